Context: an optimization exercise on an open-source flow, tuned for small area. The choices shown serve that exercise and are no tape-out recipe. Only simulation tests tie the RTL to the original design; equivalence was not proved. Runs are listed by start time; runs that overlapped did not see each other's results, and the first one shown may already differ from the original design. Some runs may be left out. An edit can pass the tests and still lose a function that they never use. Power is estimated from default activity; no workload was simulated.

==> flow/design.v <==
module mult12x16 (
  input  logic [11:0] Din,
  input  logic [15:0] Coeff,
  output logic [27:0] Product
);
localparam XOR_VAL = 28'hFFFFFFF;
logic [15:0][27:0]  next_r;
logic [27:0] 	      next_r2;
logic [15:0]        b;
genvar  i;
integer j;
generate
  for (i=0; i < 16; i++) begin
    assign next_r[i] = (b[i] == 1) ? (Din << i) : 28'd0;
  end
endgenerate
always_comb begin
  if (Coeff[15]) begin
    b = (Coeff ^ XOR_VAL) + 16'd1;
    Product = (next_r2 ^ XOR_VAL) + 16'd1;
  end
  else begin
    b = Coeff;
    Product = next_r2;
  end
end
always_comb begin
  next_r2 = '0;
  for (j = 0; j < 16; j=j+1) begin
    next_r2 = next_r2 + next_r[j];
  end
end
endmodule
module fir_transpose #(
  parameter NUMTAPS = 32
)(
  input   logic               clk,             
  input   logic               rst_n,           
  input   logic [NUMTAPS-1:0][15:0]  coefficients,
  input   logic [11:0]        din,             
  output  logic [11:0]        dout             
);
logic signed  [NUMTAPS-1:0][27:0]  product_c;
logic signed  [NUMTAPS-1:0][27:0]  sum_r;
integer i;
integer l;
genvar  k;
generate
  for (k = 0; k < NUMTAPS; k=k+1) begin : generate_multipliers
    mult12x16 multiplier (
      .Din(din),
      .Coeff(coefficients[NUMTAPS-k-1]),
      .Product(product_c[k])
    );
  end
endgenerate
always_ff @(posedge clk or negedge rst_n) begin
  if (~rst_n) begin
    for (l = 0; l < NUMTAPS; l=l+1) begin
      sum_r[l] <= '0;
    end    
  end
  else begin
    sum_r[0] <= product_c[0];
    for (i = 1; i < NUMTAPS; i=i+1) begin
      sum_r[i] <= sum_r[i-1] + $signed(product_c[i]);
    end
  end
end
assign dout = sum_r[NUMTAPS-1][26:15];
endmodule
module fir_coeff_reg #(
  parameter NUMTAPS = 32
)(
  input   logic                      clk,
  input   logic                      rst_n,
  input   logic [7:0]                write_address,
  input   logic [15:0]               write_data,
  input   logic                      write_en,
  output  logic [NUMTAPS-1:0][15:0]  fir_coeff
);
integer i;
always_ff @(posedge clk or negedge rst_n) begin
  if (~rst_n) begin
    for (i = 0; i < NUMTAPS; i = i + 1) begin
      fir_coeff[i] <= '0;
    end
  end
  else begin
    for (i = 0; i < NUMTAPS; i = i + 1) begin
      if (write_en && write_address == 8'h50 + i) begin
        fir_coeff[i] <= write_data;
      end
    end
  end
end
endmodule
module fir_top (
  input   logic clk,
  input   logic rst_n,
  input   logic [11:0] din,
  output  logic [11:0] dout,
  input   logic        coef_we,
  input   logic [7:0]  coef_addr,
  input   logic [15:0] coef_data
);
logic [11:0]        din_r;
logic [11:0]        dout_r;
logic [31:0][15:0]  fir_coeff;
logic       [11:0]  fir_dout;
fir_transpose #(
  .NUMTAPS(32)
)
fir_filter (
  .clk(clk),
  .rst_n(rst_n),
  .coefficients(fir_coeff),
  .din(din_r),
  .dout(fir_dout)
);
fir_coeff_reg #(
  .NUMTAPS(32)
)
coeff_reg (
  .clk(clk),
  .rst_n(rst_n),
  .write_address(coef_addr),
  .write_data(coef_data),
  .write_en(coef_we),
  .fir_coeff(fir_coeff)
);
always_ff @(posedge clk or negedge rst_n) begin
  if (~rst_n) begin
    din_r   <= '0;
    dout_r  <= '0;
  end
  else begin
    din_r   <= din;
    dout_r  <= fir_dout;
  end
end
assign dout = dout_r;
endmodule
==> flow/run.sh <==
#!/bin/bash
# synth_recipe.tcl (not shown) runs the flow's synth.tcl, then flattens the netlist and writes it again
# the make line also repeats each setting of config.mk as NAME=value (left out here)
make -C /OpenROAD-flow-scripts/flow DESIGN_CONFIG=/design/flow/config.mk WORK_HOME=/design/flow/orfs CLKGATE_MAP_FILE= SYNTH_SCRIPT=/design/flow/synth_recipe.tcl finish
==> flow/config.mk <==
export PLATFORM = sky130hd
export DESIGN_NAME = fir_top
export DESIGN_NICKNAME = fir_top
export VERILOG_FILES = /design/flow/design.v
export SDC_FILE = /design/flow/constraint.sdc
export NUM_CORES = 4
export LEC_CHECK = 0
export CAP_MARGIN = 20
export CORE_MARGIN = 2
export CORE_UTILIZATION = 40
export SLEW_MARGIN = 20
==> flow/constraint.sdc <==
create_clock -name core_clock -period 12.0 [get_ports {clk}]
set_input_delay 2.4000 -clock core_clock [delete_from_list [all_inputs] [get_ports {clk}]]
set_output_delay 2.4000 -clock core_clock [all_outputs]
set_load 0.01 [all_outputs]
==> impl_metrics.toml, run 1 <==
[cts]
worstSkewPairLatency_ps = 960
cts_num_sinks = 1385
clock_tree.buffer_depth = 4
worst_setup_hold_path_clk_slew_ps = 60
post-cts-setup-buffers = 0
post_cts_hold_buffer_count = 0
ctsRootBufferMaster = "clkbuf_16"
quantity_of_gates_resized_following_cts = 0
tritoncts = "done"
cts_buffers = 182
cts-htree-levels = 4

[yosys]
post_synth.cell_area_avg_um2 = 8.974
yosys_warnings = 4
synth_ff_type = "dfrtp_1"
mappedNetlistNets = 39010
count_of_mapped_cells_out_of_synthesis = 31690
synthArstFlopShare = 1.000
proportion_of_synthesized_chip_area_in_sequential_cells = 0.1219
post_synth_instance_area_mm2 = 0.2844
synth-seq-cells = 1385
synth_enable_flop_cells = 0
yosys.cell_types.count = 107

[flow_run]
max_cap_viol_count = 0

[setup_path]
cpMaxStageDelayCell = "fa_1"
timing.critical_path.arrival_ps = 11700
path_common_cell = "a21oi_1"
setup.worst_path.start_class = "flip-flop"
critical_path.max_stage_delay_ps = 510
crit_required_ps = 12820
crit_type = "reg -> reg"
critPathMaxFanout = 12
setup.worst_path.end_class = "flip-flop"

[global_routing]
groute.usage.overall = 0.2139
grt_antenna_before_repair = 52
grt_max_degree = 161
grt_pass1_vias = 226400
grt_overflow = 0
grt_first_pass_wirelength_um = 1239000

[timing]
max_slew.worst_pin.slew_ps = 1162
max_slew_vio_count = 0
hold_viol = 0
maxClockFrequency_mhz = 91.92
timing.max_slew.rel_slack = 0.2256
grt_setup_unrepaired = "false"
setup-violations-final = 0
fraction_of_the_cycle_the_final_worst_path_needs = 0.9065
clock_skew_ps = 70.31
timing.final.crit_period_ps = 10880
setup_tns_final_ps = 0

[die]
coreArea_mm2 = 0.7083
initial_core_utilization = 0.4015
die_area_mm2 = 0.7178
die-width_um = 847.2
std_cell_rows = 309
i_o_pin_count = 51
die_h_um = 847.2

[placed_design]
routability_congestion_estimate_from_global_placement = 0.8826
final_hpwl_from_detailed_placement_um = 582500
buffer_ports.inserted = 50

[final_layout]
largest_register_ffs = 849
area_growth_syn_to_layout_pct = 6.731
fraction_of_final_layout_cells_sized_beyond_drive_strength_1 = 0.05564
num-nets-final = 38320

[routing]
detail_route.drc_violations = 0
first_pass_detailed_route_iteration_total = 6
routed_wl_um = 761800
vias = 214700
drt_first_iter_violations = 12290
routed_via_density = 5.272
post_drt_wl_per_cell_um = 18.70
postRouteAntennaNets = 0

[hold_path]
hp-class = "reg -> reg"

[status]
result_of_the_run = "complete, no violations"
[kinds of logic (layout without fill, tap and decap cells)]
group           after synthesis  count (layout)  synth area share
simple gates              10210           10210            0.1731
xor+xnor                   2629            2629           0.08142
flops                      1385            1385            0.1219
compound gates             3953            3953           0.08934
other cells                   0              99                 0
mux                         459             459           0.01813
fa+ha+maj                  7277            7277            0.4398
buf+inv                    5781            5236           0.07631
[worst paths after layout]
| check | cells past startpoint | slack (ps) | end | startpoint |
|---|---|---|---|---|
| min reg2reg | 0 | 350 | dout_r[3] | fir_filter.sum_r[886] |
| max in group asynchronous | 4 | 8370 | fir_filter.sum_r[647] | rst_n |
| min | 0 | 350 | dout_r[3] | fir_filter.sum_r[886] |
| min in group asynchronous | 1 | 1370 | coeff_reg.fir_coeff[245] | rst_n |
| max | 47 | 1120 | fir_filter.sum_r[894] | coeff_reg.fir_coeff[1] |
| max reg2reg | 47 | 1120 | fir_filter.sum_r[894] | coeff_reg.fir_coeff[1] |
[worst max-delay path, delay by kind of cell (launching register included)]
family / cells / cell delay [ps]
multiplexers: 1 / 140
adder cells (fa/ha/maj): 9 / 3480
buffers and inverters: 7 / 740
AO/OA/AOI/OAI: 20 / 4310
XOR/XNOR: 3 / 520
flip-flops: 1 / 380
AND/OR/NAND/NOR: 7 / 1170
[synth_stat cells, types with 450 or more instances]
library cell / number / area share
nand2b_1: 540 / 0.012
xor2_1: 619 / 0.019
nor2_1: 900 / 0.012
clkbuf_1: 1456 / 0.019
ha_1: 2743 / 0.12
xnor2_1: 2000 / 0.062
mux2_2: 450 / 0.018
a21oi_1: 947 / 0.017
and2_1: 1541 / 0.034
inv_1: 4311 / 0.057
nor2b_1: 800 / 0.018
fa_1: 4534 / 0.32
nand2_1: 4929 / 0.065
o21ai_0: 1043 / 0.018
dfrtp_1: 1385 / 0.12
[final cells by class]
| type | count | area (um^2) |
|---|---|---|
| fill | 69440 | 404700 |
| multi-input combinational | 24520 | 229000 |
| sequential | 1385 | 34700 |
| inverter | 4312 | 16190 |
| tap | 9485 | 11870 |
| timing repair buffer | 595 | 5079 |
| clock buffer | 224 | 5019 |
| clock inverter | 105 | 1410 |
| antenna | 99 | 247.7 |
[stage by stage]
stage / cell area, um^2 / hold slack (ps) / std cells / util / setup WS (ps)
after CTS: 302800 / 355.5 / 40630 / 0.4275 / 1218
after global routing: 303400 / 373.3 / 40660 / 0.4283 / 318.2
after floorplan: 284400 / 331.2 / 31690 / - / 1805
after detailed placement: 296400 / 351.6 / 40300 / 0.4184 / 1335
final: 303500 / 353.0 / 40730 / 0.4286 / 1121
after global placement: 296000 / 346.4 / 40290 / 0.4179 / 981.9
[placed cells by master, fill, tap and decap left out, types with 38 or more instances in the layout]
| cell | Yosys | layout |
|---|---|---|
| xor2_1 | 619 | 585 |
| and3_1 | 121 | 121 |
| mux2_2 | 450 | 450 |
| nand3_1 | 242 | 242 |
| xnor2_1 | 2000 | 1935 |
| nand4_1 | 60 | 60 |
| nor4_1 | 57 | 57 |
| clkbuf_16 | 0 | 187 |
| a21boi_0 | 38 | 38 |
| or4_1 | 91 | 91 |
| nor2_1 | 900 | 885 |
| or3_1 | 220 | 220 |
| a31oi_1 | 108 | 108 |
| nor2b_1 | 800 | 800 |
| fa_1 | 4534 | 4534 |
| a21oi_1 | 947 | 947 |
| nand3b_1 | 53 | 53 |
| dfrtp_1 | 1385 | 1372 |
| nand2b_1 | 540 | 540 |
| o31a_1 | 43 | 43 |
| o21bai_1 | 193 | 193 |
| nand2_1 | 4929 | 4929 |
| ha_1 | 2743 | 2743 |
| o211ai_1 | 60 | 60 |
| o21a_1 | 181 | 181 |
| nor3_1 | 329 | 323 |
| xnor2_2 | 1 | 66 |
| buf_4 | 0 | 517 |
| diode_2 | 0 | 99 |
| and2_1 | 1541 | 1541 |
| o31ai_1 | 298 | 298 |
| or2_2 | 143 | 143 |
| o41ai_1 | 122 | 122 |
| a21o_1 | 436 | 436 |
| inv_1 | 4311 | 4311 |
| a211oi_1 | 115 | 115 |
| o21ai_0 | 1043 | 1029 |
[per-layer routing]
layer,global-route usage,part of all wire,up-vias
li1,-,-,99100
met1,0.2802,0.43,109600
met2,0.3694,0.49,4969
met3,0.02522,0.051,1023
met4,0.06850,0.033,14
met5,0.0005289,0.00011,-
Power of run 1 is not shown: the default activity estimate is doubtful for this run.
==> inputs of run 2 (changes only) <==
==> flow/design.v (replaced) <==
module coef_dec (
  input  logic [15:0] coef,
  input  logic        valid,
  output logic [23:0] sel    
);
  genvar k;
  generate
    for (k = 0; k < 7; k = k + 1) begin : g_d
      assign sel[3*k]   = valid &  coef[2*k] & ~coef[2*k+1];
      assign sel[3*k+1] = valid & ~coef[2*k] &  coef[2*k+1];
      assign sel[3*k+2] = valid &  coef[2*k] &  coef[2*k+1];
    end
  endgenerate
  assign sel[21] = valid &  coef[14] & ~coef[15];
  assign sel[22] = valid &  coef[14] &  coef[15];
  assign sel[23] = valid & ~coef[14] &  coef[15];
endmodule
module mult12x16 (
  input  logic [11:0] m1,    
  input  logic [13:0] m3,    
  input  logic [12:0] n1,    
  input  logic [23:0] sel,
  output logic [110:0] ppn
);
  wire [12:0] m2 = {m1, 1'b0};
  wire [12:0] n2 = {n1[11:0], 1'b0};
  wire s1_0 = sel[0];
  wire s2_0 = sel[1];
  wire s3_0 = sel[2];
  wire s1_1 = sel[3];
  wire s2_1 = sel[4];
  wire s3_1 = sel[5];
  wire s1_2 = sel[6];
  wire s2_2 = sel[7];
  wire s3_2 = sel[8];
  wire s1_3 = sel[9];
  wire s2_3 = sel[10];
  wire s3_3 = sel[11];
  wire s1_4 = sel[12];
  wire s2_4 = sel[13];
  wire s3_4 = sel[14];
  wire s1_5 = sel[15];
  wire s2_5 = sel[16];
  wire s3_5 = sel[17];
  wire s1_6 = sel[18];
  wire s2_6 = sel[19];
  wire s3_6 = sel[20];
  wire t1  = sel[21];
  wire tm1 = sel[22];
  wire tm2 = sel[23];
  assign ppn[0] = ~((s1_0 & m1[0]) | (s3_0 & m3[0]));   
  assign ppn[1] = ~((s1_0 & m1[1]) | (s2_0 & m2[1]) | (s3_0 & m3[1]));   
  assign ppn[2] = ~((s1_0 & m1[2]) | (s2_0 & m2[2]) | (s3_0 & m3[2]));   
  assign ppn[3] = ~((s1_0 & m1[3]) | (s2_0 & m2[3]) | (s3_0 & m3[3]));   
  assign ppn[4] = ~((s1_0 & m1[4]) | (s2_0 & m2[4]) | (s3_0 & m3[4]));   
  assign ppn[5] = ~((s1_0 & m1[5]) | (s2_0 & m2[5]) | (s3_0 & m3[5]));   
  assign ppn[6] = ~((s1_0 & m1[6]) | (s2_0 & m2[6]) | (s3_0 & m3[6]));   
  assign ppn[7] = ~((s1_0 & m1[7]) | (s2_0 & m2[7]) | (s3_0 & m3[7]));   
  assign ppn[8] = ~((s1_0 & m1[8]) | (s2_0 & m2[8]) | (s3_0 & m3[8]));   
  assign ppn[9] = ~((s1_0 & m1[9]) | (s2_0 & m2[9]) | (s3_0 & m3[9]));   
  assign ppn[10] = ~((s1_0 & m1[10]) | (s2_0 & m2[10]) | (s3_0 & m3[10]));   
  assign ppn[11] = ~((s1_0 & m1[11]) | (s2_0 & m2[11]) | (s3_0 & m3[11]));   
  assign ppn[12] = ~((s2_0 & m2[12]) | (s3_0 & m3[12]));   
  assign ppn[13] = ~((s3_0 & m3[13]));   
  assign ppn[14] = ~((s1_1 & m1[0]) | (s3_1 & m3[0]));   
  assign ppn[15] = ~((s1_1 & m1[1]) | (s2_1 & m2[1]) | (s3_1 & m3[1]));   
  assign ppn[16] = ~((s1_1 & m1[2]) | (s2_1 & m2[2]) | (s3_1 & m3[2]));   
  assign ppn[17] = ~((s1_1 & m1[3]) | (s2_1 & m2[3]) | (s3_1 & m3[3]));   
  assign ppn[18] = ~((s1_1 & m1[4]) | (s2_1 & m2[4]) | (s3_1 & m3[4]));   
  assign ppn[19] = ~((s1_1 & m1[5]) | (s2_1 & m2[5]) | (s3_1 & m3[5]));   
  assign ppn[20] = ~((s1_1 & m1[6]) | (s2_1 & m2[6]) | (s3_1 & m3[6]));   
  assign ppn[21] = ~((s1_1 & m1[7]) | (s2_1 & m2[7]) | (s3_1 & m3[7]));   
  assign ppn[22] = ~((s1_1 & m1[8]) | (s2_1 & m2[8]) | (s3_1 & m3[8]));   
  assign ppn[23] = ~((s1_1 & m1[9]) | (s2_1 & m2[9]) | (s3_1 & m3[9]));   
  assign ppn[24] = ~((s1_1 & m1[10]) | (s2_1 & m2[10]) | (s3_1 & m3[10]));   
  assign ppn[25] = ~((s1_1 & m1[11]) | (s2_1 & m2[11]) | (s3_1 & m3[11]));   
  assign ppn[26] = ~((s2_1 & m2[12]) | (s3_1 & m3[12]));   
  assign ppn[27] = ~((s3_1 & m3[13]));   
  assign ppn[28] = ~((s1_2 & m1[0]) | (s3_2 & m3[0]));   
  assign ppn[29] = ~((s1_2 & m1[1]) | (s2_2 & m2[1]) | (s3_2 & m3[1]));   
  assign ppn[30] = ~((s1_2 & m1[2]) | (s2_2 & m2[2]) | (s3_2 & m3[2]));   
  assign ppn[31] = ~((s1_2 & m1[3]) | (s2_2 & m2[3]) | (s3_2 & m3[3]));   
  assign ppn[32] = ~((s1_2 & m1[4]) | (s2_2 & m2[4]) | (s3_2 & m3[4]));   
  assign ppn[33] = ~((s1_2 & m1[5]) | (s2_2 & m2[5]) | (s3_2 & m3[5]));   
  assign ppn[34] = ~((s1_2 & m1[6]) | (s2_2 & m2[6]) | (s3_2 & m3[6]));   
  assign ppn[35] = ~((s1_2 & m1[7]) | (s2_2 & m2[7]) | (s3_2 & m3[7]));   
  assign ppn[36] = ~((s1_2 & m1[8]) | (s2_2 & m2[8]) | (s3_2 & m3[8]));   
  assign ppn[37] = ~((s1_2 & m1[9]) | (s2_2 & m2[9]) | (s3_2 & m3[9]));   
  assign ppn[38] = ~((s1_2 & m1[10]) | (s2_2 & m2[10]) | (s3_2 & m3[10]));   
  assign ppn[39] = ~((s1_2 & m1[11]) | (s2_2 & m2[11]) | (s3_2 & m3[11]));   
  assign ppn[40] = ~((s2_2 & m2[12]) | (s3_2 & m3[12]));   
  assign ppn[41] = ~((s3_2 & m3[13]));   
  assign ppn[42] = ~((s1_3 & m1[0]) | (s3_3 & m3[0]));   
  assign ppn[43] = ~((s1_3 & m1[1]) | (s2_3 & m2[1]) | (s3_3 & m3[1]));   
  assign ppn[44] = ~((s1_3 & m1[2]) | (s2_3 & m2[2]) | (s3_3 & m3[2]));   
  assign ppn[45] = ~((s1_3 & m1[3]) | (s2_3 & m2[3]) | (s3_3 & m3[3]));   
  assign ppn[46] = ~((s1_3 & m1[4]) | (s2_3 & m2[4]) | (s3_3 & m3[4]));   
  assign ppn[47] = ~((s1_3 & m1[5]) | (s2_3 & m2[5]) | (s3_3 & m3[5]));   
  assign ppn[48] = ~((s1_3 & m1[6]) | (s2_3 & m2[6]) | (s3_3 & m3[6]));   
  assign ppn[49] = ~((s1_3 & m1[7]) | (s2_3 & m2[7]) | (s3_3 & m3[7]));   
  assign ppn[50] = ~((s1_3 & m1[8]) | (s2_3 & m2[8]) | (s3_3 & m3[8]));   
  assign ppn[51] = ~((s1_3 & m1[9]) | (s2_3 & m2[9]) | (s3_3 & m3[9]));   
  assign ppn[52] = ~((s1_3 & m1[10]) | (s2_3 & m2[10]) | (s3_3 & m3[10]));   
  assign ppn[53] = ~((s1_3 & m1[11]) | (s2_3 & m2[11]) | (s3_3 & m3[11]));   
  assign ppn[54] = ~((s2_3 & m2[12]) | (s3_3 & m3[12]));   
  assign ppn[55] = ~((s3_3 & m3[13]));   
  assign ppn[56] = ~((s1_4 & m1[0]) | (s3_4 & m3[0]));   
  assign ppn[57] = ~((s1_4 & m1[1]) | (s2_4 & m2[1]) | (s3_4 & m3[1]));   
  assign ppn[58] = ~((s1_4 & m1[2]) | (s2_4 & m2[2]) | (s3_4 & m3[2]));   
  assign ppn[59] = ~((s1_4 & m1[3]) | (s2_4 & m2[3]) | (s3_4 & m3[3]));   
  assign ppn[60] = ~((s1_4 & m1[4]) | (s2_4 & m2[4]) | (s3_4 & m3[4]));   
  assign ppn[61] = ~((s1_4 & m1[5]) | (s2_4 & m2[5]) | (s3_4 & m3[5]));   
  assign ppn[62] = ~((s1_4 & m1[6]) | (s2_4 & m2[6]) | (s3_4 & m3[6]));   
  assign ppn[63] = ~((s1_4 & m1[7]) | (s2_4 & m2[7]) | (s3_4 & m3[7]));   
  assign ppn[64] = ~((s1_4 & m1[8]) | (s2_4 & m2[8]) | (s3_4 & m3[8]));   
  assign ppn[65] = ~((s1_4 & m1[9]) | (s2_4 & m2[9]) | (s3_4 & m3[9]));   
  assign ppn[66] = ~((s1_4 & m1[10]) | (s2_4 & m2[10]) | (s3_4 & m3[10]));   
  assign ppn[67] = ~((s1_4 & m1[11]) | (s2_4 & m2[11]) | (s3_4 & m3[11]));   
  assign ppn[68] = ~((s2_4 & m2[12]) | (s3_4 & m3[12]));   
  assign ppn[69] = ~((s3_4 & m3[13]));   
  assign ppn[70] = ~((s1_5 & m1[0]) | (s3_5 & m3[0]));   
  assign ppn[71] = ~((s1_5 & m1[1]) | (s2_5 & m2[1]) | (s3_5 & m3[1]));   
  assign ppn[72] = ~((s1_5 & m1[2]) | (s2_5 & m2[2]) | (s3_5 & m3[2]));   
  assign ppn[73] = ~((s1_5 & m1[3]) | (s2_5 & m2[3]) | (s3_5 & m3[3]));   
  assign ppn[74] = ~((s1_5 & m1[4]) | (s2_5 & m2[4]) | (s3_5 & m3[4]));   
  assign ppn[75] = ~((s1_5 & m1[5]) | (s2_5 & m2[5]) | (s3_5 & m3[5]));   
  assign ppn[76] = ~((s1_5 & m1[6]) | (s2_5 & m2[6]) | (s3_5 & m3[6]));   
  assign ppn[77] = ~((s1_5 & m1[7]) | (s2_5 & m2[7]) | (s3_5 & m3[7]));   
  assign ppn[78] = ~((s1_5 & m1[8]) | (s2_5 & m2[8]) | (s3_5 & m3[8]));   
  assign ppn[79] = ~((s1_5 & m1[9]) | (s2_5 & m2[9]) | (s3_5 & m3[9]));   
  assign ppn[80] = ~((s1_5 & m1[10]) | (s2_5 & m2[10]) | (s3_5 & m3[10]));   
  assign ppn[81] = ~((s1_5 & m1[11]) | (s2_5 & m2[11]) | (s3_5 & m3[11]));   
  assign ppn[82] = ~((s2_5 & m2[12]) | (s3_5 & m3[12]));   
  assign ppn[83] = ~((s3_5 & m3[13]));   
  assign ppn[84] = ~((s1_6 & m1[0]) | (s3_6 & m3[0]));   
  assign ppn[85] = ~((s1_6 & m1[1]) | (s2_6 & m2[1]) | (s3_6 & m3[1]));   
  assign ppn[86] = ~((s1_6 & m1[2]) | (s2_6 & m2[2]) | (s3_6 & m3[2]));   
  assign ppn[87] = ~((s1_6 & m1[3]) | (s2_6 & m2[3]) | (s3_6 & m3[3]));   
  assign ppn[88] = ~((s1_6 & m1[4]) | (s2_6 & m2[4]) | (s3_6 & m3[4]));   
  assign ppn[89] = ~((s1_6 & m1[5]) | (s2_6 & m2[5]) | (s3_6 & m3[5]));   
  assign ppn[90] = ~((s1_6 & m1[6]) | (s2_6 & m2[6]) | (s3_6 & m3[6]));   
  assign ppn[91] = ~((s1_6 & m1[7]) | (s2_6 & m2[7]) | (s3_6 & m3[7]));   
  assign ppn[92] = ~((s1_6 & m1[8]) | (s2_6 & m2[8]) | (s3_6 & m3[8]));   
  assign ppn[93] = ~((s1_6 & m1[9]) | (s2_6 & m2[9]) | (s3_6 & m3[9]));   
  assign ppn[94] = ~((s1_6 & m1[10]) | (s2_6 & m2[10]) | (s3_6 & m3[10]));   
  assign ppn[95] = ~((s1_6 & m1[11]) | (s2_6 & m2[11]) | (s3_6 & m3[11]));   
  assign ppn[96] = ~((s2_6 & m2[12]) | (s3_6 & m3[12]));   
  assign ppn[97] = ~((s3_6 & m3[13]));   
  assign ppn[98] = ~((t1 & m1[0]) | (tm1 & n1[0]));   
  assign ppn[99] = ~((t1 & m1[1]) | (tm1 & n1[1]) | (tm2 & n2[1]));   
  assign ppn[100] = ~((t1 & m1[2]) | (tm1 & n1[2]) | (tm2 & n2[2]));   
  assign ppn[101] = ~((t1 & m1[3]) | (tm1 & n1[3]) | (tm2 & n2[3]));   
  assign ppn[102] = ~((t1 & m1[4]) | (tm1 & n1[4]) | (tm2 & n2[4]));   
  assign ppn[103] = ~((t1 & m1[5]) | (tm1 & n1[5]) | (tm2 & n2[5]));   
  assign ppn[104] = ~((t1 & m1[6]) | (tm1 & n1[6]) | (tm2 & n2[6]));   
  assign ppn[105] = ~((t1 & m1[7]) | (tm1 & n1[7]) | (tm2 & n2[7]));   
  assign ppn[106] = ~((t1 & m1[8]) | (tm1 & n1[8]) | (tm2 & n2[8]));   
  assign ppn[107] = ~((t1 & m1[9]) | (tm1 & n1[9]) | (tm2 & n2[9]));   
  assign ppn[108] = ~((t1 & m1[10]) | (tm1 & n1[10]) | (tm2 & n2[10]));   
  assign ppn[109] = ~((t1 & m1[11]) | (tm1 & n1[11]) | (tm2 & n2[11]));   
  assign ppn[110] = ~((tm1 & n1[12]) | (tm2 & n2[12]));   
endmodule
module fir_transpose #(
  parameter NUMTAPS = 32
)(
  input  logic clk,
  input  logic rst_n,
  input  logic [NUMTAPS-1:0][15:0] coefficients,
  input  logic [NUMTAPS-1:0]       valid,
  input  logic [11:0] m1,
  input  logic [13:0] m3,
  input  logic [12:0] n1,
  output logic [11:0] sum_hi_n    
);
  logic [NUMTAPS-1:0][110:0] ppn;
  logic [NUMTAPS-2:0][26:0] r;
  genvar k;
  generate
    for (k = 0; k < NUMTAPS; k = k + 1) begin : g_pp
      logic [23:0] sel;
      coef_dec u_dec (.coef(coefficients[NUMTAPS-1-k]), .valid(valid[NUMTAPS-1-k]), .sel(sel));
      mult12x16 u_pp (.m1(m1), .m3(m3), .n1(n1), .sel(sel), .ppn(ppn[k]));
    end
  endgenerate
  mac_first #(.K(27'd45585738)) u_s0 (.clk(clk), .rst_n(rst_n), .ppn(ppn[0]), .r_out(r[0]));
  mac_stage #(.K(27'd819189)) u_s1 (.clk(clk), .rst_n(rst_n), .r_in(r[0]), .ppn(ppn[1]), .r_out(r[1]));
  mac_stage #(.K(27'd90270368)) u_s2 (.clk(clk), .rst_n(rst_n), .r_in(r[1]), .ppn(ppn[2]), .r_out(r[2]));
  mac_stage #(.K(27'd45503819)) u_s3 (.clk(clk), .rst_n(rst_n), .r_in(r[2]), .ppn(ppn[3]), .r_out(r[3]));
  mac_stage #(.K(27'd737270)) u_s4 (.clk(clk), .rst_n(rst_n), .r_in(r[3]), .ppn(ppn[4]), .r_out(r[4]));
  mac_stage #(.K(27'd90188449)) u_s5 (.clk(clk), .rst_n(rst_n), .r_in(r[4]), .ppn(ppn[5]), .r_out(r[5]));
  mac_stage #(.K(27'd45421900)) u_s6 (.clk(clk), .rst_n(rst_n), .r_in(r[5]), .ppn(ppn[6]), .r_out(r[6]));
  mac_stage #(.K(27'd655351)) u_s7 (.clk(clk), .rst_n(rst_n), .r_in(r[6]), .ppn(ppn[7]), .r_out(r[7]));
  mac_stage #(.K(27'd90106530)) u_s8 (.clk(clk), .rst_n(rst_n), .r_in(r[7]), .ppn(ppn[8]), .r_out(r[8]));
  mac_stage #(.K(27'd45339981)) u_s9 (.clk(clk), .rst_n(rst_n), .r_in(r[8]), .ppn(ppn[9]), .r_out(r[9]));
  mac_stage #(.K(27'd573432)) u_s10 (.clk(clk), .rst_n(rst_n), .r_in(r[9]), .ppn(ppn[10]), .r_out(r[10]));
  mac_stage #(.K(27'd90024611)) u_s11 (.clk(clk), .rst_n(rst_n), .r_in(r[10]), .ppn(ppn[11]), .r_out(r[11]));
  mac_stage #(.K(27'd45258062)) u_s12 (.clk(clk), .rst_n(rst_n), .r_in(r[11]), .ppn(ppn[12]), .r_out(r[12]));
  mac_stage #(.K(27'd491513)) u_s13 (.clk(clk), .rst_n(rst_n), .r_in(r[12]), .ppn(ppn[13]), .r_out(r[13]));
  mac_stage #(.K(27'd89942692)) u_s14 (.clk(clk), .rst_n(rst_n), .r_in(r[13]), .ppn(ppn[14]), .r_out(r[14]));
  mac_stage #(.K(27'd45176143)) u_s15 (.clk(clk), .rst_n(rst_n), .r_in(r[14]), .ppn(ppn[15]), .r_out(r[15]));
  mac_stage #(.K(27'd409594)) u_s16 (.clk(clk), .rst_n(rst_n), .r_in(r[15]), .ppn(ppn[16]), .r_out(r[16]));
  mac_stage #(.K(27'd89860773)) u_s17 (.clk(clk), .rst_n(rst_n), .r_in(r[16]), .ppn(ppn[17]), .r_out(r[17]));
  mac_stage #(.K(27'd45094224)) u_s18 (.clk(clk), .rst_n(rst_n), .r_in(r[17]), .ppn(ppn[18]), .r_out(r[18]));
  mac_stage #(.K(27'd327675)) u_s19 (.clk(clk), .rst_n(rst_n), .r_in(r[18]), .ppn(ppn[19]), .r_out(r[19]));
  mac_stage #(.K(27'd89778854)) u_s20 (.clk(clk), .rst_n(rst_n), .r_in(r[19]), .ppn(ppn[20]), .r_out(r[20]));
  mac_stage #(.K(27'd45012305)) u_s21 (.clk(clk), .rst_n(rst_n), .r_in(r[20]), .ppn(ppn[21]), .r_out(r[21]));
  mac_stage #(.K(27'd245756)) u_s22 (.clk(clk), .rst_n(rst_n), .r_in(r[21]), .ppn(ppn[22]), .r_out(r[22]));
  mac_stage #(.K(27'd89696935)) u_s23 (.clk(clk), .rst_n(rst_n), .r_in(r[22]), .ppn(ppn[23]), .r_out(r[23]));
  mac_stage #(.K(27'd44930386)) u_s24 (.clk(clk), .rst_n(rst_n), .r_in(r[23]), .ppn(ppn[24]), .r_out(r[24]));
  mac_stage #(.K(27'd163837)) u_s25 (.clk(clk), .rst_n(rst_n), .r_in(r[24]), .ppn(ppn[25]), .r_out(r[25]));
  mac_stage #(.K(27'd89615016)) u_s26 (.clk(clk), .rst_n(rst_n), .r_in(r[25]), .ppn(ppn[26]), .r_out(r[26]));
  mac_stage #(.K(27'd44848467)) u_s27 (.clk(clk), .rst_n(rst_n), .r_in(r[26]), .ppn(ppn[27]), .r_out(r[27]));
  mac_stage #(.K(27'd81918)) u_s28 (.clk(clk), .rst_n(rst_n), .r_in(r[27]), .ppn(ppn[28]), .r_out(r[28]));
  mac_stage #(.K(27'd89533097)) u_s29 (.clk(clk), .rst_n(rst_n), .r_in(r[28]), .ppn(ppn[29]), .r_out(r[29]));
  mac_stage #(.K(27'd44766548)) u_s30 (.clk(clk), .rst_n(rst_n), .r_in(r[29]), .ppn(ppn[30]), .r_out(r[30]));
  mac_last #(.K(27'd134217727)) u_s31 (.clk(clk), .rst_n(rst_n), .r_in(r[30]), .ppn(ppn[31]), .r_out(sum_hi_n));
endmodule
module mac_first #(
  parameter logic [26:0] K = 27'd0
)(
  input  logic clk,
  input  logic rst_n,
  input  logic [110:0] ppn,
  output logic [26:0] r_out
);
  wire n1 = 1'b1 ^ ppn[0];
  wire n2 = 1'b1 & ppn[0];
  wire n3 = 1'b1 ^ ppn[1] ^ n2;
  wire n4 = (1'b1 & ppn[1]) | (1'b1 & n2) | (ppn[1] & n2);
  wire n5 = 1'b1 ^ ppn[14] ^ ppn[2];
  wire n6 = (1'b1 & ppn[14]) | (1'b1 & ppn[2]) | (ppn[14] & ppn[2]);
  wire n7 = n5 ^ n4;
  wire n8 = n5 & n4;
  wire n9 = 1'b1 ^ ppn[15] ^ ppn[3];
  wire n10 = (1'b1 & ppn[15]) | (1'b1 & ppn[3]) | (ppn[15] & ppn[3]);
  wire n11 = n6 ^ n9 ^ n8;
  wire n12 = (n6 & n9) | (n6 & n8) | (n9 & n8);
  wire n13 = 1'b1 ^ ppn[16] ^ ppn[28];
  wire n14 = (1'b1 & ppn[16]) | (1'b1 & ppn[28]) | (ppn[16] & ppn[28]);
  wire n15 = ppn[4] ^ n10 ^ n13;
  wire n16 = (ppn[4] & n10) | (ppn[4] & n13) | (n10 & n13);
  wire n17 = n15 ^ n12;
  wire n18 = n15 & n12;
  wire n19 = ppn[17] ^ ppn[29] ^ ppn[5];
  wire n20 = (ppn[17] & ppn[29]) | (ppn[17] & ppn[5]) | (ppn[29] & ppn[5]);
  wire n21 = n14 ^ n19 ^ n16;
  wire n22 = (n14 & n19) | (n14 & n16) | (n19 & n16);
  wire n23 = n21 ^ n18;
  wire n24 = n21 & n18;
  wire n25 = ppn[18] ^ ppn[30] ^ ppn[42];
  wire n26 = (ppn[18] & ppn[30]) | (ppn[18] & ppn[42]) | (ppn[30] & ppn[42]);
  wire n27 = ppn[6] ^ n20 ^ n25;
  wire n28 = (ppn[6] & n20) | (ppn[6] & n25) | (n20 & n25);
  wire n29 = n27 ^ n22 ^ n24;
  wire n30 = (n27 & n22) | (n27 & n24) | (n22 & n24);
  wire n31 = 1'b1 ^ ppn[19] ^ ppn[31];
  wire n32 = (1'b1 & ppn[19]) | (1'b1 & ppn[31]) | (ppn[19] & ppn[31]);
  wire n33 = ppn[43] ^ ppn[7] ^ n26;
  wire n34 = (ppn[43] & ppn[7]) | (ppn[43] & n26) | (ppn[7] & n26);
  wire n35 = n31 ^ n28 ^ n33;
  wire n36 = (n31 & n28) | (n31 & n33) | (n28 & n33);
  wire n37 = n35 ^ n30;
  wire n38 = n35 & n30;
  wire n39 = ppn[20] ^ ppn[32] ^ ppn[44];
  wire n40 = (ppn[20] & ppn[32]) | (ppn[20] & ppn[44]) | (ppn[32] & ppn[44]);
  wire n41 = ppn[56] ^ ppn[8] ^ n32;
  wire n42 = (ppn[56] & ppn[8]) | (ppn[56] & n32) | (ppn[8] & n32);
  wire n43 = n39 ^ n34 ^ n41;
  wire n44 = (n39 & n34) | (n39 & n41) | (n34 & n41);
  wire n45 = n36 ^ n43 ^ n38;
  wire n46 = (n36 & n43) | (n36 & n38) | (n43 & n38);
  wire n47 = 1'b1 ^ ppn[21] ^ ppn[33];
  wire n48 = (1'b1 & ppn[21]) | (1'b1 & ppn[33]) | (ppn[21] & ppn[33]);
  wire n49 = ppn[45] ^ ppn[57] ^ ppn[9];
  wire n50 = (ppn[45] & ppn[57]) | (ppn[45] & ppn[9]) | (ppn[57] & ppn[9]);
  wire n51 = n40 ^ n47 ^ n49;
  wire n52 = (n40 & n47) | (n40 & n49) | (n47 & n49);
  wire n53 = n42 ^ n51 ^ n44;
  wire n54 = (n42 & n51) | (n42 & n44) | (n51 & n44);
  wire n55 = n53 ^ n46;
  wire n56 = n53 & n46;
  wire n57 = ppn[10] ^ ppn[22] ^ ppn[34];
  wire n58 = (ppn[10] & ppn[22]) | (ppn[10] & ppn[34]) | (ppn[22] & ppn[34]);
  wire n59 = ppn[46] ^ ppn[58] ^ ppn[70];
  wire n60 = (ppn[46] & ppn[58]) | (ppn[46] & ppn[70]) | (ppn[58] & ppn[70]);
  wire n61 = n48 ^ n50 ^ n57;
  wire n62 = (n48 & n50) | (n48 & n57) | (n50 & n57);
  wire n63 = n59 ^ n52 ^ n61;
  wire n64 = (n59 & n52) | (n59 & n61) | (n52 & n61);
  wire n65 = n63 ^ n54 ^ n56;
  wire n66 = (n63 & n54) | (n63 & n56) | (n54 & n56);
  wire n67 = 1'b1 ^ ppn[11] ^ ppn[23];
  wire n68 = (1'b1 & ppn[11]) | (1'b1 & ppn[23]) | (ppn[11] & ppn[23]);
  wire n69 = ppn[35] ^ ppn[47] ^ ppn[59];
  wire n70 = (ppn[35] & ppn[47]) | (ppn[35] & ppn[59]) | (ppn[47] & ppn[59]);
  wire n71 = ppn[71] ^ n58 ^ n60;
  wire n72 = (ppn[71] & n58) | (ppn[71] & n60) | (n58 & n60);
  wire n73 = n67 ^ n69 ^ n62;
  wire n74 = (n67 & n69) | (n67 & n62) | (n69 & n62);
  wire n75 = n71 ^ n64 ^ n73;
  wire n76 = (n71 & n64) | (n71 & n73) | (n64 & n73);
  wire n77 = n75 ^ n66;
  wire n78 = n75 & n66;
  wire n79 = ppn[12] ^ ppn[24] ^ ppn[36];
  wire n80 = (ppn[12] & ppn[24]) | (ppn[12] & ppn[36]) | (ppn[24] & ppn[36]);
  wire n81 = ppn[48] ^ ppn[60] ^ ppn[72];
  wire n82 = (ppn[48] & ppn[60]) | (ppn[48] & ppn[72]) | (ppn[60] & ppn[72]);
  wire n83 = ppn[84] ^ n68 ^ n70;
  wire n84 = (ppn[84] & n68) | (ppn[84] & n70) | (n68 & n70);
  wire n85 = n79 ^ n81 ^ n72;
  wire n86 = (n79 & n81) | (n79 & n72) | (n81 & n72);
  wire n87 = n83 ^ n74 ^ n85;
  wire n88 = (n83 & n74) | (n83 & n85) | (n74 & n85);
  wire n89 = n76 ^ n87 ^ n78;
  wire n90 = (n76 & n87) | (n76 & n78) | (n87 & n78);
  wire n91 = 1'b1 ^ ppn[13] ^ ppn[25];
  wire n92 = (1'b1 & ppn[13]) | (1'b1 & ppn[25]) | (ppn[13] & ppn[25]);
  wire n93 = ppn[37] ^ ppn[49] ^ ppn[61];
  wire n94 = (ppn[37] & ppn[49]) | (ppn[37] & ppn[61]) | (ppn[49] & ppn[61]);
  wire n95 = ppn[73] ^ ppn[85] ^ n80;
  wire n96 = (ppn[73] & ppn[85]) | (ppn[73] & n80) | (ppn[85] & n80);
  wire n97 = n82 ^ n91 ^ n93;
  wire n98 = (n82 & n91) | (n82 & n93) | (n91 & n93);
  wire n99 = n84 ^ n95 ^ n97;
  wire n100 = (n84 & n95) | (n84 & n97) | (n95 & n97);
  wire n101 = n86 ^ n99 ^ n88;
  wire n102 = (n86 & n99) | (n86 & n88) | (n99 & n88);
  wire n103 = n101 ^ n90;
  wire n104 = n101 & n90;
  wire n105 = ppn[26] ^ ppn[38] ^ ppn[50];
  wire n106 = (ppn[26] & ppn[38]) | (ppn[26] & ppn[50]) | (ppn[38] & ppn[50]);
  wire n107 = ppn[62] ^ ppn[74] ^ ppn[86];
  wire n108 = (ppn[62] & ppn[74]) | (ppn[62] & ppn[86]) | (ppn[74] & ppn[86]);
  wire n109 = ppn[98] ^ n92 ^ n94;
  wire n110 = (ppn[98] & n92) | (ppn[98] & n94) | (n92 & n94);
  wire n111 = n105 ^ n107 ^ n96;
  wire n112 = (n105 & n107) | (n105 & n96) | (n107 & n96);
  wire n113 = n109 ^ n98 ^ n111;
  wire n114 = (n109 & n98) | (n109 & n111) | (n98 & n111);
  wire n115 = n100 ^ n113 ^ n102;
  wire n116 = (n100 & n113) | (n100 & n102) | (n113 & n102);
  wire n117 = n115 ^ n104;
  wire n118 = n115 & n104;
  wire n119 = 1'b1 ^ ppn[27] ^ ppn[39];
  wire n120 = (1'b1 & ppn[27]) | (1'b1 & ppn[39]) | (ppn[27] & ppn[39]);
  wire n121 = ppn[51] ^ ppn[63] ^ ppn[75];
  wire n122 = (ppn[51] & ppn[63]) | (ppn[51] & ppn[75]) | (ppn[63] & ppn[75]);
  wire n123 = ppn[87] ^ ppn[99] ^ n106;
  wire n124 = (ppn[87] & ppn[99]) | (ppn[87] & n106) | (ppn[99] & n106);
  wire n125 = n108 ^ n119 ^ n121;
  wire n126 = (n108 & n119) | (n108 & n121) | (n119 & n121);
  wire n127 = n110 ^ n123 ^ n125;
  wire n128 = (n110 & n123) | (n110 & n125) | (n123 & n125);
  wire n129 = n112 ^ n127 ^ n114;
  wire n130 = (n112 & n127) | (n112 & n114) | (n127 & n114);
  wire n131 = n129 ^ n116 ^ n118;
  wire n132 = (n129 & n116) | (n129 & n118) | (n116 & n118);
  wire n133 = ppn[100] ^ ppn[40] ^ ppn[52];
  wire n134 = (ppn[100] & ppn[40]) | (ppn[100] & ppn[52]) | (ppn[40] & ppn[52]);
  wire n135 = ppn[64] ^ ppn[76] ^ ppn[88];
  wire n136 = (ppn[64] & ppn[76]) | (ppn[64] & ppn[88]) | (ppn[76] & ppn[88]);
  wire n137 = n120 ^ n122 ^ n133;
  wire n138 = (n120 & n122) | (n120 & n133) | (n122 & n133);
  wire n139 = n135 ^ n124 ^ n126;
  wire n140 = (n135 & n124) | (n135 & n126) | (n124 & n126);
  wire n141 = n137 ^ n128 ^ n139;
  wire n142 = (n137 & n128) | (n137 & n139) | (n128 & n139);
  wire n143 = n141 ^ n130 ^ n132;
  wire n144 = (n141 & n130) | (n141 & n132) | (n130 & n132);
  wire n145 = 1'b1 ^ ppn[101] ^ ppn[41];
  wire n146 = (1'b1 & ppn[101]) | (1'b1 & ppn[41]) | (ppn[101] & ppn[41]);
  wire n147 = ppn[53] ^ ppn[65] ^ ppn[77];
  wire n148 = (ppn[53] & ppn[65]) | (ppn[53] & ppn[77]) | (ppn[65] & ppn[77]);
  wire n149 = ppn[89] ^ n134 ^ n136;
  wire n150 = (ppn[89] & n134) | (ppn[89] & n136) | (n134 & n136);
  wire n151 = n145 ^ n147 ^ n138;
  wire n152 = (n145 & n147) | (n145 & n138) | (n147 & n138);
  wire n153 = n149 ^ n140 ^ n151;
  wire n154 = (n149 & n140) | (n149 & n151) | (n140 & n151);
  wire n155 = n142 ^ n153 ^ n144;
  wire n156 = (n142 & n153) | (n142 & n144) | (n153 & n144);
  wire n157 = ppn[102] ^ ppn[54] ^ ppn[66];
  wire n158 = (ppn[102] & ppn[54]) | (ppn[102] & ppn[66]) | (ppn[54] & ppn[66]);
  wire n159 = ppn[78] ^ ppn[90] ^ n146;
  wire n160 = (ppn[78] & ppn[90]) | (ppn[78] & n146) | (ppn[90] & n146);
  wire n161 = n148 ^ n157 ^ n150;
  wire n162 = (n148 & n157) | (n148 & n150) | (n157 & n150);
  wire n163 = n159 ^ n152 ^ n161;
  wire n164 = (n159 & n152) | (n159 & n161) | (n152 & n161);
  wire n165 = n154 ^ n163 ^ n156;
  wire n166 = (n154 & n163) | (n154 & n156) | (n163 & n156);
  wire n167 = ppn[103] ^ ppn[55] ^ ppn[67];
  wire n168 = (ppn[103] & ppn[55]) | (ppn[103] & ppn[67]) | (ppn[55] & ppn[67]);
  wire n169 = ppn[79] ^ ppn[91] ^ n158;
  wire n170 = (ppn[79] & ppn[91]) | (ppn[79] & n158) | (ppn[91] & n158);
  wire n171 = n167 ^ n160 ^ n169;
  wire n172 = (n167 & n160) | (n167 & n169) | (n160 & n169);
  wire n173 = n162 ^ n171 ^ n164;
  wire n174 = (n162 & n171) | (n162 & n164) | (n171 & n164);
  wire n175 = n173 ^ n166;
  wire n176 = n173 & n166;
  wire n177 = ppn[104] ^ ppn[68] ^ ppn[80];
  wire n178 = (ppn[104] & ppn[68]) | (ppn[104] & ppn[80]) | (ppn[68] & ppn[80]);
  wire n179 = ppn[92] ^ n168 ^ n177;
  wire n180 = (ppn[92] & n168) | (ppn[92] & n177) | (n168 & n177);
  wire n181 = n170 ^ n179 ^ n172;
  wire n182 = (n170 & n179) | (n170 & n172) | (n179 & n172);
  wire n183 = n181 ^ n174 ^ n176;
  wire n184 = (n181 & n174) | (n181 & n176) | (n174 & n176);
  wire n185 = 1'b1 ^ ppn[105] ^ ppn[69];
  wire n186 = (1'b1 & ppn[105]) | (1'b1 & ppn[69]) | (ppn[105] & ppn[69]);
  wire n187 = ppn[81] ^ ppn[93] ^ n178;
  wire n188 = (ppn[81] & ppn[93]) | (ppn[81] & n178) | (ppn[93] & n178);
  wire n189 = n185 ^ n180 ^ n187;
  wire n190 = (n185 & n180) | (n185 & n187) | (n180 & n187);
  wire n191 = n189 ^ n182 ^ n184;
  wire n192 = (n189 & n182) | (n189 & n184) | (n182 & n184);
  wire n193 = 1'b1 ^ ppn[106] ^ ppn[82];
  wire n194 = (1'b1 & ppn[106]) | (1'b1 & ppn[82]) | (ppn[106] & ppn[82]);
  wire n195 = ppn[94] ^ n186 ^ n193;
  wire n196 = (ppn[94] & n186) | (ppn[94] & n193) | (n186 & n193);
  wire n197 = n188 ^ n195 ^ n190;
  wire n198 = (n188 & n195) | (n188 & n190) | (n195 & n190);
  wire n199 = n197 ^ n192;
  wire n200 = n197 & n192;
  wire n201 = ppn[107] ^ ppn[83] ^ ppn[95];
  wire n202 = (ppn[107] & ppn[83]) | (ppn[107] & ppn[95]) | (ppn[83] & ppn[95]);
  wire n203 = n194 ^ n201 ^ n196;
  wire n204 = (n194 & n201) | (n194 & n196) | (n201 & n196);
  wire n205 = n203 ^ n198 ^ n200;
  wire n206 = (n203 & n198) | (n203 & n200) | (n198 & n200);
  wire n207 = 1'b1 ^ ppn[108] ^ ppn[96];
  wire n208 = (1'b1 & ppn[108]) | (1'b1 & ppn[96]) | (ppn[108] & ppn[96]);
  wire n209 = n202 ^ n207 ^ n204;
  wire n210 = (n202 & n207) | (n202 & n204) | (n207 & n204);
  wire n211 = n209 ^ n206;
  wire n212 = n209 & n206;
  wire n213 = ppn[109] ^ ppn[97] ^ n208;
  wire n214 = (ppn[109] & ppn[97]) | (ppn[109] & n208) | (ppn[97] & n208);
  wire n215 = n213 ^ n210 ^ n212;
  wire n216 = (n213 & n210) | (n213 & n212) | (n210 & n212);
  wire n217 = 1'b1 ^ ppn[110] ^ n214;
  wire n218 = n217 ^ n216;
  logic [26:0] r_nx;
  assign r_nx[0] = n1;
  assign r_nx[1] = n3;
  assign r_nx[2] = n7;
  assign r_nx[3] = n11;
  assign r_nx[4] = n17;
  assign r_nx[5] = n23;
  assign r_nx[6] = n29;
  assign r_nx[7] = n37;
  assign r_nx[8] = n45;
  assign r_nx[9] = n55;
  assign r_nx[10] = n65;
  assign r_nx[11] = n77;
  assign r_nx[12] = n89;
  assign r_nx[13] = n103;
  assign r_nx[14] = n117;
  assign r_nx[15] = n131;
  assign r_nx[16] = n143;
  assign r_nx[17] = n155;
  assign r_nx[18] = n165;
  assign r_nx[19] = n175;
  assign r_nx[20] = n183;
  assign r_nx[21] = n191;
  assign r_nx[22] = n199;
  assign r_nx[23] = n205;
  assign r_nx[24] = n211;
  assign r_nx[25] = n215;
  assign r_nx[26] = n218;
  always_ff @(posedge clk or negedge rst_n) begin
    if (~rst_n) begin
      r_out <= K[26:0];
    end else begin
      r_out <= r_nx;
    end
  end
endmodule
module mac_stage #(
  parameter logic [26:0] K = 27'd0
)(
  input  logic clk,
  input  logic rst_n,
  input  logic [26:0] r_in,
  input  logic [110:0] ppn,
  output logic [26:0] r_out
);
  wire n1 = r_in[0] ^ ppn[0];
  wire n2 = r_in[0] & ppn[0];
  wire n3 = r_in[1] ^ ppn[1] ^ n2;
  wire n4 = (r_in[1] & ppn[1]) | (r_in[1] & n2) | (ppn[1] & n2);
  wire n5 = r_in[2] ^ ppn[14] ^ ppn[2];
  wire n6 = (r_in[2] & ppn[14]) | (r_in[2] & ppn[2]) | (ppn[14] & ppn[2]);
  wire n7 = n5 ^ n4;
  wire n8 = n5 & n4;
  wire n9 = r_in[3] ^ ppn[15] ^ ppn[3];
  wire n10 = (r_in[3] & ppn[15]) | (r_in[3] & ppn[3]) | (ppn[15] & ppn[3]);
  wire n11 = n6 ^ n9 ^ n8;
  wire n12 = (n6 & n9) | (n6 & n8) | (n9 & n8);
  wire n13 = r_in[4] ^ ppn[16] ^ ppn[28];
  wire n14 = (r_in[4] & ppn[16]) | (r_in[4] & ppn[28]) | (ppn[16] & ppn[28]);
  wire n15 = ppn[4] ^ n10 ^ n13;
  wire n16 = (ppn[4] & n10) | (ppn[4] & n13) | (n10 & n13);
  wire n17 = n15 ^ n12;
  wire n18 = n15 & n12;
  wire n19 = r_in[5] ^ ppn[17] ^ ppn[29];
  wire n20 = (r_in[5] & ppn[17]) | (r_in[5] & ppn[29]) | (ppn[17] & ppn[29]);
  wire n21 = ppn[5] ^ n14 ^ n19;
  wire n22 = (ppn[5] & n14) | (ppn[5] & n19) | (n14 & n19);
  wire n23 = n16 ^ n21 ^ n18;
  wire n24 = (n16 & n21) | (n16 & n18) | (n21 & n18);
  wire n25 = r_in[6] ^ ppn[18] ^ ppn[30];
  wire n26 = (r_in[6] & ppn[18]) | (r_in[6] & ppn[30]) | (ppn[18] & ppn[30]);
  wire n27 = ppn[42] ^ ppn[6] ^ n20;
  wire n28 = (ppn[42] & ppn[6]) | (ppn[42] & n20) | (ppn[6] & n20);
  wire n29 = n25 ^ n22 ^ n27;
  wire n30 = (n25 & n22) | (n25 & n27) | (n22 & n27);
  wire n31 = n29 ^ n24;
  wire n32 = n29 & n24;
  wire n33 = r_in[7] ^ ppn[19] ^ ppn[31];
  wire n34 = (r_in[7] & ppn[19]) | (r_in[7] & ppn[31]) | (ppn[19] & ppn[31]);
  wire n35 = ppn[43] ^ ppn[7] ^ n26;
  wire n36 = (ppn[43] & ppn[7]) | (ppn[43] & n26) | (ppn[7] & n26);
  wire n37 = n33 ^ n28 ^ n35;
  wire n38 = (n33 & n28) | (n33 & n35) | (n28 & n35);
  wire n39 = n30 ^ n37 ^ n32;
  wire n40 = (n30 & n37) | (n30 & n32) | (n37 & n32);
  wire n41 = r_in[8] ^ ppn[20] ^ ppn[32];
  wire n42 = (r_in[8] & ppn[20]) | (r_in[8] & ppn[32]) | (ppn[20] & ppn[32]);
  wire n43 = ppn[44] ^ ppn[56] ^ ppn[8];
  wire n44 = (ppn[44] & ppn[56]) | (ppn[44] & ppn[8]) | (ppn[56] & ppn[8]);
  wire n45 = n34 ^ n41 ^ n43;
  wire n46 = (n34 & n41) | (n34 & n43) | (n41 & n43);
  wire n47 = n36 ^ n45 ^ n38;
  wire n48 = (n36 & n45) | (n36 & n38) | (n45 & n38);
  wire n49 = n47 ^ n40;
  wire n50 = n47 & n40;
  wire n51 = r_in[9] ^ ppn[21] ^ ppn[33];
  wire n52 = (r_in[9] & ppn[21]) | (r_in[9] & ppn[33]) | (ppn[21] & ppn[33]);
  wire n53 = ppn[45] ^ ppn[57] ^ ppn[9];
  wire n54 = (ppn[45] & ppn[57]) | (ppn[45] & ppn[9]) | (ppn[57] & ppn[9]);
  wire n55 = n42 ^ n44 ^ n51;
  wire n56 = (n42 & n44) | (n42 & n51) | (n44 & n51);
  wire n57 = n53 ^ n46 ^ n55;
  wire n58 = (n53 & n46) | (n53 & n55) | (n46 & n55);
  wire n59 = n57 ^ n48 ^ n50;
  wire n60 = (n57 & n48) | (n57 & n50) | (n48 & n50);
  wire n61 = r_in[10] ^ ppn[10] ^ ppn[22];
  wire n62 = (r_in[10] & ppn[10]) | (r_in[10] & ppn[22]) | (ppn[10] & ppn[22]);
  wire n63 = ppn[34] ^ ppn[46] ^ ppn[58];
  wire n64 = (ppn[34] & ppn[46]) | (ppn[34] & ppn[58]) | (ppn[46] & ppn[58]);
  wire n65 = ppn[70] ^ n52 ^ n54;
  wire n66 = (ppn[70] & n52) | (ppn[70] & n54) | (n52 & n54);
  wire n67 = n61 ^ n63 ^ n56;
  wire n68 = (n61 & n63) | (n61 & n56) | (n63 & n56);
  wire n69 = n65 ^ n58 ^ n67;
  wire n70 = (n65 & n58) | (n65 & n67) | (n58 & n67);
  wire n71 = n69 ^ n60;
  wire n72 = n69 & n60;
  wire n73 = r_in[11] ^ ppn[11] ^ ppn[23];
  wire n74 = (r_in[11] & ppn[11]) | (r_in[11] & ppn[23]) | (ppn[11] & ppn[23]);
  wire n75 = ppn[35] ^ ppn[47] ^ ppn[59];
  wire n76 = (ppn[35] & ppn[47]) | (ppn[35] & ppn[59]) | (ppn[47] & ppn[59]);
  wire n77 = ppn[71] ^ n62 ^ n64;
  wire n78 = (ppn[71] & n62) | (ppn[71] & n64) | (n62 & n64);
  wire n79 = n73 ^ n75 ^ n66;
  wire n80 = (n73 & n75) | (n73 & n66) | (n75 & n66);
  wire n81 = n77 ^ n68 ^ n79;
  wire n82 = (n77 & n68) | (n77 & n79) | (n68 & n79);
  wire n83 = n70 ^ n81 ^ n72;
  wire n84 = (n70 & n81) | (n70 & n72) | (n81 & n72);
  wire n85 = r_in[12] ^ ppn[12] ^ ppn[24];
  wire n86 = (r_in[12] & ppn[12]) | (r_in[12] & ppn[24]) | (ppn[12] & ppn[24]);
  wire n87 = ppn[36] ^ ppn[48] ^ ppn[60];
  wire n88 = (ppn[36] & ppn[48]) | (ppn[36] & ppn[60]) | (ppn[48] & ppn[60]);
  wire n89 = ppn[72] ^ ppn[84] ^ n74;
  wire n90 = (ppn[72] & ppn[84]) | (ppn[72] & n74) | (ppn[84] & n74);
  wire n91 = n76 ^ n85 ^ n87;
  wire n92 = (n76 & n85) | (n76 & n87) | (n85 & n87);
  wire n93 = n78 ^ n89 ^ n91;
  wire n94 = (n78 & n89) | (n78 & n91) | (n89 & n91);
  wire n95 = n80 ^ n93 ^ n82;
  wire n96 = (n80 & n93) | (n80 & n82) | (n93 & n82);
  wire n97 = n95 ^ n84;
  wire n98 = n95 & n84;
  wire n99 = r_in[13] ^ ppn[13] ^ ppn[25];
  wire n100 = (r_in[13] & ppn[13]) | (r_in[13] & ppn[25]) | (ppn[13] & ppn[25]);
  wire n101 = ppn[37] ^ ppn[49] ^ ppn[61];
  wire n102 = (ppn[37] & ppn[49]) | (ppn[37] & ppn[61]) | (ppn[49] & ppn[61]);
  wire n103 = ppn[73] ^ ppn[85] ^ n86;
  wire n104 = (ppn[73] & ppn[85]) | (ppn[73] & n86) | (ppn[85] & n86);
  wire n105 = n88 ^ n101 ^ n99;
  wire n106 = (n88 & n101) | (n88 & n99) | (n101 & n99);
  wire n107 = n90 ^ n103 ^ n92;
  wire n108 = (n90 & n103) | (n90 & n92) | (n103 & n92);
  wire n109 = n105 ^ n94 ^ n107;
  wire n110 = (n105 & n94) | (n105 & n107) | (n94 & n107);
  wire n111 = n109 ^ n96 ^ n98;
  wire n112 = (n109 & n96) | (n109 & n98) | (n96 & n98);
  wire n113 = r_in[14] ^ ppn[26] ^ ppn[38];
  wire n114 = (r_in[14] & ppn[26]) | (r_in[14] & ppn[38]) | (ppn[26] & ppn[38]);
  wire n115 = ppn[50] ^ ppn[62] ^ ppn[74];
  wire n116 = (ppn[50] & ppn[62]) | (ppn[50] & ppn[74]) | (ppn[62] & ppn[74]);
  wire n117 = ppn[86] ^ ppn[98] ^ n100;
  wire n118 = (ppn[86] & ppn[98]) | (ppn[86] & n100) | (ppn[98] & n100);
  wire n119 = n102 ^ n113 ^ n115;
  wire n120 = (n102 & n113) | (n102 & n115) | (n113 & n115);
  wire n121 = n104 ^ n106 ^ n117;
  wire n122 = (n104 & n106) | (n104 & n117) | (n106 & n117);
  wire n123 = n119 ^ n108 ^ n121;
  wire n124 = (n119 & n108) | (n119 & n121) | (n108 & n121);
  wire n125 = n110 ^ n123 ^ n112;
  wire n126 = (n110 & n123) | (n110 & n112) | (n123 & n112);
  wire n127 = r_in[15] ^ ppn[27] ^ ppn[39];
  wire n128 = (r_in[15] & ppn[27]) | (r_in[15] & ppn[39]) | (ppn[27] & ppn[39]);
  wire n129 = ppn[51] ^ ppn[63] ^ ppn[75];
  wire n130 = (ppn[51] & ppn[63]) | (ppn[51] & ppn[75]) | (ppn[63] & ppn[75]);
  wire n131 = ppn[87] ^ ppn[99] ^ n114;
  wire n132 = (ppn[87] & ppn[99]) | (ppn[87] & n114) | (ppn[99] & n114);
  wire n133 = n116 ^ n127 ^ n129;
  wire n134 = (n116 & n127) | (n116 & n129) | (n127 & n129);
  wire n135 = n118 ^ n120 ^ n131;
  wire n136 = (n118 & n120) | (n118 & n131) | (n120 & n131);
  wire n137 = n133 ^ n122 ^ n135;
  wire n138 = (n133 & n122) | (n133 & n135) | (n122 & n135);
  wire n139 = n124 ^ n137 ^ n126;
  wire n140 = (n124 & n137) | (n124 & n126) | (n137 & n126);
  wire n141 = r_in[16] ^ ppn[100] ^ ppn[40];
  wire n142 = (r_in[16] & ppn[100]) | (r_in[16] & ppn[40]) | (ppn[100] & ppn[40]);
  wire n143 = ppn[52] ^ ppn[64] ^ ppn[76];
  wire n144 = (ppn[52] & ppn[64]) | (ppn[52] & ppn[76]) | (ppn[64] & ppn[76]);
  wire n145 = ppn[88] ^ n128 ^ n130;
  wire n146 = (ppn[88] & n128) | (ppn[88] & n130) | (n128 & n130);
  wire n147 = n141 ^ n143 ^ n132;
  wire n148 = (n141 & n143) | (n141 & n132) | (n143 & n132);
  wire n149 = n134 ^ n145 ^ n136;
  wire n150 = (n134 & n145) | (n134 & n136) | (n145 & n136);
  wire n151 = n147 ^ n138 ^ n149;
  wire n152 = (n147 & n138) | (n147 & n149) | (n138 & n149);
  wire n153 = n151 ^ n140;
  wire n154 = n151 & n140;
  wire n155 = r_in[17] ^ ppn[101] ^ ppn[41];
  wire n156 = (r_in[17] & ppn[101]) | (r_in[17] & ppn[41]) | (ppn[101] & ppn[41]);
  wire n157 = ppn[53] ^ ppn[65] ^ ppn[77];
  wire n158 = (ppn[53] & ppn[65]) | (ppn[53] & ppn[77]) | (ppn[65] & ppn[77]);
  wire n159 = ppn[89] ^ n142 ^ n144;
  wire n160 = (ppn[89] & n142) | (ppn[89] & n144) | (n142 & n144);
  wire n161 = n155 ^ n157 ^ n146;
  wire n162 = (n155 & n157) | (n155 & n146) | (n157 & n146);
  wire n163 = n159 ^ n148 ^ n161;
  wire n164 = (n159 & n148) | (n159 & n161) | (n148 & n161);
  wire n165 = n150 ^ n163 ^ n152;
  wire n166 = (n150 & n163) | (n150 & n152) | (n163 & n152);
  wire n167 = n165 ^ n154;
  wire n168 = n165 & n154;
  wire n169 = r_in[18] ^ ppn[102] ^ ppn[54];
  wire n170 = (r_in[18] & ppn[102]) | (r_in[18] & ppn[54]) | (ppn[102] & ppn[54]);
  wire n171 = ppn[66] ^ ppn[78] ^ ppn[90];
  wire n172 = (ppn[66] & ppn[78]) | (ppn[66] & ppn[90]) | (ppn[78] & ppn[90]);
  wire n173 = n156 ^ n158 ^ n169;
  wire n174 = (n156 & n158) | (n156 & n169) | (n158 & n169);
  wire n175 = n171 ^ n160 ^ n173;
  wire n176 = (n171 & n160) | (n171 & n173) | (n160 & n173);
  wire n177 = n162 ^ n175 ^ n164;
  wire n178 = (n162 & n175) | (n162 & n164) | (n175 & n164);
  wire n179 = n177 ^ n166 ^ n168;
  wire n180 = (n177 & n166) | (n177 & n168) | (n166 & n168);
  wire n181 = r_in[19] ^ ppn[103] ^ ppn[55];
  wire n182 = (r_in[19] & ppn[103]) | (r_in[19] & ppn[55]) | (ppn[103] & ppn[55]);
  wire n183 = ppn[67] ^ ppn[79] ^ ppn[91];
  wire n184 = (ppn[67] & ppn[79]) | (ppn[67] & ppn[91]) | (ppn[79] & ppn[91]);
  wire n185 = n170 ^ n172 ^ n181;
  wire n186 = (n170 & n172) | (n170 & n181) | (n172 & n181);
  wire n187 = n183 ^ n174 ^ n185;
  wire n188 = (n183 & n174) | (n183 & n185) | (n174 & n185);
  wire n189 = n176 ^ n187 ^ n178;
  wire n190 = (n176 & n187) | (n176 & n178) | (n187 & n178);
  wire n191 = n189 ^ n180;
  wire n192 = n189 & n180;
  wire n193 = r_in[20] ^ ppn[104] ^ ppn[68];
  wire n194 = (r_in[20] & ppn[104]) | (r_in[20] & ppn[68]) | (ppn[104] & ppn[68]);
  wire n195 = ppn[80] ^ ppn[92] ^ n182;
  wire n196 = (ppn[80] & ppn[92]) | (ppn[80] & n182) | (ppn[92] & n182);
  wire n197 = n184 ^ n193 ^ n186;
  wire n198 = (n184 & n193) | (n184 & n186) | (n193 & n186);
  wire n199 = n195 ^ n188 ^ n197;
  wire n200 = (n195 & n188) | (n195 & n197) | (n188 & n197);
  wire n201 = n199 ^ n190 ^ n192;
  wire n202 = (n199 & n190) | (n199 & n192) | (n190 & n192);
  wire n203 = r_in[21] ^ ppn[105] ^ ppn[69];
  wire n204 = (r_in[21] & ppn[105]) | (r_in[21] & ppn[69]) | (ppn[105] & ppn[69]);
  wire n205 = ppn[81] ^ ppn[93] ^ n194;
  wire n206 = (ppn[81] & ppn[93]) | (ppn[81] & n194) | (ppn[93] & n194);
  wire n207 = n203 ^ n196 ^ n205;
  wire n208 = (n203 & n196) | (n203 & n205) | (n196 & n205);
  wire n209 = n198 ^ n207 ^ n200;
  wire n210 = (n198 & n207) | (n198 & n200) | (n207 & n200);
  wire n211 = n209 ^ n202;
  wire n212 = n209 & n202;
  wire n213 = r_in[22] ^ ppn[106] ^ ppn[82];
  wire n214 = (r_in[22] & ppn[106]) | (r_in[22] & ppn[82]) | (ppn[106] & ppn[82]);
  wire n215 = ppn[94] ^ n204 ^ n213;
  wire n216 = (ppn[94] & n204) | (ppn[94] & n213) | (n204 & n213);
  wire n217 = n206 ^ n215 ^ n208;
  wire n218 = (n206 & n215) | (n206 & n208) | (n215 & n208);
  wire n219 = n217 ^ n210 ^ n212;
  wire n220 = (n217 & n210) | (n217 & n212) | (n210 & n212);
  wire n221 = r_in[23] ^ ppn[107] ^ ppn[83];
  wire n222 = (r_in[23] & ppn[107]) | (r_in[23] & ppn[83]) | (ppn[107] & ppn[83]);
  wire n223 = ppn[95] ^ n214 ^ n221;
  wire n224 = (ppn[95] & n214) | (ppn[95] & n221) | (n214 & n221);
  wire n225 = n216 ^ n223 ^ n218;
  wire n226 = (n216 & n223) | (n216 & n218) | (n223 & n218);
  wire n227 = n225 ^ n220;
  wire n228 = n225 & n220;
  wire n229 = r_in[24] ^ ppn[108] ^ ppn[96];
  wire n230 = (r_in[24] & ppn[108]) | (r_in[24] & ppn[96]) | (ppn[108] & ppn[96]);
  wire n231 = n222 ^ n229 ^ n224;
  wire n232 = (n222 & n229) | (n222 & n224) | (n229 & n224);
  wire n233 = n231 ^ n226 ^ n228;
  wire n234 = (n231 & n226) | (n231 & n228) | (n226 & n228);
  wire n235 = r_in[25] ^ ppn[109] ^ ppn[97];
  wire n236 = (r_in[25] & ppn[109]) | (r_in[25] & ppn[97]) | (ppn[109] & ppn[97]);
  wire n237 = n230 ^ n235 ^ n232;
  wire n238 = (n230 & n235) | (n230 & n232) | (n235 & n232);
  wire n239 = n237 ^ n234;
  wire n240 = n237 & n234;
  wire n241 = r_in[26] ^ ppn[110] ^ n236;
  wire n242 = n241 ^ n238 ^ n240;
  logic [26:0] r_nx;
  assign r_nx[0] = n1;
  assign r_nx[1] = n3;
  assign r_nx[2] = n7;
  assign r_nx[3] = n11;
  assign r_nx[4] = n17;
  assign r_nx[5] = n23;
  assign r_nx[6] = n31;
  assign r_nx[7] = n39;
  assign r_nx[8] = n49;
  assign r_nx[9] = n59;
  assign r_nx[10] = n71;
  assign r_nx[11] = n83;
  assign r_nx[12] = n97;
  assign r_nx[13] = n111;
  assign r_nx[14] = n125;
  assign r_nx[15] = n139;
  assign r_nx[16] = n153;
  assign r_nx[17] = n167;
  assign r_nx[18] = n179;
  assign r_nx[19] = n191;
  assign r_nx[20] = n201;
  assign r_nx[21] = n211;
  assign r_nx[22] = n219;
  assign r_nx[23] = n227;
  assign r_nx[24] = n233;
  assign r_nx[25] = n239;
  assign r_nx[26] = n242;
  always_ff @(posedge clk or negedge rst_n) begin
    if (~rst_n) begin
      r_out <= K[26:0];
    end else begin
      r_out <= r_nx;
    end
  end
endmodule
module mac_last #(
  parameter logic [26:0] K = 27'd0
)(
  input  logic clk,
  input  logic rst_n,
  input  logic [26:0] r_in,
  input  logic [110:0] ppn,
  output logic [11:0] r_out
);
  wire n1 = r_in[0] ^ ppn[0];
  wire n2 = r_in[0] & ppn[0];
  wire n3 = r_in[1] ^ ppn[1] ^ n2;
  wire n4 = (r_in[1] & ppn[1]) | (r_in[1] & n2) | (ppn[1] & n2);
  wire n5 = r_in[2] ^ ppn[14] ^ ppn[2];
  wire n6 = (r_in[2] & ppn[14]) | (r_in[2] & ppn[2]) | (ppn[14] & ppn[2]);
  wire n7 = n5 ^ n4;
  wire n8 = n5 & n4;
  wire n9 = r_in[3] ^ ppn[15] ^ ppn[3];
  wire n10 = (r_in[3] & ppn[15]) | (r_in[3] & ppn[3]) | (ppn[15] & ppn[3]);
  wire n11 = n6 ^ n9 ^ n8;
  wire n12 = (n6 & n9) | (n6 & n8) | (n9 & n8);
  wire n13 = r_in[4] ^ ppn[16] ^ ppn[28];
  wire n14 = (r_in[4] & ppn[16]) | (r_in[4] & ppn[28]) | (ppn[16] & ppn[28]);
  wire n15 = ppn[4] ^ n10 ^ n13;
  wire n16 = (ppn[4] & n10) | (ppn[4] & n13) | (n10 & n13);
  wire n17 = n15 ^ n12;
  wire n18 = n15 & n12;
  wire n19 = r_in[5] ^ ppn[17] ^ ppn[29];
  wire n20 = (r_in[5] & ppn[17]) | (r_in[5] & ppn[29]) | (ppn[17] & ppn[29]);
  wire n21 = ppn[5] ^ n14 ^ n19;
  wire n22 = (ppn[5] & n14) | (ppn[5] & n19) | (n14 & n19);
  wire n23 = n16 ^ n21 ^ n18;
  wire n24 = (n16 & n21) | (n16 & n18) | (n21 & n18);
  wire n25 = r_in[6] ^ ppn[18] ^ ppn[30];
  wire n26 = (r_in[6] & ppn[18]) | (r_in[6] & ppn[30]) | (ppn[18] & ppn[30]);
  wire n27 = ppn[42] ^ ppn[6] ^ n20;
  wire n28 = (ppn[42] & ppn[6]) | (ppn[42] & n20) | (ppn[6] & n20);
  wire n29 = n25 ^ n22 ^ n27;
  wire n30 = (n25 & n22) | (n25 & n27) | (n22 & n27);
  wire n31 = n29 ^ n24;
  wire n32 = n29 & n24;
  wire n33 = r_in[7] ^ ppn[19] ^ ppn[31];
  wire n34 = (r_in[7] & ppn[19]) | (r_in[7] & ppn[31]) | (ppn[19] & ppn[31]);
  wire n35 = ppn[43] ^ ppn[7] ^ n26;
  wire n36 = (ppn[43] & ppn[7]) | (ppn[43] & n26) | (ppn[7] & n26);
  wire n37 = n33 ^ n28 ^ n35;
  wire n38 = (n33 & n28) | (n33 & n35) | (n28 & n35);
  wire n39 = n30 ^ n37 ^ n32;
  wire n40 = (n30 & n37) | (n30 & n32) | (n37 & n32);
  wire n41 = r_in[8] ^ ppn[20] ^ ppn[32];
  wire n42 = (r_in[8] & ppn[20]) | (r_in[8] & ppn[32]) | (ppn[20] & ppn[32]);
  wire n43 = ppn[44] ^ ppn[56] ^ ppn[8];
  wire n44 = (ppn[44] & ppn[56]) | (ppn[44] & ppn[8]) | (ppn[56] & ppn[8]);
  wire n45 = n34 ^ n41 ^ n43;
  wire n46 = (n34 & n41) | (n34 & n43) | (n41 & n43);
  wire n47 = n36 ^ n45 ^ n38;
  wire n48 = (n36 & n45) | (n36 & n38) | (n45 & n38);
  wire n49 = n47 ^ n40;
  wire n50 = n47 & n40;
  wire n51 = r_in[9] ^ ppn[21] ^ ppn[33];
  wire n52 = (r_in[9] & ppn[21]) | (r_in[9] & ppn[33]) | (ppn[21] & ppn[33]);
  wire n53 = ppn[45] ^ ppn[57] ^ ppn[9];
  wire n54 = (ppn[45] & ppn[57]) | (ppn[45] & ppn[9]) | (ppn[57] & ppn[9]);
  wire n55 = n42 ^ n44 ^ n51;
  wire n56 = (n42 & n44) | (n42 & n51) | (n44 & n51);
  wire n57 = n53 ^ n46 ^ n55;
  wire n58 = (n53 & n46) | (n53 & n55) | (n46 & n55);
  wire n59 = n57 ^ n48 ^ n50;
  wire n60 = (n57 & n48) | (n57 & n50) | (n48 & n50);
  wire n61 = r_in[10] ^ ppn[10] ^ ppn[22];
  wire n62 = (r_in[10] & ppn[10]) | (r_in[10] & ppn[22]) | (ppn[10] & ppn[22]);
  wire n63 = ppn[34] ^ ppn[46] ^ ppn[58];
  wire n64 = (ppn[34] & ppn[46]) | (ppn[34] & ppn[58]) | (ppn[46] & ppn[58]);
  wire n65 = ppn[70] ^ n52 ^ n54;
  wire n66 = (ppn[70] & n52) | (ppn[70] & n54) | (n52 & n54);
  wire n67 = n61 ^ n63 ^ n56;
  wire n68 = (n61 & n63) | (n61 & n56) | (n63 & n56);
  wire n69 = n65 ^ n58 ^ n67;
  wire n70 = (n65 & n58) | (n65 & n67) | (n58 & n67);
  wire n71 = n69 ^ n60;
  wire n72 = n69 & n60;
  wire n73 = r_in[11] ^ ppn[11] ^ ppn[23];
  wire n74 = (r_in[11] & ppn[11]) | (r_in[11] & ppn[23]) | (ppn[11] & ppn[23]);
  wire n75 = ppn[35] ^ ppn[47] ^ ppn[59];
  wire n76 = (ppn[35] & ppn[47]) | (ppn[35] & ppn[59]) | (ppn[47] & ppn[59]);
  wire n77 = ppn[71] ^ n62 ^ n64;
  wire n78 = (ppn[71] & n62) | (ppn[71] & n64) | (n62 & n64);
  wire n79 = n73 ^ n75 ^ n66;
  wire n80 = (n73 & n75) | (n73 & n66) | (n75 & n66);
  wire n81 = n77 ^ n68 ^ n79;
  wire n82 = (n77 & n68) | (n77 & n79) | (n68 & n79);
  wire n83 = n70 ^ n81 ^ n72;
  wire n84 = (n70 & n81) | (n70 & n72) | (n81 & n72);
  wire n85 = r_in[12] ^ ppn[12] ^ ppn[24];
  wire n86 = (r_in[12] & ppn[12]) | (r_in[12] & ppn[24]) | (ppn[12] & ppn[24]);
  wire n87 = ppn[36] ^ ppn[48] ^ ppn[60];
  wire n88 = (ppn[36] & ppn[48]) | (ppn[36] & ppn[60]) | (ppn[48] & ppn[60]);
  wire n89 = ppn[72] ^ ppn[84] ^ n74;
  wire n90 = (ppn[72] & ppn[84]) | (ppn[72] & n74) | (ppn[84] & n74);
  wire n91 = n76 ^ n85 ^ n87;
  wire n92 = (n76 & n85) | (n76 & n87) | (n85 & n87);
  wire n93 = n78 ^ n89 ^ n91;
  wire n94 = (n78 & n89) | (n78 & n91) | (n89 & n91);
  wire n95 = n80 ^ n93 ^ n82;
  wire n96 = (n80 & n93) | (n80 & n82) | (n93 & n82);
  wire n97 = n95 ^ n84;
  wire n98 = n95 & n84;
  wire n99 = r_in[13] ^ ppn[13] ^ ppn[25];
  wire n100 = (r_in[13] & ppn[13]) | (r_in[13] & ppn[25]) | (ppn[13] & ppn[25]);
  wire n101 = ppn[37] ^ ppn[49] ^ ppn[61];
  wire n102 = (ppn[37] & ppn[49]) | (ppn[37] & ppn[61]) | (ppn[49] & ppn[61]);
  wire n103 = ppn[73] ^ ppn[85] ^ n86;
  wire n104 = (ppn[73] & ppn[85]) | (ppn[73] & n86) | (ppn[85] & n86);
  wire n105 = n88 ^ n101 ^ n99;
  wire n106 = (n88 & n101) | (n88 & n99) | (n101 & n99);
  wire n107 = n90 ^ n103 ^ n92;
  wire n108 = (n90 & n103) | (n90 & n92) | (n103 & n92);
  wire n109 = n105 ^ n94 ^ n107;
  wire n110 = (n105 & n94) | (n105 & n107) | (n94 & n107);
  wire n111 = n109 ^ n96 ^ n98;
  wire n112 = (n109 & n96) | (n109 & n98) | (n96 & n98);
  wire n113 = r_in[14] ^ ppn[26] ^ ppn[38];
  wire n114 = (r_in[14] & ppn[26]) | (r_in[14] & ppn[38]) | (ppn[26] & ppn[38]);
  wire n115 = ppn[50] ^ ppn[62] ^ ppn[74];
  wire n116 = (ppn[50] & ppn[62]) | (ppn[50] & ppn[74]) | (ppn[62] & ppn[74]);
  wire n117 = ppn[86] ^ ppn[98] ^ n100;
  wire n118 = (ppn[86] & ppn[98]) | (ppn[86] & n100) | (ppn[98] & n100);
  wire n119 = n102 ^ n113 ^ n115;
  wire n120 = (n102 & n113) | (n102 & n115) | (n113 & n115);
  wire n121 = n104 ^ n106 ^ n117;
  wire n122 = (n104 & n106) | (n104 & n117) | (n106 & n117);
  wire n123 = n119 ^ n108 ^ n121;
  wire n124 = (n119 & n108) | (n119 & n121) | (n108 & n121);
  wire n125 = n110 ^ n123 ^ n112;
  wire n126 = (n110 & n123) | (n110 & n112) | (n123 & n112);
  wire n127 = r_in[15] ^ ppn[27] ^ ppn[39];
  wire n128 = (r_in[15] & ppn[27]) | (r_in[15] & ppn[39]) | (ppn[27] & ppn[39]);
  wire n129 = ppn[51] ^ ppn[63] ^ ppn[75];
  wire n130 = (ppn[51] & ppn[63]) | (ppn[51] & ppn[75]) | (ppn[63] & ppn[75]);
  wire n131 = ppn[87] ^ ppn[99] ^ n114;
  wire n132 = (ppn[87] & ppn[99]) | (ppn[87] & n114) | (ppn[99] & n114);
  wire n133 = n116 ^ n127 ^ n129;
  wire n134 = (n116 & n127) | (n116 & n129) | (n127 & n129);
  wire n135 = n118 ^ n120 ^ n131;
  wire n136 = (n118 & n120) | (n118 & n131) | (n120 & n131);
  wire n137 = n133 ^ n122 ^ n135;
  wire n138 = (n133 & n122) | (n133 & n135) | (n122 & n135);
  wire n139 = n124 ^ n137 ^ n126;
  wire n140 = (n124 & n137) | (n124 & n126) | (n137 & n126);
  wire n141 = r_in[16] ^ ppn[100] ^ ppn[40];
  wire n142 = (r_in[16] & ppn[100]) | (r_in[16] & ppn[40]) | (ppn[100] & ppn[40]);
  wire n143 = ppn[52] ^ ppn[64] ^ ppn[76];
  wire n144 = (ppn[52] & ppn[64]) | (ppn[52] & ppn[76]) | (ppn[64] & ppn[76]);
  wire n145 = ppn[88] ^ n128 ^ n130;
  wire n146 = (ppn[88] & n128) | (ppn[88] & n130) | (n128 & n130);
  wire n147 = n141 ^ n143 ^ n132;
  wire n148 = (n141 & n143) | (n141 & n132) | (n143 & n132);
  wire n149 = n134 ^ n145 ^ n136;
  wire n150 = (n134 & n145) | (n134 & n136) | (n145 & n136);
  wire n151 = n147 ^ n138 ^ n149;
  wire n152 = (n147 & n138) | (n147 & n149) | (n138 & n149);
  wire n153 = n151 ^ n140;
  wire n154 = n151 & n140;
  wire n155 = r_in[17] ^ ppn[101] ^ ppn[41];
  wire n156 = (r_in[17] & ppn[101]) | (r_in[17] & ppn[41]) | (ppn[101] & ppn[41]);
  wire n157 = ppn[53] ^ ppn[65] ^ ppn[77];
  wire n158 = (ppn[53] & ppn[65]) | (ppn[53] & ppn[77]) | (ppn[65] & ppn[77]);
  wire n159 = ppn[89] ^ n142 ^ n144;
  wire n160 = (ppn[89] & n142) | (ppn[89] & n144) | (n142 & n144);
  wire n161 = n155 ^ n157 ^ n146;
  wire n162 = (n155 & n157) | (n155 & n146) | (n157 & n146);
  wire n163 = n159 ^ n148 ^ n161;
  wire n164 = (n159 & n148) | (n159 & n161) | (n148 & n161);
  wire n165 = n150 ^ n163 ^ n152;
  wire n166 = (n150 & n163) | (n150 & n152) | (n163 & n152);
  wire n167 = n165 ^ n154;
  wire n168 = n165 & n154;
  wire n169 = r_in[18] ^ ppn[102] ^ ppn[54];
  wire n170 = (r_in[18] & ppn[102]) | (r_in[18] & ppn[54]) | (ppn[102] & ppn[54]);
  wire n171 = ppn[66] ^ ppn[78] ^ ppn[90];
  wire n172 = (ppn[66] & ppn[78]) | (ppn[66] & ppn[90]) | (ppn[78] & ppn[90]);
  wire n173 = n156 ^ n158 ^ n169;
  wire n174 = (n156 & n158) | (n156 & n169) | (n158 & n169);
  wire n175 = n171 ^ n160 ^ n173;
  wire n176 = (n171 & n160) | (n171 & n173) | (n160 & n173);
  wire n177 = n162 ^ n175 ^ n164;
  wire n178 = (n162 & n175) | (n162 & n164) | (n175 & n164);
  wire n179 = n177 ^ n166 ^ n168;
  wire n180 = (n177 & n166) | (n177 & n168) | (n166 & n168);
  wire n181 = r_in[19] ^ ppn[103] ^ ppn[55];
  wire n182 = (r_in[19] & ppn[103]) | (r_in[19] & ppn[55]) | (ppn[103] & ppn[55]);
  wire n183 = ppn[67] ^ ppn[79] ^ ppn[91];
  wire n184 = (ppn[67] & ppn[79]) | (ppn[67] & ppn[91]) | (ppn[79] & ppn[91]);
  wire n185 = n170 ^ n172 ^ n181;
  wire n186 = (n170 & n172) | (n170 & n181) | (n172 & n181);
  wire n187 = n183 ^ n174 ^ n185;
  wire n188 = (n183 & n174) | (n183 & n185) | (n174 & n185);
  wire n189 = n176 ^ n187 ^ n178;
  wire n190 = (n176 & n187) | (n176 & n178) | (n187 & n178);
  wire n191 = n189 ^ n180;
  wire n192 = n189 & n180;
  wire n193 = r_in[20] ^ ppn[104] ^ ppn[68];
  wire n194 = (r_in[20] & ppn[104]) | (r_in[20] & ppn[68]) | (ppn[104] & ppn[68]);
  wire n195 = ppn[80] ^ ppn[92] ^ n182;
  wire n196 = (ppn[80] & ppn[92]) | (ppn[80] & n182) | (ppn[92] & n182);
  wire n197 = n184 ^ n193 ^ n186;
  wire n198 = (n184 & n193) | (n184 & n186) | (n193 & n186);
  wire n199 = n195 ^ n188 ^ n197;
  wire n200 = (n195 & n188) | (n195 & n197) | (n188 & n197);
  wire n201 = n199 ^ n190 ^ n192;
  wire n202 = (n199 & n190) | (n199 & n192) | (n190 & n192);
  wire n203 = r_in[21] ^ ppn[105] ^ ppn[69];
  wire n204 = (r_in[21] & ppn[105]) | (r_in[21] & ppn[69]) | (ppn[105] & ppn[69]);
  wire n205 = ppn[81] ^ ppn[93] ^ n194;
  wire n206 = (ppn[81] & ppn[93]) | (ppn[81] & n194) | (ppn[93] & n194);
  wire n207 = n203 ^ n196 ^ n205;
  wire n208 = (n203 & n196) | (n203 & n205) | (n196 & n205);
  wire n209 = n198 ^ n207 ^ n200;
  wire n210 = (n198 & n207) | (n198 & n200) | (n207 & n200);
  wire n211 = n209 ^ n202;
  wire n212 = n209 & n202;
  wire n213 = r_in[22] ^ ppn[106] ^ ppn[82];
  wire n214 = (r_in[22] & ppn[106]) | (r_in[22] & ppn[82]) | (ppn[106] & ppn[82]);
  wire n215 = ppn[94] ^ n204 ^ n213;
  wire n216 = (ppn[94] & n204) | (ppn[94] & n213) | (n204 & n213);
  wire n217 = n206 ^ n215 ^ n208;
  wire n218 = (n206 & n215) | (n206 & n208) | (n215 & n208);
  wire n219 = n217 ^ n210 ^ n212;
  wire n220 = (n217 & n210) | (n217 & n212) | (n210 & n212);
  wire n221 = r_in[23] ^ ppn[107] ^ ppn[83];
  wire n222 = (r_in[23] & ppn[107]) | (r_in[23] & ppn[83]) | (ppn[107] & ppn[83]);
  wire n223 = ppn[95] ^ n214 ^ n221;
  wire n224 = (ppn[95] & n214) | (ppn[95] & n221) | (n214 & n221);
  wire n225 = n216 ^ n223 ^ n218;
  wire n226 = (n216 & n223) | (n216 & n218) | (n223 & n218);
  wire n227 = n225 ^ n220;
  wire n228 = n225 & n220;
  wire n229 = r_in[24] ^ ppn[108] ^ ppn[96];
  wire n230 = (r_in[24] & ppn[108]) | (r_in[24] & ppn[96]) | (ppn[108] & ppn[96]);
  wire n231 = n222 ^ n229 ^ n224;
  wire n232 = (n222 & n229) | (n222 & n224) | (n229 & n224);
  wire n233 = n231 ^ n226 ^ n228;
  wire n234 = (n231 & n226) | (n231 & n228) | (n226 & n228);
  wire n235 = r_in[25] ^ ppn[109] ^ ppn[97];
  wire n236 = (r_in[25] & ppn[109]) | (r_in[25] & ppn[97]) | (ppn[109] & ppn[97]);
  wire n237 = n230 ^ n235 ^ n232;
  wire n238 = (n230 & n235) | (n230 & n232) | (n235 & n232);
  wire n239 = n237 ^ n234;
  wire n240 = n237 & n234;
  wire n241 = r_in[26] ^ ppn[110] ^ n236;
  wire n242 = n241 ^ n238 ^ n240;
  logic [11:0] r_nx;
  assign r_nx[0] = n139;
  assign r_nx[1] = n153;
  assign r_nx[2] = n167;
  assign r_nx[3] = n179;
  assign r_nx[4] = n191;
  assign r_nx[5] = n201;
  assign r_nx[6] = n211;
  assign r_nx[7] = n219;
  assign r_nx[8] = n227;
  assign r_nx[9] = n233;
  assign r_nx[10] = n239;
  assign r_nx[11] = n242;
  always_ff @(posedge clk or negedge rst_n) begin
    if (~rst_n) begin
      r_out <= K[26:15];
    end else begin
      r_out <= r_nx;
    end
  end
endmodule
module fir_coeff_reg #(
  parameter NUMTAPS = 32
)(
  input   logic                      clk,
  input   logic                      rst_n,
  input   logic [7:0]                write_address,
  input   logic [15:0]               write_data,
  input   logic                      write_en,
  output  logic [NUMTAPS-1:0][15:0]  fir_coeff,
  output  logic [NUMTAPS-1:0]        fir_valid
);
integer i;
always_ff @(posedge clk) begin
  for (i = 0; i < NUMTAPS; i = i + 1) begin
    if (write_en && write_address == 8'h50 + i) begin
      fir_coeff[i] <= write_data;
    end
  end
end
always_ff @(posedge clk or negedge rst_n) begin
  if (~rst_n) begin
    fir_valid <= '0;
  end
  else begin
    for (i = 0; i < NUMTAPS; i = i + 1) begin
      if (write_en && write_address == 8'h50 + i) begin
        fir_valid[i] <= 1'b1;
      end
    end
  end
end
endmodule
module fir_top (
  input   logic clk,
  input   logic rst_n,
  input   logic [11:0] din,
  output  logic [11:0] dout,
  input   logic        coef_we,
  input   logic [7:0]  coef_addr,
  input   logic [15:0] coef_data
);
logic [31:0][15:0]  fir_coeff;
logic [31:0]        fir_valid;
logic [11:0]        sum_hi_n;
logic [11:0]        dout_r;
logic [11:0] d_r;
logic [13:1] m3_r;
logic [12:1] n1_r;
wire  [13:0] m3_c = {1'b0, din, 1'b0} + {2'b00, din};
wire  [12:0] n1_c = 13'd0 - {1'b0, din};
always_ff @(posedge clk) begin
  d_r  <= din;
  m3_r <= m3_c[13:1];
  n1_r <= n1_c[12:1];
end
wire [11:0] m1 = d_r;
wire [13:0] m3 = {m3_r, d_r[0]};
wire [12:0] n1 = {n1_r, d_r[0]};
fir_transpose #(
  .NUMTAPS(32)
)
fir_filter (
  .clk(clk),
  .rst_n(rst_n),
  .coefficients(fir_coeff),
  .valid(fir_valid),
  .m1(m1),
  .m3(m3),
  .n1(n1),
  .sum_hi_n(sum_hi_n)
);
fir_coeff_reg #(
  .NUMTAPS(32)
)
coeff_reg (
  .clk(clk),
  .rst_n(rst_n),
  .write_address(coef_addr),
  .write_data(coef_data),
  .write_en(coef_we),
  .fir_coeff(fir_coeff),
  .fir_valid(fir_valid)
);
always_ff @(posedge clk or negedge rst_n) begin
  if (~rst_n) begin
    dout_r  <= '0;
  end
  else begin
    dout_r  <= ~sum_hi_n;
  end
end
assign dout = dout_r;
endmodule
--- a/flow/config.mk
+++ b/flow/config.mk
@@ -5,6 +5,7 @@
 export SDC_FILE = /design/flow/constraint.sdc
 export NUM_CORES = 4
 export LEC_CHECK = 0
+export ABC_AREA = 1
 export CAP_MARGIN = 20
 export CORE_MARGIN = 2
 export CORE_UTILIZATION = 40
==> impl_metrics.toml, run 2 <==
[status]
result_of_the_run = "complete, no violations"

[routing]
postRouteAntennaNets = 0
vias = 159500
first_pass_detailed_route_iteration_total = 13
post_drt_wl_per_cell_um = 33.02
routed_via_density = 6.534
drt_first_iter_violations = 27990
detail_route.drc_violations = 0
routed_wl_um = 806100

[yosys]
post_synth_instance_area_mm2 = 0.1790
synthArstFlopShare = 0.6197
post_synthesis_share_of_cell_area_spent_on_xor_and_xnor_gates = 0.007145
multiplexer_share_of_the_synthesized_area = 0
yosys.cell_types.count = 38
synth_top_family_by_area = "adder cells"
synth-seq-cells = 1441
post-synth-top-area-cell = "fa_1"
synth_enable_flop_cells = 512
mappedNetlistNets = 22690
synth.top_cells.by_count = "inv_1 (4382), fa_1 (3393), a22oi_1 (1612)"
yosys_warnings = 34
proportion_of_synthesized_chip_area_in_sequential_cells = 0.2179
post-synth-top-area-fraction = 0.3795
synth_ff_type = "edfxtp_1"
synth_simple_gate_area_frac = 0.04322
yosys.area_share.adder = 0.4106
post_synth.cell_area_avg_um2 = 9.512
ys_top_cells_by_area = "fa_1 (38%), inv_1 (9.2%), edfxtp_1 (8.6%)"
count_of_mapped_cells_out_of_synthesis = 18820
synth_compound_gate_area_share = 0.1964
yosys.cell_count.top_type = "inv_1"

[final_layout]
finalCoreUtilization = 0.4334
largest_register_ffs = 512
area_growth_syn_to_layout_pct = 7.869
most_common_library_cell_in_the_layout_ignoring_fill_and_taps = "inv_1"
mostFrequentLayoutCells = "inv_1 (4368), fa_1 (3393), a22oi_1 (1612)"
num-nets-final = 22050
fraction_of_final_layout_cells_sized_beyond_drive_strength_1 = 0.08210

[cts]
cts-htree-levels = 4
ctsRootBufferMaster = "clkbuf_16"
cts_num_sinks = 1441
tritoncts = "done"
worstSkewPairLatency_ps = 1000
worst_setup_hold_path_clk_slew_ps = 70
post-cts-setup-buffers = 0
post_cts_hold_buffer_count = 0
clock_tree.buffer_depth = 4
quantity_of_gates_resized_following_cts = 0
cts_buffers = 188

[pwr]
p_leak_nw = 84.45
p_comb_frac = 0.712
p_clk_frac = 0.109
vdd.ir_drop.worst_mv = 0.2556
sw_frac_of_total = 0.4876
cellPowerDensity_mw_per_mm2 = 285.3
power_switching_mw = 26.86
share_seq_of_total_power = 0.178
power.internal_mw = 28.23

[global_routing]
grt_first_pass_wirelength_um = 1147000
grt_overflow = 0
grt_pass1_vias = 159600
grt_max_degree = 132
grt_antenna_before_repair = 74
groute.usage.overall = 0.3497

[die]
die_h_um = 672.9
initial_core_utilization = 0.4018
std_cell_rows = 245
i_o_pin_count = 51
coreArea_mm2 = 0.4454
die_area_mm2 = 0.4528
die-width_um = 672.9

[timing]
clock_skew_ps = 73.44
setup-violations-final = 0
fraction_of_the_cycle_the_final_worst_path_needs = 0.8068
max_slew_vio_count = 0
layout_setup_ws_ps = 2318
grt_setup_unrepaired = "false"
maxClockFrequency_mhz = 103.3
timing.max_slew.rel_slack = 0.1287
max_slew.worst_pin.slew_ps = 1307
setup_tns_final_ps = 0
timing.final.crit_period_ps = 9682
hold_viol = 0

[hold_path]
min_from = "fir_filter.u_s31.r_out[9]"
hp-class = "reg -> reg"

[setup_path]
path_common_cell = "fa_1"
critical_path.max_stage_delay_ps = 940
critical_path.startpoint = "d_r[2]"
setup.worst_path.start_class = "flip-flop"
worstPathBufferInverterCount = 9
setup.worst_path.end_class = "flip-flop"
cpMaxStageDelayCell = "dfxtp_4"
worst_r2r_startpoint = "d_r[2]"
timing.critical_path.arrival_ps = 10520
worst_path_dominant_cell_family = "adder cells"
crit_type = "reg -> reg"
critPathMaxFanout = 53
crit_required_ps = 12840

[flow_run]
max_cap_viol_count = 0

[placed_design]
post-place-ws_ps = 2475
final_hpwl_from_detailed_placement_um = 518200
buffer_ports.inserted = 50
routability_congestion_estimate_from_global_placement = 0.9732
-- run 2: final timing paths --
check / endpoint / slack, ps / cells past startpoint
setup / recovery: fir_filter.u_s0.r_out[26] / 2320 / 36
hold / removal: dout_r[9] / 410 / 1
setup reg to reg: fir_filter.u_s0.r_out[26] / 2320 / 36
hold reg to reg: dout_r[9] / 410 / 1
max in group asynchronous: fir_filter.u_s30.r_out[13] / 8610 / 3
min in group asynchronous: fir_filter.u_s5.r_out[12] / 1370 / 1
-- run 2: stage by stage --
step,hold WS (ps),instance area [um^2],instances,power (mW)
after floorplan,405.1,179000,18820,34.68
after global placement,407.0,186300,23910,48.16
after detailed placement,409.2,186400,23910,48.47
after CTS,414.0,192700,24260,55.04
after global routing,422.1,192800,24310,60.89
final,411.8,193100,24410,55.09
-- run 2: cell type report --
| type | count | area (um^2) |
|---|---|---|
| antenna | 154 | 385.4 |
| clock buffer | 254 | 5384 |
| clock inverter | 95 | 940.9 |
| fill | 42900 | 252300 |
| inverter | 4464 | 16940 |
| multi-input combinational | 11540 | 117800 |
| sequential | 1441 | 39120 |
| tap | 5928 | 7417 |
| timing repair buffer | 536 | 5040 |
-- run 2: layer usage --
| layer | wire length (um) | track usage | share of wire | vias to the layer above |
|---|---|---|---|---|
| met3 | 137300 | 0.1534 | 0.17 | 4820 |
| met5 | 369 | 0 | 0.00046 | - |
| met1 | 274400 | 0.4377 | 0.34 | 77920 |
| met4 | 70380 | 0.2481 | 0.087 | 34 |
| met2 | 323700 | 0.4800 | 0.40 | 16390 |
| li1 | - | - | - | 60360 |
-- run 2: logic make-up (layout without fill, tap and decap cells) --
kind of cell | after synthesis | after routing
compound gates | 5747 | 5747
xor+xnor | 146 | 146
fa+ha+maj | 3837 | 3837
buf+inv | 5832 | 5349
flops | 1441 | 1441
other cells | 0 | 154
simple gates | 1812 | 1812
-- run 2: worst reg2reg max path: cells and delay by family, from the launching register on --
family / cells / cell delay, ps
AO/OA/AOI/OAI: 1 / 480
XOR/XNOR: 2 / 340
adder cells (fa/ha/maj): 24 / 6770
buffers and inverters: 9 / 980
flip-flops: 1 / 940
-- run 2: power groups by stage --
stage	Sequential (mW)	Clock, mW	Combinational (mW)
2_1_floorplan	9.15	0	25.5
3_3_place_gp	9.83	0	38.3
3_5_place_dp	9.82	0	38.6
4_1_cts	9.76	6.07	39.2
5_1_grt	9.88	6.23	44.8
6_report	9.82	6.02	39.3
==> inputs of run 3 (changes only) <==
--- a/flow/design.v
+++ b/flow/design.v
@@ -24,141 +24,117 @@
 );
   wire [12:0] m2 = {m1, 1'b0};
   wire [12:0] n2 = {n1[11:0], 1'b0};
-  wire s1_0 = sel[0];
-  wire s2_0 = sel[1];
-  wire s3_0 = sel[2];
-  wire s1_1 = sel[3];
-  wire s2_1 = sel[4];
-  wire s3_1 = sel[5];
-  wire s1_2 = sel[6];
-  wire s2_2 = sel[7];
-  wire s3_2 = sel[8];
-  wire s1_3 = sel[9];
-  wire s2_3 = sel[10];
-  wire s3_3 = sel[11];
-  wire s1_4 = sel[12];
-  wire s2_4 = sel[13];
-  wire s3_4 = sel[14];
-  wire s1_5 = sel[15];
-  wire s2_5 = sel[16];
-  wire s3_5 = sel[17];
-  wire s1_6 = sel[18];
-  wire s2_6 = sel[19];
-  wire s3_6 = sel[20];
-  wire t1  = sel[21];
-  wire tm1 = sel[22];
-  wire tm2 = sel[23];
-  assign ppn[0] = ~((s1_0 & m1[0]) | (s3_0 & m3[0]));   
-  assign ppn[1] = ~((s1_0 & m1[1]) | (s2_0 & m2[1]) | (s3_0 & m3[1]));   
-  assign ppn[2] = ~((s1_0 & m1[2]) | (s2_0 & m2[2]) | (s3_0 & m3[2]));   
-  assign ppn[3] = ~((s1_0 & m1[3]) | (s2_0 & m2[3]) | (s3_0 & m3[3]));   
-  assign ppn[4] = ~((s1_0 & m1[4]) | (s2_0 & m2[4]) | (s3_0 & m3[4]));   
-  assign ppn[5] = ~((s1_0 & m1[5]) | (s2_0 & m2[5]) | (s3_0 & m3[5]));   
-  assign ppn[6] = ~((s1_0 & m1[6]) | (s2_0 & m2[6]) | (s3_0 & m3[6]));   
-  assign ppn[7] = ~((s1_0 & m1[7]) | (s2_0 & m2[7]) | (s3_0 & m3[7]));   
-  assign ppn[8] = ~((s1_0 & m1[8]) | (s2_0 & m2[8]) | (s3_0 & m3[8]));   
-  assign ppn[9] = ~((s1_0 & m1[9]) | (s2_0 & m2[9]) | (s3_0 & m3[9]));   
-  assign ppn[10] = ~((s1_0 & m1[10]) | (s2_0 & m2[10]) | (s3_0 & m3[10]));   
-  assign ppn[11] = ~((s1_0 & m1[11]) | (s2_0 & m2[11]) | (s3_0 & m3[11]));   
-  assign ppn[12] = ~((s2_0 & m2[12]) | (s3_0 & m3[12]));   
-  assign ppn[13] = ~((s3_0 & m3[13]));   
-  assign ppn[14] = ~((s1_1 & m1[0]) | (s3_1 & m3[0]));   
-  assign ppn[15] = ~((s1_1 & m1[1]) | (s2_1 & m2[1]) | (s3_1 & m3[1]));   
-  assign ppn[16] = ~((s1_1 & m1[2]) | (s2_1 & m2[2]) | (s3_1 & m3[2]));   
-  assign ppn[17] = ~((s1_1 & m1[3]) | (s2_1 & m2[3]) | (s3_1 & m3[3]));   
-  assign ppn[18] = ~((s1_1 & m1[4]) | (s2_1 & m2[4]) | (s3_1 & m3[4]));   
-  assign ppn[19] = ~((s1_1 & m1[5]) | (s2_1 & m2[5]) | (s3_1 & m3[5]));   
-  assign ppn[20] = ~((s1_1 & m1[6]) | (s2_1 & m2[6]) | (s3_1 & m3[6]));   
-  assign ppn[21] = ~((s1_1 & m1[7]) | (s2_1 & m2[7]) | (s3_1 & m3[7]));   
-  assign ppn[22] = ~((s1_1 & m1[8]) | (s2_1 & m2[8]) | (s3_1 & m3[8]));   
-  assign ppn[23] = ~((s1_1 & m1[9]) | (s2_1 & m2[9]) | (s3_1 & m3[9]));   
-  assign ppn[24] = ~((s1_1 & m1[10]) | (s2_1 & m2[10]) | (s3_1 & m3[10]));   
-  assign ppn[25] = ~((s1_1 & m1[11]) | (s2_1 & m2[11]) | (s3_1 & m3[11]));   
-  assign ppn[26] = ~((s2_1 & m2[12]) | (s3_1 & m3[12]));   
-  assign ppn[27] = ~((s3_1 & m3[13]));   
-  assign ppn[28] = ~((s1_2 & m1[0]) | (s3_2 & m3[0]));   
-  assign ppn[29] = ~((s1_2 & m1[1]) | (s2_2 & m2[1]) | (s3_2 & m3[1]));   
-  assign ppn[30] = ~((s1_2 & m1[2]) | (s2_2 & m2[2]) | (s3_2 & m3[2]));   
-  assign ppn[31] = ~((s1_2 & m1[3]) | (s2_2 & m2[3]) | (s3_2 & m3[3]));   
-  assign ppn[32] = ~((s1_2 & m1[4]) | (s2_2 & m2[4]) | (s3_2 & m3[4]));   
-  assign ppn[33] = ~((s1_2 & m1[5]) | (s2_2 & m2[5]) | (s3_2 & m3[5]));   
-  assign ppn[34] = ~((s1_2 & m1[6]) | (s2_2 & m2[6]) | (s3_2 & m3[6]));   
-  assign ppn[35] = ~((s1_2 & m1[7]) | (s2_2 & m2[7]) | (s3_2 & m3[7]));   
-  assign ppn[36] = ~((s1_2 & m1[8]) | (s2_2 & m2[8]) | (s3_2 & m3[8]));   
-  assign ppn[37] = ~((s1_2 & m1[9]) | (s2_2 & m2[9]) | (s3_2 & m3[9]));   
-  assign ppn[38] = ~((s1_2 & m1[10]) | (s2_2 & m2[10]) | (s3_2 & m3[10]));   
-  assign ppn[39] = ~((s1_2 & m1[11]) | (s2_2 & m2[11]) | (s3_2 & m3[11]));   
-  assign ppn[40] = ~((s2_2 & m2[12]) | (s3_2 & m3[12]));   
-  assign ppn[41] = ~((s3_2 & m3[13]));   
-  assign ppn[42] = ~((s1_3 & m1[0]) | (s3_3 & m3[0]));   
-  assign ppn[43] = ~((s1_3 & m1[1]) | (s2_3 & m2[1]) | (s3_3 & m3[1]));   
-  assign ppn[44] = ~((s1_3 & m1[2]) | (s2_3 & m2[2]) | (s3_3 & m3[2]));   
-  assign ppn[45] = ~((s1_3 & m1[3]) | (s2_3 & m2[3]) | (s3_3 & m3[3]));   
-  assign ppn[46] = ~((s1_3 & m1[4]) | (s2_3 & m2[4]) | (s3_3 & m3[4]));   
-  assign ppn[47] = ~((s1_3 & m1[5]) | (s2_3 & m2[5]) | (s3_3 & m3[5]));   
-  assign ppn[48] = ~((s1_3 & m1[6]) | (s2_3 & m2[6]) | (s3_3 & m3[6]));   
-  assign ppn[49] = ~((s1_3 & m1[7]) | (s2_3 & m2[7]) | (s3_3 & m3[7]));   
-  assign ppn[50] = ~((s1_3 & m1[8]) | (s2_3 & m2[8]) | (s3_3 & m3[8]));   
-  assign ppn[51] = ~((s1_3 & m1[9]) | (s2_3 & m2[9]) | (s3_3 & m3[9]));   
-  assign ppn[52] = ~((s1_3 & m1[10]) | (s2_3 & m2[10]) | (s3_3 & m3[10]));   
-  assign ppn[53] = ~((s1_3 & m1[11]) | (s2_3 & m2[11]) | (s3_3 & m3[11]));   
-  assign ppn[54] = ~((s2_3 & m2[12]) | (s3_3 & m3[12]));   
-  assign ppn[55] = ~((s3_3 & m3[13]));   
-  assign ppn[56] = ~((s1_4 & m1[0]) | (s3_4 & m3[0]));   
-  assign ppn[57] = ~((s1_4 & m1[1]) | (s2_4 & m2[1]) | (s3_4 & m3[1]));   
-  assign ppn[58] = ~((s1_4 & m1[2]) | (s2_4 & m2[2]) | (s3_4 & m3[2]));   
-  assign ppn[59] = ~((s1_4 & m1[3]) | (s2_4 & m2[3]) | (s3_4 & m3[3]));   
-  assign ppn[60] = ~((s1_4 & m1[4]) | (s2_4 & m2[4]) | (s3_4 & m3[4]));   
-  assign ppn[61] = ~((s1_4 & m1[5]) | (s2_4 & m2[5]) | (s3_4 & m3[5]));   
-  assign ppn[62] = ~((s1_4 & m1[6]) | (s2_4 & m2[6]) | (s3_4 & m3[6]));   
-  assign ppn[63] = ~((s1_4 & m1[7]) | (s2_4 & m2[7]) | (s3_4 & m3[7]));   
-  assign ppn[64] = ~((s1_4 & m1[8]) | (s2_4 & m2[8]) | (s3_4 & m3[8]));   
-  assign ppn[65] = ~((s1_4 & m1[9]) | (s2_4 & m2[9]) | (s3_4 & m3[9]));   
-  assign ppn[66] = ~((s1_4 & m1[10]) | (s2_4 & m2[10]) | (s3_4 & m3[10]));   
-  assign ppn[67] = ~((s1_4 & m1[11]) | (s2_4 & m2[11]) | (s3_4 & m3[11]));   
-  assign ppn[68] = ~((s2_4 & m2[12]) | (s3_4 & m3[12]));   
-  assign ppn[69] = ~((s3_4 & m3[13]));   
-  assign ppn[70] = ~((s1_5 & m1[0]) | (s3_5 & m3[0]));   
-  assign ppn[71] = ~((s1_5 & m1[1]) | (s2_5 & m2[1]) | (s3_5 & m3[1]));   
-  assign ppn[72] = ~((s1_5 & m1[2]) | (s2_5 & m2[2]) | (s3_5 & m3[2]));   
-  assign ppn[73] = ~((s1_5 & m1[3]) | (s2_5 & m2[3]) | (s3_5 & m3[3]));   
-  assign ppn[74] = ~((s1_5 & m1[4]) | (s2_5 & m2[4]) | (s3_5 & m3[4]));   
-  assign ppn[75] = ~((s1_5 & m1[5]) | (s2_5 & m2[5]) | (s3_5 & m3[5]));   
-  assign ppn[76] = ~((s1_5 & m1[6]) | (s2_5 & m2[6]) | (s3_5 & m3[6]));   
-  assign ppn[77] = ~((s1_5 & m1[7]) | (s2_5 & m2[7]) | (s3_5 & m3[7]));   
-  assign ppn[78] = ~((s1_5 & m1[8]) | (s2_5 & m2[8]) | (s3_5 & m3[8]));   
-  assign ppn[79] = ~((s1_5 & m1[9]) | (s2_5 & m2[9]) | (s3_5 & m3[9]));   
-  assign ppn[80] = ~((s1_5 & m1[10]) | (s2_5 & m2[10]) | (s3_5 & m3[10]));   
-  assign ppn[81] = ~((s1_5 & m1[11]) | (s2_5 & m2[11]) | (s3_5 & m3[11]));   
-  assign ppn[82] = ~((s2_5 & m2[12]) | (s3_5 & m3[12]));   
-  assign ppn[83] = ~((s3_5 & m3[13]));   
-  assign ppn[84] = ~((s1_6 & m1[0]) | (s3_6 & m3[0]));   
-  assign ppn[85] = ~((s1_6 & m1[1]) | (s2_6 & m2[1]) | (s3_6 & m3[1]));   
-  assign ppn[86] = ~((s1_6 & m1[2]) | (s2_6 & m2[2]) | (s3_6 & m3[2]));   
-  assign ppn[87] = ~((s1_6 & m1[3]) | (s2_6 & m2[3]) | (s3_6 & m3[3]));   
-  assign ppn[88] = ~((s1_6 & m1[4]) | (s2_6 & m2[4]) | (s3_6 & m3[4]));   
-  assign ppn[89] = ~((s1_6 & m1[5]) | (s2_6 & m2[5]) | (s3_6 & m3[5]));   
-  assign ppn[90] = ~((s1_6 & m1[6]) | (s2_6 & m2[6]) | (s3_6 & m3[6]));   
-  assign ppn[91] = ~((s1_6 & m1[7]) | (s2_6 & m2[7]) | (s3_6 & m3[7]));   
-  assign ppn[92] = ~((s1_6 & m1[8]) | (s2_6 & m2[8]) | (s3_6 & m3[8]));   
-  assign ppn[93] = ~((s1_6 & m1[9]) | (s2_6 & m2[9]) | (s3_6 & m3[9]));   
-  assign ppn[94] = ~((s1_6 & m1[10]) | (s2_6 & m2[10]) | (s3_6 & m3[10]));   
-  assign ppn[95] = ~((s1_6 & m1[11]) | (s2_6 & m2[11]) | (s3_6 & m3[11]));   
-  assign ppn[96] = ~((s2_6 & m2[12]) | (s3_6 & m3[12]));   
-  assign ppn[97] = ~((s3_6 & m3[13]));   
-  assign ppn[98] = ~((t1 & m1[0]) | (tm1 & n1[0]));   
-  assign ppn[99] = ~((t1 & m1[1]) | (tm1 & n1[1]) | (tm2 & n2[1]));   
-  assign ppn[100] = ~((t1 & m1[2]) | (tm1 & n1[2]) | (tm2 & n2[2]));   
-  assign ppn[101] = ~((t1 & m1[3]) | (tm1 & n1[3]) | (tm2 & n2[3]));   
-  assign ppn[102] = ~((t1 & m1[4]) | (tm1 & n1[4]) | (tm2 & n2[4]));   
-  assign ppn[103] = ~((t1 & m1[5]) | (tm1 & n1[5]) | (tm2 & n2[5]));   
-  assign ppn[104] = ~((t1 & m1[6]) | (tm1 & n1[6]) | (tm2 & n2[6]));   
-  assign ppn[105] = ~((t1 & m1[7]) | (tm1 & n1[7]) | (tm2 & n2[7]));   
-  assign ppn[106] = ~((t1 & m1[8]) | (tm1 & n1[8]) | (tm2 & n2[8]));   
-  assign ppn[107] = ~((t1 & m1[9]) | (tm1 & n1[9]) | (tm2 & n2[9]));   
-  assign ppn[108] = ~((t1 & m1[10]) | (tm1 & n1[10]) | (tm2 & n2[10]));   
-  assign ppn[109] = ~((t1 & m1[11]) | (tm1 & n1[11]) | (tm2 & n2[11]));   
-  assign ppn[110] = ~((tm1 & n1[12]) | (tm2 & n2[12]));   
+  assign ppn[0] = ~((sel[0] & m1[0]) | (sel[2] & m3[0]));   
+  assign ppn[1] = ~((sel[0] & m1[1]) | (sel[1] & m2[1]) | (sel[2] & m3[1]));   
+  assign ppn[2] = ~((sel[0] & m1[2]) | (sel[1] & m2[2]) | (sel[2] & m3[2]));   
+  assign ppn[3] = ~((sel[0] & m1[3]) | (sel[1] & m2[3]) | (sel[2] & m3[3]));   
+  assign ppn[4] = ~((sel[0] & m1[4]) | (sel[1] & m2[4]) | (sel[2] & m3[4]));   
+  assign ppn[5] = ~((sel[0] & m1[5]) | (sel[1] & m2[5]) | (sel[2] & m3[5]));   
+  assign ppn[6] = ~((sel[0] & m1[6]) | (sel[1] & m2[6]) | (sel[2] & m3[6]));   
+  assign ppn[7] = ~((sel[0] & m1[7]) | (sel[1] & m2[7]) | (sel[2] & m3[7]));   
+  assign ppn[8] = ~((sel[0] & m1[8]) | (sel[1] & m2[8]) | (sel[2] & m3[8]));   
+  assign ppn[9] = ~((sel[0] & m1[9]) | (sel[1] & m2[9]) | (sel[2] & m3[9]));   
+  assign ppn[10] = ~((sel[0] & m1[10]) | (sel[1] & m2[10]) | (sel[2] & m3[10]));   
+  assign ppn[11] = ~((sel[0] & m1[11]) | (sel[1] & m2[11]) | (sel[2] & m3[11]));   
+  assign ppn[12] = ~((sel[1] & m2[12]) | (sel[2] & m3[12]));   
+  assign ppn[13] = ~((sel[2] & m3[13]));   
+  assign ppn[14] = ~((sel[3] & m1[0]) | (sel[5] & m3[0]));   
+  assign ppn[15] = ~((sel[3] & m1[1]) | (sel[4] & m2[1]) | (sel[5] & m3[1]));   
+  assign ppn[16] = ~((sel[3] & m1[2]) | (sel[4] & m2[2]) | (sel[5] & m3[2]));   
+  assign ppn[17] = ~((sel[3] & m1[3]) | (sel[4] & m2[3]) | (sel[5] & m3[3]));   
+  assign ppn[18] = ~((sel[3] & m1[4]) | (sel[4] & m2[4]) | (sel[5] & m3[4]));   
+  assign ppn[19] = ~((sel[3] & m1[5]) | (sel[4] & m2[5]) | (sel[5] & m3[5]));   
+  assign ppn[20] = ~((sel[3] & m1[6]) | (sel[4] & m2[6]) | (sel[5] & m3[6]));   
+  assign ppn[21] = ~((sel[3] & m1[7]) | (sel[4] & m2[7]) | (sel[5] & m3[7]));   
+  assign ppn[22] = ~((sel[3] & m1[8]) | (sel[4] & m2[8]) | (sel[5] & m3[8]));   
+  assign ppn[23] = ~((sel[3] & m1[9]) | (sel[4] & m2[9]) | (sel[5] & m3[9]));   
+  assign ppn[24] = ~((sel[3] & m1[10]) | (sel[4] & m2[10]) | (sel[5] & m3[10]));   
+  assign ppn[25] = ~((sel[3] & m1[11]) | (sel[4] & m2[11]) | (sel[5] & m3[11]));   
+  assign ppn[26] = ~((sel[4] & m2[12]) | (sel[5] & m3[12]));   
+  assign ppn[27] = ~((sel[5] & m3[13]));   
+  assign ppn[28] = ~((sel[6] & m1[0]) | (sel[8] & m3[0]));   
+  assign ppn[29] = ~((sel[6] & m1[1]) | (sel[7] & m2[1]) | (sel[8] & m3[1]));   
+  assign ppn[30] = ~((sel[6] & m1[2]) | (sel[7] & m2[2]) | (sel[8] & m3[2]));   
+  assign ppn[31] = ~((sel[6] & m1[3]) | (sel[7] & m2[3]) | (sel[8] & m3[3]));   
+  assign ppn[32] = ~((sel[6] & m1[4]) | (sel[7] & m2[4]) | (sel[8] & m3[4]));   
+  assign ppn[33] = ~((sel[6] & m1[5]) | (sel[7] & m2[5]) | (sel[8] & m3[5]));   
+  assign ppn[34] = ~((sel[6] & m1[6]) | (sel[7] & m2[6]) | (sel[8] & m3[6]));   
+  assign ppn[35] = ~((sel[6] & m1[7]) | (sel[7] & m2[7]) | (sel[8] & m3[7]));   
+  assign ppn[36] = ~((sel[6] & m1[8]) | (sel[7] & m2[8]) | (sel[8] & m3[8]));   
+  assign ppn[37] = ~((sel[6] & m1[9]) | (sel[7] & m2[9]) | (sel[8] & m3[9]));   
+  assign ppn[38] = ~((sel[6] & m1[10]) | (sel[7] & m2[10]) | (sel[8] & m3[10]));   
+  assign ppn[39] = ~((sel[6] & m1[11]) | (sel[7] & m2[11]) | (sel[8] & m3[11]));   
+  assign ppn[40] = ~((sel[7] & m2[12]) | (sel[8] & m3[12]));   
+  assign ppn[41] = ~((sel[8] & m3[13]));   
+  assign ppn[42] = ~((sel[9] & m1[0]) | (sel[11] & m3[0]));   
+  assign ppn[43] = ~((sel[9] & m1[1]) | (sel[10] & m2[1]) | (sel[11] & m3[1]));   
+  assign ppn[44] = ~((sel[9] & m1[2]) | (sel[10] & m2[2]) | (sel[11] & m3[2]));   
+  assign ppn[45] = ~((sel[9] & m1[3]) | (sel[10] & m2[3]) | (sel[11] & m3[3]));   
+  assign ppn[46] = ~((sel[9] & m1[4]) | (sel[10] & m2[4]) | (sel[11] & m3[4]));   
+  assign ppn[47] = ~((sel[9] & m1[5]) | (sel[10] & m2[5]) | (sel[11] & m3[5]));   
+  assign ppn[48] = ~((sel[9] & m1[6]) | (sel[10] & m2[6]) | (sel[11] & m3[6]));   
+  assign ppn[49] = ~((sel[9] & m1[7]) | (sel[10] & m2[7]) | (sel[11] & m3[7]));   
+  assign ppn[50] = ~((sel[9] & m1[8]) | (sel[10] & m2[8]) | (sel[11] & m3[8]));   
+  assign ppn[51] = ~((sel[9] & m1[9]) | (sel[10] & m2[9]) | (sel[11] & m3[9]));   
+  assign ppn[52] = ~((sel[9] & m1[10]) | (sel[10] & m2[10]) | (sel[11] & m3[10]));   
+  assign ppn[53] = ~((sel[9] & m1[11]) | (sel[10] & m2[11]) | (sel[11] & m3[11]));   
+  assign ppn[54] = ~((sel[10] & m2[12]) | (sel[11] & m3[12]));   
+  assign ppn[55] = ~((sel[11] & m3[13]));   
+  assign ppn[56] = ~((sel[12] & m1[0]) | (sel[14] & m3[0]));   
+  assign ppn[57] = ~((sel[12] & m1[1]) | (sel[13] & m2[1]) | (sel[14] & m3[1]));   
+  assign ppn[58] = ~((sel[12] & m1[2]) | (sel[13] & m2[2]) | (sel[14] & m3[2]));   
+  assign ppn[59] = ~((sel[12] & m1[3]) | (sel[13] & m2[3]) | (sel[14] & m3[3]));   
+  assign ppn[60] = ~((sel[12] & m1[4]) | (sel[13] & m2[4]) | (sel[14] & m3[4]));   
+  assign ppn[61] = ~((sel[12] & m1[5]) | (sel[13] & m2[5]) | (sel[14] & m3[5]));   
+  assign ppn[62] = ~((sel[12] & m1[6]) | (sel[13] & m2[6]) | (sel[14] & m3[6]));   
+  assign ppn[63] = ~((sel[12] & m1[7]) | (sel[13] & m2[7]) | (sel[14] & m3[7]));   
+  assign ppn[64] = ~((sel[12] & m1[8]) | (sel[13] & m2[8]) | (sel[14] & m3[8]));   
+  assign ppn[65] = ~((sel[12] & m1[9]) | (sel[13] & m2[9]) | (sel[14] & m3[9]));   
+  assign ppn[66] = ~((sel[12] & m1[10]) | (sel[13] & m2[10]) | (sel[14] & m3[10]));   
+  assign ppn[67] = ~((sel[12] & m1[11]) | (sel[13] & m2[11]) | (sel[14] & m3[11]));   
+  assign ppn[68] = ~((sel[13] & m2[12]) | (sel[14] & m3[12]));   
+  assign ppn[69] = ~((sel[14] & m3[13]));   
+  assign ppn[70] = ~((sel[15] & m1[0]) | (sel[17] & m3[0]));   
+  assign ppn[71] = ~((sel[15] & m1[1]) | (sel[16] & m2[1]) | (sel[17] & m3[1]));   
+  assign ppn[72] = ~((sel[15] & m1[2]) | (sel[16] & m2[2]) | (sel[17] & m3[2]));   
+  assign ppn[73] = ~((sel[15] & m1[3]) | (sel[16] & m2[3]) | (sel[17] & m3[3]));   
+  assign ppn[74] = ~((sel[15] & m1[4]) | (sel[16] & m2[4]) | (sel[17] & m3[4]));   
+  assign ppn[75] = ~((sel[15] & m1[5]) | (sel[16] & m2[5]) | (sel[17] & m3[5]));   
+  assign ppn[76] = ~((sel[15] & m1[6]) | (sel[16] & m2[6]) | (sel[17] & m3[6]));   
+  assign ppn[77] = ~((sel[15] & m1[7]) | (sel[16] & m2[7]) | (sel[17] & m3[7]));   
+  assign ppn[78] = ~((sel[15] & m1[8]) | (sel[16] & m2[8]) | (sel[17] & m3[8]));   
+  assign ppn[79] = ~((sel[15] & m1[9]) | (sel[16] & m2[9]) | (sel[17] & m3[9]));   
+  assign ppn[80] = ~((sel[15] & m1[10]) | (sel[16] & m2[10]) | (sel[17] & m3[10]));   
+  assign ppn[81] = ~((sel[15] & m1[11]) | (sel[16] & m2[11]) | (sel[17] & m3[11]));   
+  assign ppn[82] = ~((sel[16] & m2[12]) | (sel[17] & m3[12]));   
+  assign ppn[83] = ~((sel[17] & m3[13]));   
+  assign ppn[84] = ~((sel[18] & m1[0]) | (sel[20] & m3[0]));   
+  assign ppn[85] = ~((sel[18] & m1[1]) | (sel[19] & m2[1]) | (sel[20] & m3[1]));   
+  assign ppn[86] = ~((sel[18] & m1[2]) | (sel[19] & m2[2]) | (sel[20] & m3[2]));   
+  assign ppn[87] = ~((sel[18] & m1[3]) | (sel[19] & m2[3]) | (sel[20] & m3[3]));   
+  assign ppn[88] = ~((sel[18] & m1[4]) | (sel[19] & m2[4]) | (sel[20] & m3[4]));   
+  assign ppn[89] = ~((sel[18] & m1[5]) | (sel[19] & m2[5]) | (sel[20] & m3[5]));   
+  assign ppn[90] = ~((sel[18] & m1[6]) | (sel[19] & m2[6]) | (sel[20] & m3[6]));   
+  assign ppn[91] = ~((sel[18] & m1[7]) | (sel[19] & m2[7]) | (sel[20] & m3[7]));   
+  assign ppn[92] = ~((sel[18] & m1[8]) | (sel[19] & m2[8]) | (sel[20] & m3[8]));   
+  assign ppn[93] = ~((sel[18] & m1[9]) | (sel[19] & m2[9]) | (sel[20] & m3[9]));   
+  assign ppn[94] = ~((sel[18] & m1[10]) | (sel[19] & m2[10]) | (sel[20] & m3[10]));   
+  assign ppn[95] = ~((sel[18] & m1[11]) | (sel[19] & m2[11]) | (sel[20] & m3[11]));   
+  assign ppn[96] = ~((sel[19] & m2[12]) | (sel[20] & m3[12]));   
+  assign ppn[97] = ~((sel[20] & m3[13]));   
+  assign ppn[98] = ~((sel[21] & m1[0]) | (sel[22] & n1[0]));   
+  assign ppn[99] = ~((sel[21] & m1[1]) | (sel[22] & n1[1]) | (sel[23] & n2[1]));   
+  assign ppn[100] = ~((sel[21] & m1[2]) | (sel[22] & n1[2]) | (sel[23] & n2[2]));   
+  assign ppn[101] = ~((sel[21] & m1[3]) | (sel[22] & n1[3]) | (sel[23] & n2[3]));   
+  assign ppn[102] = ~((sel[21] & m1[4]) | (sel[22] & n1[4]) | (sel[23] & n2[4]));   
+  assign ppn[103] = ~((sel[21] & m1[5]) | (sel[22] & n1[5]) | (sel[23] & n2[5]));   
+  assign ppn[104] = ~((sel[21] & m1[6]) | (sel[22] & n1[6]) | (sel[23] & n2[6]));   
+  assign ppn[105] = ~((sel[21] & m1[7]) | (sel[22] & n1[7]) | (sel[23] & n2[7]));   
+  assign ppn[106] = ~((sel[21] & m1[8]) | (sel[22] & n1[8]) | (sel[23] & n2[8]));   
+  assign ppn[107] = ~((sel[21] & m1[9]) | (sel[22] & n1[9]) | (sel[23] & n2[9]));   
+  assign ppn[108] = ~((sel[21] & m1[10]) | (sel[22] & n1[10]) | (sel[23] & n2[10]));   
+  assign ppn[109] = ~((sel[21] & m1[11]) | (sel[22] & n1[11]) | (sel[23] & n2[11]));   
+  assign ppn[110] = ~((sel[22] & n1[12]) | (sel[23] & n2[12]));   
 endmodule
 module fir_transpose #(
   parameter NUMTAPS = 32
@@ -223,252 +199,251 @@
   input  logic [110:0] ppn,
   output logic [26:0] r_out
 );
-  wire n1 = 1'b1 ^ ppn[0];
-  wire n2 = 1'b1 & ppn[0];
-  wire n3 = 1'b1 ^ ppn[1] ^ n2;
-  wire n4 = (1'b1 & ppn[1]) | (1'b1 & n2) | (ppn[1] & n2);
-  wire n5 = 1'b1 ^ ppn[14] ^ ppn[2];
-  wire n6 = (1'b1 & ppn[14]) | (1'b1 & ppn[2]) | (ppn[14] & ppn[2]);
-  wire n7 = n5 ^ n4;
-  wire n8 = n5 & n4;
-  wire n9 = 1'b1 ^ ppn[15] ^ ppn[3];
-  wire n10 = (1'b1 & ppn[15]) | (1'b1 & ppn[3]) | (ppn[15] & ppn[3]);
-  wire n11 = n6 ^ n9 ^ n8;
-  wire n12 = (n6 & n9) | (n6 & n8) | (n9 & n8);
-  wire n13 = 1'b1 ^ ppn[16] ^ ppn[28];
-  wire n14 = (1'b1 & ppn[16]) | (1'b1 & ppn[28]) | (ppn[16] & ppn[28]);
-  wire n15 = ppn[4] ^ n10 ^ n13;
-  wire n16 = (ppn[4] & n10) | (ppn[4] & n13) | (n10 & n13);
-  wire n17 = n15 ^ n12;
-  wire n18 = n15 & n12;
-  wire n19 = ppn[17] ^ ppn[29] ^ ppn[5];
-  wire n20 = (ppn[17] & ppn[29]) | (ppn[17] & ppn[5]) | (ppn[29] & ppn[5]);
-  wire n21 = n14 ^ n19 ^ n16;
-  wire n22 = (n14 & n19) | (n14 & n16) | (n19 & n16);
-  wire n23 = n21 ^ n18;
-  wire n24 = n21 & n18;
-  wire n25 = ppn[18] ^ ppn[30] ^ ppn[42];
-  wire n26 = (ppn[18] & ppn[30]) | (ppn[18] & ppn[42]) | (ppn[30] & ppn[42]);
-  wire n27 = ppn[6] ^ n20 ^ n25;
-  wire n28 = (ppn[6] & n20) | (ppn[6] & n25) | (n20 & n25);
-  wire n29 = n27 ^ n22 ^ n24;
-  wire n30 = (n27 & n22) | (n27 & n24) | (n22 & n24);
-  wire n31 = 1'b1 ^ ppn[19] ^ ppn[31];
-  wire n32 = (1'b1 & ppn[19]) | (1'b1 & ppn[31]) | (ppn[19] & ppn[31]);
-  wire n33 = ppn[43] ^ ppn[7] ^ n26;
-  wire n34 = (ppn[43] & ppn[7]) | (ppn[43] & n26) | (ppn[7] & n26);
-  wire n35 = n31 ^ n28 ^ n33;
-  wire n36 = (n31 & n28) | (n31 & n33) | (n28 & n33);
-  wire n37 = n35 ^ n30;
-  wire n38 = n35 & n30;
-  wire n39 = ppn[20] ^ ppn[32] ^ ppn[44];
-  wire n40 = (ppn[20] & ppn[32]) | (ppn[20] & ppn[44]) | (ppn[32] & ppn[44]);
-  wire n41 = ppn[56] ^ ppn[8] ^ n32;
-  wire n42 = (ppn[56] & ppn[8]) | (ppn[56] & n32) | (ppn[8] & n32);
-  wire n43 = n39 ^ n34 ^ n41;
-  wire n44 = (n39 & n34) | (n39 & n41) | (n34 & n41);
-  wire n45 = n36 ^ n43 ^ n38;
-  wire n46 = (n36 & n43) | (n36 & n38) | (n43 & n38);
-  wire n47 = 1'b1 ^ ppn[21] ^ ppn[33];
-  wire n48 = (1'b1 & ppn[21]) | (1'b1 & ppn[33]) | (ppn[21] & ppn[33]);
-  wire n49 = ppn[45] ^ ppn[57] ^ ppn[9];
-  wire n50 = (ppn[45] & ppn[57]) | (ppn[45] & ppn[9]) | (ppn[57] & ppn[9]);
-  wire n51 = n40 ^ n47 ^ n49;
-  wire n52 = (n40 & n47) | (n40 & n49) | (n47 & n49);
-  wire n53 = n42 ^ n51 ^ n44;
-  wire n54 = (n42 & n51) | (n42 & n44) | (n51 & n44);
-  wire n55 = n53 ^ n46;
-  wire n56 = n53 & n46;
-  wire n57 = ppn[10] ^ ppn[22] ^ ppn[34];
-  wire n58 = (ppn[10] & ppn[22]) | (ppn[10] & ppn[34]) | (ppn[22] & ppn[34]);
-  wire n59 = ppn[46] ^ ppn[58] ^ ppn[70];
-  wire n60 = (ppn[46] & ppn[58]) | (ppn[46] & ppn[70]) | (ppn[58] & ppn[70]);
-  wire n61 = n48 ^ n50 ^ n57;
-  wire n62 = (n48 & n50) | (n48 & n57) | (n50 & n57);
-  wire n63 = n59 ^ n52 ^ n61;
-  wire n64 = (n59 & n52) | (n59 & n61) | (n52 & n61);
-  wire n65 = n63 ^ n54 ^ n56;
-  wire n66 = (n63 & n54) | (n63 & n56) | (n54 & n56);
-  wire n67 = 1'b1 ^ ppn[11] ^ ppn[23];
-  wire n68 = (1'b1 & ppn[11]) | (1'b1 & ppn[23]) | (ppn[11] & ppn[23]);
-  wire n69 = ppn[35] ^ ppn[47] ^ ppn[59];
-  wire n70 = (ppn[35] & ppn[47]) | (ppn[35] & ppn[59]) | (ppn[47] & ppn[59]);
-  wire n71 = ppn[71] ^ n58 ^ n60;
-  wire n72 = (ppn[71] & n58) | (ppn[71] & n60) | (n58 & n60);
-  wire n73 = n67 ^ n69 ^ n62;
-  wire n74 = (n67 & n69) | (n67 & n62) | (n69 & n62);
-  wire n75 = n71 ^ n64 ^ n73;
-  wire n76 = (n71 & n64) | (n71 & n73) | (n64 & n73);
-  wire n77 = n75 ^ n66;
-  wire n78 = n75 & n66;
-  wire n79 = ppn[12] ^ ppn[24] ^ ppn[36];
-  wire n80 = (ppn[12] & ppn[24]) | (ppn[12] & ppn[36]) | (ppn[24] & ppn[36]);
-  wire n81 = ppn[48] ^ ppn[60] ^ ppn[72];
-  wire n82 = (ppn[48] & ppn[60]) | (ppn[48] & ppn[72]) | (ppn[60] & ppn[72]);
-  wire n83 = ppn[84] ^ n68 ^ n70;
-  wire n84 = (ppn[84] & n68) | (ppn[84] & n70) | (n68 & n70);
-  wire n85 = n79 ^ n81 ^ n72;
-  wire n86 = (n79 & n81) | (n79 & n72) | (n81 & n72);
-  wire n87 = n83 ^ n74 ^ n85;
-  wire n88 = (n83 & n74) | (n83 & n85) | (n74 & n85);
-  wire n89 = n76 ^ n87 ^ n78;
-  wire n90 = (n76 & n87) | (n76 & n78) | (n87 & n78);
-  wire n91 = 1'b1 ^ ppn[13] ^ ppn[25];
-  wire n92 = (1'b1 & ppn[13]) | (1'b1 & ppn[25]) | (ppn[13] & ppn[25]);
-  wire n93 = ppn[37] ^ ppn[49] ^ ppn[61];
-  wire n94 = (ppn[37] & ppn[49]) | (ppn[37] & ppn[61]) | (ppn[49] & ppn[61]);
-  wire n95 = ppn[73] ^ ppn[85] ^ n80;
-  wire n96 = (ppn[73] & ppn[85]) | (ppn[73] & n80) | (ppn[85] & n80);
-  wire n97 = n82 ^ n91 ^ n93;
-  wire n98 = (n82 & n91) | (n82 & n93) | (n91 & n93);
-  wire n99 = n84 ^ n95 ^ n97;
-  wire n100 = (n84 & n95) | (n84 & n97) | (n95 & n97);
-  wire n101 = n86 ^ n99 ^ n88;
-  wire n102 = (n86 & n99) | (n86 & n88) | (n99 & n88);
-  wire n103 = n101 ^ n90;
-  wire n104 = n101 & n90;
-  wire n105 = ppn[26] ^ ppn[38] ^ ppn[50];
-  wire n106 = (ppn[26] & ppn[38]) | (ppn[26] & ppn[50]) | (ppn[38] & ppn[50]);
-  wire n107 = ppn[62] ^ ppn[74] ^ ppn[86];
-  wire n108 = (ppn[62] & ppn[74]) | (ppn[62] & ppn[86]) | (ppn[74] & ppn[86]);
-  wire n109 = ppn[98] ^ n92 ^ n94;
-  wire n110 = (ppn[98] & n92) | (ppn[98] & n94) | (n92 & n94);
-  wire n111 = n105 ^ n107 ^ n96;
-  wire n112 = (n105 & n107) | (n105 & n96) | (n107 & n96);
-  wire n113 = n109 ^ n98 ^ n111;
-  wire n114 = (n109 & n98) | (n109 & n111) | (n98 & n111);
-  wire n115 = n100 ^ n113 ^ n102;
-  wire n116 = (n100 & n113) | (n100 & n102) | (n113 & n102);
-  wire n117 = n115 ^ n104;
-  wire n118 = n115 & n104;
-  wire n119 = 1'b1 ^ ppn[27] ^ ppn[39];
-  wire n120 = (1'b1 & ppn[27]) | (1'b1 & ppn[39]) | (ppn[27] & ppn[39]);
-  wire n121 = ppn[51] ^ ppn[63] ^ ppn[75];
-  wire n122 = (ppn[51] & ppn[63]) | (ppn[51] & ppn[75]) | (ppn[63] & ppn[75]);
-  wire n123 = ppn[87] ^ ppn[99] ^ n106;
-  wire n124 = (ppn[87] & ppn[99]) | (ppn[87] & n106) | (ppn[99] & n106);
-  wire n125 = n108 ^ n119 ^ n121;
-  wire n126 = (n108 & n119) | (n108 & n121) | (n119 & n121);
-  wire n127 = n110 ^ n123 ^ n125;
-  wire n128 = (n110 & n123) | (n110 & n125) | (n123 & n125);
-  wire n129 = n112 ^ n127 ^ n114;
-  wire n130 = (n112 & n127) | (n112 & n114) | (n127 & n114);
-  wire n131 = n129 ^ n116 ^ n118;
-  wire n132 = (n129 & n116) | (n129 & n118) | (n116 & n118);
-  wire n133 = ppn[100] ^ ppn[40] ^ ppn[52];
-  wire n134 = (ppn[100] & ppn[40]) | (ppn[100] & ppn[52]) | (ppn[40] & ppn[52]);
-  wire n135 = ppn[64] ^ ppn[76] ^ ppn[88];
-  wire n136 = (ppn[64] & ppn[76]) | (ppn[64] & ppn[88]) | (ppn[76] & ppn[88]);
-  wire n137 = n120 ^ n122 ^ n133;
-  wire n138 = (n120 & n122) | (n120 & n133) | (n122 & n133);
-  wire n139 = n135 ^ n124 ^ n126;
-  wire n140 = (n135 & n124) | (n135 & n126) | (n124 & n126);
-  wire n141 = n137 ^ n128 ^ n139;
-  wire n142 = (n137 & n128) | (n137 & n139) | (n128 & n139);
-  wire n143 = n141 ^ n130 ^ n132;
-  wire n144 = (n141 & n130) | (n141 & n132) | (n130 & n132);
-  wire n145 = 1'b1 ^ ppn[101] ^ ppn[41];
-  wire n146 = (1'b1 & ppn[101]) | (1'b1 & ppn[41]) | (ppn[101] & ppn[41]);
-  wire n147 = ppn[53] ^ ppn[65] ^ ppn[77];
-  wire n148 = (ppn[53] & ppn[65]) | (ppn[53] & ppn[77]) | (ppn[65] & ppn[77]);
-  wire n149 = ppn[89] ^ n134 ^ n136;
-  wire n150 = (ppn[89] & n134) | (ppn[89] & n136) | (n134 & n136);
-  wire n151 = n145 ^ n147 ^ n138;
-  wire n152 = (n145 & n147) | (n145 & n138) | (n147 & n138);
-  wire n153 = n149 ^ n140 ^ n151;
-  wire n154 = (n149 & n140) | (n149 & n151) | (n140 & n151);
-  wire n155 = n142 ^ n153 ^ n144;
-  wire n156 = (n142 & n153) | (n142 & n144) | (n153 & n144);
-  wire n157 = ppn[102] ^ ppn[54] ^ ppn[66];
-  wire n158 = (ppn[102] & ppn[54]) | (ppn[102] & ppn[66]) | (ppn[54] & ppn[66]);
-  wire n159 = ppn[78] ^ ppn[90] ^ n146;
-  wire n160 = (ppn[78] & ppn[90]) | (ppn[78] & n146) | (ppn[90] & n146);
-  wire n161 = n148 ^ n157 ^ n150;
-  wire n162 = (n148 & n157) | (n148 & n150) | (n157 & n150);
-  wire n163 = n159 ^ n152 ^ n161;
-  wire n164 = (n159 & n152) | (n159 & n161) | (n152 & n161);
-  wire n165 = n154 ^ n163 ^ n156;
-  wire n166 = (n154 & n163) | (n154 & n156) | (n163 & n156);
-  wire n167 = ppn[103] ^ ppn[55] ^ ppn[67];
-  wire n168 = (ppn[103] & ppn[55]) | (ppn[103] & ppn[67]) | (ppn[55] & ppn[67]);
-  wire n169 = ppn[79] ^ ppn[91] ^ n158;
-  wire n170 = (ppn[79] & ppn[91]) | (ppn[79] & n158) | (ppn[91] & n158);
-  wire n171 = n167 ^ n160 ^ n169;
-  wire n172 = (n167 & n160) | (n167 & n169) | (n160 & n169);
-  wire n173 = n162 ^ n171 ^ n164;
-  wire n174 = (n162 & n171) | (n162 & n164) | (n171 & n164);
-  wire n175 = n173 ^ n166;
-  wire n176 = n173 & n166;
-  wire n177 = ppn[104] ^ ppn[68] ^ ppn[80];
-  wire n178 = (ppn[104] & ppn[68]) | (ppn[104] & ppn[80]) | (ppn[68] & ppn[80]);
-  wire n179 = ppn[92] ^ n168 ^ n177;
-  wire n180 = (ppn[92] & n168) | (ppn[92] & n177) | (n168 & n177);
-  wire n181 = n170 ^ n179 ^ n172;
-  wire n182 = (n170 & n179) | (n170 & n172) | (n179 & n172);
-  wire n183 = n181 ^ n174 ^ n176;
-  wire n184 = (n181 & n174) | (n181 & n176) | (n174 & n176);
-  wire n185 = 1'b1 ^ ppn[105] ^ ppn[69];
-  wire n186 = (1'b1 & ppn[105]) | (1'b1 & ppn[69]) | (ppn[105] & ppn[69]);
-  wire n187 = ppn[81] ^ ppn[93] ^ n178;
-  wire n188 = (ppn[81] & ppn[93]) | (ppn[81] & n178) | (ppn[93] & n178);
-  wire n189 = n185 ^ n180 ^ n187;
-  wire n190 = (n185 & n180) | (n185 & n187) | (n180 & n187);
-  wire n191 = n189 ^ n182 ^ n184;
-  wire n192 = (n189 & n182) | (n189 & n184) | (n182 & n184);
-  wire n193 = 1'b1 ^ ppn[106] ^ ppn[82];
-  wire n194 = (1'b1 & ppn[106]) | (1'b1 & ppn[82]) | (ppn[106] & ppn[82]);
-  wire n195 = ppn[94] ^ n186 ^ n193;
-  wire n196 = (ppn[94] & n186) | (ppn[94] & n193) | (n186 & n193);
-  wire n197 = n188 ^ n195 ^ n190;
-  wire n198 = (n188 & n195) | (n188 & n190) | (n195 & n190);
-  wire n199 = n197 ^ n192;
-  wire n200 = n197 & n192;
-  wire n201 = ppn[107] ^ ppn[83] ^ ppn[95];
-  wire n202 = (ppn[107] & ppn[83]) | (ppn[107] & ppn[95]) | (ppn[83] & ppn[95]);
-  wire n203 = n194 ^ n201 ^ n196;
-  wire n204 = (n194 & n201) | (n194 & n196) | (n201 & n196);
-  wire n205 = n203 ^ n198 ^ n200;
-  wire n206 = (n203 & n198) | (n203 & n200) | (n198 & n200);
-  wire n207 = 1'b1 ^ ppn[108] ^ ppn[96];
-  wire n208 = (1'b1 & ppn[108]) | (1'b1 & ppn[96]) | (ppn[108] & ppn[96]);
-  wire n209 = n202 ^ n207 ^ n204;
-  wire n210 = (n202 & n207) | (n202 & n204) | (n207 & n204);
-  wire n211 = n209 ^ n206;
-  wire n212 = n209 & n206;
-  wire n213 = ppn[109] ^ ppn[97] ^ n208;
-  wire n214 = (ppn[109] & ppn[97]) | (ppn[109] & n208) | (ppn[97] & n208);
-  wire n215 = n213 ^ n210 ^ n212;
-  wire n216 = (n213 & n210) | (n213 & n212) | (n210 & n212);
-  wire n217 = 1'b1 ^ ppn[110] ^ n214;
-  wire n218 = n217 ^ n216;
+  wire n1 = ~ppn[0];
+  wire n2 = ~(ppn[0] ^ ppn[1]);
+  wire n3 = ppn[0] | ppn[1];
+  wire n4 = ~(ppn[14] ^ ppn[2]);
+  wire n5 = ppn[14] | ppn[2];
+  wire n6 = n3 ^ n4;
+  wire n7 = n3 & n4;
+  wire n8 = ~(ppn[15] ^ ppn[3]);
+  wire n9 = ppn[15] | ppn[3];
+  wire n10 = n5 ^ n8 ^ n7;
+  wire n11 = (n5 & n8) | (n5 & n7) | (n8 & n7);
+  wire n12 = ~(ppn[16] ^ ppn[28]);
+  wire n13 = ppn[16] | ppn[28];
+  wire n14 = ppn[4] ^ n9 ^ n12;
+  wire n15 = (ppn[4] & n9) | (ppn[4] & n12) | (n9 & n12);
+  wire n16 = n14 ^ n11;
+  wire n17 = n14 & n11;
+  wire n18 = ppn[17] ^ ppn[29] ^ ppn[5];
+  wire n19 = (ppn[17] & ppn[29]) | (ppn[17] & ppn[5]) | (ppn[29] & ppn[5]);
+  wire n20 = n13 ^ n18 ^ n15;
+  wire n21 = (n13 & n18) | (n13 & n15) | (n18 & n15);
+  wire n22 = n20 ^ n17;
+  wire n23 = n20 & n17;
+  wire n24 = ppn[18] ^ ppn[30] ^ ppn[42];
+  wire n25 = (ppn[18] & ppn[30]) | (ppn[18] & ppn[42]) | (ppn[30] & ppn[42]);
+  wire n26 = ppn[6] ^ n19 ^ n24;
+  wire n27 = (ppn[6] & n19) | (ppn[6] & n24) | (n19 & n24);
+  wire n28 = n26 ^ n21 ^ n23;
+  wire n29 = (n26 & n21) | (n26 & n23) | (n21 & n23);
+  wire n30 = ~(ppn[19] ^ ppn[31]);
+  wire n31 = ppn[19] | ppn[31];
+  wire n32 = ppn[43] ^ ppn[7] ^ n25;
+  wire n33 = (ppn[43] & ppn[7]) | (ppn[43] & n25) | (ppn[7] & n25);
+  wire n34 = n30 ^ n27 ^ n32;
+  wire n35 = (n30 & n27) | (n30 & n32) | (n27 & n32);
+  wire n36 = n34 ^ n29;
+  wire n37 = n34 & n29;
+  wire n38 = ppn[20] ^ ppn[32] ^ ppn[44];
+  wire n39 = (ppn[20] & ppn[32]) | (ppn[20] & ppn[44]) | (ppn[32] & ppn[44]);
+  wire n40 = ppn[56] ^ ppn[8] ^ n31;
+  wire n41 = (ppn[56] & ppn[8]) | (ppn[56] & n31) | (ppn[8] & n31);
+  wire n42 = n38 ^ n33 ^ n40;
+  wire n43 = (n38 & n33) | (n38 & n40) | (n33 & n40);
+  wire n44 = n35 ^ n42 ^ n37;
+  wire n45 = (n35 & n42) | (n35 & n37) | (n42 & n37);
+  wire n46 = ~(ppn[21] ^ ppn[33]);
+  wire n47 = ppn[21] | ppn[33];
+  wire n48 = ppn[45] ^ ppn[57] ^ ppn[9];
+  wire n49 = (ppn[45] & ppn[57]) | (ppn[45] & ppn[9]) | (ppn[57] & ppn[9]);
+  wire n50 = n39 ^ n46 ^ n48;
+  wire n51 = (n39 & n46) | (n39 & n48) | (n46 & n48);
+  wire n52 = n41 ^ n50 ^ n43;
+  wire n53 = (n41 & n50) | (n41 & n43) | (n50 & n43);
+  wire n54 = n52 ^ n45;
+  wire n55 = n52 & n45;
+  wire n56 = ppn[10] ^ ppn[22] ^ ppn[34];
+  wire n57 = (ppn[10] & ppn[22]) | (ppn[10] & ppn[34]) | (ppn[22] & ppn[34]);
+  wire n58 = ppn[46] ^ ppn[58] ^ ppn[70];
+  wire n59 = (ppn[46] & ppn[58]) | (ppn[46] & ppn[70]) | (ppn[58] & ppn[70]);
+  wire n60 = n47 ^ n49 ^ n56;
+  wire n61 = (n47 & n49) | (n47 & n56) | (n49 & n56);
+  wire n62 = n58 ^ n51 ^ n60;
+  wire n63 = (n58 & n51) | (n58 & n60) | (n51 & n60);
+  wire n64 = n62 ^ n53 ^ n55;
+  wire n65 = (n62 & n53) | (n62 & n55) | (n53 & n55);
+  wire n66 = ~(ppn[11] ^ ppn[23]);
+  wire n67 = ppn[11] | ppn[23];
+  wire n68 = ppn[35] ^ ppn[47] ^ ppn[59];
+  wire n69 = (ppn[35] & ppn[47]) | (ppn[35] & ppn[59]) | (ppn[47] & ppn[59]);
+  wire n70 = ppn[71] ^ n57 ^ n59;
+  wire n71 = (ppn[71] & n57) | (ppn[71] & n59) | (n57 & n59);
+  wire n72 = n66 ^ n68 ^ n61;
+  wire n73 = (n66 & n68) | (n66 & n61) | (n68 & n61);
+  wire n74 = n70 ^ n63 ^ n72;
+  wire n75 = (n70 & n63) | (n70 & n72) | (n63 & n72);
+  wire n76 = n74 ^ n65;
+  wire n77 = n74 & n65;
+  wire n78 = ppn[12] ^ ppn[24] ^ ppn[36];
+  wire n79 = (ppn[12] & ppn[24]) | (ppn[12] & ppn[36]) | (ppn[24] & ppn[36]);
+  wire n80 = ppn[48] ^ ppn[60] ^ ppn[72];
+  wire n81 = (ppn[48] & ppn[60]) | (ppn[48] & ppn[72]) | (ppn[60] & ppn[72]);
+  wire n82 = ppn[84] ^ n67 ^ n69;
+  wire n83 = (ppn[84] & n67) | (ppn[84] & n69) | (n67 & n69);
+  wire n84 = n78 ^ n80 ^ n71;
+  wire n85 = (n78 & n80) | (n78 & n71) | (n80 & n71);
+  wire n86 = n82 ^ n73 ^ n84;
+  wire n87 = (n82 & n73) | (n82 & n84) | (n73 & n84);
+  wire n88 = n75 ^ n86 ^ n77;
+  wire n89 = (n75 & n86) | (n75 & n77) | (n86 & n77);
+  wire n90 = ~(ppn[13] ^ ppn[25]);
+  wire n91 = ppn[13] | ppn[25];
+  wire n92 = ppn[37] ^ ppn[49] ^ ppn[61];
+  wire n93 = (ppn[37] & ppn[49]) | (ppn[37] & ppn[61]) | (ppn[49] & ppn[61]);
+  wire n94 = ppn[73] ^ ppn[85] ^ n79;
+  wire n95 = (ppn[73] & ppn[85]) | (ppn[73] & n79) | (ppn[85] & n79);
+  wire n96 = n81 ^ n90 ^ n92;
+  wire n97 = (n81 & n90) | (n81 & n92) | (n90 & n92);
+  wire n98 = n83 ^ n94 ^ n96;
+  wire n99 = (n83 & n94) | (n83 & n96) | (n94 & n96);
+  wire n100 = n85 ^ n98 ^ n87;
+  wire n101 = (n85 & n98) | (n85 & n87) | (n98 & n87);
+  wire n102 = n100 ^ n89;
+  wire n103 = n100 & n89;
+  wire n104 = ppn[26] ^ ppn[38] ^ ppn[50];
+  wire n105 = (ppn[26] & ppn[38]) | (ppn[26] & ppn[50]) | (ppn[38] & ppn[50]);
+  wire n106 = ppn[62] ^ ppn[74] ^ ppn[86];
+  wire n107 = (ppn[62] & ppn[74]) | (ppn[62] & ppn[86]) | (ppn[74] & ppn[86]);
+  wire n108 = ppn[98] ^ n91 ^ n93;
+  wire n109 = (ppn[98] & n91) | (ppn[98] & n93) | (n91 & n93);
+  wire n110 = n104 ^ n106 ^ n95;
+  wire n111 = (n104 & n106) | (n104 & n95) | (n106 & n95);
+  wire n112 = n108 ^ n97 ^ n110;
+  wire n113 = (n108 & n97) | (n108 & n110) | (n97 & n110);
+  wire n114 = n99 ^ n112 ^ n101;
+  wire n115 = (n99 & n112) | (n99 & n101) | (n112 & n101);
+  wire n116 = n114 ^ n103;
+  wire n117 = n114 & n103;
+  wire n118 = ~(ppn[27] ^ ppn[39]);
+  wire n119 = ppn[27] | ppn[39];
+  wire n120 = ppn[51] ^ ppn[63] ^ ppn[75];
+  wire n121 = (ppn[51] & ppn[63]) | (ppn[51] & ppn[75]) | (ppn[63] & ppn[75]);
+  wire n122 = ppn[87] ^ ppn[99] ^ n105;
+  wire n123 = (ppn[87] & ppn[99]) | (ppn[87] & n105) | (ppn[99] & n105);
+  wire n124 = n107 ^ n118 ^ n120;
+  wire n125 = (n107 & n118) | (n107 & n120) | (n118 & n120);
+  wire n126 = n109 ^ n122 ^ n124;
+  wire n127 = (n109 & n122) | (n109 & n124) | (n122 & n124);
+  wire n128 = n111 ^ n126 ^ n113;
+  wire n129 = (n111 & n126) | (n111 & n113) | (n126 & n113);
+  wire n130 = n128 ^ n115 ^ n117;
+  wire n131 = (n128 & n115) | (n128 & n117) | (n115 & n117);
+  wire n132 = ppn[100] ^ ppn[40] ^ ppn[52];
+  wire n133 = (ppn[100] & ppn[40]) | (ppn[100] & ppn[52]) | (ppn[40] & ppn[52]);
+  wire n134 = ppn[64] ^ ppn[76] ^ ppn[88];
+  wire n135 = (ppn[64] & ppn[76]) | (ppn[64] & ppn[88]) | (ppn[76] & ppn[88]);
+  wire n136 = n119 ^ n121 ^ n132;
+  wire n137 = (n119 & n121) | (n119 & n132) | (n121 & n132);
+  wire n138 = n134 ^ n123 ^ n125;
+  wire n139 = (n134 & n123) | (n134 & n125) | (n123 & n125);
+  wire n140 = n136 ^ n127 ^ n138;
+  wire n141 = (n136 & n127) | (n136 & n138) | (n127 & n138);
+  wire n142 = n140 ^ n129 ^ n131;
+  wire n143 = (n140 & n129) | (n140 & n131) | (n129 & n131);
+  wire n144 = ~(ppn[101] ^ ppn[41]);
+  wire n145 = ppn[101] | ppn[41];
+  wire n146 = ppn[53] ^ ppn[65] ^ ppn[77];
+  wire n147 = (ppn[53] & ppn[65]) | (ppn[53] & ppn[77]) | (ppn[65] & ppn[77]);
+  wire n148 = ppn[89] ^ n133 ^ n135;
+  wire n149 = (ppn[89] & n133) | (ppn[89] & n135) | (n133 & n135);
+  wire n150 = n144 ^ n146 ^ n137;
+  wire n151 = (n144 & n146) | (n144 & n137) | (n146 & n137);
+  wire n152 = n148 ^ n139 ^ n150;
+  wire n153 = (n148 & n139) | (n148 & n150) | (n139 & n150);
+  wire n154 = n141 ^ n152 ^ n143;
+  wire n155 = (n141 & n152) | (n141 & n143) | (n152 & n143);
+  wire n156 = ppn[102] ^ ppn[54] ^ ppn[66];
+  wire n157 = (ppn[102] & ppn[54]) | (ppn[102] & ppn[66]) | (ppn[54] & ppn[66]);
+  wire n158 = ppn[78] ^ ppn[90] ^ n145;
+  wire n159 = (ppn[78] & ppn[90]) | (ppn[78] & n145) | (ppn[90] & n145);
+  wire n160 = n147 ^ n156 ^ n149;
+  wire n161 = (n147 & n156) | (n147 & n149) | (n156 & n149);
+  wire n162 = n158 ^ n151 ^ n160;
+  wire n163 = (n158 & n151) | (n158 & n160) | (n151 & n160);
+  wire n164 = n153 ^ n162 ^ n155;
+  wire n165 = (n153 & n162) | (n153 & n155) | (n162 & n155);
+  wire n166 = ppn[103] ^ ppn[55] ^ ppn[67];
+  wire n167 = (ppn[103] & ppn[55]) | (ppn[103] & ppn[67]) | (ppn[55] & ppn[67]);
+  wire n168 = ppn[79] ^ ppn[91] ^ n157;
+  wire n169 = (ppn[79] & ppn[91]) | (ppn[79] & n157) | (ppn[91] & n157);
+  wire n170 = n166 ^ n159 ^ n168;
+  wire n171 = (n166 & n159) | (n166 & n168) | (n159 & n168);
+  wire n172 = n161 ^ n170 ^ n163;
+  wire n173 = (n161 & n170) | (n161 & n163) | (n170 & n163);
+  wire n174 = n172 ^ n165;
+  wire n175 = n172 & n165;
+  wire n176 = ppn[104] ^ ppn[68] ^ ppn[80];
+  wire n177 = (ppn[104] & ppn[68]) | (ppn[104] & ppn[80]) | (ppn[68] & ppn[80]);
+  wire n178 = ppn[92] ^ n167 ^ n176;
+  wire n179 = (ppn[92] & n167) | (ppn[92] & n176) | (n167 & n176);
+  wire n180 = n169 ^ n178 ^ n171;
+  wire n181 = (n169 & n178) | (n169 & n171) | (n178 & n171);
+  wire n182 = n180 ^ n173 ^ n175;
+  wire n183 = (n180 & n173) | (n180 & n175) | (n173 & n175);
+  wire n184 = ~(ppn[105] ^ ppn[69]);
+  wire n185 = ppn[105] | ppn[69];
+  wire n186 = ppn[81] ^ ppn[93] ^ n177;
+  wire n187 = (ppn[81] & ppn[93]) | (ppn[81] & n177) | (ppn[93] & n177);
+  wire n188 = n184 ^ n179 ^ n186;
+  wire n189 = (n184 & n179) | (n184 & n186) | (n179 & n186);
+  wire n190 = n188 ^ n181 ^ n183;
+  wire n191 = (n188 & n181) | (n188 & n183) | (n181 & n183);
+  wire n192 = ~(ppn[106] ^ ppn[82]);
+  wire n193 = ppn[106] | ppn[82];
+  wire n194 = ppn[94] ^ n185 ^ n192;
+  wire n195 = (ppn[94] & n185) | (ppn[94] & n192) | (n185 & n192);
+  wire n196 = n187 ^ n194 ^ n189;
+  wire n197 = (n187 & n194) | (n187 & n189) | (n194 & n189);
+  wire n198 = n196 ^ n191;
+  wire n199 = n196 & n191;
+  wire n200 = ppn[107] ^ ppn[83] ^ ppn[95];
+  wire n201 = (ppn[107] & ppn[83]) | (ppn[107] & ppn[95]) | (ppn[83] & ppn[95]);
+  wire n202 = n193 ^ n200 ^ n195;
+  wire n203 = (n193 & n200) | (n193 & n195) | (n200 & n195);
+  wire n204 = n202 ^ n197 ^ n199;
+  wire n205 = (n202 & n197) | (n202 & n199) | (n197 & n199);
+  wire n206 = ~(ppn[108] ^ ppn[96]);
+  wire n207 = ppn[108] | ppn[96];
+  wire n208 = n201 ^ n206 ^ n203;
+  wire n209 = (n201 & n206) | (n201 & n203) | (n206 & n203);
+  wire n210 = n208 ^ n205;
+  wire n211 = n208 & n205;
+  wire n212 = ppn[109] ^ ppn[97] ^ n207;
+  wire n213 = (ppn[109] & ppn[97]) | (ppn[109] & n207) | (ppn[97] & n207);
+  wire n214 = n212 ^ n209 ^ n211;
+  wire n215 = (n212 & n209) | (n212 & n211) | (n209 & n211);
+  wire n216 = ~(ppn[110] ^ n213);
+  wire n217 = n216 ^ n215;
   logic [26:0] r_nx;
   assign r_nx[0] = n1;
-  assign r_nx[1] = n3;
-  assign r_nx[2] = n7;
-  assign r_nx[3] = n11;
-  assign r_nx[4] = n17;
-  assign r_nx[5] = n23;
-  assign r_nx[6] = n29;
-  assign r_nx[7] = n37;
-  assign r_nx[8] = n45;
-  assign r_nx[9] = n55;
-  assign r_nx[10] = n65;
-  assign r_nx[11] = n77;
-  assign r_nx[12] = n89;
-  assign r_nx[13] = n103;
-  assign r_nx[14] = n117;
-  assign r_nx[15] = n131;
-  assign r_nx[16] = n143;
-  assign r_nx[17] = n155;
-  assign r_nx[18] = n165;
-  assign r_nx[19] = n175;
-  assign r_nx[20] = n183;
-  assign r_nx[21] = n191;
-  assign r_nx[22] = n199;
-  assign r_nx[23] = n205;
-  assign r_nx[24] = n211;
-  assign r_nx[25] = n215;
-  assign r_nx[26] = n218;
+  assign r_nx[1] = n2;
+  assign r_nx[2] = n6;
+  assign r_nx[3] = n10;
+  assign r_nx[4] = n16;
+  assign r_nx[5] = n22;
+  assign r_nx[6] = n28;
+  assign r_nx[7] = n36;
+  assign r_nx[8] = n44;
+  assign r_nx[9] = n54;
+  assign r_nx[10] = n64;
+  assign r_nx[11] = n76;
+  assign r_nx[12] = n88;
+  assign r_nx[13] = n102;
+  assign r_nx[14] = n116;
+  assign r_nx[15] = n130;
+  assign r_nx[16] = n142;
+  assign r_nx[17] = n154;
+  assign r_nx[18] = n164;
+  assign r_nx[19] = n174;
+  assign r_nx[20] = n182;
+  assign r_nx[21] = n190;
+  assign r_nx[22] = n198;
+  assign r_nx[23] = n204;
+  assign r_nx[24] = n210;
+  assign r_nx[25] = n214;
+  assign r_nx[26] = n217;
   always_ff @(posedge clk or negedge rst_n) begin
     if (~rst_n) begin
       r_out <= K[26:0];
@@ -1083,17 +1058,17 @@
 logic [11:0]        dout_r;
 logic [11:0] d_r;
 logic [13:1] m3_r;
-logic [12:1] n1_r;
+logic [12:2] n1_r;
 wire  [13:0] m3_c = {1'b0, din, 1'b0} + {2'b00, din};
 wire  [12:0] n1_c = 13'd0 - {1'b0, din};
 always_ff @(posedge clk) begin
   d_r  <= din;
   m3_r <= m3_c[13:1];
-  n1_r <= n1_c[12:1];
+  n1_r <= n1_c[12:2];
 end
 wire [11:0] m1 = d_r;
 wire [13:0] m3 = {m3_r, d_r[0]};
-wire [12:0] n1 = {n1_r, d_r[0]};
+wire [12:0] n1 = {n1_r, m3_r[1], d_r[0]};
 fir_transpose #(
   .NUMTAPS(32)
 )
==> flow/flow/run.sh (new file) <==
#!/bin/bash
# Layout flow: the standard synthesis, then the logic between its registers is
# rewritten cell by cell by flow/netgen.py (same registers, names and cell types;
# full adders, a222oi partial products and no stray inverters), then the
# standard flow from floorplan to finish.  If netgen refuses, the standard
# netlist is used unchanged.
set -uo pipefail
R=orfs/results/sky130hd/fir_top/base
DEFER="$(cat flow/defer.txt 2>/dev/null || true)"
bash standard.sh synth > synth.log 2>&1 || { echo "standard synthesis failed"; exit 1; }
cp $R/1_2_yosys.v std_netlist.v
if python3 flow/netgen.py std_netlist.v gen_netlist.v --defer "$DEFER" > netgen.log 2>&1; then
  cp gen_netlist.v $R/1_2_yosys.v
  rm -f $R/1_synth.odb $R/1_synth.sdc
  echo "using netgen netlist" >> netgen.log
else
  echo "netgen failed; using the standard netlist" >> netgen.log
fi
export CTS_ARGS="-sink_clustering_enable -repair_clock_nets -dont_use_dummy_load"
bash standard.sh finish > layout.log 2>&1
==> flow/flow/fircore.py (new file) <==
"""Shared structure of the radix-4 carry-save FIR (used by gen.py for the RTL and
by netgen.py for the gate netlist, so that both describe the same circuit)."""

W = 27            # sums are kept mod 2^27 (bit 27 never reaches dout)
NT = 32           # taps
MASK = (1 << W) - 1
OUT_LO = 15       # the last stage keeps bits 26:15

# delay model (ns) used only to order the compressor tree
T_FA_S, T_FA_C, T_HA_S, T_HA_C = 0.45, 0.40, 0.30, 0.25
T_REG, T_PP = 0.45, 1.40


def pp_layout():
    """(column, [(select index, multiple, bit)]) for one tap's inverted partial products.
    Select index 3k+0/1/2 picks D/2D/3D for digit k (k = 0..6); 21/22/23 pick D/-D/-2D
    for the signed top digit (coefficient bits 15:14)."""
    pps = []
    for k in range(7):
        for j in range(14):
            terms = []
            if j < 12: terms.append((3 * k, 'm1', j))
            if 1 <= j <= 12: terms.append((3 * k + 1, 'm2', j))
            terms.append((3 * k + 2, 'm3', j))
            pps.append((2 * k + j, terms))
    for j in range(13):
        terms = []
        if j < 12: terms.append((21, 'm1', j))
        terms.append((22, 'n1', j))
        if j >= 1: terms.append((23, 'n2', j))
        pps.append((14 + j, terms))
    return pps


PPS = pp_layout()
NPP = len(PPS)
CPP = sum(1 << c for c, _ in PPS) & MASK   # value of all-ones pp bits
INJECT = (-1 - NT * CPP) & MASK            # added once, in stage 0


def offsets():
    """K_s: reset value of stage s's register (it holds K_s - S_s)."""
    K, k = [], 0
    for s in range(NT):
        k = (k + CPP + (INJECT if s == 0 else 0)) & MASK
        K.append(k)
    assert K[-1] == MASK
    return K


def multiple_bit(m, j):
    """Name of bit j of a shared multiple, in terms of m1 (D), m3 (3D), n1 (-D mod 2^13)."""
    if m == 'm2':
        return ('m1', j - 1)
    if m == 'n2':
        return ('n1', j - 1)
    return (m, j)


class Comp:
    """Column compressor: greedy earliest-three full adders, one bit left per column.

    ops: ('fa', [a,b,c], [s,co]), ('fa1', [a,b], [s,co]) (third input is 1: s=~(a^b), co=a|b),
         ('ha', [a,b], [s,co]), ('inv', [a], [s]), ('x3', [a,b,c], [s]), ('x2', [a,b], [s]),
         ('x2n', [a,b], [s]) (s = ~(a^b)).  '1' is the constant one."""

    def __init__(self, prefix):
        self.ops = []
        self.n = 0
        self.prefix = prefix

    def w(self):
        self.n += 1
        return '%s%d' % (self.prefix, self.n)

    def run(self, cols, defer_cols=()):
        out, deferred = {}, []
        for c in range(W):
            bits = sorted(cols.get(c, []))
            assert sum(1 for _, b in bits if b == '1') <= 1
            if c in defer_cols and len(bits) > 1:
                t, nm = bits.pop()          # latest bit goes on to the next stage
                assert nm != '1'
                deferred.append((c, nm))
            top = (c == W - 1)
            while len(bits) >= 2:
                if len(bits) >= 3:
                    trio, bits = bits[:3], bits[3:]
                    t = max(x[0] for x in trio)
                    names = [x[1] for x in trio]
                    s = self.w()
                    if '1' in names:
                        names.remove('1')
                        if top:
                            self.ops.append(('x2n', names, [s]))
                        else:
                            co = self.w()
                            self.ops.append(('fa1', names, [s, co]))
                            cols.setdefault(c + 1, []).append((t + T_FA_C, co))
                    else:
                        if top:
                            self.ops.append(('x3', names, [s]))
                        else:
                            co = self.w()
                            self.ops.append(('fa', names, [s, co]))
                            cols.setdefault(c + 1, []).append((t + T_FA_C, co))
                    bits.append((t + T_FA_S, s))
                    bits.sort()
                else:
                    (t1, a), (t2, b) = bits
                    t = max(t1, t2)
                    s = self.w()
                    if '1' in (a, b):
                        x = b if a == '1' else a
                        self.ops.append(('inv', [x], [s]))
                        if not top:
                            cols.setdefault(c + 1, []).append((t, x))
                    else:
                        if top:
                            self.ops.append(('x2', [a, b], [s]))
                        else:
                            co = self.w()
                            self.ops.append(('ha', [a, b], [s, co]))
                            cols.setdefault(c + 1, []).append((t + T_HA_C, co))
                    bits = [(t + T_HA_S, s)]
            assert bits and bits[0][1] != '1', (c, bits)
            out[c] = bits[0]
        return out, deferred


def stage_ops(kind, defer):
    """kind: 'first' | 'mid' | 'last'.  Inputs are named ppn[i], r_in[c], d_in[i].
    Returns (ops, out_names {col: name} for the kept columns, deferred [(col, name)])."""
    comp = Comp('n')
    cols = {}
    for i, (c, _) in enumerate(PPS):
        cols.setdefault(c, []).append((T_PP, 'ppn[%d]' % i))
    if kind != 'first':
        for c in range(W):
            cols.setdefault(c, []).append((T_REG, 'r_in[%d]' % c))
        for i, c in enumerate(defer):
            cols.setdefault(c, []).append((T_REG, 'd_in[%d]' % i))
    else:
        for c in range(W):
            if (INJECT >> c) & 1:
                cols.setdefault(c, []).append((0.0, '1'))
    odef = () if kind == 'last' else defer
    out, deferred = comp.run(cols, odef)
    assert [c for c, _ in deferred] == list(odef), (deferred, odef)
    lo = OUT_LO if kind == 'last' else 0
    return comp.ops, {c: out[c][1] for c in range(lo, W)}, deferred, max(t for t, _ in out.values())
==> flow/flow/netgen.py (new file) <==
#!/usr/bin/env python3
"""Write fir_top's gate netlist (sky130hd cells) in place of the standard synthesis's.

Usage: netgen.py STD_NETLIST OUT_NETLIST [--defer 13,20]

The registers are taken from STD_NETLIST (the standard synthesis of the same RTL):
the same instances, names and cell types; only the logic between them is written
here, from the structure in fircore.py.  Exits non-zero if the register sets differ.
"""
import re, sys, os, argparse
sys.path.insert(0, os.path.dirname(os.path.abspath(__file__)))
from fircore import W, NT, PPS, NPP, OUT_LO, offsets, stage_ops, multiple_bit

P = 'sky130_fd_sc_hd__'


def esc(n):
    if re.fullmatch(r'(din|dout|coef_addr|coef_data)\[\d+\]', n):
        return n
    return n if re.fullmatch(r'[A-Za-z_][A-Za-z0-9_]*', n) else '\\' + n + ' '


class Net:
    def __init__(self):
        self.cells = []
        self.wires = set()
        self.n = 0

    def new(self, base='w'):
        self.n += 1
        nm = '%s_%d' % (base, self.n)
        self.wires.add(nm)
        return nm

    def cell(self, ty, pins, name=None):
        self.n += 1
        name = name or ('g_%d' % self.n)
        conn = ', '.join('.%s(%s)' % (p, esc(v)) for p, v in pins)
        self.cells.append('  %s%s %s (%s);' % (P, ty, esc(name), conn))

    def g(self, ty, out_pin, pins, base='w'):
        o = self.new(base)
        self.cell(ty, pins + [(out_pin, o)])
        return o


def parse_std(path):
    txt = open(path).read()
    regs = {}
    for m in re.finditer(r'\b(sky130_fd_sc_hd__(?:df\w+|edf\w+))\s+(\\\S+|\w+)\s*\((.*?)\);', txt, re.S):
        ty, name, pins = m.group(1), m.group(2), m.group(3)
        name = name[1:] if name.startswith('\\') else name
        key = name.split('$')[0]
        q = re.search(r'\.Q\(\s*(\\\S+\s|[\w\[\]]+)\s*\)', pins)
        qn = q.group(1).strip()
        qn = qn[1:] if qn.startswith('\\') else qn
        assert key not in regs, key
        regs[key] = (name, ty[len(P):], qn)
    return regs


def main():
    ap = argparse.ArgumentParser()
    ap.add_argument('std')
    ap.add_argument('out')
    ap.add_argument('--defer', default='')
    a = ap.parse_args()
    defer = tuple(int(x) for x in a.defer.split(',') if x)
    regs = parse_std(a.std)
    K = offsets()
    N = Net()
    used = set()
    ports_out = set('dout[%d]' % i for i in range(12))

    def flop(key, d, kind, de=None):
        """kind: 'r0' async reset to 0, 'r1' async set, 'x' plain, 'e' enable."""
        name, ty, qn = regs[key]
        used.add(key)
        base = re.sub(r'_\d+$', '', ty)
        want = {'r0': 'dfrtp', 'r1': 'dfstp', 'x': 'dfxtp', 'e': 'edfxtp'}[kind]
        assert base == P[:0] + want, (key, ty, kind)
        if qn not in ports_out:
            N.wires.add(qn)
        pins = [('CLK', 'clk'), ('D', d)]
        if kind == 'r0': pins.append(('RESET_B', 'rst_n'))
        if kind == 'r1': pins.append(('SET_B', 'rst_n'))
        if kind == 'e': pins.append(('DE', de))
        pins.append(('Q', qn))
        N.cell(ty, pins, name)
        return qn

    def Q(key):
        return regs[key][2]

    # ---------------- input sample and its multiples (before the register)
    din = ['din[%d]' % i for i in range(12)]
    # 3D = D + 2D: bit 0 = d0, ripple from bit 1
    m3c = {}
    c = None
    for j in range(1, 13):
        a_, b_ = (din[j] if j < 12 else None), din[j - 1]
        ins = [x for x in (a_, b_, c) if x is not None]
        if len(ins) == 3:
            s, co = N.new('m3s'), N.new('m3c')
            N.cell('fa_1', [('A', ins[0]), ('B', ins[1]), ('CIN', ins[2]), ('COUT', co), ('SUM', s)])
        else:
            s, co = N.new('m3s'), N.new('m3c')
            N.cell('ha_1', [('A', ins[0]), ('B', ins[1]), ('COUT', co), ('SUM', s)])
        m3c[j] = s
        c = co
    m3c[13] = c
    # -D mod 2^13: bit j = d_j ^ (d_{j-1} | ... | d_0), bit 12 = d_11 | ... | d_0
    n1c = {}
    o = din[0]
    for j in range(1, 13):
        if j >= 2:
            n1c[j] = N.g('xor2_1', 'X', [('A', din[j]), ('B', o)]) if j < 12 else None
        if j < 12:
            o = N.g('or2_1', 'X', [('A', o), ('B', din[j])])
    n1c[12] = o
    for i in range(12):
        flop('d_r[%d]' % i, din[i], 'x')
    for j in range(1, 14):
        flop('m3_r[%d]' % j, m3c[j], 'x')
    for j in range(2, 13):
        flop('n1_r[%d]' % j, n1c[j], 'x')
    mult = {'m1': [Q('d_r[%d]' % i) for i in range(12)],
            'm3': [Q('d_r[0]')] + [Q('m3_r[%d]' % j) for j in range(1, 14)],
            'n1': [Q('d_r[0]'), Q('m3_r[1]')] + [Q('n1_r[%d]' % j) for j in range(2, 13)]}

    # ---------------- coefficient write decode and registers
    adr = ['coef_addr[%d]' % i for i in range(8)]
    we = 'coef_we'
    x5 = N.g('and4bb_1', 'X', [('A_N', adr[7]), ('B_N', adr[5]), ('C', adr[6]), ('D', adr[4])])
    x6 = N.g('and4bb_1', 'X', [('A_N', adr[7]), ('B_N', adr[4]), ('C', adr[6]), ('D', adr[5])])
    hi = [N.g('and2_1', 'X', [('A', x5), ('B', we)]), N.g('and2_1', 'X', [('A', x6), ('B', we)])]

    def dec2(lo, hi_):
        return [N.g('nor2_1', 'Y', [('A', lo), ('B', hi_)]),
                N.g('nor2b_1', 'Y', [('A', hi_), ('B_N', lo)]),
                N.g('nor2b_1', 'Y', [('A', lo), ('B_N', hi_)]),
                N.g('and2_1', 'X', [('A', lo), ('B', hi_)])]
    p01 = dec2(adr[0], adr[1])
    p23 = dec2(adr[2], adr[3])
    coef = {}
    valid = {}
    for t in range(NT):
        wej = N.g('and3_1', 'X', [('A', hi[t >> 4]), ('B', p01[t & 3]), ('C', p23[(t >> 2) & 3])])
        for b in range(16):
            i = t * 16 + b
            coef[(t, b)] = flop('coeff_reg.fir_coeff[%d]' % i, 'coef_data[%d]' % b, 'e', wej)
        vq = Q('coeff_reg.fir_valid[%d]' % t)
        vd = N.g('or2_1', 'X', [('A', vq), ('B', wej)])
        valid[t] = flop('coeff_reg.fir_valid[%d]' % t, vd, 'r0')

    # ---------------- per-tap select decode and partial products, then the compressor
    prev = None
    prev_d = None
    for s in range(NT):
        tap = NT - 1 - s
        v = valid[tap]
        cb = [coef[(tap, b)] for b in range(16)]
        sel = []
        for k in range(8):
            lo_, hi_ = cb[2 * k], cb[2 * k + 1]
            if k < 7:
                sel += [N.g('and3b_1', 'X', [('A_N', hi_), ('B', v), ('C', lo_)]),
                        N.g('and3b_1', 'X', [('A_N', lo_), ('B', v), ('C', hi_)]),
                        N.g('and3_1', 'X', [('A', v), ('B', lo_), ('C', hi_)])]
            else:   # bits 15:14 -> +1, -1, -2
                sel += [N.g('and3b_1', 'X', [('A_N', hi_), ('B', v), ('C', lo_)]),
                        N.g('and3_1', 'X', [('A', v), ('B', lo_), ('C', hi_)]),
                        N.g('and3b_1', 'X', [('A_N', lo_), ('B', v), ('C', hi_)])]
        ppn = []
        for c_, terms in PPS:
            tl = []
            for si, m, j in terms:
                mm, jj = multiple_bit(m, j)
                tl.append((sel[si], mult[mm][jj]))
            if len(tl) == 3:
                pins = [('A1', tl[0][0]), ('A2', tl[0][1]), ('B1', tl[1][0]), ('B2', tl[1][1]),
                        ('C1', tl[2][0]), ('C2', tl[2][1])]
                ppn.append(N.g('a222oi_1', 'Y', pins, 'pp'))
            elif len(tl) == 2:
                pins = [('A1', tl[0][0]), ('A2', tl[0][1]), ('B1', tl[1][0]), ('B2', tl[1][1])]
                ppn.append(N.g('a22oi_1', 'Y', pins, 'pp'))
            else:
                ppn.append(N.g('nand2_1', 'Y', [('A', tl[0][0]), ('B', tl[0][1])], 'pp'))

        kind = 'first' if s == 0 else ('last' if s == NT - 1 else 'mid')
        ops, out, deferred, _ = stage_ops(kind, defer)
        env = {}
        for i in range(NPP):
            env['ppn[%d]' % i] = ppn[i]
        if prev is not None:
            for c_ in range(W):
                env['r_in[%d]' % c_] = prev[c_]
            for i in range(len(defer)):
                env['d_in[%d]' % i] = prev_d[i]
        # liveness: which op outputs are used
        need = set(out.values()) | set(nm for _, nm in deferred)
        for kind_, ins, outs in reversed(ops):
            if any(o in need for o in outs):
                need.update(ins)

        def sig(x):
            return env[x]
        for kind_, ins, outs in ops:
            live = [o in need for o in outs]
            if not any(live):
                continue
            iv = [sig(x) for x in ins]
            on = [N.new('s%d' % s) for _ in outs]
            for o_, n_ in zip(outs, on):
                env[o_] = n_
            if kind_ == 'fa':
                if live[0]:
                    pins = [('A', iv[0]), ('B', iv[1]), ('CIN', iv[2]), ('SUM', on[0])]
                    if live[1]:
                        pins.append(('COUT', on[1]))
                    N.cell('fa_1', pins)
                else:
                    N.cell('maj3_1', [('A', iv[0]), ('B', iv[1]), ('C', iv[2]), ('X', on[1])])
            elif kind_ == 'fa1':
                if live[0]:
                    N.cell('xnor2_1', [('A', iv[0]), ('B', iv[1]), ('Y', on[0])])
                if live[1]:
                    N.cell('or2_1', [('A', iv[0]), ('B', iv[1]), ('X', on[1])])
            elif kind_ == 'ha':
                if live[0] and live[1]:
                    N.cell('ha_1', [('A', iv[0]), ('B', iv[1]), ('COUT', on[1]), ('SUM', on[0])])
                elif live[0]:
                    N.cell('xor2_1', [('A', iv[0]), ('B', iv[1]), ('X', on[0])])
                else:
                    N.cell('and2_1', [('A', iv[0]), ('B', iv[1]), ('X', on[1])])
            elif kind_ == 'inv':
                N.cell('inv_1', [('A', iv[0]), ('Y', on[0])])
            elif kind_ == 'x3':
                N.cell('fa_1', [('A', iv[0]), ('B', iv[1]), ('CIN', iv[2]), ('SUM', on[0])])
            elif kind_ == 'x2':
                N.cell('xor2_1', [('A', iv[0]), ('B', iv[1]), ('X', on[0])])
            elif kind_ == 'x2n':
                N.cell('xnor2_1', [('A', iv[0]), ('B', iv[1]), ('Y', on[0])])
            else:
                raise ValueError(kind_)
        lo = OUT_LO if kind == 'last' else 0
        cur = {}
        for c_ in range(lo, W):
            bit = (K[s] >> c_) & 1
            cur[c_] = flop('fir_filter.u_s%d.r_out[%d]' % (s, c_ - lo), sig(out[c_]), 'r1' if bit else 'r0')
        cur_d = []
        for i, (c_, nm) in enumerate(deferred):
            cur_d.append(flop('fir_filter.u_s%d.d_out[%d]' % (s, i), sig(nm), 'r0'))
        prev, prev_d = cur, cur_d

    # ---------------- output register: dout = ~(last stage's bits 26:15)
    for i in range(12):
        d = N.g('inv_1', 'Y', [('A', prev[OUT_LO + i])])
        flop('dout_r[%d]' % i, d, 'r0')

    missing = set(regs) - used
    if missing:
        sys.exit('netgen: standard synthesis has registers this netlist lacks: %s' % sorted(missing)[:10])

    L = ['module fir_top(clk, rst_n, din, dout, coef_we, coef_addr, coef_data);',
         '  input clk;', '  input rst_n;', '  input [11:0] din;', '  output [11:0] dout;',
         '  input coef_we;', '  input [7:0] coef_addr;', '  input [15:0] coef_data;']
    for w in sorted(N.wires):
        L.append('  wire %s;' % esc(w))
    L.extend(N.cells)
    L.append('endmodule')
    open(a.out, 'w').write('\n'.join(L) + '\n')
    from collections import Counter
    cnt = Counter(re.match(r'\s*' + P + r'(\w+)', c).group(1) for c in N.cells)
    print('netgen: %d cells' % len(N.cells), dict(cnt))


if __name__ == '__main__':
    main()
==> flow/standard.sh (new file) <==
#!/bin/bash
# synth_recipe.tcl (not shown) runs the flow's synth.tcl, then flattens the netlist and writes it again
# the make line also repeats each setting of config.mk as NAME=value (left out here)
make -C /OpenROAD-flow-scripts/flow DESIGN_CONFIG=/design/flow/config.mk WORK_HOME=/design/flow/orfs CLKGATE_MAP_FILE= SYNTH_SCRIPT=/design/flow/synth_recipe.tcl "${@:-finish}"
--- a/flow/config.mk
+++ b/flow/config.mk
@@ -5,8 +5,10 @@
 export SDC_FILE = /design/flow/constraint.sdc
 export NUM_CORES = 4
 export LEC_CHECK = 0
-export ABC_AREA = 1
 export CAP_MARGIN = 20
+export CELL_PAD_IN_SITES_DETAIL_PLACEMENT = 2
+export CELL_PAD_IN_SITES_GLOBAL_PLACEMENT = 3
 export CORE_MARGIN = 2
-export CORE_UTILIZATION = 40
+export CORE_UTILIZATION = 30
+export PLACE_DENSITY = 0.4
 export SLEW_MARGIN = 20
removed: flow/run.sh
==> impl_metrics.toml, run 3 <==
[status]
result_of_the_run = "complete, no violations"

[yosys]
mappedNetlistNets = 13640
yosys_warnings = 34
post_synth.cell_area_avg_um2 = 15.68
post_synth_instance_area_mm2 = 0.1534
count_of_mapped_cells_out_of_synthesis = 9787

[setup_path]
crit_type = "reg -> reg"
setup.worst_path.start_class = "flip-flop"
worst_path_dominant_cell_family = "adder cells"
critPathMaxFanout = 33
cpMaxStageDelayCell = "dfxtp_4"
critical_path.max_stage_delay_ps = 860
crit_required_ps = 12770
timing.critical_path.arrival_ps = 10340
critical_path.startpoint = "m3_r[1]"
worst_r2r_startpoint = "m3_r[1]"
setup.worst_path.end_class = "flip-flop"
worstPathBufferInverterCount = 2

[pwr]
power_switching_mw = 13.16
p_comb_frac = 0.523
design_power_total_mw = 30.49
power.internal_mw = 17.33
p_leak_nw = 47.55
vdd.ir_drop.worst_mv = 0.1216
cellPowerDensity_mw_per_mm2 = 175.2
sw_frac_of_total = 0.4315
share_seq_of_total_power = 0.299
p_clk_frac = 0.178

[timing]
clock_skew_ps = 87.34
grt_setup_unrepaired = "false"
setup-violations-final = 0
fraction_of_the_cycle_the_final_worst_path_needs = 0.7975
timing.final.crit_period_ps = 9570
hold_ws_ps = 422.3
maxClockFrequency_mhz = 104.5
layout_setup_ws_ps = 2430
max_slew_vio_count = 0
max_slew.worst_pin.slew_ps = 1156
hold_viol = 0
timing.max_slew.rel_slack = 0.2295

[placed_design]
routability_congestion_estimate_from_global_placement = 0.8050
post-place-ws_ps = 2489
buffer_ports.inserted = 50
final_hpwl_from_detailed_placement_um = 505500
placement.cell_area_mm2 = 0.1685

[routing]
drt_first_iter_violations = 26230
routed_wl_um = 773400
met3_routed_wirelength_um = 59020
dr.max_layer_used = "met5"
first_pass_detailed_route_iteration_total = 14
post_drt_wl_per_cell_um = 44.83
drt-met1-wl_um = 316500
detailroute.wirelength.met2_um = 370800
detail_route.drc_violations = 0
routed_via_density = 7.067
vias = 121900
postRouteAntennaNets = 0

[hold_path]
min_from = "fir_filter.u_s31.r_out[4]"
hp-class = "reg -> reg"

[cts]
cts_buffers = 212
post_cts_hold_buffer_count = 0
tritoncts = "done"
cts-htree-levels = 4
post-cts-setup-buffers = 0
ctsRootBufferMaster = "clkbuf_16"
cts_num_sinks = 1441
clock_tree.buffer_depth = 4
worstSkewPairLatency_ps = 960
worst_setup_hold_path_clk_slew_ps = 60
quantity_of_gates_resized_following_cts = 0

[final_layout]
mostFrequentLayoutCells = "fa_1 (3147), a222oi_1 (2816), edfxtp_1 (512), a22oi_1 (512), and3b_1 (512)"
fraction_of_final_layout_cells_sized_beyond_drive_strength_1 = 0.1693
design_area_mm2 = 0.1740
finalCoreUtilization = 0.3415
most_common_library_cell_in_the_layout_ignoring_fill_and_taps = "fa_1"
num-nets-final = 14300
largest_register_ffs = 512
area_growth_syn_to_layout_pct = 13.39

[global_routing]
grt_antenna_before_repair = 50
grt_pass1_vias = 140400
grt_max_degree = 142
groute.usage.overall = 0.2929
grt_overflow = 0
grt_first_pass_wirelength_um = 1103000

[die]
die-width_um = 719.2
coreArea_mm2 = 0.5094
initial_core_utilization = 0.3012
die_area_mm2 = 0.5172
die_h_um = 719.2
std_cell_rows = 262
i_o_pin_count = 51

[flow_run]
max_cap_viol_count = 0
[run 3: power groups by stage]
stage | clock network [mW] | logic [mW] | registers [mW]
final | 5.42 | 15.9 | 9.12
after global placement | 0 | 15.9 | 9.28
after floorplan | 0 | 9.04 | 8.85
after detailed placement | 0 | 16.0 | 9.26
after CTS | 5.66 | 16.4 | 9.22
after global routing | 5.79 | 18.1 | 9.34
[run 3: final cells by class]
type                       instances  area (um^2)
fill                           51040       335400
antenna                           70        175.2
multi-input combinational       8333       116100
sequential                      1441        39130
inverter                          13        48.80
tap                             6732         8423
timing repair buffer             452         4840
clock buffer                     212         5305
[run 3: worst paths after layout]
check | end | slack, ps | depth (start not counted)
worst max-delay path | fir_filter.u_s28.r_out[26] | 2430 | 29
worst min-delay path | dout_r[4] | 420 | 1
worst max register to register | fir_filter.u_s28.r_out[26] | 2430 | 29
worst min register to register | dout_r[4] | 420 | 1
max in group asynchronous | fir_filter.u_s17.r_out[8] | 8480 | 3
min in group asynchronous | fir_filter.u_s9.r_out[1] | 1360 | 1
[run 3: per-layer routing]
layer / global-route usage / vias up
met5: 0 / -
met4: 0.1034 / 14
met3: 0.03951 / 1265
met2: 0.4823 / 7425
met1: 0.3964 / 68360
li1: - / 44870
[run 3: through the flow]
step,setup TNS (ps),instances
global placement,0,16970
detailed placement,0,16970
floorplan,-207.8,9787
finish,0,17250
CTS,0,17180
global route,0,17200

## separate check: timing with driven ports
No port has a modelled driver above. Below, the same layouts with a new extraction and two added sets of constraints.
Step 1 sets driving cells, clkbuf_16 on the clock port and buf_2 on the other inputs (assumed; they add their load-dependent delay and slew).
Step 2 adds t to the input delays and takes it off the output delays; t is the mean of the earliest and latest rising clock arrival at the registers after step 1. Input paths then give back, and output paths get back, about the clock's delay inside the block.
Slacks: no drivers / after step 1 / after step 2; pairs: no drivers / after step 1.
| run | t (ns) | setup WS [ns] | slew at the worst register clock pin (ns) | pins driven straight from the clock port |
|---|---|---|---|---|
| run 1 | 1.077 | 1.121 / 1.121 / 1.121 | 0.08 / 0.08 | 1 |
| run 2 | 1.089 | 2.318 / 2.318 / 2.318 | 0.07 / 0.07 | 1 |
| run 3 | 1.040 | 2.430 / 2.430 / 2.430 | 0.06 / 0.06 | 1 |
After both steps every run listed still meets setup and hold.
